This is an optimization exercise on Yosys and OpenROAD, whose aim is small area, a short achievable clock period and few clock cycles per item, not a production implementation. Only simulation tests tie the RTL to the original design; equivalence was not proved. Runs are listed by start time; runs that overlapped did not see each other's results, and the first one shown may already differ from the original design. The series may have gaps, and a smaller design here may also do less where the tests do not look. No activity file was given, so power comes from the tool's default toggle rates.

==> design/flow/run.sh <==
#!/bin/bash
# synth_recipe.tcl (not shown) runs the flow's synth.tcl, then flattens the netlist and writes it again
# the make line also repeats each setting of config.mk as NAME=value (left out here)
make -C /OpenROAD-flow-scripts/flow DESIGN_CONFIG=/design/flow/config.mk WORK_HOME=/design/flow/orfs CLKGATE_MAP_FILE= SYNTH_SCRIPT=/design/flow/synth_recipe.tcl finish
==> design/flow/config.mk <==
export PLATFORM = sky130hd
export DESIGN_NAME = gactx_tile
export DESIGN_NICKNAME = gactx_tile
export VERILOG_FILES = /design/flow/design.v
export SDC_FILE = /design/flow/constraint.sdc
export NUM_CORES = 4
export LEC_CHECK = 0
export CAP_MARGIN = 20
export CORE_MARGIN = 2
export CORE_UTILIZATION = 40
export SLEW_MARGIN = 20
==> design/flow/constraint.sdc <==
create_clock -name core_clock -period 10.0 [get_ports {clk}]
set_input_delay 2.0000 -clock core_clock [delete_from_list [all_inputs] [get_ports {clk}]]
set_output_delay 2.0000 -clock core_clock [all_outputs]
set_load 0.01 [all_outputs]
==> design/flow/design.v <==
module Ascii2Nt (
    input [7:0] ascii,
    input complement,
    output reg [3:0] nt);
    localparam A=1, C=2, G=3, T=4, N=0;
    always @(*) begin
        case ({ascii})
            8'h61 : nt = (complement) ? T : A;  
            8'h41 : nt = (complement) ? T : A;  
            8'h63 : nt = (complement) ? G : C;  
            8'h43 : nt = (complement) ? G : C;  
            8'h67 : nt = (complement) ? C : G;  
            8'h47 : nt = (complement) ? C : G;  
            8'h74 : nt = (complement) ? A : T;  
            8'h54 : nt = (complement) ? A : T;  
            8'h6e : nt = N;
            8'h4e : nt = N;
            default : nt = N;
        endcase
    end
endmodule
module Nt2Param #(
    parameter PE_WIDTH=16
)
(
    input [3:0] nt,
    input [13*PE_WIDTH-1:0] in_param,
    output reg [4*PE_WIDTH-1:0] out_param);
    localparam A=1, C=2, G=3, T=4, N=0;
    always @(*) begin
        case ({nt})
            A : out_param = {in_param[13*PE_WIDTH-1:9*PE_WIDTH]};
            C : out_param = {in_param[12*PE_WIDTH-1:11*PE_WIDTH], in_param[9*PE_WIDTH-1:6*PE_WIDTH]};
            G : out_param = {in_param[11*PE_WIDTH-1:10*PE_WIDTH], in_param[8*PE_WIDTH-1:7*PE_WIDTH], in_param[6*PE_WIDTH-1:4*PE_WIDTH]};
            T : out_param = {in_param[10*PE_WIDTH-1:9*PE_WIDTH], in_param[7*PE_WIDTH-1:6*PE_WIDTH], in_param[5*PE_WIDTH-1:3*PE_WIDTH]};
            N : out_param = {in_param[3*PE_WIDTH-1:2*PE_WIDTH], in_param[3*PE_WIDTH-1:2*PE_WIDTH], in_param[3*PE_WIDTH-1:2*PE_WIDTH], in_param[3*PE_WIDTH-1:2*PE_WIDTH]};
            default : out_param = {{(4*PE_WIDTH){1'b0}}};
        endcase
    end
endmodule
module DP_BRAM #( 
  parameter ADDR_WIDTH = 4,
  parameter DATA_WIDTH = 8
)(
  input clk,
  input rst,
  input [ADDR_WIDTH-1:0] raddr,
  input [ADDR_WIDTH-1:0] waddr,
  input wr_en,
  input [DATA_WIDTH-1:0] data_in,
  output reg [DATA_WIDTH-1:0] data_out);
  localparam DEPTH = 2**ADDR_WIDTH;
  reg [DATA_WIDTH*DEPTH-1:0] mem;
  genvar g;
  generate
  for (g = 0; g < DEPTH; g = g + 1) begin : entry
      always @(posedge clk) begin
          if (rst)
              mem[g*DATA_WIDTH +: DATA_WIDTH] <= {DATA_WIDTH{1'b0}};
          else if (wr_en == 1 && waddr == g)
              mem[g*DATA_WIDTH +: DATA_WIDTH] <= data_in;
      end
  end
  endgenerate
  always @(posedge clk) begin
      data_out <= mem[raddr*DATA_WIDTH +: DATA_WIDTH];
  end
endmodule
module mux_1OfN #(
    parameter NUM_PORTS_WIDTH = 2,
    parameter DATA_WIDTH = 32
)(
    input clk,
    input [NUM_PORTS_WIDTH-1:0] select,
    input [(2 ** NUM_PORTS_WIDTH)*DATA_WIDTH-1:0] data_in,
    output reg [DATA_WIDTH-1:0] data_out
);
localparam NUM_PORTS = 2**NUM_PORTS_WIDTH;
always @(posedge clk) begin
    data_out <= data_in[(select+1)*DATA_WIDTH-1-:DATA_WIDTH];
end
endmodule
module GACTX_NWPE #(
    parameter WIDTH = 10,
    parameter REF_WIDTH = 10,
    parameter BT_BRAM_ADDR_WIDTH = 10,
    parameter QUERY_LEN_WIDTH = 10,
    parameter LOG_NUM_PE = 2,
    parameter PE_ID = 0
)(
    input  clk,                      
    input  rst,                      
    input [WIDTH-1:0] sub_A_in,
    input [WIDTH-1:0] sub_C_in,
    input [WIDTH-1:0] sub_G_in,
    input [WIDTH-1:0] sub_T_in,
    input [WIDTH-1:0] sub_N_in,
    input [WIDTH-1:0] gap_open_in,
    input [WIDTH-1:0] gap_extend_in,
    input [WIDTH-1:0] y_in,
    input set_param,
    input  [WIDTH-1:0] V_in,         
    input  [WIDTH-1:0] M_in,         
    input  [WIDTH-1:0] F_in,         
    input  [WIDTH-1:0] E_in,         
    input  [2:0] T_in,               
    input  init_in,                  
    input  [WIDTH-1:0] init_V,       
    input  [WIDTH-1:0] init_E,       
    input  [WIDTH-1:0] init_M,       
    input start_final,
    input [BT_BRAM_ADDR_WIDTH-1:0] max_ref_pos_in,
    input [BT_BRAM_ADDR_WIDTH-1:0] max_ref_mod_in,
    input [QUERY_LEN_WIDTH-1:0] max_query_mod_in,
    input [QUERY_LEN_WIDTH-1:0] max_stripe_num_in,
    input [LOG_NUM_PE-1:0] max_query_pos_in,
    input [1:0] max_pe_state_in,
    input last_query_sent,
    input compute_max_in,
    input compute_global_max_in,
    input last,
    input last_in,
    input [WIDTH-1:0] global_max_in,
    input [WIDTH-1:0] max_with_y,
    input [REF_WIDTH-1:0] start_pos,
    input [REF_WIDTH-1:0] stop_pos,
    input [REF_WIDTH-1:0] ref_length,
    input [QUERY_LEN_WIDTH-1:0] query_length,
    input start_increment,
    input start_transmit_in,
    input [BT_BRAM_ADDR_WIDTH-1:0] current_position,
    output wire [WIDTH-1:0] global_max_out,
    output reg [BT_BRAM_ADDR_WIDTH-1:0] max_ref_pos_out,
    output reg [BT_BRAM_ADDR_WIDTH-1:0] max_ref_mod_out,
    output reg [LOG_NUM_PE-1:0] max_query_pos_out,
    output reg [QUERY_LEN_WIDTH-1:0] max_query_mod_out,
    output reg [1:0] max_pe_state_out,
    output reg [QUERY_LEN_WIDTH-1:0] max_stripe_num_out,
    output reg start_transmit_out,
    output reg compute_max_out,
    output reg compute_global_max_out,
    output reg last_out,
    output wire [WIDTH-1:0] V_out,        
    output wire [WIDTH-1:0] E_out,        
    output wire [WIDTH-1:0] F_out,        
    output wire [WIDTH-1:0] M_out,        
    output wire [2:0] T_out,              
    output wire init_out,                 
    output reg dir_valid,
    output wire [BT_BRAM_ADDR_WIDTH-1:0] dir_addr, 
    output reg signed [3:0] dir, 
    output wire max_with_y_out,
    output reg [REF_WIDTH-1:0] curr_ref_mod
    );
    localparam ZERO=0, MATCH=3, VER=1, HOR=2;
    reg [2:0] T;
    reg signed [WIDTH-1:0] V_diag;
    reg signed [WIDTH-1:0] F_diag;
    reg signed [WIDTH-1:0] E_diag;
    reg signed [WIDTH-1:0] V;
    reg signed [WIDTH-1:0] M;
    reg signed [WIDTH-1:0] E;
    reg signed [WIDTH-1:0] F;
    reg signed [WIDTH-1:0] max_V;
    reg store_S;
    reg init;
    reg reg_last;
    reg [BT_BRAM_ADDR_WIDTH-1:0] curr_ref_pos;
    reg [QUERY_LEN_WIDTH-1:0] stripe_num;
    reg [QUERY_LEN_WIDTH-1:0] curr_query_mod;
    reg [REF_WIDTH-1:0] curr_start_pos;
    reg [REF_WIDTH-1:0] prev_start_pos;
    reg signed [WIDTH-1:0] sub_A;
    reg signed [WIDTH-1:0] sub_C;
    reg signed [WIDTH-1:0] sub_G;
    reg signed [WIDTH-1:0] sub_T;
    reg signed [WIDTH-1:0] sub_N;
    reg signed [WIDTH-1:0] gap_open;
    reg signed [WIDTH-1:0] gap_extend;
    reg signed [WIDTH-1:0] y;
    reg signed [WIDTH-1:0] V_gap_open;
    reg signed [WIDTH-1:0] E_gap_extend;
    reg signed [WIDTH-1:0] upV_gap_open;
    reg signed [WIDTH-1:0] upF_gap_extend;
    reg signed [WIDTH-1:0] match_score;
    reg signed [WIDTH-1:0] match_scoreF;
    reg signed [WIDTH-1:0] match_scoreE;
    reg signed [WIDTH-1:0] match_scoreV;
    reg signed [WIDTH-1:0] new_E;
    reg signed [WIDTH-1:0] new_M;
    reg signed [WIDTH-1:0] new_F;
    reg signed [WIDTH-1:0] new_V;
    reg [3:0] new_dir;
    reg signed [WIDTH-1:0] global_max_out_reg;
    reg signed [WIDTH-1:0] match_reward;
    reg [1:0] pe_state;
    reg [1:0] last_pe_state;
    reg compute_global_max_in_reg;
    reg stop_last_query_sent;
    assign global_max_out = global_max_out_reg;
    assign V_out = V;
    assign M_out = M;
    assign E_out = E;
    assign F_out = F;
    assign T_out = T;
    assign init_out = init;
    assign store_S_out = store_S;
    assign dir_addr = curr_ref_pos-1;
    always @(*) begin
        y <= y_in;
        case ({T_in}) 
            3'b000 : match_reward = sub_N;
            3'b001 : match_reward = sub_A;
            3'b010 : match_reward = sub_C;
            3'b011 : match_reward = sub_G;
            3'b100 : match_reward = sub_T;
            default : match_reward = 0;
        endcase
    end
    always @(*) begin
        V_gap_open = M + gap_open;
        E_gap_extend = E + gap_extend;
        upV_gap_open = M_in + gap_open;
        upF_gap_extend = F_in + gap_extend;
        match_score = V_diag + match_reward;          
        if ($signed(V_gap_open) >= $signed(E_gap_extend)) begin
            new_E = V_gap_open;
            new_dir[3] = 1;
        end
        else begin
            new_E = E_gap_extend;
            new_dir[3] = 0;
        end
        if ($signed(upV_gap_open) >= $signed(upF_gap_extend)) begin
            new_F = upV_gap_open;
            new_dir[2] = 1;
        end
        else begin
            new_F = upF_gap_extend;
            new_dir[2] = 0;
        end
        if ($signed(match_score) >= $signed(new_E) && $signed(match_score) >= $signed(new_F)) begin
            new_V = match_score;
            pe_state = MATCH;
            new_dir[1:0] = 3;
        end
        else if ($signed(new_F) >= $signed(new_E)) begin
            new_V = new_F;
            pe_state = VER;
            new_dir[1:0] = 1;
        end
        else begin
            new_V = new_E;
            pe_state = HOR;
            new_dir[1:0] = 2;
        end
    end
    always @(posedge clk) begin
        last_pe_state <= pe_state;
        if (rst) begin
            max_ref_pos_out <= 0;
            max_ref_mod_out <= 0;
            max_query_mod_out <= 0;
            max_pe_state_out <= 0;
            max_V <= 0;
            max_stripe_num_out <= 0;
        end
        else if ((init == 1'b1) && ((reg_last == 1'b1) || (stop_last_query_sent==0 &&  $signed(V) >= $signed(max_V)))) begin
            max_ref_pos_out <= curr_ref_pos - 1;
            max_ref_mod_out <= curr_ref_mod - 1;
            max_query_mod_out <= curr_query_mod - 1;
            max_pe_state_out <= last_pe_state;
            max_V <= V;
            max_stripe_num_out <= stripe_num;
        end
        else if (compute_max_in) begin
            if ((($signed(max_V) < $signed(V_in)) || (last_in == 1'b1)) && (reg_last == 1'b0)) begin
                max_ref_pos_out <= max_ref_pos_in;
                max_ref_mod_out <= max_ref_mod_in;
                max_query_mod_out <= max_query_mod_in;
                max_pe_state_out <= max_pe_state_in;
                max_stripe_num_out <= max_stripe_num_in;
            end
        end
    end
    always @(posedge clk) begin
        if (rst) begin
            T <= 0;
            V_diag <= 0;
            F_diag <= 0;
            E_diag <= 0;
            M <= 0;
            V <= 0;
            E <= (2'b11 << (WIDTH-2));
            F <= 0;
            store_S <= 0;
            init <= 0;
            dir <= 0;
            dir_valid <= 0;
            curr_ref_pos <= 0;
            curr_ref_mod <= 0;
            prev_start_pos <= 0;
            curr_start_pos <= 0;
            curr_query_mod <= 0;
            max_query_pos_out <= PE_ID;
            compute_max_out <= 0;
            compute_global_max_out <= 0;
            reg_last <= 0;
            stripe_num <= -1;
            stop_last_query_sent <= 0;
        end 
        else if (set_param) begin
            sub_A <= sub_A_in;
            sub_C <= sub_C_in;
            sub_G <= sub_G_in;
            sub_T <= sub_T_in;
            sub_N <= sub_N_in;
            gap_open <= gap_open_in;
            gap_extend <= gap_extend_in;
            reg_last <= last;
            init <= 0; 
            dir_valid <= 0;
            curr_start_pos <= start_pos;
            prev_start_pos <= curr_start_pos;
            curr_ref_pos <= current_position;
            curr_ref_mod <= start_pos;
            curr_query_mod <= curr_query_mod + 1;
            V <= init_V;
            E <= init_E;
            M <= init_M;
            stop_last_query_sent <= last_query_sent;
            stripe_num <= stripe_num +1;
            F_diag <= (2'b11) << (WIDTH-2);
            E_diag <= (2'b11) << (WIDTH-2);
            if((curr_query_mod==0 && PE_ID==0)) begin
                V_diag <= init_V - gap_open_in;
            end
            else if(start_pos == 0) begin
                V_diag <= init_V - gap_extend_in;
            end
            else begin
                V_diag <= (2'b11) << (WIDTH-2);
            end
        end 
        else begin
            init <= init_in;
            T <= T_in;
            compute_max_out <= compute_max_in;
            compute_global_max_out <= compute_global_max_in;
            last_out <= (reg_last | last_in);
            compute_global_max_in_reg <= compute_global_max_in;
            start_transmit_out <= start_transmit_in;
            if (init_in) begin
                E <= new_E;
                F <= new_F;
                M <= match_score;
                V_diag <= V_in;
                F_diag <= F_in;
                E_diag <= E_in;
                V <= new_V;
                dir <= new_dir;
                dir_valid <= 1;
                curr_ref_mod <= curr_ref_mod + 1;
                curr_ref_pos <= curr_ref_pos +1;
            end 
            else if (compute_max_in) begin
                if (((($signed(max_V) >= $signed(V_in)) || (reg_last == 1'b1))) && (last_in == 1'b0)) begin
                    V <= max_V;
                    max_query_pos_out <= PE_ID;
                end
                else begin
                    max_query_pos_out <= max_query_pos_in;
                    V <= V_in; 
                end
                dir_valid <= 0;
            end 
            else begin
                dir_valid <= 0;
            end
        end
    end
    generate
        assign max_with_y_out = ($signed(V) >= $signed(max_with_y)) ? 1 : 0;
    endgenerate
    always@(posedge clk) begin
        if(rst) begin
            global_max_out_reg <= 0;
        end
        else if (!set_param) begin
            if(compute_global_max_in ==1) begin
                if($signed(global_max_in) >= $signed(V) && $signed(global_max_in) > $signed(global_max_out)) begin
                    global_max_out_reg <= global_max_in;
                end
                else begin
                    if($signed(global_max_out) < $signed(V) && $signed(global_max_in) < $signed(V)) begin
                        global_max_out_reg <= V;
                    end
                end
            end
        end
    end
endmodule
module GACTX_BTLogic #(
  parameter ADDR_WIDTH = 20,
  parameter REF_LEN_WIDTH = 12,
  parameter LOG_NUM_PE = 6
)
(
    input clk,
    input rst,
    input start,
    input [REF_LEN_WIDTH-1:0] ref_length,
    input [ADDR_WIDTH-1:0] max_score_mod_addr,
    input [ADDR_WIDTH-1:0] max_score_addr,
    input [LOG_NUM_PE-1:0] max_score_pe,
    input [1:0] max_score_pe_state,
    input [3:0] input_dir,
    input [3:0] input_dir_diag,
    input [REF_LEN_WIDTH-1:0] start_pos,
    input [REF_LEN_WIDTH-1:0] next_stop_pos,
    input [REF_LEN_WIDTH-1:0] max_stripe_num,
    output reg [ADDR_WIDTH-1:0] next_addr,
    output reg [LOG_NUM_PE-1:0] next_pe,
    output wire [ADDR_WIDTH-1:0] next_addr_diag,
    output wire [LOG_NUM_PE-1:0] next_pe_diag,
    output wire addr_valid,
    output wire [1:0] dir,
    output wire dir_valid,
    output wire [REF_LEN_WIDTH-1:0] start_pos_addr,
    output wire [REF_LEN_WIDTH-1:0] next_stop_pos_addr,
    output reg [REF_LEN_WIDTH-1:0] H_offset,
    input [REF_LEN_WIDTH-1:0] max_H_offset,
    output reg [REF_LEN_WIDTH-1:0] V_offset,
    input [REF_LEN_WIDTH-1:0] max_V_offset,
    output reg [ADDR_WIDTH+LOG_NUM_PE-1:0] num_tb_steps,
    output done
);
  localparam MAX_PE = (2**LOG_NUM_PE) - 1;
  reg [REF_LEN_WIDTH-1:0] max_stripe;
  reg [ADDR_WIDTH-1:0] mod_count;
  reg [1:0] next_pe_state;
  reg [2:0] state;
  reg [2:0] next_state;
  reg final_H;
  reg final_V;
  reg stripe_change;
  reg stripe0;
  reg [REF_LEN_WIDTH-1:0] curr_start_pos;
  reg [REF_LEN_WIDTH-1:0] curr_stop_pos;
  reg [REF_LEN_WIDTH-1:0] position_addr;
  localparam WAIT=0, BLOCK0=1, BLOCK1=2, BLOCK2=3, CALC=4, DONE=5;
  localparam ZERO=0, M=3, V=1, H=2;
  wire [LOG_NUM_PE-1:0] next_pe_decr_mod;
  wire [ADDR_WIDTH-1:0] next_addr_mod;
  wire [REF_LEN_WIDTH-1:0] next_V_offset;
  wire [REF_LEN_WIDTH-1:0] next_H_offset;
  assign done = (state == DONE);
  assign dir_valid = (state == CALC) && (dir != 0);
  assign addr_valid = (next_state == CALC);
  assign dir = next_pe_state;
  assign start_pos_addr = position_addr;
  assign next_stop_pos_addr = position_addr;
  assign next_pe_decr_mod = (next_pe == 0) ? MAX_PE : (next_pe - 1);
  assign next_addr_mod = (next_pe == 0) ? (next_addr - next_stop_pos + start_pos -2) : (next_addr - 1);
  assign next_addr_diag = next_addr_mod;
  assign next_pe_diag = next_pe_decr_mod;
  assign next_V_offset = ((next_pe_state == M) || (next_pe_state == V)) ? (V_offset + 1) : V_offset;
  assign next_H_offset = ((next_pe_state == M) || (next_pe_state == H)) ? (H_offset + 1) : H_offset;
  always @(posedge clk) begin
      curr_start_pos <= start_pos;
      curr_stop_pos <= next_stop_pos;
  end
  always @(posedge clk) begin
      if (rst) begin
          state <= WAIT;
      end
      else begin
          state <= next_state;
          case (state)
              WAIT: begin
                  stripe0 <= 0;
                  max_stripe <= max_stripe_num;
                  mod_count <= max_score_mod_addr;
                  next_addr <= max_score_addr;
                  next_pe <= max_score_pe; 
                  next_pe_state <= max_score_pe_state;
                  H_offset <= 0;
                  V_offset <= 0;
                  num_tb_steps <= 0;
                  final_H <= 0;
                  final_V <= 0;
                  stripe_change <= 0;
                  if(max_stripe_num > 0) begin
                      position_addr <= max_stripe_num - 1;
                  end
                  else begin
                      stripe0 <= 1;
                      position_addr <= 0;
                  end
              end
              BLOCK0: begin
              end
              BLOCK1: begin
              end
              BLOCK2: begin
              end
              CALC: begin
                  H_offset <= next_H_offset;
                  V_offset <= next_V_offset;
                  num_tb_steps <= num_tb_steps + (dir != 0);
                  if (next_pe_state == M) begin
                      if (next_pe == 0 && position_addr > 0) begin
                          position_addr <= position_addr - 1;
                      end
                      else if(next_pe == 0 && position_addr == 0) begin
                          stripe0 <= 1;
                      end
                      if(next_pe==0 && next_addr ==0) begin
                          next_pe_state <= ZERO;
                      end
                      else begin
                          if(mod_count == 0 && ((stripe0 == 1 && next_pe > 0) || (stripe0 == 0))) begin
                              final_V <= 1;
                              next_pe_state <= V;
                              if (next_pe == 0 && stripe0 == 0) begin
                                  next_pe <= MAX_PE;
                                  next_addr <= next_addr - curr_stop_pos + curr_start_pos - 1;
                              end
                              else begin
                                  next_pe <= next_pe - 1;
                              end
                          end
                          else if ((next_pe==0 && mod_count > 0) && (next_addr < curr_stop_pos) && (stripe0 == 1)) begin
                              next_pe_state <= H;
                              final_H <= 1;
                              mod_count <= mod_count - 1;
                              next_addr <= next_addr - 1;
                          end
                          else begin 
                              if (next_pe == 0 && stripe0 == 0) begin
                                  next_addr <= next_addr - curr_stop_pos + curr_start_pos - 2;
                                  next_pe <= MAX_PE;
                              end
                              else begin
                                  next_addr <= next_addr - 1;
                                  next_pe <= next_pe - 1;
                              end
                              next_pe_state <= input_dir_diag[1:0];
                              mod_count <= mod_count - 1;
                          end
                      end
                  end
                  else if (next_pe_state == V) begin
                      if (next_pe == 0 && position_addr > 0) begin
                          position_addr <= position_addr - 1;
                      end
                      else if(next_pe == 0 && position_addr == 0) begin
                          stripe0 <= 1;
                      end
                      if(next_pe==0 && next_addr==0) begin
                          next_pe_state <= ZERO;
                          final_V <= 0;
                      end
                      else begin
                          if ((next_pe == 0 && mod_count > 0) && (next_addr < curr_stop_pos) && (stripe0 == 1)) begin
                              next_pe_state <= H; 
                              final_H <= 1;
                          end
                          else begin
                              if (next_pe == 0 && stripe0 == 0) begin
                                  next_pe <= MAX_PE;
                                  next_addr <= next_addr - curr_stop_pos + curr_start_pos -1;
                              end
                              else begin
                                  next_pe <= next_pe - 1;
                              end
                              if(input_dir[2] == 0 || final_V) begin
                                  next_pe_state <= V;
                              end
                              else begin
                                  next_pe_state <= M;
                              end
                          end
                      end
                  end
                  else if (next_pe_state == H) begin
                      if(next_addr == 0 && next_pe == 0) begin
                          next_pe_state <= ZERO;
                          final_H <= 0;
                      end
                      else begin
                          if(mod_count == 0 && ((stripe0 == 1 && next_pe > 0) || (stripe0 == 0))) begin
                              final_V <= 1;
                              next_pe_state <= V;
                          end
                          else begin
                              if (input_dir[3] == 0 || (final_H && next_addr > 0)) begin
                                  next_pe_state <= H;
                              end
                              else begin
                                  next_pe_state <= M;
                              end
                          end
                          mod_count <= mod_count - 1;
                          next_addr <= next_addr - 1;
                      end
                  end
              end
             DONE: begin
             end
         endcase
     end
  end
  always @(*) 
  begin
      next_state = state;
      case (state)
          WAIT:
              if (start)
                  next_state = BLOCK0;
          BLOCK0:
              next_state = BLOCK1;
          BLOCK1:
              next_state = BLOCK2;
          BLOCK2:
              next_state = CALC;
          CALC:
              if ((next_pe_state == ZERO) || (next_H_offset == max_H_offset) || (next_V_offset == max_V_offset))
                  next_state = DONE;
              else
                  next_state = BLOCK1;
          DONE:
              next_state = WAIT;
      endcase
  end
endmodule
module GACTX_ArrayTop #(
    parameter NUM_PE = 32,
    parameter LOG_NUM_PE = 5,
    parameter REF_LEN_WIDTH = 10,
    parameter QUERY_LEN_WIDTH = 10,
    parameter PE_WIDTH = 8,
    parameter PARAM_ADDR_WIDTH = 10,
    parameter BT_BRAM_ADDR_WIDTH = 22 - LOG_NUM_PE
)(
    input  clk,         
    input  rst,        
    input start,
    input [13*PE_WIDTH-1:0] in_param,
    input reverse_ref_in,
    input reverse_query_in,
    input complement_ref_in,
    input complement_query_in,
    input [REF_LEN_WIDTH-1:0] ref_length,
    input [QUERY_LEN_WIDTH-1:0] query_length,
    output reg [REF_LEN_WIDTH-1:0] ref_bram_rd_addr, 
    input [7:0] ref_bram_data_in,
    output reg [PARAM_ADDR_WIDTH-1:0] query_bram_rd_addr,
    input [7:0] query_bram_data_in,
    input [PE_WIDTH-1:0] y_in, 
    input start_last,
    output reg [PE_WIDTH-1:0] max_score,
    output reg [REF_LEN_WIDTH-1:0] H_offset,
    input [REF_LEN_WIDTH-1:0] max_H_offset,
    output reg [QUERY_LEN_WIDTH-1:0] V_offset,
    input [QUERY_LEN_WIDTH-1:0] max_V_offset,
    output reg [REF_LEN_WIDTH-1:0] ref_max_score_pos,
    output reg [QUERY_LEN_WIDTH-1:0] query_max_score_pos,
    output reg [(REF_LEN_WIDTH + (QUERY_LEN_WIDTH - LOG_NUM_PE))+LOG_NUM_PE-1:0] num_tb_steps,
    output wire [1:0] dir,
    output wire dir_valid,
    output done);
    localparam PARAM_WIDTH = 4 * PE_WIDTH;
    localparam V_FIFO_DEPTH_WIDTH = REF_LEN_WIDTH;
    localparam M_FIFO_DEPTH_WIDTH = REF_LEN_WIDTH;
    localparam F_FIFO_DEPTH_WIDTH = REF_LEN_WIDTH;
    reg first_query_block;
    reg global_max_fifo_rd_en;
    reg [NUM_PE-1:0] set_param;
    reg [NUM_PE-1:0] last;
    wire [PARAM_WIDTH-1:0] param;
    wire [PARAM_WIDTH-1:0] param_out;
    reg [REF_LEN_WIDTH-1:0] curr_ref_len;
    reg [QUERY_LEN_WIDTH-1:0] curr_query_len;
    reg reverse_query, reverse_ref;
    reg complement_query, complement_ref;
    reg rst_pe[NUM_PE-1:0];
    reg [3:0] state;
    wire [3:0] ref_nt; 
    wire [3:0] query_nt; 
    wire [4*NUM_PE-1:0] select_dir_data_in;
    wire [PE_WIDTH-1:0] sub_A_in;
    wire [PE_WIDTH-1:0] sub_C_in;
    wire [PE_WIDTH-1:0] sub_G_in;
    wire [PE_WIDTH-1:0] sub_T_in;
    reg [PE_WIDTH-1:0] sub_N_in;
    wire [PE_WIDTH-1:0] y; 
    wire [PE_WIDTH-1:0] F_in[0:NUM_PE-1];
    wire [2:0] T_in[0:NUM_PE-1];
    wire [PE_WIDTH-1:0] V_in[0:NUM_PE-1];
    wire [PE_WIDTH-1:0] M_in[0:NUM_PE-1];
    wire [PE_WIDTH-1:0] E_in[0:NUM_PE-1];
    wire [PE_WIDTH-1:0] F_out[0:NUM_PE-1];
    wire [2:0] T_out[0:NUM_PE-1];
    wire [PE_WIDTH-1:0] V_out[0:NUM_PE-1];
    wire [PE_WIDTH-1:0] M_out[0:NUM_PE-1];
    wire [PE_WIDTH-1:0] E_out[0:NUM_PE-1];
    reg [PE_WIDTH-1:0] reg_init_V;
    wire [PE_WIDTH-1:0] init_V;
    wire [PE_WIDTH-1:0] init_M;
    wire [PE_WIDTH-1:0] init_E;
    wire [3:0] pe_dir [0:NUM_PE-1];
    wire [BT_BRAM_ADDR_WIDTH-1:0] pe_dir_addr [0:NUM_PE-1];
    wire [BT_BRAM_ADDR_WIDTH-1:0] bt_current_addr [0:NUM_PE-1];
    wire pe_dir_valid [0:NUM_PE-1];
    wire pe_dir_valid_y_drop [0:NUM_PE-1];
    wire init_in [0:NUM_PE-1];
    wire init_out [0:NUM_PE-1];
    wire start_transmit_out [0:NUM_PE-1];
    wire start_transmit_in [0:NUM_PE-1];
    wire [BT_BRAM_ADDR_WIDTH-1:0] max_ref_pos_in [0:NUM_PE-1];
    wire [BT_BRAM_ADDR_WIDTH-1:0] max_ref_pos_out [0:NUM_PE-1];
    wire [BT_BRAM_ADDR_WIDTH-1:0] max_ref_mod_in [0:NUM_PE-1];
    wire [BT_BRAM_ADDR_WIDTH-1:0] max_ref_mod_out [0:NUM_PE-1];
    wire [LOG_NUM_PE-1:0] max_query_pos_in [0:NUM_PE-1];
    wire [LOG_NUM_PE-1:0] max_query_pos_out [0:NUM_PE-1];
    wire [QUERY_LEN_WIDTH-1:0] max_query_mod_in [0:NUM_PE-1];
    wire [QUERY_LEN_WIDTH-1:0] max_query_mod_out [0:NUM_PE-1];
    wire [QUERY_LEN_WIDTH-1:0] max_stripe_num_out [0:NUM_PE-1];
    wire [QUERY_LEN_WIDTH-1:0] max_stripe_num_in [0:NUM_PE-1];
    wire [1:0] max_pe_state_in [0:NUM_PE-1];
    wire [1:0] max_pe_state_out [0:NUM_PE-1];
    wire max_with_y_out [0:NUM_PE-1];
    wire [PE_WIDTH-1:0] global_max_in [0:NUM_PE-1];
    wire [PE_WIDTH-1:0] global_max_out [0:NUM_PE-1];
    wire compute_global_max_in [0:NUM_PE-1];
    wire compute_global_max_out [0:NUM_PE-1];
    wire compute_max_in [0:NUM_PE-1];
    wire compute_max_out [0:NUM_PE-1];
    wire last_in [0:NUM_PE-1];
    wire last_out [0:NUM_PE-1];
    wire stall;
    wire [BT_BRAM_ADDR_WIDTH-1:0] bt_bram_addr[0:NUM_PE-1];
    wire [3:0] bt_bram_data_out[0:NUM_PE-1];
    wire V_intern_fifo_wr_en;
    wire [PE_WIDTH-1:0] V_intern_fifo_wr_data_in;
    wire [PE_WIDTH-1:0] V_intern_fifo_rd_data_out;
    wire F_intern_fifo_wr_en;
    wire [PE_WIDTH-1:0] F_intern_fifo_wr_data_in;
    wire [PE_WIDTH-1:0] F_intern_fifo_rd_data_out;
    wire E_intern_fifo_wr_en;
    wire [PE_WIDTH-1:0] E_intern_fifo_wr_data_in;
    wire [PE_WIDTH-1:0] E_intern_fifo_rd_data_out;
    wire M_intern_fifo_wr_en;
    wire [PE_WIDTH-1:0] M_intern_fifo_wr_data_in;
    wire [PE_WIDTH-1:0] M_intern_fifo_rd_data_out;
    wire bt_logic_start;
    wire [BT_BRAM_ADDR_WIDTH-1:0] bt_logic_max_score_addr;
    wire [BT_BRAM_ADDR_WIDTH-1:0] bt_logic_max_score_mod_addr;
    wire [LOG_NUM_PE-1:0] bt_logic_max_score_pe;
    wire [1:0] bt_logic_max_score_pe_state;
    wire [3:0] bt_logic_input_dir;
    wire [3:0] bt_logic_input_dir_diag;
    wire [BT_BRAM_ADDR_WIDTH-1:0] bt_logic_next_addr;
    wire [BT_BRAM_ADDR_WIDTH-1:0] bt_logic_next_addr_diag;
    wire [LOG_NUM_PE-1:0] bt_logic_next_pe;
    wire [LOG_NUM_PE-1:0] bt_logic_next_pe_diag;
    wire bt_logic_addr_valid;
    wire [1:0] bt_logic_dir_out;
    wire [REF_LEN_WIDTH-1:0] bt_logic_H_offset;
    wire [REF_LEN_WIDTH-1:0] bt_logic_V_offset;
    wire bt_logic_dir_valid;
    wire bt_logic_done;
    reg [REF_LEN_WIDTH-1:0] bt_ref_length;
    wire[BT_BRAM_ADDR_WIDTH+LOG_NUM_PE-1:0] bt_logic_num_tb_steps;
    wire [REF_LEN_WIDTH-1:0] bt_start_pos;
    wire [REF_LEN_WIDTH-1:0] bt_next_stop_pos;
    wire [QUERY_LEN_WIDTH-1:0] bt_max_stripe_num;
    wire [REF_LEN_WIDTH-1:0] bt_start_pos_addr;
    wire [REF_LEN_WIDTH-1:0] bt_next_stop_pos_addr;
    wire start_final;
    wire stop_final;
    wire stop;
    wire [QUERY_LEN_WIDTH-1:0] rd_start_pos_counter;
    wire [QUERY_LEN_WIDTH-1:0] wr_start_pos_counter;
    wire wr_start_pos_en;
    wire [REF_LEN_WIDTH-1:0] start_pos_in;
    wire [REF_LEN_WIDTH-1:0] start_pos_out;
    reg [REF_LEN_WIDTH-1:0] start_pos_in_reg;
    reg wr_start_pos_en_reg;
    reg state_wr_en_reg;
    reg [QUERY_LEN_WIDTH-1:0] wr_start_pos_counter_reg;
    wire [QUERY_LEN_WIDTH-1:0] rd_stop_pos_counter;
    wire [QUERY_LEN_WIDTH-1:0] wr_stop_pos_counter;
    wire wr_stop_pos_en;
    wire [REF_LEN_WIDTH-1:0] stop_pos_in;
    wire [REF_LEN_WIDTH-1:0] stop_pos_out;
    reg [REF_LEN_WIDTH-1:0] stop_pos_in_reg;
    reg wr_stop_pos_en_reg;
    reg [QUERY_LEN_WIDTH-1:0] wr_stop_pos_counter_reg;
    reg max_val_for_stop[NUM_PE-1:0];
    reg [PE_WIDTH-1:0] global_max;  
    reg [PE_WIDTH-1:0] reg_y;  
    reg [PE_WIDTH-1:0] global_max_in_0;
    reg [PE_WIDTH-1:0] F_in_0;
    reg [PE_WIDTH-1:0] E_in_0;
    reg [PE_WIDTH-1:0] V_in_0;
    reg [PE_WIDTH-1:0] M_in_0;
    reg [3:0] T_in_0;
    reg last_query_sent;
    reg init_in_0;
    reg delayed_init_in_0;
    reg delayed_compute_global_max_in_0;
    reg compute_max_in_0;
    reg compute_global_max_in_0;
    reg first_start;
    reg first_element_first_query_block;
    reg [PE_WIDTH-1:0] gap_open;
    reg [PE_WIDTH-1:0] gap_extend;
    reg [1:0]first_element_start; 
    reg [REF_LEN_WIDTH-1:0] first_pe_counter;
    wire [PE_WIDTH-1:0] max_with_y;
    reg stop_prev;
    wire [REF_LEN_WIDTH-1:0] start_pos_pe [NUM_PE-1:0];
    wire [REF_LEN_WIDTH-1:0] V_dpbram_waddr;  
    wire [REF_LEN_WIDTH-1:0] F_dpbram_waddr;  
    wire [REF_LEN_WIDTH-1:0] E_dpbram_waddr;  
    wire [REF_LEN_WIDTH-1:0] M_dpbram_waddr;  
    reg [REF_LEN_WIDTH-1:0] start_pos;
    reg [REF_LEN_WIDTH-1:0] prev_start_pos;
    reg [REF_LEN_WIDTH-1:0] stop_pos;
    reg start_done;
    reg stop_done;
    reg [BT_BRAM_ADDR_WIDTH-1:0] current_position;
    Ascii2Nt ref_ascii2nt
    (
        .ascii(ref_bram_data_in),
        .complement(complement_ref),
        .nt(ref_nt)
    );
    Ascii2Nt query_ascii2nt (
        .ascii(query_bram_data_in),
        .complement(complement_query),
        .nt(query_nt)
    );
    Nt2Param #(
        .PE_WIDTH(PE_WIDTH)
    ) query_nt2param (
        .nt(query_nt),
        .in_param(in_param),
        .out_param(param_out)
    );
    genvar k;
    integer t;
    localparam WAIT=0, READ_PARAM_FIFO=1, SET_PARAM=2, STREAM_REF_START=3, STREAM_REF=4, STREAM_REF_STOP=5, STREAM_CONTINUE=6, STREAM_REF_DONE=7, COMPUTE_MAX_START=8, COMPUTE_MAX_WAIT=9, BT_START=10, BT_WAIT=11, DONE=12;
    generate
        genvar k1;
        genvar k2;
        for (k1=0;k1<LOG_NUM_PE;k1=k1+1) begin: gen_levels
            for (k2=0;k2 < 2**(LOG_NUM_PE - k1 -1); k2=k2+1) begin: gen_nodes
                wire in1;
                wire in2;
                wire out;
                if(k1 == 0) begin
                    assign in1 = max_with_y_out[k2*2];
                    assign in2 = max_with_y_out[k2*2 + 1];
                end
                else begin
                    assign in1 = gen_levels[k1-1].gen_nodes[k2*2].out;
                    assign in2 = gen_levels[k1-1].gen_nodes[k2*2+1].out;
                end
                assign out = in1 | in2;
            end
        end
        assign stop = gen_levels[LOG_NUM_PE-1].gen_nodes[0].out;
    endgenerate
    assign dir = bt_logic_dir_out; 
    assign dir_valid = bt_logic_dir_valid;
    assign param = (curr_query_len > query_length) ? 0 : param_out;
    assign done = (state == DONE);
    assign init_V = (start_pos == 0) ? reg_init_V : ((2'b11) << (PE_WIDTH-2));  
    assign init_M = ((2'b11) << (PE_WIDTH-2));
    assign y = y_in;
    assign max_with_y = global_max - reg_y;
    assign start_final = ~stop_prev & stop;
    assign stop_final = stop_prev & ~stop;
    always@(posedge clk) begin
        if(stop == 1 || stop == 0) begin
            stop_prev<=stop;
        end
        else begin  
            stop_prev <= 0;
        end
    end
    always@(posedge clk) begin 
        reg_y <= y_in;
        global_max <= global_max_out[NUM_PE-1];
        if(rst) begin
            start_pos <=0;
            start_pos_in_reg <= 0;
            stop_pos <= ref_length;
            start_done <= 0;
            stop_done <= 1;
        end
        else begin
            if(state == WAIT) begin
                start_pos <=0;
                start_pos_in_reg <= 0;
                stop_pos <= ref_length;
            end
            else if(state == STREAM_REF || state == STREAM_CONTINUE) begin
                if((first_query_block && (start_pos_pe[0]-1)==0) || (~first_query_block && ((start_final == 1 && stop_done == 1) || (init_out[0]==1 && stop ==1 && stop_done==1 && start_pos_pe[0]-1 >=start_pos && start_pos_pe[0]-1 <= stop_pos)))) begin
                    start_pos <= start_pos_pe[0]-1;
                    start_pos_in_reg <= start_pos_pe[0]-1;
                    wr_start_pos_en_reg <= 1;
                    stop_done <= 0;
                    start_done <= 1;
                end
                else begin
                    if(start_done==1) begin
                        if(stop_final==1 &&(first_query_block || start_pos_pe[0]>=stop_pos+1)) begin
                            stop_pos <= start_pos_pe[0]-1;
                            stop_pos_in_reg <= start_pos_pe[0]-1;
                            wr_stop_pos_en_reg <= 1;
                            stop_done <= 1;
                            start_done <= 0;
                        end
                        else if(stop==0 && start_pos_pe[0]-1>=stop_pos) begin
                            stop_pos <= start_pos_pe[0]-1;
                            stop_pos_in_reg <= start_pos_pe[0]-1;
                            wr_stop_pos_en_reg <= 1;
                            stop_done <= 1;
                            start_done <= 0;
                        end
                        else if(start_pos_pe[0] >= ref_length) begin
                            stop_pos <= ref_length -1;
                            stop_pos_in_reg <= ref_length-1;
                            wr_stop_pos_en_reg <= 1;
                            stop_done <= 1;
                            start_done <= 0;
                        end
                    end
                    else begin
                        wr_start_pos_en_reg <= 0;
                        wr_stop_pos_en_reg <= 0;
                    end
                end
            end
        end
    end
    always @(posedge clk) begin
      if (rst) begin
          set_param <= 0;
          last <= 0;
          first_query_block <= 1'b0;
          first_element_first_query_block <= 1'b0;
          curr_query_len <= 0;
          H_offset <= 0;
          V_offset <= 0;
          init_in_0 <= 0;
          compute_global_max_in_0 <= 0;
          wr_start_pos_counter_reg <= 0;
          wr_stop_pos_counter_reg <= 0;
          ref_max_score_pos <=0;
          query_max_score_pos <= 0;
          ref_bram_rd_addr <= 0;
          query_bram_rd_addr <= 0;
      end
      else begin
          delayed_init_in_0 <= init_in_0;
          delayed_compute_global_max_in_0 <= compute_global_max_in_0;
          case(state)
              WAIT: begin
                  bt_ref_length <= ref_length;
                  reverse_query <= reverse_query_in;
                  reverse_ref <= reverse_ref_in;
                  complement_query <= complement_query_in;
                  complement_ref <= complement_ref_in;
                  sub_N_in <= in_param[3*PE_WIDTH-1-:PE_WIDTH];
                  gap_open <= in_param[2*PE_WIDTH-1-:PE_WIDTH];
                  gap_extend <= in_param[PE_WIDTH-1:0];
                  first_query_block <= 1'b1;
                  first_start <= 1'b0;
                  last_query_sent <= 0;
                  ref_max_score_pos <=0;
                  query_max_score_pos <= 0;
              end
              READ_PARAM_FIFO: begin
                  wr_start_pos_counter_reg <= 0;
                  wr_stop_pos_counter_reg <= 0;
                  prev_start_pos <= 0;
                  if (reverse_query) begin
                      query_bram_rd_addr <= query_length - 1;
                  end
                  else begin
                      query_bram_rd_addr <= 0;
                  end
                  reg_init_V <= gap_open;
                  if(first_query_block == 1) begin
                      current_position <= 0;
                  end
              end
              SET_PARAM: begin
                  if (reverse_query) begin
                      query_bram_rd_addr <= query_bram_rd_addr - 1;
                  end
                  else begin
                      query_bram_rd_addr <= query_bram_rd_addr + 1;
                  end
                  curr_query_len <= curr_query_len + 1;
                  if (curr_query_len == query_length) begin
                      last_query_sent <= 1;
                  end
                  if (set_param == 0) begin
                      state_wr_en_reg <= 1;
                      set_param <= 1;
                      if ((start_last == 1'b1) && (curr_query_len + 1 == query_length)) begin
                          last <= 1;
                      end
                      else begin
                          last <= 0;
                      end
                  end
                  else begin
                      state_wr_en_reg <= 0;
                      prev_start_pos <= start_pos;
                      set_param <= (set_param << 1);
                      reg_init_V <= reg_init_V + gap_extend;
                      if ((start_last == 1'b1) && (curr_query_len + 1 == query_length)) begin
                          last <= (set_param << 1);
                      end
                      else begin
                          last <= 0;
                      end
                  end
              end
              STREAM_REF_START: begin
                  first_element_start <= 2'd2;
                  set_param <= 0;
                  last <= 0;
                  curr_ref_len <= start_pos +1;
                  if (reverse_ref) begin
                      ref_bram_rd_addr <= ref_length - 1 - start_pos;
                  end
                  else begin
                      ref_bram_rd_addr <= start_pos;
                  end
                  global_max_fifo_rd_en <= 1;
                  first_pe_counter <= start_pos;
              end
              STREAM_REF: begin
                  init_in_0 <= 1;
                  compute_global_max_in_0 <= 1;
                  curr_ref_len <= curr_ref_len + 1;
                  if(first_element_start == 2'd2) begin
                      first_element_start <= 2'd1;
                      first_element_first_query_block <=1;
                  end
                  else if(first_element_start== 2'd1)begin
                      first_element_start <= 0;
                      first_element_first_query_block <= 0;
                  end
                  else begin
                      first_start <= 1'b0;
                      first_element_first_query_block <= 0;
                  end
                  if (reverse_ref) begin
                      ref_bram_rd_addr <= ref_bram_rd_addr - 1;
                  end
                  else begin
                      ref_bram_rd_addr <= ref_bram_rd_addr + 1;
                  end
                  first_pe_counter <= first_pe_counter + 1;
              end
              STREAM_CONTINUE: begin
                  init_in_0 <= 0;              
                  first_query_block <= 0;
                  first_pe_counter <= first_pe_counter + 1;
              end
              STREAM_REF_STOP: begin
                  init_in_0 <= 0;              
                  compute_global_max_in_0 <= 0;
                  first_query_block <= 0;
                  current_position <= current_position + stop_pos - prev_start_pos + 1;
                  wr_start_pos_counter_reg <= wr_start_pos_counter_reg +1;
                  wr_stop_pos_counter_reg <= wr_stop_pos_counter_reg +1;
                  reg_init_V <= reg_init_V + gap_extend;
              end
              BT_WAIT: begin
                  if (bt_logic_done) begin
                      H_offset <= bt_logic_H_offset;
                      V_offset <= bt_logic_V_offset;
                      num_tb_steps <= bt_logic_num_tb_steps;
                  end
              end
              BT_START: begin
                  max_score <= V_out[NUM_PE-1];
                  ref_max_score_pos <= max_ref_mod_out[NUM_PE-1];
                  query_max_score_pos <= (max_query_mod_out[NUM_PE-1] << LOG_NUM_PE) + max_query_pos_out[NUM_PE-1];
              end
          endcase
      end
  end
  assign stall = 0;
  genvar j;
  assign {sub_A_in, sub_C_in, sub_G_in, sub_T_in} = param;
  assign init_E = ((2'b11) << (PE_WIDTH-2));  
  assign compute_max_in[0] = compute_max_in_0;
  assign last_in[0] = 0;
  assign max_ref_pos_in[0] = 0;
  assign max_ref_mod_in[0] = 0;
  assign max_query_pos_in[0] = 0;
  assign max_query_mod_in[0] = 0;
  assign max_pe_state_in[0] = 0;
  assign max_stripe_num_in[0] = 0;
  assign E_in[0] = E_in_0;
  assign F_in[0] = F_in_0;
  assign V_in[0] = V_in_0;
  assign M_in[0] = M_in_0;
  assign T_in[0] = T_in_0; 
  assign init_in[0] = delayed_init_in_0; 
  assign compute_global_max_in[0] = delayed_compute_global_max_in_0;
  assign global_max_in[0] = global_max_in_0;
  always @(posedge clk) begin
      if (rst) begin
          E_in_0 <= 0;
          F_in_0 <= 0;
          T_in_0 <= 0;
          compute_max_in_0 <= 0;
      end
      else begin          
          if(first_query_block) begin
              E_in_0 <= (2'b11) << (PE_WIDTH-2);
              F_in_0 <= (2'b11) << (PE_WIDTH-2);
              M_in_0 <= (2'b11) << (PE_WIDTH-2);
              global_max_in_0 <= 0;
              if(state == STREAM_REF_START || state == WAIT || state == READ_PARAM_FIFO || state == SET_PARAM || first_element_start==2'd2) begin
                  V_in_0 <= 0;
              end
              else begin
                  if(first_element_first_query_block == 1'b1) begin
                      V_in_0 <= V_in_0 + gap_open;
                  end
                  else begin
                      V_in_0 <= V_in_0 + gap_extend;
                  end
              end
          end
          else if(state == COMPUTE_MAX_START) begin
              E_in_0 <= E_intern_fifo_rd_data_out;
              F_in_0 <= F_intern_fifo_rd_data_out;
              V_in_0 <= 0;
              global_max_in_0 <= 0;
          end
          else begin
              if(first_pe_counter < stop_pos+2) begin
                  E_in_0 <= E_intern_fifo_rd_data_out;
                  F_in_0 <= F_intern_fifo_rd_data_out;
                  V_in_0 <= V_intern_fifo_rd_data_out;
                  M_in_0 <= M_intern_fifo_rd_data_out;
              end
              else begin
                  E_in_0 <= ((2'b11) << (PE_WIDTH-2));
                  F_in_0 <= ((2'b11) << (PE_WIDTH-2));
                  V_in_0 <= ((2'b11) << (PE_WIDTH-2));
                  M_in_0 <= ((2'b11) << (PE_WIDTH-2));
              end
          end
          T_in_0 <= ref_nt; 
          compute_max_in_0 <= (state == COMPUTE_MAX_START);
      end
  end
  generate
  for (j = 0; j < NUM_PE; j = j+1)
  begin: rst_pe_gen
      always @(posedge clk) begin
          if (rst) begin
              rst_pe[j] <= 1;
          end
          else begin
              rst_pe[j] <= 0;
          end
      end
  end
  endgenerate
  generate
  for (j = 1; j < NUM_PE; j=j+1) 
  begin:systolic_connections
      assign F_in[j] = F_out[j-1]; 
      assign E_in[j] = E_out[j-1]; 
      assign M_in[j] = M_out[j-1]; 
      assign T_in[j] = T_out[j-1]; 
      assign V_in[j] = V_out[j-1]; 
      assign compute_global_max_in[j] = compute_global_max_out[j-1];
      assign compute_max_in[j] = compute_max_out[j-1];
      assign last_in[j] = last_out[j-1];
      assign max_ref_pos_in[j] = max_ref_pos_out[j-1];
      assign max_ref_mod_in[j] = max_ref_mod_out[j-1];
      assign max_query_pos_in[j] = max_query_pos_out[j-1]; 
      assign max_query_mod_in[j] = max_query_mod_out[j-1]; 
      assign max_pe_state_in[j] = max_pe_state_out[j-1];
      assign max_stripe_num_in[j] = max_stripe_num_out[j-1];
      assign init_in[j] = init_out[j-1];
      assign global_max_in[j] = global_max_out[j-1];
  end
  endgenerate
  generate
  for (k = 0; k < NUM_PE; k = k + 1) 
  begin:pe_gen 
  GACTX_NWPE #(
          .WIDTH(PE_WIDTH),
          .REF_WIDTH(REF_LEN_WIDTH),
          .BT_BRAM_ADDR_WIDTH(BT_BRAM_ADDR_WIDTH),
          .QUERY_LEN_WIDTH(QUERY_LEN_WIDTH),
          .LOG_NUM_PE(LOG_NUM_PE),
          .PE_ID(k)
      ) inst_nwpe (
          .clk (clk),
          .rst (rst_pe[k]),
          .sub_A_in (sub_A_in),
          .sub_C_in (sub_C_in),
          .sub_G_in (sub_G_in),
          .sub_N_in (sub_N_in),
          .sub_T_in (sub_T_in),
          .gap_extend_in (gap_extend),
          .gap_open_in (gap_open),
          .y_in(reg_y),
          .set_param (set_param[k]),
          .start_increment(pe_dir_valid_y_drop[k]),
          .E_in (E_in[k]),
          .F_in (F_in[k]),
          .T_in (T_in[k]),
          .V_in (V_in[k]),
          .M_in (M_in[k]),
          .init_E (init_E),
          .init_V (init_V),
          .init_M (init_M),
          .init_in (init_in[k]),
          .start_transmit_in(start_transmit_in[k]),
          .start_transmit_out(start_transmit_out[k]),
          .start_final(start_final),
          .max_stripe_num_in(max_stripe_num_in[k]),
          .max_stripe_num_out(max_stripe_num_out[k]),
          .max_ref_pos_in (max_ref_pos_in[k]),
          .max_ref_mod_in (max_ref_mod_in[k]),
          .max_query_pos_in (max_query_pos_in[k]),
          .max_query_mod_in (max_query_mod_in[k]),
          .max_pe_state_in (max_pe_state_in[k]),
          .compute_max_in(compute_max_in[k]),
          .last (last[k]),
          .last_in (last_in[k]),
          .global_max_in (global_max_in[k]),
          .max_with_y(max_with_y),
          .compute_global_max_in (compute_global_max_in[k]),
          .start_pos(start_pos),
          .stop_pos(stop_pos),
          .ref_length(ref_length),
          .query_length(query_length),
          .current_position(current_position),
          .global_max_out (global_max_out[k]),
          .max_ref_pos_out (max_ref_pos_out[k]),
          .max_ref_mod_out (max_ref_mod_out[k]),
          .max_query_pos_out (max_query_pos_out[k]),
          .max_query_mod_out (max_query_mod_out[k]),
          .max_pe_state_out (max_pe_state_out[k]),
          .last_query_sent(last_query_sent),
          .compute_max_out(compute_max_out[k]),
          .compute_global_max_out (compute_global_max_out[k]),
          .last_out (last_out[k]),
          .E_out (E_out[k]),
          .F_out (F_out[k]),
          .T_out (T_out[k]),
          .V_out (V_out[k]),
          .M_out (M_out[k]),
          .init_out (init_out[k]),
          .dir_addr (pe_dir_addr[k]),
          .dir_valid (pe_dir_valid[k]),
          .dir (pe_dir[k]),
          .max_with_y_out(max_with_y_out[k]),
          .curr_ref_mod(start_pos_pe[k])
      );
  end
  endgenerate
  generate
  for (k = 0; k < NUM_PE; k = k + 1) 
  begin:bram_dir_gen
      assign select_dir_data_in[4*(k+1)-1:4*k] = bt_bram_data_out[k];
      assign bt_bram_addr[k] = (bt_logic_next_pe == k) ? bt_logic_next_addr : bt_logic_next_addr_diag;
      assign pe_dir_valid_y_drop[k] = pe_dir_valid[k] & ((k==0) ? start_transmit_in[1] : start_transmit_out[k]);
  end
  endgenerate
  generate
  for (j = 2; j < NUM_PE; j=j+1) 
  begin:systolic_transmit_connections
      assign start_transmit_in[j] = start_transmit_out[j-1];
  end
  endgenerate
  generate
    assign start_transmit_in[1] = ((first_query_block && (start_pos_pe[0]-1)==0) || (~first_query_block && ((start_final == 1 && stop_done == 1 && start_pos_pe[0]-1 < stop_pos+1) || (init_out[0]==1 && stop ==1 && stop_done==1 && start_pos_pe[0]-1 >=start_pos && start_pos_pe[0]-1<=stop_pos)))) | start_done;
  endgenerate
  generate
  for (k = 0; k < NUM_PE; k = k + 1) 
  begin:bram_gen
      DP_BRAM #(
          .ADDR_WIDTH(BT_BRAM_ADDR_WIDTH),
          .DATA_WIDTH(4)  
      ) bt_dp_bram (
      .clk(clk),
      .rst(rst),
      .waddr(pe_dir_addr[k]),
      .raddr(bt_bram_addr[k]),
      .wr_en(pe_dir_valid[k]),
      .data_in(pe_dir[k]),
      .data_out(bt_bram_data_out[k]));
  end
  endgenerate
  assign wr_start_pos_en = wr_start_pos_en_reg | state_wr_en_reg;
  assign start_pos_in  = start_pos_in_reg;
  assign wr_start_pos_counter = wr_start_pos_counter_reg;
  DP_BRAM #(
      .ADDR_WIDTH(REF_LEN_WIDTH),
      .DATA_WIDTH(REF_LEN_WIDTH)
  ) start_pos_dpbram
  (
      .clk(clk),
      .rst(rst),
      .raddr(bt_start_pos_addr),
      .waddr(wr_start_pos_counter),
      .wr_en(wr_start_pos_en),
      .data_in(start_pos_in),
      .data_out(bt_start_pos)
  );
  assign wr_stop_pos_en = wr_stop_pos_en_reg | state_wr_en_reg;
  assign stop_pos_in  = stop_pos_in_reg;
  assign wr_stop_pos_counter = wr_stop_pos_counter_reg;
  DP_BRAM #(
      .ADDR_WIDTH(REF_LEN_WIDTH),
      .DATA_WIDTH(REF_LEN_WIDTH)
  ) stop_pos_dpbram
  (
      .clk(clk),
      .rst(rst),
      .raddr(bt_next_stop_pos_addr),
      .waddr(wr_stop_pos_counter),
      .wr_en(wr_stop_pos_en),
      .data_in(stop_pos_in),
      .data_out(bt_next_stop_pos)
  );
  assign V_intern_fifo_wr_en = init_out[NUM_PE-1];
  assign V_intern_fifo_wr_data_in = V_out[NUM_PE-1];
  assign V_dpbram_waddr = start_pos_pe[NUM_PE-1]-1;
  DP_BRAM #(
      .ADDR_WIDTH(REF_LEN_WIDTH),
      .DATA_WIDTH(PE_WIDTH)
  ) V_dpbram
  (
      .clk(clk),
      .rst(rst),
      .raddr(first_pe_counter),
      .waddr(V_dpbram_waddr),
      .wr_en(V_intern_fifo_wr_en),
      .data_in(V_intern_fifo_wr_data_in),
      .data_out(V_intern_fifo_rd_data_out)
  );
  assign M_intern_fifo_wr_en = init_out[NUM_PE-1]; 
  assign M_intern_fifo_wr_data_in = M_out[NUM_PE-1];
  assign M_dpbram_waddr = start_pos_pe[NUM_PE-1]-1;
  DP_BRAM #(
      .ADDR_WIDTH(REF_LEN_WIDTH),
      .DATA_WIDTH(PE_WIDTH)
  ) M_dpbram
  (
      .clk(clk),
      .rst(rst),
      .raddr(first_pe_counter),
      .waddr(M_dpbram_waddr),
      .wr_en(M_intern_fifo_wr_en),
      .data_in(M_intern_fifo_wr_data_in),
      .data_out(M_intern_fifo_rd_data_out)
  );
  assign F_intern_fifo_wr_en = init_out[NUM_PE-1];
  assign F_intern_fifo_wr_data_in = F_out[NUM_PE-1];
  assign F_dpbram_waddr = start_pos_pe[NUM_PE-1]-1;
  DP_BRAM #(
      .ADDR_WIDTH(REF_LEN_WIDTH),
      .DATA_WIDTH(PE_WIDTH)
  ) F_dpbram
  (
      .clk(clk),
      .rst(rst),
      .raddr(first_pe_counter),
      .waddr(F_dpbram_waddr),
      .wr_en(F_intern_fifo_wr_en),
      .data_in(F_intern_fifo_wr_data_in),
      .data_out(F_intern_fifo_rd_data_out)
  );
  assign E_intern_fifo_wr_en = init_out[NUM_PE-1];
  assign E_intern_fifo_wr_data_in = E_out[NUM_PE-1];
  assign E_dpbram_waddr = start_pos_pe[NUM_PE-1]-1;
  DP_BRAM #(
      .ADDR_WIDTH(REF_LEN_WIDTH),
      .DATA_WIDTH(PE_WIDTH)
  ) E_dpbram
  (
      .clk(clk),
      .rst(rst),
      .raddr(first_pe_counter),
      .waddr(E_dpbram_waddr),
      .wr_en(E_intern_fifo_wr_en),
      .data_in(E_intern_fifo_wr_data_in),
      .data_out(E_intern_fifo_rd_data_out)
  );
  assign bt_logic_start = (state == BT_START);
  assign bt_logic_max_score_addr = max_ref_pos_out[NUM_PE-1];
  assign bt_logic_max_score_mod_addr = max_ref_mod_out[NUM_PE-1];
  assign bt_logic_max_score_pe = max_query_pos_out[NUM_PE-1];
  assign bt_logic_max_score_pe_state = max_pe_state_out[NUM_PE-1];  
  assign bt_max_stripe_num = max_stripe_num_out[NUM_PE-1];
  GACTX_BTLogic #(
      .ADDR_WIDTH(BT_BRAM_ADDR_WIDTH),
      .REF_LEN_WIDTH(REF_LEN_WIDTH),
      .LOG_NUM_PE(LOG_NUM_PE)
  ) inst_bt_logic (
      .clk(clk),
      .rst(rst),
      .start(bt_logic_start),
      .ref_length(bt_ref_length),
      .max_score_addr(bt_logic_max_score_addr),
      .max_score_mod_addr(bt_logic_max_score_mod_addr),
      .max_score_pe(bt_logic_max_score_pe),
      .max_score_pe_state(bt_logic_max_score_pe_state),
      .input_dir(bt_logic_input_dir),
      .input_dir_diag(bt_logic_input_dir_diag),
      .start_pos(bt_start_pos),
      .next_stop_pos(bt_next_stop_pos),
      .max_stripe_num(bt_max_stripe_num),
      .start_pos_addr(bt_start_pos_addr),
      .next_stop_pos_addr(bt_next_stop_pos_addr),
      .next_addr(bt_logic_next_addr),
      .next_pe(bt_logic_next_pe),
      .next_addr_diag(bt_logic_next_addr_diag),
      .next_pe_diag(bt_logic_next_pe_diag),
      .addr_valid(bt_logic_addr_valid),
      .dir(bt_logic_dir_out),
      .dir_valid(bt_logic_dir_valid),
      .H_offset(bt_logic_H_offset),
      .max_H_offset(max_H_offset),
      .V_offset(bt_logic_V_offset),
      .max_V_offset(max_V_offset),
      .num_tb_steps(bt_logic_num_tb_steps),
      .done(bt_logic_done)
  );
  mux_1OfN #( 
      .NUM_PORTS_WIDTH(LOG_NUM_PE),
      .DATA_WIDTH(4)
  ) dir_select (
      .clk(clk),
      .select (bt_logic_next_pe), 
      .data_in (select_dir_data_in),
      .data_out (bt_logic_input_dir)
  );
  mux_1OfN #( 
      .NUM_PORTS_WIDTH(LOG_NUM_PE),
      .DATA_WIDTH(4)
  ) dir_select_diag (
      .clk(clk),
      .select (bt_logic_next_pe_diag), 
      .data_in (select_dir_data_in),
      .data_out (bt_logic_input_dir_diag)
  );
  always @(posedge clk) begin
      if(rst) begin
          state <= WAIT;
      end
      else begin
          case (state)
              WAIT: begin
                  if (start) begin
                      state <= READ_PARAM_FIFO;
                  end
              end
              READ_PARAM_FIFO: begin
                  state <= SET_PARAM;
              end
              SET_PARAM: begin
                  if (set_param[NUM_PE-2] == 1) begin
                      state <= STREAM_REF_START;
                  end
              end
              STREAM_REF_START: begin
                  state <= STREAM_REF;
              end
              STREAM_REF: begin
                  if(start_done==1) begin
                      if(stop_final==1 &&(first_query_block || start_pos_pe[0]-1>=stop_pos)) begin
                          state <= STREAM_REF_STOP;
                      end
                      else if(stop==0 && start_pos_pe[0]-1>=stop_pos) begin
                          state <= STREAM_REF_STOP;
                      end
                      else if(start_pos_pe[0] >= ref_length) begin
                          state <= STREAM_REF_STOP;
                      end
                      else if (curr_ref_len >= ref_length) begin
                          state <= STREAM_CONTINUE;
                      end
                  end
                  else if(curr_ref_len >= ref_length && stop_done==1) begin
                      state <= STREAM_REF_STOP;
                  end
              end
              STREAM_CONTINUE: begin
                  if(start_done==1) begin
                      if(stop_final==1 &&(first_query_block || start_pos_pe[0]-1>=stop_pos)) begin
                          state <= STREAM_REF_STOP;
                      end
                      else if(stop==0 && start_pos_pe[0]-1>=stop_pos) begin
                          state <= STREAM_REF_STOP;
                      end
                      else if(start_pos_pe[0] >= ref_length) begin
                          state <= STREAM_REF_STOP;
                      end
                  end
              end
              STREAM_REF_STOP: begin
                  if (curr_query_len >= query_length) begin
                      state <= STREAM_REF_DONE;
                  end
                  else begin
                      state <= SET_PARAM;
                  end
              end
              STREAM_REF_DONE: begin
                  state <= COMPUTE_MAX_START;
              end
              COMPUTE_MAX_START: begin
                  state <= COMPUTE_MAX_WAIT;
              end
              COMPUTE_MAX_WAIT: begin
                  if (compute_max_out[NUM_PE-1] == 1'b1) begin
                      state <= BT_START;
                  end
              end
              BT_START: begin
                  state <= BT_WAIT;
              end
              BT_WAIT: begin
                  if (bt_logic_done) begin
                      state <= DONE;
                  end
              end
              DONE: begin
                  state <= WAIT;
              end
          endcase
      end
  end
endmodule
module gactx_tile (
    input         clk,
    input         rst,
    input         start,
    input  [155:0] in_param,
    input         reverse_ref_in,
    input         reverse_query_in,
    input         complement_ref_in,
    input         complement_query_in,
    input  [3:0]  ref_length,
    input  [3:0]  query_length,
    output [3:0]  ref_bram_rd_addr,
    input  [7:0]  ref_bram_data_in,
    output [3:0]  query_bram_rd_addr,
    input  [7:0]  query_bram_data_in,
    input  [11:0] y_in,
    input         start_last,
    output [11:0] max_score,
    output [3:0]  H_offset,
    input  [3:0]  max_H_offset,
    output [3:0]  V_offset,
    input  [3:0]  max_V_offset,
    output [3:0]  ref_max_score_pos,
    output [3:0]  query_max_score_pos,
    output [7:0]  num_tb_steps,
    output [1:0]  dir,
    output        dir_valid,
    output        done
);
    GACTX_ArrayTop #(
        .NUM_PE(4),
        .LOG_NUM_PE(2),
        .REF_LEN_WIDTH(4),
        .QUERY_LEN_WIDTH(4),
        .PE_WIDTH(12),
        .PARAM_ADDR_WIDTH(4),
        .BT_BRAM_ADDR_WIDTH(6)
    ) u_array (
        .clk                 (clk),
        .rst                 (rst),
        .start               (start),
        .in_param            (in_param),
        .reverse_ref_in      (reverse_ref_in),
        .reverse_query_in    (reverse_query_in),
        .complement_ref_in   (complement_ref_in),
        .complement_query_in (complement_query_in),
        .ref_length          (ref_length),
        .query_length        (query_length),
        .ref_bram_rd_addr    (ref_bram_rd_addr),
        .ref_bram_data_in    (ref_bram_data_in),
        .query_bram_rd_addr  (query_bram_rd_addr),
        .query_bram_data_in  (query_bram_data_in),
        .y_in                (y_in),
        .start_last          (start_last),
        .max_score           (max_score),
        .H_offset            (H_offset),
        .max_H_offset        (max_H_offset),
        .V_offset            (V_offset),
        .max_V_offset        (max_V_offset),
        .ref_max_score_pos   (ref_max_score_pos),
        .query_max_score_pos (query_max_score_pos),
        .num_tb_steps        (num_tb_steps),
        .dir                 (dir),
        .dir_valid           (dir_valid),
        .done                (done)
    );
endmodule
==> results of run 1 <==
-- worst paths after layout --
path              cells after the start                                       to
hold reg to reg                       0  u_array.inst_bt_logic.curr_start_pos[0]
setup / recovery                     25        u_array.pe_gen[1].inst_nwpe.V[11]
setup reg to reg                     25        u_array.pe_gen[1].inst_nwpe.V[11]
hold / removal                        0  u_array.inst_bt_logic.curr_start_pos[0]
-- layout make-up --
type | instances | area [sq um]
diodes | 21 | 52.55
clock buffers | 490 | 9762
clock inverters | 116 | 1197
fillers | 36849 | 210200
inverters | 576 | 2162
multi-input cells | 12364 | 83680
flip-flops and latches | 2946 | 64120
well taps | 5038 | 6304
repair buffers | 542 | 4840
-- layer usage --
layer	share of wire	GRT usage	vias to the layer above
li1	-	-	59594
met1	0.43	0.3535	60938
met2	0.44	0.4019	4272
met5	0.00023	0	-
met3	0.072	0.03561	889
met4	0.049	0.1138	18
-- stage by stage --
| step | worst slack [ps] | cell area [sq um] | std cells | hold WS, ps | total power [W] |
|---|---|---|---|---|---|
| 3_5_place_dp | 2120 | 161100 | 21465 | 344.9 | 0.02455 |
| 2_1_floorplan | 3428 | 153700 | 17046 | 336.8 | 0.02091 |
| 5_1_grt | 1244 | 172100 | 22085 | 362.9 | 0.03862 |
| 4_1_cts | 2038 | 172000 | 22071 | 351.8 | 0.03692 |
| 6_report | 1883 | 172100 | 22093 | 347.2 | 0.03698 |
| 3_3_place_gp | 2078 | 161100 | 21465 | 347.4 | 0.02450 |
-- critical path, stage by stage, from the launching register on --
cell and delay [ps]:
sky130_fd_sc_hd__edfxtp_1 420, sky130_fd_sc_hd__ha_1 260, sky130_fd_sc_hd__fa_1 510, sky130_fd_sc_hd__a211oi_1 340, sky130_fd_sc_hd__nor2_1 110, sky130_fd_sc_hd__o21a_1 180
sky130_fd_sc_hd__nor2_1 110, sky130_fd_sc_hd__xor2_1 450, sky130_fd_sc_hd__ha_1 340, sky130_fd_sc_hd__o21a_1 200, sky130_fd_sc_hd__o21a_1 190, sky130_fd_sc_hd__o31a_1 110
sky130_fd_sc_hd__a311o_1 340, sky130_fd_sc_hd__o32ai_1 360, sky130_fd_sc_hd__nand4_1 240, sky130_fd_sc_hd__nand2_1 420, sky130_fd_sc_hd__mux2_2 470, sky130_fd_sc_hd__ha_1 370
sky130_fd_sc_hd__nand4_1 160, sky130_fd_sc_hd__or4_1 570, sky130_fd_sc_hd__o32ai_1 340, sky130_fd_sc_hd__a311oi_1 120, sky130_fd_sc_hd__mux2i_1 190, sky130_fd_sc_hd__a211o_1 680
sky130_fd_sc_hd__mux2i_1 360, sky130_fd_sc_hd__o22ai_1 120
-- cell usage in the layout, fill, tap and decap left out, drive strengths merged, types with 89 or more instances in the layout --
cell type and count:
nand2 2512, dfxtp 2438, nor2 1809, a21oi 1650, mux2i 1279, ha 866
a211oi 647, inv 581, edfxtp 508, clkbuf 490, nand3 473, o21ai 365
mux4 314, buf 290, xnor2 257, clkdlybuf4s50 252, a21o 241, and2 232
a31oi 153, nor2b 149, xor2 144, nor3 131, a311oi 118, nand2b 115
o21a 89
-- cell families after synthesis --
logic type,count (synthesis),synth area share
DFF,2946,0.4169
xor gates and xnor gates,401,0.02285
adders and majority gates,917,0.07645
buffers and inverters,1736,0.04266
and+or+nand+nor,5699,0.1579
AOI/OAI and AO/OA,3714,0.1510
muxes,1633,0.1323
-- Yosys cell counts (16+ instances only) --
library cell / instances / area, sq um
sky130_fd_sc_hd__a22o_1: 39 / 341.6
sky130_fd_sc_hd__nor2b_1: 149 / 932.1
sky130_fd_sc_hd__a31oi_1: 151 / 944.7
sky130_fd_sc_hd__o21ai_1: 24 / 120.1
sky130_fd_sc_hd__mux4_2: 314 / 7072
sky130_fd_sc_hd__nor4_1: 23 / 143.9
sky130_fd_sc_hd__clkbuf_1: 1046 / 3926
sky130_fd_sc_hd__dfxtp_1: 2438 / 48810
sky130_fd_sc_hd__nor3b_1: 27 / 202.7
sky130_fd_sc_hd__fa_1: 40 / 800.8
sky130_fd_sc_hd__or3_1: 36 / 225.2
sky130_fd_sc_hd__o21bai_1: 58 / 435.4
sky130_fd_sc_hd__ha_1: 866 / 10840
sky130_fd_sc_hd__and2_1: 232 / 1451
sky130_fd_sc_hd__nand4_1: 76 / 475.5
sky130_fd_sc_hd__o211ai_1: 30 / 225.2
sky130_fd_sc_hd__or2_2: 16 / 100.1
sky130_fd_sc_hd__a311oi_1: 117 / 1025
sky130_fd_sc_hd__inv_1: 571 / 2143
sky130_fd_sc_hd__a21o_1: 241 / 1809
sky130_fd_sc_hd__o21ai_0: 339 / 1697
sky130_fd_sc_hd__o21a_1: 89 / 668.1
sky130_fd_sc_hd__nand3b_1: 18 / 135.1
sky130_fd_sc_hd__mux2i_1: 1279 / 12800
sky130_fd_sc_hd__nand2b_1: 115 / 719.4
sky130_fd_sc_hd__nor2_1: 1808 / 6787
sky130_fd_sc_hd__o31ai_1: 24 / 180.2
sky130_fd_sc_hd__a21boi_0: 16 / 120.1
sky130_fd_sc_hd__nor3_1: 129 / 645.6
sky130_fd_sc_hd__edfxtp_1: 508 / 15250
sky130_fd_sc_hd__o22ai_1: 64 / 400.4
sky130_fd_sc_hd__xnor2_1: 257 / 2251
sky130_fd_sc_hd__nand2_1: 2512 / 9429
sky130_fd_sc_hd__and3_1: 44 / 275.3
sky130_fd_sc_hd__mux2_2: 38 / 427.9
sky130_fd_sc_hd__buf_1: 101 / 379.1
sky130_fd_sc_hd__a211oi_1: 642 / 4820
sky130_fd_sc_hd__xor2_1: 144 / 1261
sky130_fd_sc_hd__a221oi_1: 60 / 525.5
sky130_fd_sc_hd__nand3_1: 472 / 2362
sky130_fd_sc_hd__a21oi_1: 1649 / 8253
-- power by group through the flow --
| stage | clock (W) | sequential [W] | combinational [W] |
|---|---|---|---|
| 2_1_floorplan | 0 | 0.0131 | 0.00784 |
| 3_3_place_gp | 0 | 0.0133 | 0.0112 |
| 3_5_place_dp | 0 | 0.0133 | 0.0112 |
| 4_1_cts | 0.0126 | 0.0130 | 0.0113 |
| 5_1_grt | 0.0130 | 0.0131 | 0.0125 |
| 6_report | 0.0124 | 0.0131 | 0.0115 |
==> qor.txt, run 1 <==
========================================================================================
Switching power as a share of total power                                         0.3547
Maximum net fanout on the critical path                                               19
Post-route DRC                                                                         0
Floorplan Core Area                                                         0.3823 sq mm
Max rail drop VDD                                                            0.0004263 V
Syn Nets                                                                           18160
Count of flip-flops with a built-in enable after synthesis                           508
Proportion of synthesized chip area in sequential cells                           0.4169
Crit. End Element                                                                   flop
Number of library cell types mapped by synthesis                                     109
CP required                                                                     10800 ps
I/O pins                                                                             256
Average vias per placed instance                                                   5.690
Post-detail-place hpwl                                                          356.8 mm
Element type at the critical path start                                             flop
CTS HTree Levels                                                                       5
Critical setup path kind                                                    flop to flop
Pin count of the biggest net entering global routing                                 214
Total negative slack for setup checks                                               0 ps
RePlAce Congestion                                                                0.9465
First-pass GRT wire length                                                      766.7 mm
Setup repair after global routing missed its margin                                   no
Netlist area before placement                                               0.1537 sq mm
Number of antenna violations at the first check in global routing                     31
Layout net count                                                                   17877
Worst reg2reg path startpoint                                               u_array.pe_gen[1].inst_nwpe.gap_extend[0]
Number of gates resized after cts                                                      0
Number of DRC violations after detailed-routing iteration 0                        13113
Internal power                                                                 0.02387 W
Remaining max-slew budget at the tightest pin                                     0.1682
Wire length after detailed routing                                              519.8 mm
Fmax                                                                           123.2 MHz
Post-CTS setup buffer count                                                            0
Row count                                                                            227
Starting density of the core                                                      0.4020
Share of async-settable or async-resettable flops after synthesis                      0
Min-delay worst type                                                        flop to flop
Cells after Synth                                                                  17046
Clock transition at the registers of the reported paths                            60 ps
Setup-violating endpoint count in the final report                                     0
Pleak                                                                           63.90 nW
Worst Tran Pin Value                                                             1248 ps
Post-route clock skew                                                           53.14 ps
Cts-stage hold buffer count                                                            0
Per-cell routed wire length                                                     23.53 um
Dominant register cell in the synthesized netlist                           sky130_fd_sc_hd__dfxtp_1
Hold_sp                                                                     u_array.start_pos_dpbram.data_out[0]
First-pass DRT Iterations                                                              6
Number of sinks driven by the clock tree                                            2946
Maximum clock path buffer count                                                        4
Yosys warning count                                                                   18
Die width                                                                       623.8 um
Core occupancy in the finished layout                                             0.4502
Combinational fraction of design power                                             0.312
Max Cap Viol                                                                           0
Reg2Reg Setup Slack                                                              1880 ps
Data arrival time of the critical path                                           8910 ps
Area Growth Syn to Fin                                                            12.00%
Root buffer cell                                                            sky130_fd_sc_hd__clkbuf_16
Net switching power of the design                                              0.01312 W
Clock network fraction of design power                                             0.335
Proportion of layout cells with a drive suffix above 1                           0.07837
Power Dens Cells                                                            214.9 mW/mm^2
First element of the critical path                                          u_array.pe_gen[1].inst_nwpe.gap_extend[0]
Most flop-heavy register                                                    u_array.bram_gen.bt_dp_bram.mem
Number of slew-limit violations in the final report                                    0
Result of the run                                       no timing/DRC/antenna violations
Post-synthesis sequential element count                                             2946
Total vias in the final route                                                     125711
Number of clock buffers inserted by TritonCTS                                        333
Clock tree from TritonCTS                                                            yes
Final global-route overflow total                                                      0
Number of global-route vias before repair                                         116765
Sequential group share of total power                                              0.353
Port buffer count                                                                    253
Tmin final                                                                       8117 ps
Largest register FFs                                                                1024
Die ar.                                                                     0.3892 sq mm
GRT Total Usage                                                                   0.2572
Endpoints failing hold                                                                 0
Portion of the clock cycle consumed by the worst path in the final layout         0.8117
Clock latency of the later-clocked register in the worst-skew pair                970 ps
Post-route antenna net violation count                                                 0
Vertical die dimension                                                          623.8 um
Mean area per synthesized cell                                               9.015 sq um
========================================================================================
Testbench counts, summed over its fixed seeds: cycles 18,871, tiles 192.
==> run 2, diff against run 1 <==
--- a/design/flow/design.v
+++ b/design/flow/design.v
@@ -41,5 +41,6 @@
 module DP_BRAM #( 
   parameter ADDR_WIDTH = 4,
-  parameter DATA_WIDTH = 8
+  parameter DATA_WIDTH = 8,
+  parameter ASYNC_READ = 0
 )(
   input clk,
@@ -49,5 +50,5 @@
   input wr_en,
   input [DATA_WIDTH-1:0] data_in,
-  output reg [DATA_WIDTH-1:0] data_out);
+  output [DATA_WIDTH-1:0] data_out);
   localparam DEPTH = 2**ADDR_WIDTH;
   reg [DATA_WIDTH*DEPTH-1:0] mem;
@@ -63,21 +64,41 @@
   end
   endgenerate
-  always @(posedge clk) begin
-      data_out <= mem[raddr*DATA_WIDTH +: DATA_WIDTH];
+  generate
+  if (ASYNC_READ) begin : rd_async
+      assign data_out = mem[raddr*DATA_WIDTH +: DATA_WIDTH];
+  end
+  else begin : rd_sync
+      reg [DATA_WIDTH-1:0] data_out_r;
+      always @(posedge clk) begin
+          data_out_r <= mem[raddr*DATA_WIDTH +: DATA_WIDTH];
+      end
+      assign data_out = data_out_r;
   end
+  endgenerate
 endmodule
 module mux_1OfN #(
     parameter NUM_PORTS_WIDTH = 2,
-    parameter DATA_WIDTH = 32
+    parameter DATA_WIDTH = 32,
+    parameter REG_OUT = 1
 )(
     input clk,
     input [NUM_PORTS_WIDTH-1:0] select,
     input [(2 ** NUM_PORTS_WIDTH)*DATA_WIDTH-1:0] data_in,
-    output reg [DATA_WIDTH-1:0] data_out
+    output [DATA_WIDTH-1:0] data_out
 );
 localparam NUM_PORTS = 2**NUM_PORTS_WIDTH;
-always @(posedge clk) begin
-    data_out <= data_in[(select+1)*DATA_WIDTH-1-:DATA_WIDTH];
+wire [DATA_WIDTH-1:0] sel_data = data_in[(select+1)*DATA_WIDTH-1-:DATA_WIDTH];
+generate
+if (REG_OUT) begin : out_reg
+    reg [DATA_WIDTH-1:0] data_out_r;
+    always @(posedge clk) begin
+        data_out_r <= sel_data;
+    end
+    assign data_out = data_out_r;
 end
+else begin : out_comb
+    assign data_out = sel_data;
+end
+endgenerate
 endmodule
 module GACTX_NWPE #(
@@ -467,7 +488,7 @@
   assign next_V_offset = ((next_pe_state == M) || (next_pe_state == V)) ? (V_offset + 1) : V_offset;
   assign next_H_offset = ((next_pe_state == M) || (next_pe_state == H)) ? (H_offset + 1) : H_offset;
-  always @(posedge clk) begin
-      curr_start_pos <= start_pos;
-      curr_stop_pos <= next_stop_pos;
+  always @(*) begin
+      curr_start_pos = start_pos;
+      curr_stop_pos = next_stop_pos;
   end
   always @(posedge clk) begin
@@ -618,5 +639,5 @@
           WAIT:
               if (start)
-                  next_state = BLOCK0;
+                  next_state = CALC;
           BLOCK0:
               next_state = BLOCK1;
@@ -629,5 +650,5 @@
                   next_state = DONE;
               else
-                  next_state = BLOCK1;
+                  next_state = CALC;
           DONE:
               next_state = WAIT;
@@ -1304,5 +1325,6 @@
       DP_BRAM #(
           .ADDR_WIDTH(BT_BRAM_ADDR_WIDTH),
-          .DATA_WIDTH(4)  
+          .DATA_WIDTH(4),  
+          .ASYNC_READ(1)
       ) bt_dp_bram (
       .clk(clk),
@@ -1320,5 +1342,6 @@
   DP_BRAM #(
       .ADDR_WIDTH(REF_LEN_WIDTH),
-      .DATA_WIDTH(REF_LEN_WIDTH)
+      .DATA_WIDTH(REF_LEN_WIDTH),
+      .ASYNC_READ(1)
   ) start_pos_dpbram
   (
@@ -1336,5 +1359,6 @@
   DP_BRAM #(
       .ADDR_WIDTH(REF_LEN_WIDTH),
-      .DATA_WIDTH(REF_LEN_WIDTH)
+      .DATA_WIDTH(REF_LEN_WIDTH),
+      .ASYNC_READ(1)
   ) stop_pos_dpbram
   (
@@ -1453,5 +1477,6 @@
   mux_1OfN #( 
       .NUM_PORTS_WIDTH(LOG_NUM_PE),
-      .DATA_WIDTH(4)
+      .DATA_WIDTH(4),
+      .REG_OUT(0)
   ) dir_select (
       .clk(clk),
@@ -1462,5 +1487,6 @@
   mux_1OfN #( 
       .NUM_PORTS_WIDTH(LOG_NUM_PE),
-      .DATA_WIDTH(4)
+      .DATA_WIDTH(4),
+      .REG_OUT(0)
   ) dir_select_diag (
       .clk(clk),
==> qor.txt, run 2 <==
========================================================================================
Switching power as a share of total power                                         0.3766   +0.02190
GRT Total Usage                                                                   0.2507   -0.006522
Total negative slack for setup checks                                               0 ps   unchanged
Cell taking the most area after synthesis                                   sky130_fd_sc_hd__dfxtp_1
Cells after Synth                                                                  16628   -2.5%
Max rail drop VDD                                                            0.0003210 V   -25%
Endpoints failing hold                                                                 0   unchanged
Hold path cells                                                                        0   unchanged
First-pass DRT Iterations                                                              7   +1
Largest register FFs                                                                1024   unchanged
Slowest Stage Delay on Critical Path                                              840 ps   +160 ps
Most common cell after layout, fill and taps aside                          sky130_fd_sc_hd__dfxtp_1
Setup-violating endpoint count in the final report                                     0   unchanged
Min-delay worst type                                                        flop to flop
Mean area per synthesized cell                                               9.200 sq um   +2.1%
Worst setup margin                                                               1798 ps   -84.78 ps
Cts-stage hold buffer count                                                            0   unchanged
Number of DRC violations after detailed-routing iteration 0                        12370   -5.7%
Number of library cell types mapped by synthesis                                      94   -14%
Worst reg2reg path startpoint                                               u_array.pe_gen[2].inst_nwpe.M[1]
Number of sinks driven by the clock tree                                            2910   -1.2%
Proportion of synthesized chip area in sequential cells                           0.4140   -0.002832
Data arrival time of the critical path                                           9030 ps   +120 ps
Remaining max-slew budget at the tightest pin                                     0.2088   +0.04059
Post-route antenna net violation count                                                 0   unchanged
Maximum net fanout on the critical path                                               23   +4
Most instantiated library cell after synthesis                              sky130_fd_sc_hd__dfxtp_1
Clock latency of the later-clocked register in the worst-skew pair                960 ps   about the same
Worst Tran Pin Value                                                             1181 ps   -66.40 ps
Port buffer count                                                                    253   unchanged
First-pass GRT wire length                                                      749.4 mm   -2.3%
Share of async-settable or async-resettable flops after synthesis                      0   unchanged
Power Dens Cells                                                            231.6 mW/mm^2   +7.8%
Final global-route overflow total                                                      0   unchanged
Most flop-heavy register                                                    u_array.bram_gen.bt_dp_bram.mem
Path depth of the worst reg2reg path                                                  26   +4.0%
Setup repair after global routing missed its margin                                   no
Met3 WL post-DR                                                                 38.18 mm   +1.8%
Clock transition at the registers of the reported paths                            60 ps   about the same
Row count                                                                            227   unchanged
Tmin final                                                                       8202 ps   +84.78 ps
Post-route clock skew                                                           58.87 ps   +5.726 ps
Number of slew-limit violations in the final report                                    0   unchanged
Overall power consumption                                                      0.03976 W   +7.5%
Master of the slowest instance on the critical path                         sky130_fd_sc_hd__o21ai_2
Sequential group share of total power                                              0.333   -0.020
Dominant register cell in the synthesized netlist                           sky130_fd_sc_hd__dfxtp_1
Sink of the worst hold path                                                 u_array.global_max[2]
I/O pins                                                                             256   unchanged
Proportion of layout cells with a drive suffix above 1                           0.09764   +0.01927
Per-cell routed wire length                                                     23.23 um   -1.2%
Crit. End Element                                                                   flop
CP required                                                                     10830 ps   +30 ps
Clock network fraction of design power                                             0.311   -0.024
Met1 wire length                                                                220.8 mm   -2.3%
Die width                                                                       622.4 um   -0.22%
Fmax                                                                           121.9 MHz   -1.0%
Starting density of the core                                                      0.4011   -0.0009095
Floorplan Core Area                                                         0.3814 sq mm   -0.22%
Sum of met2 wire segment lengths after detailed routing                         224.3 mm   -2.8%
Syn Nets                                                                           17725   -2.4%
CTS HTree Levels                                                                       5   unchanged
Yosys warning count                                                                   17   -1
Max Cap Viol                                                                           0   unchanged
Cell types occupying the most area after synthesis                          sky130_fd_sc_hd__dfxtp_1 (31%), sky130_fd_sc_hd__edfxtp_1 (10%), sky130_fd_sc_hd__mux4_2 (7.4%)
Average vias per placed instance                                                   5.706   +0.28%
Portion of the clock cycle consumed by the worst path in the final layout         0.8202   +0.008478
Post-CTS setup buffer count                                                            0   unchanged
Number of global-route vias before repair                                         115657   -0.95%
Post-route DRC                                                                         0   unchanged
Vertical die dimension                                                          622.4 um   -0.22%
Place WS                                                                         1789 ps   -331.1 ps
Top layer in use                                                                    met5
Number of clock buffers inserted by TritonCTS                                        325   -2.4%
Clock tree from TritonCTS                                                            yes
Area Growth Syn to Fin                                                            12.19%
Die ar.                                                                     0.3874 sq mm   -0.45%
Fraction of synthesized cell area taken by the top area cell type                 0.3143   -0.003280
Combinational fraction of design power                                             0.356   +0.044
Post-detail-place hpwl                                                          344.4 mm   -3.5%
Reg-to-reg critical path endpoint                                           u_array.pe_gen[3].inst_nwpe.V[4]
Pleak                                                                           62.04 nW   -2.9%
RePlAce Congestion                                                                0.9611   +1.5%
Most frequent cells in the layout                                           sky130_fd_sc_hd__dfxtp_1 (2374), sky130_fd_sc_hd__nand2_1 (2317), sky130_fd_sc_hd__a21oi_1 (1843), sky130_fd_sc_hd__nor2_1 (1575), sky130_fd_sc_hd__mux2i_1 (1031)
Number of antenna violations at the first check in global routing                     38   +23%
Result of the run                                       no timing/DRC/antenna violations
Critical setup path kind                                                    flop to flop
Element type at the critical path start                                             flop
Synth cell count leaders                                                    sky130_fd_sc_hd__dfxtp_1 (2402), sky130_fd_sc_hd__nand2_1 (2317), sky130_fd_sc_hd__a21oi_1 (1846)
Number of gates resized after cts                                                      0   unchanged
Total vias in the final route                                                     123802   -1.5%
Wire length after detailed routing                                              504.1 mm   -3.0%
Netlist area before placement                                               0.1530 sq mm   -0.45%
Maximum clock path buffer count                                                        4   unchanged
Pin count of the biggest net entering global routing                                 222   +3.7%
Net switching power of the design                                              0.01497 W   +14%
Fillcell total                                                                     36379   -1.3%
Layout net count                                                                   17483   -2.2%
Post-synthesis sequential element count                                             2910   -1.2%
Root buffer cell                                                            sky130_fd_sc_hd__clkbuf_16
Reg2Reg Setup Slack                                                              1800 ps   -80 ps
Count of flip-flops with a built-in enable after synthesis                           508   unchanged
Internal power                                                                 0.02479 W   +3.9%
========================================================================================
==> run 2: kinds of logic (layout without fill, tap and decap cells) <==
kind of cell    count (synthesis)  in the layout  synth area share
mux                          1622           1622            0.1482
other cells                     0              6                 0
fa+ha+maj                     905            905           0.07555
xor+xnor                      397            397           0.02309
compound gates               3471           3471            0.1383
flops                        2910           2910            0.4140
buf+inv                      1708           1733           0.04214
simple gates                 5615           5615            0.1587
==> run 2: area by class of cell <==
type,instances,area (sq um),share of cell area
Antenna cell,6,15.01,0.00008748
Clock buffer,460,9454,0.05508
Clock inverter,134,1451,0.008456
Inverter,576,2162,0.01260
Multi-Input combinational cell,12010,83870,0.4887
Sequential cell,2910,63400,0.3694
Tap cell,5038,6304,0.03673
Timing Repair Buffer,563,4975,0.02899
==> run 2: power groups by stage <==
stage                     Combinational, W  Clock, W  Sequential [W]
final                               0.0141    0.0124          0.0133
after global routing                0.0153    0.0130          0.0133
after CTS                           0.0138    0.0126          0.0132
after detailed placement            0.0138         0          0.0135
after global placement              0.0136         0          0.0135
after floorplan                    0.00959         0          0.0131
==> run 2: worst max-delay path: cells and delay by family (launching register included) <==
family / cells / cell delay, ps
flops: 1 / 630
fa+ha+maj: 3 / 1010
compound gates: 15 / 4530
xor+xnor: 1 / 230
simple gates: 6 / 1380
mux: 1 / 310
==> run 2: per-layer routing <==
layer,global-route usage,vias to the layer above
li1,-,58530
met1,0.3479,59908
met2,0.3929,4420
met3,0.03959,932
met4,0.09215,12
met5,0,-
==> run 2: how the worst max path moves through the flow <==
stage	start	endpoint	slack, ps	depth (start not counted)
final	u_array.pe_gen[2].inst_nwpe.M[1]	u_array.pe_gen[3].inst_nwpe.V[4]	1800	26
after global routing	u_array.inst_bt_logic.position_addr[0]	u_array.inst_bt_logic.next_pe_state[0]	1300	23
after CTS	u_array.inst_bt_logic.position_addr[0]	u_array.inst_bt_logic.next_pe_state[0]	1750	23
after detailed placement	u_array.inst_bt_logic.position_addr[0]	u_array.inst_bt_logic.next_pe_state[0]	1790	22
after global placement	u_array.inst_bt_logic.position_addr[0]	u_array.inst_bt_logic.next_pe_state[0]	1790	23
after floorplan	u_array.inst_bt_logic.position_addr[0]	u_array.inst_bt_logic.next_pe_state[0]	2760	22
==> run 2: metrics by stage <==
stage,instance area [sq um],hold slack (ps),cells,util
after floorplan,153000,363.6,16628,-
after global placement,160700,382.7,21096,0.4213
after detailed placement,160700,389.3,21096,0.4213
after CTS,171600,389.6,21690,0.4498
after global routing,171600,405.5,21693,0.4499
final,171600,392.9,21697,0.4500
Testbench counts for the RTL of run 2, summed over its fixed seeds: cycles 14,821, tiles 192.
==> run 3: too many edits to list; what changed since run 2 <==
design/flow/design.v: 1651 -> 1760 lines; modules unchanged: 4
  DP_BRAM: edited, 38 -> 65 lines
  DIR_MEM: new, 28 lines
  GACTX_NWPE: edited, 320 -> 350 lines
  GACTX_BTLogic: edited, 234 -> 235 lines
  GACTX_ArrayTop: edited, 927 -> 950 lines, shown in part
==> module DP_BRAM as of run 3 <==
module DP_BRAM #( 
  parameter ADDR_WIDTH = 4,
  parameter DATA_WIDTH = 8,
  parameter ASYNC_READ = 0,
  parameter USED = 2**ADDR_WIDTH,
  parameter VALID_BITS = 0
)(
  input clk,
  input rst,
  input [ADDR_WIDTH-1:0] raddr,
  input [ADDR_WIDTH-1:0] waddr,
  input wr_en,
  input [DATA_WIDTH-1:0] data_in,
  output [DATA_WIDTH-1:0] data_out,
  output [DATA_WIDTH*USED-1:0] contents);
  localparam DEPTH = USED;
  reg [DATA_WIDTH*DEPTH-1:0] mem;
  assign contents = mem;
  wire [DATA_WIDTH-1:0] rd_word = (raddr < DEPTH) ? mem[raddr*DATA_WIDTH +: DATA_WIDTH] : {DATA_WIDTH{1'b0}};
  genvar g;
  generate
  if (VALID_BITS) begin : vb
      reg [DEPTH-1:0] valid;
      for (g = 0; g < DEPTH; g = g + 1) begin : entry
          always @(posedge clk) begin
              if (rst)
                  valid[g] <= 1'b0;
              else if (wr_en == 1 && waddr == g)
                  valid[g] <= 1'b1;
          end
          always @(posedge clk) begin
              if (!rst && wr_en == 1 && waddr == g)
                  mem[g*DATA_WIDTH +: DATA_WIDTH] <= data_in;
          end
      end
      reg [DATA_WIDTH-1:0] data_out_r;
      reg valid_r;
      always @(posedge clk) begin
          data_out_r <= (raddr < DEPTH) ? mem[raddr*DATA_WIDTH +: DATA_WIDTH] : {DATA_WIDTH{1'b0}};
          valid_r <= (raddr < DEPTH) ? valid[raddr] : 1'b0;
      end
      assign data_out = valid_r ? data_out_r : {DATA_WIDTH{1'b0}};
  end
  else begin : nvb
  for (g = 0; g < DEPTH; g = g + 1) begin : entry
      always @(posedge clk) begin
          if (rst)
              mem[g*DATA_WIDTH +: DATA_WIDTH] <= {DATA_WIDTH{1'b0}};
          else if (wr_en == 1 && waddr == g)
              mem[g*DATA_WIDTH +: DATA_WIDTH] <= data_in;
      end
  end
  if (ASYNC_READ) begin : rd_async
      assign data_out = rd_word;
  end
  else begin : rd_sync
      reg [DATA_WIDTH-1:0] data_out_r;
      always @(posedge clk) begin
          data_out_r <= rd_word;
      end
      assign data_out = data_out_r;
  end
  end
  endgenerate
endmodule
==> module DIR_MEM as of run 3 <==
module DIR_MEM #(
  parameter ADDR_WIDTH = 6,
  parameter USED = 2**ADDR_WIDTH
)(
  input clk,
  input rst,
  input [ADDR_WIDTH-1:0] waddr,
  input wr_en,
  input [3:0] data_in,
  input [ADDR_WIDTH-1:0] raddr_a,
  input [ADDR_WIDTH-1:0] raddr_b,
  output [1:0] data_a,
  output [1:0] data_b);
  reg [4*USED-1:0] mem;
  genvar g;
  generate
  for (g = 0; g < USED; g = g + 1) begin : entry
      always @(posedge clk) begin
          if (rst)
              mem[g*4 +: 4] <= 4'b0;
          else if (wr_en == 1 && waddr == g)
              mem[g*4 +: 4] <= data_in;
      end
  end
  endgenerate
  assign data_a = (raddr_a < USED) ? mem[raddr_a*4+2 +: 2] : 2'b0;
  assign data_b = (raddr_b < USED) ? mem[raddr_b*4 +: 2] : 2'b0;
endmodule
==> module GACTX_NWPE as of run 3 <==
module GACTX_NWPE #(
    parameter WIDTH = 10,
    parameter REF_WIDTH = 10,
    parameter BT_BRAM_ADDR_WIDTH = 10,
    parameter QUERY_LEN_WIDTH = 10,
    parameter LOG_NUM_PE = 2,
    parameter PE_ID = 0
)(
    input  clk,                      
    input  rst,                      
    input [13*WIDTH-1:0] in_param,
    input [3:0] q_nt_in,
    input q_zero_in,
    input [WIDTH-1:0] gap_open_in,
    input [WIDTH-1:0] gap_extend_in,
    input [WIDTH-1:0] y_in,
    input set_param,
    input  [WIDTH-1:0] V_in,         
    input  [WIDTH-1:0] M_in,         
    input  [WIDTH-1:0] F_in,         
    input  [WIDTH-1:0] E_in,         
    input  [2:0] T_in,               
    input  [2:0] T_nxt,              
    input  init_in,                  
    input  [WIDTH-1:0] init_V,       
    input  [WIDTH-1:0] init_E,       
    input  [WIDTH-1:0] init_M,       
    input start_final,
    input [BT_BRAM_ADDR_WIDTH-1:0] max_ref_pos_in,
    input [BT_BRAM_ADDR_WIDTH-1:0] max_ref_mod_in,
    input [QUERY_LEN_WIDTH-1:0] max_query_mod_in,
    input [QUERY_LEN_WIDTH-1:0] max_stripe_num_in,
    input [LOG_NUM_PE-1:0] max_query_pos_in,
    input [1:0] max_pe_state_in,
    input last_query_sent,
    input compute_max_in,
    input compute_global_max_in,
    input last,
    input last_in,
    input [WIDTH-1:0] global_max_in,
    input [WIDTH-1:0] max_with_y,
    input [REF_WIDTH-1:0] start_pos,
    input [REF_WIDTH-1:0] stop_pos,
    input [REF_WIDTH-1:0] ref_length,
    input [QUERY_LEN_WIDTH-1:0] query_length,
    input start_increment,
    input start_transmit_in,
    input [BT_BRAM_ADDR_WIDTH-1:0] current_position,
    output wire [WIDTH-1:0] global_max_out,
    output reg [BT_BRAM_ADDR_WIDTH-1:0] max_ref_pos_out,
    output reg [BT_BRAM_ADDR_WIDTH-1:0] max_ref_mod_out,
    output reg [LOG_NUM_PE-1:0] max_query_pos_out,
    output reg [QUERY_LEN_WIDTH-1:0] max_query_mod_out,
    output reg [1:0] max_pe_state_out,
    output reg [QUERY_LEN_WIDTH-1:0] max_stripe_num_out,
    output [WIDTH-1:0] cm_V_next,
    output [BT_BRAM_ADDR_WIDTH-1:0] cm_ref_pos_next,
    output [BT_BRAM_ADDR_WIDTH-1:0] cm_ref_mod_next,
    output [LOG_NUM_PE-1:0] cm_query_pos_next,
    output [QUERY_LEN_WIDTH-1:0] cm_query_mod_next,
    output [1:0] cm_pe_state_next,
    output [QUERY_LEN_WIDTH-1:0] cm_stripe_num_next,
    output reg start_transmit_out,
    output reg compute_max_out,
    output reg compute_global_max_out,
    output reg last_out,
    output wire [WIDTH-1:0] V_out,        
    output wire [WIDTH-1:0] E_out,        
    output wire [WIDTH-1:0] F_out,        
    output wire [WIDTH-1:0] M_out,        
    output wire [WIDTH-1:0] Fg_out,       
    output wire [WIDTH-1:0] Mg_out,       
    output wire [2:0] T_out,              
    output wire [2:0] T_nxt_out,          
    output wire init_out,                 
    output reg dir_valid,
    output wire [BT_BRAM_ADDR_WIDTH-1:0] dir_addr, 
    output reg signed [3:0] dir, 
    output wire max_with_y_out,
    output reg [REF_WIDTH-1:0] curr_ref_mod
    );
    localparam ZERO=0, MATCH=3, VER=1, HOR=2;
    reg [2:0] T;
    reg signed [WIDTH-1:0] V_diag;
    reg signed [WIDTH-1:0] F_diag;
    reg signed [WIDTH-1:0] E_diag;
    reg signed [WIDTH-1:0] V;
    reg signed [WIDTH-1:0] M;
    reg signed [WIDTH-1:0] F;
    reg signed [WIDTH-1:0] Mg;
    reg signed [WIDTH-1:0] Eg;
    reg signed [WIDTH-1:0] Fg;
    reg signed [WIDTH-1:0] rew;
    reg signed [WIDTH-1:0] rew_nxt;
    reg signed [WIDTH-1:0] max_V;
    reg store_S;
    reg init;
    reg reg_last;
    reg [BT_BRAM_ADDR_WIDTH-1:0] curr_ref_pos;
    reg [QUERY_LEN_WIDTH-1:0] stripe_num;
    reg [QUERY_LEN_WIDTH-1:0] curr_query_mod;
    reg [REF_WIDTH-1:0] curr_start_pos;
    reg [REF_WIDTH-1:0] prev_start_pos;
    reg [3:0] q_nt;
    reg q_zero;
    wire [4*WIDTH-1:0] q_param;
    Nt2Param #(
        .PE_WIDTH(WIDTH)
    ) q_nt2param (
        .nt(q_nt),
        .in_param(in_param),
        .out_param(q_param)
    );
    wire signed [WIDTH-1:0] sub_A = q_zero ? {WIDTH{1'b0}} : q_param[4*WIDTH-1-:WIDTH];
    wire signed [WIDTH-1:0] sub_C = q_zero ? {WIDTH{1'b0}} : q_param[3*WIDTH-1-:WIDTH];
    wire signed [WIDTH-1:0] sub_G = q_zero ? {WIDTH{1'b0}} : q_param[2*WIDTH-1-:WIDTH];
    wire signed [WIDTH-1:0] sub_T = q_zero ? {WIDTH{1'b0}} : q_param[WIDTH-1:0];
    wire signed [WIDTH-1:0] sub_N = in_param[3*WIDTH-1-:WIDTH];
    wire signed [WIDTH-1:0] gap_open = gap_open_in;
    wire signed [WIDTH-1:0] gap_extend = gap_extend_in;
    reg signed [WIDTH-1:0] match_score;
    reg signed [WIDTH-1:0] match_scoreF;
    reg signed [WIDTH-1:0] match_scoreE;
    reg signed [WIDTH-1:0] match_scoreV;
    reg signed [WIDTH-1:0] new_E;
    reg signed [WIDTH-1:0] new_M;
    reg signed [WIDTH-1:0] new_F;
    reg signed [WIDTH-1:0] new_V;
    reg [3:0] new_dir;
    reg signed [WIDTH-1:0] global_max_out_reg;
    reg [1:0] pe_state;
    reg [1:0] last_pe_state;
    reg compute_global_max_in_reg;
    reg stop_last_query_sent;
    assign global_max_out = global_max_out_reg;
    assign V_out = V;
    assign M_out = M;
    assign E_out = {WIDTH{1'b0}};
    assign Mg_out = Mg;
    assign Fg_out = Fg;
    assign F_out = F;
    assign T_out = T;
    assign T_nxt_out = (rst || set_param) ? T : T_in;
    assign init_out = init;
    assign store_S_out = store_S;
    assign dir_addr = curr_ref_pos-1;
    always @(*) begin
        case (T_nxt)
            3'b000 : rew_nxt = sub_N;
            3'b001 : rew_nxt = sub_A;
            3'b010 : rew_nxt = sub_C;
            3'b011 : rew_nxt = sub_G;
            3'b100 : rew_nxt = sub_T;
            default : rew_nxt = 0;
        endcase
    end
    always @(posedge clk) begin
        rew <= rew_nxt;
    end
    reg signed [WIDTH-1:0] ga, gb, gc, gd;
    reg e_sel, f_sel;
    reg m_ge_E, m_ge_F, F_ge_E;
    reg signed [WIDTH-1:0] new_Eg, new_Fg, new_Mg;
    always @(*) begin
        ga = Mg;         
        gb = Eg;         
        gc = M_in;       
        gd = F_in;       
        match_score = V_diag + rew;
        new_Mg = V_diag + rew + gap_open;
        e_sel  = (ga >= gb);
        f_sel  = (gc >= gd);
        new_E = e_sel ? ga : gb;
        new_F = f_sel ? gc : gd;
        new_Eg = e_sel ? (ga + gap_extend) : (gb + gap_extend);
        new_Fg = f_sel ? (gc + gap_extend) : (gd + gap_extend);
        new_dir[3] = e_sel;
        new_dir[2] = f_sel;
        m_ge_E = (match_score >= new_E);
        m_ge_F = (match_score >= new_F);
        F_ge_E = (new_F >= new_E);
        if (m_ge_E && m_ge_F) begin
            new_V = match_score;
            pe_state = MATCH;
            new_dir[1:0] = 3;
        end
        else if (F_ge_E) begin
            new_V = new_F;
            pe_state = VER;
            new_dir[1:0] = 1;
        end
        else begin
            new_V = new_E;
            pe_state = HOR;
            new_dir[1:0] = 2;
        end
    end
    always @(posedge clk) begin
        if (!rst && !set_param && init_in)
            last_pe_state <= pe_state;
    end
    wire maxV_ge_Vin = ($signed(max_V) >= $signed(V_in));
    wire gin_ge_V = ($signed(global_max_in) >= $signed(V));
    wire cm_take_in = ((!maxV_ge_Vin) || (last_in == 1'b1)) && (reg_last == 1'b0);
    wire cm_keep_V = ((maxV_ge_Vin) || (reg_last == 1'b1)) && (last_in == 1'b0);
    assign cm_V_next = cm_keep_V ? max_V : V_in;
    assign cm_query_pos_next = cm_keep_V ? PE_ID : max_query_pos_in;
    assign cm_ref_pos_next = cm_take_in ? max_ref_pos_in : max_ref_pos_out;
    assign cm_ref_mod_next = cm_take_in ? max_ref_mod_in : max_ref_mod_out;
    assign cm_query_mod_next = cm_take_in ? max_query_mod_in : max_query_mod_out;
    assign cm_pe_state_next = cm_take_in ? max_pe_state_in : max_pe_state_out;
    assign cm_stripe_num_next = cm_take_in ? max_stripe_num_in : max_stripe_num_out;
    always @(posedge clk) begin
        if (rst) begin
            max_ref_pos_out <= 0;
            max_ref_mod_out <= 0;
            max_query_mod_out <= 0;
            max_pe_state_out <= 0;
            max_V <= 0;
            max_stripe_num_out <= 0;
        end
        else if ((init == 1'b1) && ((reg_last == 1'b1) || (stop_last_query_sent==0 &&  $signed(V) >= $signed(max_V)))) begin
            max_ref_pos_out <= curr_ref_pos - 1;
            max_ref_mod_out <= curr_ref_mod - 1;
            max_query_mod_out <= curr_query_mod - 1;
            max_pe_state_out <= last_pe_state;
            max_V <= V;
            max_stripe_num_out <= stripe_num;
        end
        else if (compute_max_in) begin
            if (((!maxV_ge_Vin) || (last_in == 1'b1)) && (reg_last == 1'b0)) begin
                max_ref_pos_out <= max_ref_pos_in;
                max_ref_mod_out <= max_ref_mod_in;
                max_query_mod_out <= max_query_mod_in;
                max_pe_state_out <= max_pe_state_in;
                max_stripe_num_out <= max_stripe_num_in;
            end
        end
    end
    always @(posedge clk) begin
        if (rst) begin
            T <= 0;
            V_diag <= 0;
            F_diag <= 0;
            E_diag <= 0;
            V <= 0;
            store_S <= 0;
            init <= 0;
            dir <= 0;
            dir_valid <= 0;
            curr_ref_pos <= 0;
            curr_ref_mod <= 0;
            prev_start_pos <= 0;
            curr_start_pos <= 0;
            curr_query_mod <= 0;
            max_query_pos_out <= PE_ID;
            compute_max_out <= 0;
            compute_global_max_out <= 0;
            reg_last <= 0;
            stripe_num <= -1;
            stop_last_query_sent <= 0;
        end 
        else if (set_param) begin
            q_nt <= q_nt_in;
            q_zero <= q_zero_in;
            reg_last <= last;
            init <= 0; 
            dir_valid <= 0;
            curr_start_pos <= start_pos;
            prev_start_pos <= curr_start_pos;
            curr_ref_pos <= current_position;
            curr_ref_mod <= start_pos;
            curr_query_mod <= curr_query_mod + 1;
            V <= init_V;
            Eg <= init_E + gap_extend_in;
            Mg <= init_M + gap_open_in;
            stop_last_query_sent <= last_query_sent;
            stripe_num <= stripe_num +1;
            F_diag <= (2'b11) << (WIDTH-2);
            E_diag <= (2'b11) << (WIDTH-2);
            if((curr_query_mod==0 && PE_ID==0)) begin
                V_diag <= init_V - gap_open_in;
            end
            else if(start_pos == 0) begin
                V_diag <= init_V - gap_extend_in;
            end
            else begin
                V_diag <= (2'b11) << (WIDTH-2);
            end
        end 
        else begin
            init <= init_in;
            T <= T_in;
            compute_max_out <= compute_max_in;
            compute_global_max_out <= compute_global_max_in;
            last_out <= (reg_last | last_in);
            compute_global_max_in_reg <= compute_global_max_in;
            start_transmit_out <= start_transmit_in;
            if (init_in) begin
                Eg <= new_Eg;
                Fg <= new_Fg;
                Mg <= new_Mg;
                F <= new_F;
                M <= match_score;
                V_diag <= V_in;
                F_diag <= F_in;
                E_diag <= E_in;
                V <= new_V;
                dir <= new_dir;
                dir_valid <= 1;
                curr_ref_mod <= curr_ref_mod + 1;
                curr_ref_pos <= curr_ref_pos +1;
            end 
            else if (compute_max_in) begin
                if ((((maxV_ge_Vin) || (reg_last == 1'b1))) && (last_in == 1'b0)) begin
                    V <= max_V;
                    max_query_pos_out <= PE_ID;
                end
                else begin
                    max_query_pos_out <= max_query_pos_in;
                    V <= V_in; 
                end
                dir_valid <= 0;
            end 
            else begin
                dir_valid <= 0;
            end
        end
    end
    generate
        assign max_with_y_out = ($signed(V) >= $signed(max_with_y)) ? 1 : 0;
    endgenerate
    always@(posedge clk) begin
        if(rst) begin
            global_max_out_reg <= 0;
        end
        else if (!set_param) begin
            if(compute_global_max_in ==1) begin
                if(gin_ge_V && $signed(global_max_in) > $signed(global_max_out)) begin
                    global_max_out_reg <= global_max_in;
                end
                else begin
                    if($signed(global_max_out) < $signed(V) && !gin_ge_V) begin
                        global_max_out_reg <= V;
                    end
                end
            end
        end
    end
endmodule
==> module GACTX_BTLogic, changes in run 3 <==
@@ -15,16 +15,16 @@
     input [3:0] input_dir,
     input [3:0] input_dir_diag,
-    input [REF_LEN_WIDTH-1:0] start_pos,
-    input [REF_LEN_WIDTH-1:0] next_stop_pos,
+    input [2*ADDR_WIDTH-1:0] off1_tab,
+    input [2*ADDR_WIDTH-1:0] off2_tab,
+    input [2*REF_LEN_WIDTH-1:0] stop_tab,
     input [REF_LEN_WIDTH-1:0] max_stripe_num,
     output reg [ADDR_WIDTH-1:0] next_addr,
     output reg [LOG_NUM_PE-1:0] next_pe,
     output wire [ADDR_WIDTH-1:0] next_addr_diag,
+    output wire [ADDR_WIDTH-1:0] next_addr_wrap,
     output wire [LOG_NUM_PE-1:0] next_pe_diag,
     output wire addr_valid,
     output wire [1:0] dir,
     output wire dir_valid,
-    output wire [REF_LEN_WIDTH-1:0] start_pos_addr,
-    output wire [REF_LEN_WIDTH-1:0] next_stop_pos_addr,
     output reg [REF_LEN_WIDTH-1:0] H_offset,
     input [REF_LEN_WIDTH-1:0] max_H_offset,
@@ -57,16 +57,16 @@
   assign addr_valid = (next_state == CALC);
   assign dir = next_pe_state;
-  assign start_pos_addr = position_addr;
-  assign next_stop_pos_addr = position_addr;
+  wire [ADDR_WIDTH-1:0] stripe_off1 = position_addr[0] ? off1_tab[2*ADDR_WIDTH-1-:ADDR_WIDTH] : off1_tab[ADDR_WIDTH-1:0];
+  wire [ADDR_WIDTH-1:0] stripe_off2 = position_addr[0] ? off2_tab[2*ADDR_WIDTH-1-:ADDR_WIDTH] : off2_tab[ADDR_WIDTH-1:0];
+  always @(*) begin
+      curr_stop_pos = position_addr[0] ? stop_tab[2*REF_LEN_WIDTH-1-:REF_LEN_WIDTH] : stop_tab[REF_LEN_WIDTH-1:0];
+  end
   assign next_pe_decr_mod = (next_pe == 0) ? MAX_PE : (next_pe - 1);
-  assign next_addr_mod = (next_pe == 0) ? (next_addr - next_stop_pos + start_pos -2) : (next_addr - 1);
+  assign next_addr_mod = (next_pe == 0) ? (next_addr + stripe_off2) : (next_addr - 1);
   assign next_addr_diag = next_addr_mod;
+  assign next_addr_wrap = next_addr + stripe_off2;
   assign next_pe_diag = next_pe_decr_mod;
   assign next_V_offset = ((next_pe_state == M) || (next_pe_state == V)) ? (V_offset + 1) : V_offset;
   assign next_H_offset = ((next_pe_state == M) || (next_pe_state == H)) ? (H_offset + 1) : H_offset;
-  always @(*) begin
-      curr_start_pos = start_pos;
-      curr_stop_pos = next_stop_pos;
-  end
   always @(posedge clk) begin
       if (rst) begin
@@ -123,5 +123,5 @@
                               if (next_pe == 0 && stripe0 == 0) begin
                                   next_pe <= MAX_PE;
-                                  next_addr <= next_addr - curr_stop_pos + curr_start_pos - 1;
+                                  next_addr <= next_addr + stripe_off1;
                               end
                               else begin
@@ -137,5 +137,5 @@
                           else begin 
                               if (next_pe == 0 && stripe0 == 0) begin
-                                  next_addr <= next_addr - curr_stop_pos + curr_start_pos - 2;
+                                  next_addr <= next_addr + stripe_off2;
                                   next_pe <= MAX_PE;
                               end
@@ -168,5 +168,5 @@
                               if (next_pe == 0 && stripe0 == 0) begin
                                   next_pe <= MAX_PE;
-                                  next_addr <= next_addr - curr_stop_pos + curr_start_pos -1;
+                                  next_addr <= next_addr + stripe_off1;
                               end
                               else begin
@@ -224,5 +224,6 @@
               next_state = CALC;
           CALC:
-              if ((next_pe_state == ZERO) || (next_H_offset == max_H_offset) || (next_V_offset == max_V_offset))
+              if ((next_pe_state == ZERO) || (next_H_offset == max_H_offset) || (next_V_offset == max_V_offset)
+                  || (next_pe == 0 && next_addr == 0))
                   next_state = DONE;
               else
==> module GACTX_ArrayTop, changes in run 3, first 42 of 498 lines <==
@@ -25,11 +25,11 @@
     input start_last,
     output reg [PE_WIDTH-1:0] max_score,
-    output reg [REF_LEN_WIDTH-1:0] H_offset,
+    output [REF_LEN_WIDTH-1:0] H_offset,
     input [REF_LEN_WIDTH-1:0] max_H_offset,
-    output reg [QUERY_LEN_WIDTH-1:0] V_offset,
+    output [QUERY_LEN_WIDTH-1:0] V_offset,
     input [QUERY_LEN_WIDTH-1:0] max_V_offset,
     output reg [REF_LEN_WIDTH-1:0] ref_max_score_pos,
     output reg [QUERY_LEN_WIDTH-1:0] query_max_score_pos,
-    output reg [(REF_LEN_WIDTH + (QUERY_LEN_WIDTH - LOG_NUM_PE))+LOG_NUM_PE-1:0] num_tb_steps,
+    output [(REF_LEN_WIDTH + (QUERY_LEN_WIDTH - LOG_NUM_PE))+LOG_NUM_PE-1:0] num_tb_steps,
     output wire [1:0] dir,
     output wire dir_valid,
@@ -51,4 +51,6 @@
     reg rst_pe[NUM_PE-1:0];
     reg [3:0] state;
+    reg prev_continue;
+    always @(posedge clk) prev_continue <= (state == STREAM_CONTINUE);
     wire [3:0] ref_nt; 
     wire [3:0] query_nt; 
@@ -62,4 +64,8 @@
     wire [PE_WIDTH-1:0] F_in[0:NUM_PE-1];
     wire [2:0] T_in[0:NUM_PE-1];
+    wire [2:0] T_nxt[0:NUM_PE-1];
+    wire [2:0] T_nxt_out[0:NUM_PE-1];
+    wire [PE_WIDTH-1:0] Fg_out[0:NUM_PE-1];
+    wire [PE_WIDTH-1:0] Mg_out[0:NUM_PE-1];
     wire [PE_WIDTH-1:0] V_in[0:NUM_PE-1];
     wire [PE_WIDTH-1:0] M_in[0:NUM_PE-1];
@@ -71,4 +77,14 @@
     wire [PE_WIDTH-1:0] E_out[0:NUM_PE-1];
     reg [PE_WIDTH-1:0] reg_init_V;
+    reg [PE_WIDTH-1:0] reg_init_V_m_go;
+    reg [PE_WIDTH-1:0] reg_init_V_m_ge;
+    reg [PE_WIDTH-1:0] c00_m_go, c00_p_go, c00_p_ge;
+    always @(posedge clk) begin
+        c00_m_go <= ((2'b11) << (PE_WIDTH-2)) - gap_open;
+        c00_p_go <= ((2'b11) << (PE_WIDTH-2)) + gap_open;
+        c00_p_ge <= ((2'b11) << (PE_WIDTH-2)) + gap_extend;
+    end
--- a/design/flow/config.mk
+++ b/design/flow/config.mk
@@ -6,6 +6,8 @@
 export NUM_CORES = 4
 export LEC_CHECK = 0
+export ABC_CLOCK_PERIOD_IN_PS = 4000
 export CAP_MARGIN = 20
 export CORE_MARGIN = 2
-export CORE_UTILIZATION = 40
+export CORE_UTILIZATION = 55
+export SETUP_SLACK_MARGIN = 5
 export SLEW_MARGIN = 20
==> qor.txt, run 3 <==
========================================================================================
Core occupancy in the finished layout                                             0.6208   +0.1708
Number of antenna violations at the first check in global routing                     21   -45%
Synth cell count leaders                                                    sky130_fd_sc_hd__dfxtp_1 (1381), sky130_fd_sc_hd__nand2_1 (1273), sky130_fd_sc_hd__a21oi_1 (1176)
Post-route antenna net violation count                                                 0   unchanged
Die ar.                                                                     0.2395 sq mm   -38%
Max Cap Viol                                                                           0   unchanged
Tmin final                                                                       4979 ps   -3223 ps
Die width                                                                       489.4 um   -21%
Share of async-settable or async-resettable flops after synthesis                      0   unchanged
Sink of the worst hold path                                                 u_array.bt_stop_tab[6]
Reg2Reg Setup Slack                                                              5020 ps   +3220 ps
Number of slew-limit violations in the final report                                    0   unchanged
Proportion of synthesized chip area in sequential cells                           0.4154   +0.001397
Critical setup path kind                                                    flop to flop
Vertical die dimension                                                          489.4 um   -21%
Number of library cell types mapped by synthesis                                     101   +7.4%
Fraction of synthesized cell area taken by the top area cell type                 0.2134   -0.1010
Post-detail-place hpwl                                                          316.3 mm   -8.1%
Post-synthesis sequential element count                                             2253   -23%
Series of cell instances along the critical path                            ha_1 > and3_4 > a221o_1 > a21oi_4 > buf_4 > a21o_2 > mux2_2 > inv_1 > ha_1 > nand3_1 > nor2_4 > nand3_2 > o21ai_2 > o21ai_0 > o2111ai_2 > a21oi_4 > a211oi_4 > buf_4 > buf_8 > clkinvlp_4 > o22ai_4 > a311oi_2
Pleak                                                                           55.23 nW   -11%
Pin count of the biggest net entering global routing                                 150   -32%
Crit. End Element                                                                   flop
Mean area per synthesized cell                                               9.644 sq um   +4.8%
Worst Tran Pin Value                                                             1278 ps   +97.02 ps
Worst reg2reg path startpoint                                               u_array.pe_gen[2].inst_nwpe.Mg[2]
Cts-stage hold buffer count                                                            0   unchanged
Setup-violating endpoint count in the final report                                     0   unchanged
Most common cell after layout, fill and taps aside                          sky130_fd_sc_hd__dfxtp_1
CTS HTree Levels                                                                       4   -1
Clock tree from TritonCTS                                                            yes
Port buffer count                                                                    253   unchanged
Wire length after detailed routing                                              456.9 mm   -9.4%
Maximum net fanout on the critical path                                               11   -52%
Number of clock buffers inserted by TritonCTS                                        235   -28%
Per-cell routed wire length                                                     27.24 um   +17%
Largest delay contributor family on the critical path                       compound AO/OA/AOI/OAI gates
RePlAce Congestion                                                                0.9837   +2.4%
Average vias per placed instance                                                   6.449   +13%
First-pass DRT Iterations                                                              9   +2
Hold_sp                                                                     u_array.stop_pos_dpbram.mem[6]
Cells after Synth                                                                  13436   -19%
Root buffer cell                                                            sky130_fd_sc_hd__clkbuf_16
Layout net count                                                                   14524   -17%
Yosys warning count                                                                   17   unchanged
Path depth of the worst reg2reg path                                                  22   -15%
First-pass GRT wire length                                                      663.6 mm   -11%
Cell taking the most area after synthesis                                   sky130_fd_sc_hd__dfxtp_1
Number of DRC violations after detailed-routing iteration 0                        12162   -1.7%
CP Depth                                                                              22   -15%
Endpoints failing hold                                                                 0   unchanged
Proportion of layout cells with a drive suffix above 1                            0.1171   +0.01942
Floorplan Core Area                                                         0.2347 sq mm   -38%
Number of global-route vias before repair                                         101310   -12%
Post-route DRC                                                                         0   unchanged
I/O pins                                                                             256   unchanged
Row count                                                                            178   -22%
Min-delay worst type                                                        flop to flop
Number of sinks driven by the clock tree                                            2253   -23%
Total vias in the final route                                                     108188   -13%
Buf+Inv Stages, Crit Path                                                              5   +5
Slowest Stage Delay on Critical Path                                              450 ps   -390 ps
Post-route clock skew                                                           106.2 ps   +47.35 ps
Data arrival time of the critical path                                           5690 ps   -3340 ps
Total negative slack for setup checks                                               0 ps   unchanged
Hold path cells                                                                        0   unchanged
Count of flip-flops with a built-in enable after synthesis                           872   +72%
Largest register FFs                                                                 768   -25%
Area Growth Syn to Fin                                                            12.46%
Fmax                                                                           200.8 MHz   +65%
Power Dens Cells                                                            264.3 mW/mm^2   +14%
Fillcell total                                                                     19481   -46%
Maximum clock path buffer count                                                        3   -1
Most frequent cells in the layout                                           sky130_fd_sc_hd__dfxtp_1 (1355), sky130_fd_sc_hd__nand2_1 (1267), sky130_fd_sc_hd__a21oi_1 (1134), sky130_fd_sc_hd__nor2_1 (1110), sky130_fd_sc_hd__edfxtp_1 (872)
Clock transition at the registers of the reported paths                            60 ps   about the same
Most flop-heavy register                                                    u_array.bram_gen.bt_dp_bram.mem
Netlist area before placement                                               0.1296 sq mm   -15%
Starting density of the core                                                      0.5520   +0.1509
Sequential cell area                                                        0.05390 sq mm   -15%
Syn Nets                                                                           14550   -18%
CP required                                                                     10710 ps   -120 ps
Post-Route Hold Slack                                                           392.3 ps   -0.6320 ps
GRT Total Usage                                                                   0.3690   +0.1183
Remaining max-slew budget at the tightest pin                                     0.1459   -0.06282
Clock latency of the later-clocked register in the worst-skew pair                930 ps   -30 ps
Placed cells                                                                       16194   -23%
Portion of the clock cycle consumed by the worst path in the final layout         0.4979   -0.3223
Combined area of the multi-input logic cells                                0.07104 sq mm   -15%
Max rail drop VDD                                                            0.0002391 V   -26%
Result of the run                                       no timing/DRC/antenna violations
Element type at the critical path start                                             flop
Dominant register cell in the synthesized netlist                           sky130_fd_sc_hd__dfxtp_1
Master of the slowest instance on the critical path                         sky130_fd_sc_hd__edfxtp_1
Cell types occupying the most area after synthesis                          sky130_fd_sc_hd__dfxtp_1 (21%), sky130_fd_sc_hd__edfxtp_1 (20%), sky130_fd_sc_hd__ha_1 (8.4%)
Final global-route overflow total                                                      0   unchanged
Number of cells in the finished layout apart from fillers                          16776   -23%
Top Registers                                                               u_array.bram_gen.bt_dp_bram.mem: 768 flops, u_array.VMF_dpbram.mem: 540 flops
Most instantiated library cell after synthesis                              sky130_fd_sc_hd__dfxtp_1
Reg-to-reg critical path endpoint                                           u_array.pe_gen[2].inst_nwpe.V[8]
Setup repair after global routing missed its margin                                  yes
========================================================================================
==> run 3: routing by layer <==
metal	wire [um]	track usage	vias to the layer above
met3	38240	0.05954	1130
met1	189400	0.5035	53177
li1	-	-	48714
met5	69	0	-
met4	27840	0.1902	10
met2	201400	0.5665	5157
==> run 3: cell families (layout without fill, tap and decap cells) <==
| logic type | after synthesis | in the layout | synth area share |
|---|---|---|---|
| buf+inv | 1662 | 1838 | 0.04844 |
| fa+ha+maj | 911 | 911 | 0.08990 |
| flops | 2253 | 2253 | 0.4154 |
| simple gates | 3707 | 3709 | 0.1264 |
| compound gates | 3270 | 3273 | 0.1609 |
| other cells | 0 | 9 | 0 |
| xor+xnor | 417 | 417 | 0.02840 |
| mux | 1216 | 1216 | 0.1305 |
==> run 3: report_power, final <==
group	switching, W	internal, W
registers	0.00108	0.0106
logic	0.0109	0.00681
clock network	0.00393	0.00523
total	0.0159	0.0226
==> run 3: area by class of cell <==
| cell class | instances | area share |
|---|---|---|
| Multi-Input combinational cell | 9526 | 0.4875 |
| Tap cell | 3150 | 0.02705 |
| Clock inverter | 125 | 0.01038 |
| Timing Repair Buffer | 663 | 0.04078 |
| Antenna cell | 9 | 0.0001545 |
| Sequential cell | 2253 | 0.3699 |
| Clock buffer | 319 | 0.04538 |
| Inverter | 731 | 0.01891 |
==> run 3: what timing repair did <==
action,4_1_cts,5_1_grt
resized for setup,111,153
pin swaps,17,44
cloned,2,8
buffers inserted,36,83
endpoints found under the setup margin,81,95
==> run 3: worst max path at each step <==
stage	from	endpoint	slack, ps
final	u_array.pe_gen[2].inst_nwpe.Mg[2]	u_array.pe_gen[2].inst_nwpe.V[8]	5020
after detailed placement	u_array.pe_gen[2].inst_nwpe.Mg[2]	u_array.pe_gen[2].inst_nwpe.last_pe_state[1]	3700
after floorplan	u_array.pe_gen[1].inst_nwpe.Mg[1]	u_array.pe_gen[1].inst_nwpe.V[11]	5060
after global placement	u_array.pe_gen[2].inst_nwpe.Mg[2]	u_array.pe_gen[2].inst_nwpe.last_pe_state[1]	3770
after CTS	u_array.start_pos_in_reg[2]	u_array.pe_gen[0].inst_nwpe.V_diag[10]	4950
after global routing	u_array.pe_gen[2].inst_nwpe.rew[1]	u_array.pe_gen[2].inst_nwpe.V[8]	4800
==> run 3: through the flow <==
stage | cell area (sq um) | worst slack (ps) | power (W)
final | 145700 | 5021 | 0.03851
after global routing | 145700 | 4800 | 0.04031
after CTS | 144200 | 4952 | 0.03730
after detailed placement | 135200 | 3705 | 0.02768
after global placement | 135200 | 3769 | 0.02734
after floorplan | 129600 | 5056 | 0.02232
==> run 3: worst reg2reg max path, cell delays in order (launching register included) <==
cell and delay (ps):
sky130_fd_sc_hd__edfxtp_1 450, sky130_fd_sc_hd__ha_1 330, sky130_fd_sc_hd__and3_4 210, sky130_fd_sc_hd__a221o_1 390
sky130_fd_sc_hd__a21oi_4 210, sky130_fd_sc_hd__buf_4 140, sky130_fd_sc_hd__a21o_2 190, sky130_fd_sc_hd__mux2_2 420
sky130_fd_sc_hd__inv_1 150, sky130_fd_sc_hd__ha_1 170, sky130_fd_sc_hd__nand3_1 120, sky130_fd_sc_hd__nor2_4 150
sky130_fd_sc_hd__nand3_2 100, sky130_fd_sc_hd__o21ai_2 170, sky130_fd_sc_hd__o21ai_0 130, sky130_fd_sc_hd__o2111ai_2 340
sky130_fd_sc_hd__a21oi_4 100, sky130_fd_sc_hd__a211oi_4 290, sky130_fd_sc_hd__buf_4 180, sky130_fd_sc_hd__buf_8 150
sky130_fd_sc_hd__clkinvlp_4 160, sky130_fd_sc_hd__o22ai_4 170, sky130_fd_sc_hd__a311oi_2 110
Testbench counts for the RTL of run 3, summed over its fixed seeds: cycles 13,695, tiles 192.
==> run 4, diff against run 3 <==
--- a/design/flow/design.v
+++ b/design/flow/design.v
@@ -331,6 +331,6 @@
         new_E = e_sel ? ga : gb;
         new_F = f_sel ? gc : gd;
-        new_Eg = e_sel ? (ga + gap_extend) : (gb + gap_extend);
-        new_Fg = f_sel ? (gc + gap_extend) : (gd + gap_extend);
+        new_Eg = new_E + gap_extend;
+        new_Fg = new_F + gap_extend;
         new_dir[3] = e_sel;
         new_dir[2] = f_sel;
==> design/flow/flow/run.sh (new file) <==
#!/bin/bash
set -euo pipefail
bash standard.sh SETUP_SLACK_MARGIN=5.8 finish > flow_make.log 2>&1
==> design/flow/standard.sh (new file) <==
#!/bin/bash
# synth_recipe.tcl (not shown) runs the flow's synth.tcl, then flattens the netlist and writes it again
# the make line also repeats each setting of config.mk as NAME=value (left out here)
make -C /OpenROAD-flow-scripts/flow DESIGN_CONFIG=/design/flow/config.mk WORK_HOME=/design/flow/orfs CLKGATE_MAP_FILE= SYNTH_SCRIPT=/design/flow/synth_recipe.tcl "${@:-finish}"
--- a/design/flow/config.mk
+++ b/design/flow/config.mk
@@ -9,5 +9,4 @@
 export CAP_MARGIN = 20
 export CORE_MARGIN = 2
-export CORE_UTILIZATION = 55
-export SETUP_SLACK_MARGIN = 5
+export CORE_UTILIZATION = 65
 export SLEW_MARGIN = 20
removed: design/flow/run.sh
==> qor.txt, run 4 <==
========================================================================================
Cell types occupying the most area after synthesis                          sky130_fd_sc_hd__dfxtp_1 (22%), sky130_fd_sc_hd__edfxtp_1 (21%), sky130_fd_sc_hd__ha_1 (8.4%)
Most common cell after layout, fill and taps aside                          sky130_fd_sc_hd__dfxtp_1
Max Cap Viol                                                                           0   unchanged
Most flop-heavy register                                                    u_array.bram_gen.bt_dp_bram.mem
Proportion of synthesized chip area in sequential cells                           0.4225   +0.007058
Mean area per synthesized cell                                               9.799 sq um   +1.6%
Fmax                                                                           190.5 MHz   -5.1%
Final global-route overflow total                                                      0   unchanged
Netlist area before placement                                               0.1274 sq mm   -1.7%
Element type at the critical path start                                             flop
Crit. End Element                                                                   flop
RePlAce Congestion                                                                 1.045   +6.3%
Syn Nets                                                                           14094   -3.1%
Clock tree from TritonCTS                                                            yes
Total vias in the final route                                                     111075   +2.7%
Setup-violating endpoint count in the final report                                     0   unchanged
Post-route clock skew                                                           96.44 ps   -9.776 ps
Area Growth Syn to Fin                                                            16.40%
Min-delay worst type                                                        flop to flop
Post-route antenna net violation count                                                 0   unchanged
Clock network fraction of design power                                             0.217   -0.021
Series of cell instances along the critical path                            ha_1 > nand4_1 > o21bai_2 > o31ai_4 > mux2i_4 > buf_6 > buf_12 > mux2i_4 > ha_4 > nor2b_4 > o21a_1 > o21ai_1 > nand2b_1 > maj3_2 > maj3_2 > a221oi_2 > o21ai_2 > buf_12 > mux2_2 > o211ai_1 > a211oi_1
Pleak                                                                           56.49 nW   +2.3%
Internal power                                                                 0.02494 W   +10%
Number of slew-limit violations in the final report                                    0   unchanged
Result of the run                                       no timing/DRC/antenna violations
Max rail drop VDD                                                            0.0004858 V   +100%
Net switching power of the design                                              0.01734 W   +8.9%
Most frequent cells in the layout                                           sky130_fd_sc_hd__dfxtp_1 (1346), sky130_fd_sc_hd__nand2_1 (1158), sky130_fd_sc_hd__nor2_1 (1076), sky130_fd_sc_hd__a21oi_1 (972), sky130_fd_sc_hd__edfxtp_1 (872)
Clock transition at the registers of the reported paths                            60 ps   about the same
Largest register FFs                                                                 768   unchanged
Total negative slack for setup checks                                               0 ps   unchanged
Cell taking the most area after synthesis                                   sky130_fd_sc_hd__dfxtp_1
Number of library cell types mapped by synthesis                                      98   -3.0%
Wire length after detailed routing                                              460.3 mm   +0.74%
Overall power consumption                                                      0.04228 W   +9.8%
Proportion of layout cells with a drive suffix above 1                            0.1634   +0.04630
Remaining max-slew budget at the tightest pin                                    0.04425   -0.1017
Maximum clock path buffer count                                                        3   unchanged
Core occupancy in the finished layout                                             0.7613   +0.1406
Slowest Stage Delay on Critical Path                                              490 ps   +40 ps
Portion of the clock cycle consumed by the worst path in the final layout         0.5249   +0.02697
Fillcell total                                                                     12738   -35%
Per-cell routed wire length                                                     28.48 um   +4.6%
Floorplan Core Area                                                         0.1948 sq mm   -17%
Vertical die dimension                                                          446.7 um   -8.7%
Switching power as a share of total power                                         0.4101   -0.003284
Port buffer count                                                                    253   unchanged
Tmin final                                                                       5249 ps   +269.7 ps
Average vias per placed instance                                                   6.873   +6.6%
Data arrival time of the critical path                                           5950 ps   +260 ps
Clock latency of the later-clocked register in the worst-skew pair                940 ps   about the same
Most instantiated library cell after synthesis                              sky130_fd_sc_hd__dfxtp_1
Endpoints failing hold                                                                 0   unchanged
Top Registers                                                               u_array.bram_gen.bt_dp_bram.mem: 768 flops, u_array.VMF_dpbram.mem: 540 flops
Pin count of the biggest net entering global routing                                 225   +50%
I/O pins                                                                             256   unchanged
First-pass GRT wire length                                                      657.6 mm   -0.90%
Maximum net fanout on the critical path                                                6   -5
Root buffer cell                                                            sky130_fd_sc_hd__clkbuf_16
Power Dens Cells                                                            285.1 mW/mm^2   +7.9%
Critical setup path kind                                                    flop to flop
Yosys warning count                                                                   17   unchanged
Number of global-route vias before repair                                         105669   +4.3%
Number of antenna violations at the first check in global routing                     22   +4.8%
Master of the slowest instance on the critical path                         sky130_fd_sc_hd__edfxtp_1
Combinational fraction of design power                                             0.512   +0.052
Starting density of the core                                                      0.6541   +0.1021
Synth cell count leaders                                                    sky130_fd_sc_hd__dfxtp_1 (1381), sky130_fd_sc_hd__nand2_1 (1188), sky130_fd_sc_hd__nor2_1 (1147)
Count of flip-flops with a built-in enable after synthesis                           872   unchanged
Post-synthesis sequential element count                                             2253   unchanged
Setup repair after global routing missed its margin                                  yes
Die ar.                                                                     0.1996 sq mm   -17%
Layout net count                                                                   14413   -0.76%
Dominant register cell in the synthesized netlist                           sky130_fd_sc_hd__dfxtp_1
CTS HTree Levels                                                                       4   unchanged
CP required                                                                     10700 ps   about the same
Post-route DRC                                                                         0   unchanged
Fraction of synthesized cell area taken by the top area cell type                 0.2170   +0.003625
First-pass DRT Iterations                                                              9   unchanged
Share of async-settable or async-resettable flops after synthesis                      0   unchanged
Number of DRC violations after detailed-routing iteration 0                        15908   +31%
Number of clock buffers inserted by TritonCTS                                        227   -3.4%
Worst Tran Pin Value                                                             1431 ps   +152.3 ps
Sequential group share of total power                                              0.271   -0.031
Row count                                                                            162   -9.0%
Post-detail-place hpwl                                                          296.2 mm   -6.3%
Cells after Synth                                                                  13002   -3.2%
Cts-stage hold buffer count                                                            0   unchanged
Die width                                                                       446.7 um   -8.7%
Number of sinks driven by the clock tree                                            2253   unchanged
GRT Total Usage                                                                   0.4362   +0.06724
========================================================================================
==> run 4: changes by cell type after synthesis, moves of 32 or more <==
cell | previous run | this run
sky130_fd_sc_hd__a21o_1 | 235 | 181
sky130_fd_sc_hd__a21oi_1 | 1176 | 1078
sky130_fd_sc_hd__a22oi_1 | 148 | 185
sky130_fd_sc_hd__buf_1 | 159 | 127
sky130_fd_sc_hd__clkbuf_1 | 758 | 720
sky130_fd_sc_hd__nand2_1 | 1273 | 1188
sky130_fd_sc_hd__o21ai_0 | 514 | 444
sky130_fd_sc_hd__o21bai_1 | 62 | 97
==> run 4: final timing paths <==
kind / end / slack [ps] / depth (start not counted) / startpoint
setup / recovery: u_array.pe_gen[1].inst_nwpe.V[8] / 4750 / 21 / u_array.pe_gen[1].inst_nwpe.Mg[8]
hold / removal: u_array.bt_stop_tab[6] / 380 / 0 / u_array.stop_pos_dpbram.mem[6]
setup reg to reg: u_array.pe_gen[1].inst_nwpe.V[8] / 4750 / 21 / u_array.pe_gen[1].inst_nwpe.Mg[8]
hold reg to reg: u_array.bt_stop_tab[6] / 380 / 0 / u_array.stop_pos_dpbram.mem[6]
==> run 4: area by class of cell <==
cell class,count,area (sq um),share of cell area
clock buffers,332,6787,0.04576
clock inverters,98,1314,0.008859
repair buffers,960,8853,0.05970
flip-flops and latches,2253,53890,0.3634
diodes,16,40.04,0.0002700
inverters,706,2668,0.01799
multi-input cells,9173,71460,0.4819
well taps,2624,3283,0.02214
==> run 4: power groups by stage <==
stage | Combinational [W] | Sequential (W) | Clock [W]
finish | 0.0217 | 0.0115 | 0.00916
global route | 0.0226 | 0.0115 | 0.00953
CTS | 0.0185 | 0.0114 | 0.00914
detailed placement | 0.0152 | 0.0116 | 0
global placement | 0.0147 | 0.0116 | 0
floorplan | 0.0109 | 0.0112 | 0
==> run 4: worst max-delay path: cells and delay by family (launching register included) <==
kind / cells / cell delay [ps]
AOI/OAI and AO/OA: 8 / 1520
adders and majority gates: 4 / 1260
buffers and inverters: 3 / 420
DFF: 1 / 490
muxes: 3 / 930
and+or+nand+nor: 3 / 420
==> run 4: timing repair <==
item | in CTS | in global routing
pin swaps | 181 | 196
buffers inserted | 311 | 132
setup endpoints to repair | 233 | 190
cloned | 15 | 4
gates resized for setup | 423 | 320
==> run 4: logic make-up after synthesis <==
logic type	Yosys count	share of synthesized area
mux	1248	0.1357
buf+inv	1582	0.04714
simple gates	3578	0.1242
compound gates	3025	0.1519
xor+xnor	423	0.02908
fa+ha+maj	893	0.08948
flops	2253	0.4225
==> run 4: per-layer routing <==
layer / track usage / up-vias / wire length [um]
li1: - / 47854 / -
met4: 0.2964 / 22 / 38570
met2: 0.6619 / 7620 / 201000
met3: 0.1066 / 2085 / 54500
met1: 0.5519 / 53494 / 166000
met5: 0.005128 / - / 208
==> run 4: stage by stage <==
| stage | hold WS [ps] | worst slack [ps] | cells | instance area [sq um] |
|---|---|---|---|---|
| 3_5_place_dp | 368.9 | 4020 | 15253 | 132900 |
| 5_1_grt | 378.7 | 4680 | 16151 | 148300 |
| 6_report | 377.8 | 4751 | 16162 | 148300 |
| 2_1_floorplan | 350.8 | 5480 | 13002 | 128200 |
| 4_1_cts | 375.5 | 5110 | 16009 | 145700 |
| 3_3_place_gp | 367.5 | 4053 | 15252 | 132800 |
Testbench counts for the RTL of run 4, summed over its fixed seeds: cycles 13,695, tiles 192.
==> run 5, diff against run 4 <==
--- a/design/flow/design.v
+++ b/design/flow/design.v
@@ -118,12 +118,11 @@
   output [1:0] data_b);
   reg [4*USED-1:0] mem;
+  wire [3:0] wdata = rst ? 4'b0 : data_in;
   genvar g;
   generate
   for (g = 0; g < USED; g = g + 1) begin : entry
       always @(posedge clk) begin
-          if (rst)
-              mem[g*4 +: 4] <= 4'b0;
-          else if (wr_en == 1 && waddr == g)
-              mem[g*4 +: 4] <= data_in;
+          if (rst || (wr_en == 1 && waddr == g))
+              mem[g*4 +: 4] <= wdata;
       end
   end
@@ -796,4 +795,20 @@
     reg prev_continue;
     always @(posedge clk) prev_continue <= (state == STREAM_CONTINUE);
+    reg [1:0] cont_cnt;
+    always @(posedge clk) begin
+        if (rst || state == STREAM_REF)
+            cont_cnt <= 0;
+        else if (state == STREAM_CONTINUE && cont_cnt != 2'd3)
+            cont_cnt <= cont_cnt + 1'b1;
+    end
+    wire last_stripe_end = (state == STREAM_REF_STOP) && (curr_query_len >= query_length);
+    wire cms_in_stop = last_stripe_end && (cont_cnt >= 2'd2);
+    wire sp0_in_stop = (state == STREAM_REF_STOP) && !(curr_query_len >= query_length) && (cont_cnt == 2'd3);
+    wire cont_end = (start_done == 1) &&
+                    ((stop_final == 1 && (first_query_block || start_pos_pe[0]-1 >= stop_pos)) ||
+                     (stop == 0 && start_pos_pe[0]-1 >= stop_pos) ||
+                     (start_pos_pe[0] >= ref_length));
+    wire cms_in_cont = (state == STREAM_CONTINUE) && (curr_query_len >= query_length) && (cont_cnt >= 2'd2) && cont_end;
+    wire cms_now = (state == COMPUTE_MAX_START) || cms_in_stop || cms_in_cont;
     wire [3:0] ref_nt; 
     wire [3:0] query_nt; 
@@ -1245,4 +1260,6 @@
                   first_query_block <= 0;
                   first_pe_counter <= first_pe_counter + 1;
+                  if (cms_in_cont)
+                      compute_global_max_in_0 <= 0;
               end
               STREAM_REF_STOP: begin
@@ -1256,4 +1273,24 @@
                   reg_init_V_m_go <= reg_init_V_m_go + gap_extend;
                   reg_init_V_m_ge <= reg_init_V_m_ge + gap_extend;
+                  if (sp0_in_stop) begin
+                      if (reverse_query) begin
+                          query_bram_rd_addr <= query_bram_rd_addr - 1;
+                      end
+                      else begin
+                          query_bram_rd_addr <= query_bram_rd_addr + 1;
+                      end
+                      curr_query_len <= curr_query_len + 1;
+                      if (curr_query_len == query_length) begin
+                          last_query_sent <= 1;
+                      end
+                      state_wr_en_reg <= 1;
+                      set_param <= 1;
+                      if ((start_last == 1'b1) && (curr_query_len + 1 == query_length)) begin
+                          last <= 1;
+                      end
+                      else begin
+                          last <= 0;
+                      end
+                  end
               end
               COMPUTE_MAX_WAIT: if (compute_max_out[NUM_PE-2] == 1'b1) begin
@@ -1314,5 +1351,5 @@
               end
           end
-          else if(state == COMPUTE_MAX_START) begin
+          else if(cms_now) begin
               E_in_0 <= E_intern_fifo_rd_data_out;
               F_in_0 <= F_intern_fifo_rd_data_out;
@@ -1340,5 +1377,5 @@
           end
           T_in_0 <= ref_nt; 
-          compute_max_in_0 <= (state == COMPUTE_MAX_START);
+          compute_max_in_0 <= cms_now;
       end
   end
@@ -1643,5 +1680,8 @@
               end
               STREAM_CONTINUE: begin
-                  if(start_done==1) begin
+                  if (cms_in_cont) begin
+                      state <= COMPUTE_MAX_WAIT;
+                  end
+                  else if(start_done==1) begin
                       if(stop_final==1 &&(first_query_block || start_pos_pe[0]-1>=stop_pos)) begin
                           state <= STREAM_REF_STOP;
@@ -1657,5 +1697,7 @@
               STREAM_REF_STOP: begin
                   if (curr_query_len >= query_length) begin
-                      if (prev_continue)
+                      if (cms_in_stop)
+                          state <= COMPUTE_MAX_WAIT;
+                      else if (prev_continue)
                           state <= COMPUTE_MAX_START;
                       else
--- a/design/flow/config.mk
+++ b/design/flow/config.mk
@@ -6,7 +6,6 @@
 export NUM_CORES = 4
 export LEC_CHECK = 0
-export ABC_CLOCK_PERIOD_IN_PS = 4000
 export CAP_MARGIN = 20
 export CORE_MARGIN = 2
-export CORE_UTILIZATION = 65
+export CORE_UTILIZATION = 55
 export SLEW_MARGIN = 20
==> qor.txt, run 5 <==
========================================================================================
Result of the run                                       no timing/DRC/antenna violations
Clock latency of the later-clocked register in the worst-skew pair                930 ps   about the same
Count of flip-flops with a built-in enable after synthesis                          1640   +88%
Cell taking the most area after synthesis                                   sky130_fd_sc_hd__edfxtp_1
Post-synthesis sequential element count                                             2255   +0.089%
Synth cell count leaders                                                    sky130_fd_sc_hd__edfxtp_1 (1640), sky130_fd_sc_hd__ha_1 (847), sky130_fd_sc_hd__nand2_1 (772)
Critical setup path kind                                                    flop to flop
Wire length after detailed routing                                              428.1 mm   -7.0%
Max rail drop VDD                                                            0.0005894 V   +21%
CP required                                                                     10710 ps   about the same
Post-route antenna net violation count                                                 0   unchanged
Cells after Synth                                                                  10863   -16%
Portion of the clock cycle consumed by the worst path in the final layout         0.4712   -0.05370
Pin count of the biggest net entering global routing                                  99   -56%
Share of async-settable or async-resettable flops after synthesis                      0   unchanged
Element type at the critical path start                                             flop
Die width                                                                       479.3 um   +7.3%
First-pass DRT Iterations                                                             10   +1
Proportion of synthesized chip area in sequential cells                           0.4954   +0.07289
Most common cell after layout, fill and taps aside                          sky130_fd_sc_hd__edfxtp_1
Min-delay worst type                                                        flop to flop
Floorplan Core Area                                                         0.2247 sq mm   +15%
Row count                                                                            174   +7.4%
Total negative slack for setup checks                                               0 ps   unchanged
Top Registers                                                               u_array.bram_gen.bt_dp_bram.mem: 768 flops, u_array.VMF_dpbram.mem: 540 flops
Vertical die dimension                                                          479.3 um   +7.3%
Setup repair after global routing missed its margin                                  yes
Power Dens Cells                                                            296.5 mW/mm^2   +4.0%
Maximum net fanout on the critical path                                                7   +1
Mean area per synthesized cell                                               11.44 sq um   +17%
Dominant register cell in the synthesized netlist                           sky130_fd_sc_hd__edfxtp_1
Remaining max-slew budget at the tightest pin                                     0.1380   +0.09378
Post-detail-place hpwl                                                          291.5 mm   -1.6%
Number of sinks driven by the clock tree                                            2255   +0.089%
Average vias per placed instance                                                   6.484   -5.6%
Final global-route overflow total                                                      0   unchanged
First-pass GRT wire length                                                      611.9 mm   -6.9%
Hold path cells                                                                        0   unchanged
Total vias in the final route                                                      95386   -14%
Number of DRC violations after detailed-routing iteration 0                        10863   -32%
Number of library cell types mapped by synthesis                                     101   +3.1%
Setup-violating endpoint count in the final report                                     0   unchanged
Fmax                                                                           212.2 MHz   +11%
Number of antenna violations at the first check in global routing                     33   +50%
Per-cell routed wire length                                                     29.10 um   +2.2%
Post-route clock skew                                                           94.80 ps   -1.639 ps
Maximum clock path buffer count                                                        3   unchanged
Area Growth Syn to Fin                                                            19.00%
Number of slew-limit violations in the final report                                    0   unchanged
Endpoints failing hold                                                                 0   unchanged
Largest register FFs                                                                 768   unchanged
Root buffer cell                                                            sky130_fd_sc_hd__clkbuf_16
Path depth of the worst reg2reg path                                                  25   +19%
Placed cells                                                                       13746   -9.9%
Proportion of layout cells with a drive suffix above 1                            0.2060   +0.04267
Tmin final                                                                       4712 ps   -537.0 ps
CTS HTree Levels                                                                       4   unchanged
Number of clock buffers inserted by TritonCTS                                        233   +2.6%
Port buffer count                                                                    253   unchanged
Most frequent cells in the layout                                           sky130_fd_sc_hd__edfxtp_1 (1640), sky130_fd_sc_hd__ha_1 (774), sky130_fd_sc_hd__nand2_1 (744), sky130_fd_sc_hd__inv_1 (661), sky130_fd_sc_hd__nor2_1 (642)
Most instantiated library cell after synthesis                              sky130_fd_sc_hd__edfxtp_1
Fraction of synthesized cell area taken by the top area cell type                 0.3963   +0.1793
Syn Nets                                                                           11951   -15%
Number of cells in the finished layout apart from fillers                          14710   -9.0%
Cell types occupying the most area after synthesis                          sky130_fd_sc_hd__edfxtp_1 (40%), sky130_fd_sc_hd__dfxtp_1 (9.9%), sky130_fd_sc_hd__ha_1 (8.5%)
Netlist area before placement                                               0.1243 sq mm   -2.5%
Crit. End Element                                                                   flop
I/O pins                                                                             256   unchanged
Die ar.                                                                     0.2298 sq mm   +15%
Layout net count                                                                   12580   -13%
Yosys warning count                                                                   17   unchanged
RePlAce Congestion                                                                 1.009   -3.5%
Clock tree from TritonCTS                                                            yes
Number of global-route vias before repair                                          91665   -13%
GRT Total Usage                                                                   0.3607   -0.07556
Post-route DRC                                                                         0   unchanged
Max Cap Viol                                                                           0   unchanged
Data arrival time of the critical path                                           5420 ps   -530 ps
Worst Tran Pin Value                                                             1293 ps   -137.7 ps
Clock transition at the registers of the reported paths                            60 ps   about the same
Pleak                                                                           56.84 nW   +0.63%
Most flop-heavy register                                                    u_array.bram_gen.bt_dp_bram.mem
Starting density of the core                                                      0.5531   -0.1010
========================================================================================
[run 5: metrics by stage]
step / hold slack [ps] / power [W] / area [sq um] / setup WS, ps / utilization
floorplan: 350.8 / 0.02318 / 124900 / 5422 / -
global placement: 383.4 / 0.02788 / 131000 / 3967 / 0.5831
detailed placement: 386.8 / 0.02830 / 131100 / 3830 / 0.5836
CTS: 403.1 / 0.04098 / 144500 / 5374 / 0.6433
global route: 408.8 / 0.04569 / 147800 / 5146 / 0.6580
finish: 398.8 / 0.04385 / 147900 / 5288 / 0.6582
[run 5: kinds of logic (layout without fill, tap and decap cells)]
kind of cell    Yosys count  in the layout  synth area share
flops                  2255           2255            0.4954
other cells               0             16                 0
xor+xnor                419            419           0.02953
buf+inv                1329           2160           0.04056
mux                     917            917            0.1132
compound gates         2745           2749            0.1444
simple gates           2314           2318           0.08592
fa+ha+maj               884            884           0.09093
[run 5: area by class of cell]
class / instances / area, sq um
diodes: 16 / 40.04
clock buffers: 316 / 6507
clock inverters: 129 / 1588
fillers: 16959 / 76800
inverters: 707 / 2688
multi-input cells: 7287 / 62420
flip-flops and latches: 2255 / 61620
well taps: 2992 / 3744
repair buffers: 1008 / 9259
[run 5: power by group]
part	internal, W	leakage, nW	switching, W
Clock	0.00521	3.93	0.00387
Sequential	0.0114	21.0	0.000907
Combinational	0.0100	31.9	0.0124
Total	0.0267	56.8	0.0171
[run 5: timing repair]
action / in CTS / in global routing
setup buffers: 308 / 172
setup endpoints to repair: 274 / 236
gates cloned: 16 / 5
pin swaps: 269 / 266
gates resized for setup: 549 / 380
hold buffers: 0 / 0
[run 5: worst paths after layout]
path	startpoint	endpoint	slack, ps
setup reg to reg	u_array.pe_gen[2].inst_nwpe.Mg[5]	u_array.pe_gen[2].inst_nwpe.V[1]	5290
setup / recovery	u_array.pe_gen[2].inst_nwpe.Mg[5]	u_array.pe_gen[2].inst_nwpe.V[1]	5290
hold reg to reg	u_array.stop_pos_dpbram.mem[5]	u_array.bt_stop_tab[5]	400
hold / removal	u_array.stop_pos_dpbram.mem[5]	u_array.bt_stop_tab[5]	400
[run 5: metal layers]
metal  routed length [um]  up-vias  global-route usage
met5                  153        -                   0
met4                25510       24              0.1769
met3                40450     1142             0.07142
met2               191900     4874              0.5571
met1               170100    47415              0.4882
li1                     -    41931                   -
[run 5: critical path, stage by stage, from the launching register on]
cell                       delay, ps
sky130_fd_sc_hd__edfxtp_1        450
sky130_fd_sc_hd__ha_4            290
sky130_fd_sc_hd__a21oi_2         150
sky130_fd_sc_hd__o21ai_1         100
sky130_fd_sc_hd__a221oi_2        240
sky130_fd_sc_hd__o211ai_1        140
sky130_fd_sc_hd__o22ai_2         240
sky130_fd_sc_hd__buf_6           160
sky130_fd_sc_hd__buf_16          110
sky130_fd_sc_hd__buf_4           100
sky130_fd_sc_hd__buf_6           100
sky130_fd_sc_hd__buf_6           120
sky130_fd_sc_hd__mux2i_4         240
sky130_fd_sc_hd__ha_1            250
sky130_fd_sc_hd__and3_4          170
sky130_fd_sc_hd__nand3_4          70
sky130_fd_sc_hd__nor3_2           50
sky130_fd_sc_hd__o32ai_2         360
sky130_fd_sc_hd__mux2i_1         270
sky130_fd_sc_hd__buf_4           190
sky130_fd_sc_hd__buf_6           100
sky130_fd_sc_hd__and2_4          210
sky130_fd_sc_hd__nor2_4           60
sky130_fd_sc_hd__buf_12          180
sky130_fd_sc_hd__o211ai_1        100
sky130_fd_sc_hd__a21oi_1         100
Testbench counts for the RTL of run 5, summed over its fixed seeds: cycles 13,033, tiles 192.
==> run 6, diff against run 5 <==
--- a/design/flow/design.v
+++ b/design/flow/design.v
@@ -315,4 +315,26 @@
         rew <= rew_nxt;
     end
+    function sge;
+        input [WIDTH-1:0] a;
+        input [WIDTH-1:0] b;
+        reg [WIDTH-1:0] x, y;
+        reg [WIDTH-1:0] g, e;
+        integer i, s;
+        begin
+            x = {~a[WIDTH-1], a[WIDTH-2:0]};
+            y = {~b[WIDTH-1], b[WIDTH-2:0]};
+            g = x & ~y;
+            e = ~(x ^ y);
+            for (s = 1; s < WIDTH; s = s * 2) begin
+                for (i = WIDTH-1; i >= 0; i = i - 1) begin
+                    if (i - s >= 0) begin
+                        g[i] = g[i] | (e[i] & g[i-s]);
+                        e[i] = e[i] & e[i-s];
+                    end
+                end
+            end
+            sge = g[WIDTH-1] | e[WIDTH-1];
+        end
+    endfunction
     reg signed [WIDTH-1:0] ga, gb, gc, gd;
     reg e_sel, f_sel;
@@ -326,6 +348,6 @@
         match_score = V_diag + rew;
         new_Mg = V_diag + rew + gap_open;
-        e_sel  = (ga >= gb);
-        f_sel  = (gc >= gd);
+        e_sel  = sge(ga, gb);
+        f_sel  = sge(gc, gd);
         new_E = e_sel ? ga : gb;
         new_F = f_sel ? gc : gd;
@@ -334,7 +356,7 @@
         new_dir[3] = e_sel;
         new_dir[2] = f_sel;
-        m_ge_E = (match_score >= new_E);
-        m_ge_F = (match_score >= new_F);
-        F_ge_E = (new_F >= new_E);
+        m_ge_E = sge(match_score, new_E);
+        m_ge_F = sge(match_score, new_F);
+        F_ge_E = sge(new_F, new_E);
         if (m_ge_E && m_ge_F) begin
             new_V = match_score;
==> qor.txt, run 6 <==
========================================================================================
Result of the run                                       no timing/DRC/antenna violations
Root buffer cell                                                            sky130_fd_sc_hd__clkbuf_16
Syn Nets                                                                           12082   +1.1%
Setup repair after global routing missed its margin                                  yes
First-pass GRT wire length                                                      621.4 mm   +1.5%
Largest register FFs                                                                 768   unchanged
Portion of the clock cycle consumed by the worst path in the final layout         0.4728   +0.001663
Pin count of the biggest net entering global routing                                 154   +56%
Post-Place Cell Area                                                        0.1311 sq mm   about the same
Critical setup path kind                                                    flop to flop
Top Registers                                                               u_array.bram_gen.bt_dp_bram.mem: 768 flops, u_array.VMF_dpbram.mem: 540 flops
Number of slew-limit violations in the final report                                    0   unchanged
Most frequent cells in the layout                                           sky130_fd_sc_hd__edfxtp_1 (1640), sky130_fd_sc_hd__nand2_1 (912), sky130_fd_sc_hd__ha_1 (817), sky130_fd_sc_hd__nor2_1 (674), sky130_fd_sc_hd__inv_1 (655)
Path depth of the worst reg2reg path                                                  19   -24%
Worst Tran Pin Value                                                             1283 ps   -10.24 ps
Cts-stage hold buffer count                                                            0   unchanged
Total vias in the final route                                                      96004   +0.65%
Proportion of synthesized chip area in sequential cells                           0.4938   -0.001596
Total negative slack for setup checks                                               0 ps   unchanged
Post-detail-place hpwl                                                          299.3 mm   +2.7%
Mean area per synthesized cell                                               11.37 sq um   -0.65%
Fraction of met1 tracks used by global routing                                    0.4962   +0.008049
Fraction of synthesized cell area taken by the top area cell type                 0.3950   -0.001277
Maximum net fanout on the critical path                                                7   unchanged
Netlist area before placement                                               0.1247 sq mm   +0.32%
Dominant register cell in the synthesized netlist                           sky130_fd_sc_hd__edfxtp_1
Average vias per placed instance                                                   6.493   +0.14%
Clock transition at the registers of the reported paths                            60 ps   about the same
Post-synthesis sequential element count                                             2255   unchanged
Fmax                                                                           211.5 MHz   -0.35%
Overall power consumption                                                      0.03049 W   -30%
Clock tree from TritonCTS                                                            yes
Number of antenna violations at the first check in global routing                     28   -15%
Layout net count                                                                   12680   +0.79%
Min-delay worst type                                                        flop to flop
RePlAce Congestion                                                                 1.000   -0.89%
Number of DRC violations after detailed-routing iteration 0                        10858   -0.046%
Cell types occupying the most area after synthesis                          sky130_fd_sc_hd__edfxtp_1 (40%), sky130_fd_sc_hd__dfxtp_1 (9.9%), sky130_fd_sc_hd__ha_1 (8.8%)
Area Growth Syn to Fin                                                            18.12%
Number of library cell types mapped by synthesis                                     101   unchanged
Global Route met3 Usage                                                          0.07255   +0.001132
GRT Total Usage                                                                   0.3654   +0.004782
Number of sinks driven by the clock tree                                            2255   unchanged
Crit. End Element                                                                   flop
CP required                                                                     10710 ps   about the same
Die width                                                                       480.1 um   +0.16%
Pleak                                                                           56.41 nW   -0.75%
Port buffer count                                                                    253   unchanged
Starting density of the core                                                      0.5538   +0.0007144
Synth cell count leaders                                                    sky130_fd_sc_hd__edfxtp_1 (1640), sky130_fd_sc_hd__nand2_1 (935), sky130_fd_sc_hd__ha_1 (872)
CTS HTree Levels                                                                       4   unchanged
Cell area after layout                                                      0.1473 sq mm   -0.42%
Post-route antenna net violation count                                                 0   unchanged
Floorplan Core Area                                                         0.2251 sq mm   +0.19%
Count of flip-flops with a built-in enable after synthesis                          1640   unchanged
Most instantiated library cell after synthesis                              sky130_fd_sc_hd__edfxtp_1
Place WS                                                                         3878 ps   +48.27 ps
Post-Route Hold Slack                                                           321.9 ps   -76.88 ps
Row count                                                                            174   unchanged
Setup-violating endpoint count in the final report                                     0   unchanged
Share of async-settable or async-resettable flops after synthesis                      0   unchanged
Most common cell after layout, fill and taps aside                          sky130_fd_sc_hd__edfxtp_1
Number of clock buffers inserted by TritonCTS                                        230   -1.3%
Met2 track utilization from global routing                                        0.5592   +0.002121
Worst setup margin                                                               5272 ps   -16.63 ps
Power Dens Cells                                                            207.1 mW/mm^2   -30%
Post-route clock skew                                                           123.3 ps   +28.47 ps
Wire length after detailed routing                                              433.4 mm   +1.2%
Tmin final                                                                       4728 ps   +16.63 ps
First-pass DRT Iterations                                                              6   -4
Data arrival time of the critical path                                           5440 ps   +20 ps
Most flop-heavy register                                                    u_array.bram_gen.bt_dp_bram.mem
Per-cell routed wire length                                                     29.31 um   +0.72%
Endpoints failing hold                                                                 0   unchanged
Clock latency of the later-clocked register in the worst-skew pair                950 ps   +20 ps
Element type at the critical path start                                             flop
Final global-route overflow total                                                      0   unchanged
Hold path cells                                                                        0   unchanged
Cells after Synth                                                                  10969   +0.98%
GRT busiest layer                                                                   met2
Die ar.                                                                     0.2305 sq mm   +0.32%
Max rail drop VDD                                                            0.0002015 V   -66%
Remaining max-slew budget at the tightest pin                                     0.1314   -0.006689
Proportion of layout cells with a drive suffix above 1                            0.1889   -0.01714
Yosys warning count                                                                   17   unchanged
Post-route DRC                                                                         0   unchanged
Maximum clock path buffer count                                                        3   unchanged
I/O pins                                                                             256   unchanged
Cell taking the most area after synthesis                                   sky130_fd_sc_hd__edfxtp_1
Max Cap Viol                                                                           0   unchanged
Vertical die dimension                                                          480.1 um   +0.16%
Number of global-route vias before repair                                          92310   +0.70%
========================================================================================
## run 6: cell count changes after synthesis, sizes merged, moves of 44 or more
cell   change
nand2    +165
a21o      -74
mux2i     +46
a21oi    -109
xnor2     -44
o21ai     +56
## run 6: path summary, 6_finish.rpt
path | slack [ps] | to | startpoint
hold reg to reg | 320 | u_array.bt_stop_tab[1] | u_array.stop_pos_dpbram.mem[1]
setup / recovery | 5270 | u_array.pe_gen[0].inst_nwpe.V[9] | u_array.pe_gen[0].inst_nwpe.Mg[0]
hold / removal | 320 | u_array.bt_stop_tab[1] | u_array.stop_pos_dpbram.mem[1]
setup reg to reg | 5270 | u_array.pe_gen[0].inst_nwpe.V[9] | u_array.pe_gen[0].inst_nwpe.Mg[0]
## run 6: through the flow
step | util | cells
detailed placement | 0.5825 | 13856
finish | 0.6541 | 14785
global placement | 0.5823 | 13855
floorplan | - | 10969
CTS | 0.6410 | 14603
global route | 0.6540 | 14772
## run 6: final cells by class
class	count	area, sq um
Multi-Input combinational cell	7405	62260
Sequential cell	2255	61610
Clock inverter	136	1660
Fill cell	16923	77860
Antenna cell	19	47.55
Tap cell	2992	3744
Inverter	699	2661
Clock buffer	303	6359
Timing Repair Buffer	976	8914
## run 6: worst max-delay path: stages, from the launching register on
cell                       delay, ps
sky130_fd_sc_hd__edfxtp_1        420
sky130_fd_sc_hd__ha_1            300
sky130_fd_sc_hd__o21ai_1         130
sky130_fd_sc_hd__nand2b_1         70
sky130_fd_sc_hd__a21oi_1         150
sky130_fd_sc_hd__o21ai_1         100
sky130_fd_sc_hd__a221o_1         340
sky130_fd_sc_hd__a31oi_4         190
sky130_fd_sc_hd__buf_12          150
sky130_fd_sc_hd__buf_4           160
sky130_fd_sc_hd__mux2i_2         570
sky130_fd_sc_hd__ha_1            370
sky130_fd_sc_hd__a211oi_1        240
sky130_fd_sc_hd__nand3_1         160
sky130_fd_sc_hd__a221oi_4        300
sky130_fd_sc_hd__buf_6           170
sky130_fd_sc_hd__buf_8           140
sky130_fd_sc_hd__nand2_2          80
sky130_fd_sc_hd__o211ai_1        290
sky130_fd_sc_hd__a311oi_1        160
## run 6: layer usage
metal	part of all wire	wire length, um	up-vias
met5	0.00015	64	-
met4	0.059	25710	10
met3	0.094	40850	1090
met2	0.45	193700	5003
met1	0.40	173100	47548
li1	-	-	42353
## run 6: power by group
group          internal, W  switching [W]  leakage, nW
logic              0.00441        0.00586         31.5
clock network      0.00510        0.00391         3.88
registers           0.0107       0.000502         21.0
total               0.0202         0.0103         56.4
## run 6: logic make-up after synthesis
family | after synthesis | share of synthesized area
AO/OA/AOI/OAI | 2705 | 0.1424
AND/OR/NAND/NOR | 2469 | 0.08912
flip-flops | 2255 | 0.4938
buffers and inverters | 1320 | 0.04033
multiplexers | 938 | 0.1151
adder cells (fa/ha/maj) | 906 | 0.09290
XOR/XNOR | 376 | 0.02642
## run 6: what timing repair did
action / 4_1_cts / 5_1_grt
endpoints found under the setup margin: 230 / 220
gates cloned: 14 / 2
gates resized for setup: 576 / 341
pin swaps: 200 / 251
buffers inserted: 294 / 155
Testbench counts for the RTL of run 6, summed over its fixed seeds: cycles 13,033, tiles 192.
==> run 7, diff against run 6 <==
--- a/design/flow/config.mk
+++ b/design/flow/config.mk
@@ -9,3 +9,4 @@
 export CORE_MARGIN = 2
 export CORE_UTILIZATION = 55
+export CTS_CLUSTER_SIZE = 30
 export SLEW_MARGIN = 20
==> qor.txt, run 7 <==
========================================================================================
Post-detail-place hpwl                                                          299.3 mm   unchanged
Clock tree from TritonCTS                                                            yes
Setup-violating endpoint count in the final report                                     0   unchanged
Remaining max-slew budget at the tightest pin                                     0.1314   unchanged
Vertical die dimension                                                          480.1 um   unchanged
Xor/xnor share of the synthesized area                                           0.02642   unchanged
GRT Total Usage                                                                   0.3654   unchanged
Synth cell count leaders                                                    sky130_fd_sc_hd__edfxtp_1 (1640), sky130_fd_sc_hd__nand2_1 (935), sky130_fd_sc_hd__ha_1 (872)
Average vias per placed instance                                                   6.493   unchanged
Sum of met2 wire segment lengths after detailed routing                         193.7 mm   unchanged
Combinational family with the most area after synthesis                     compound AO/OA/AOI/OAI gates
Most frequent cells in the layout                                           sky130_fd_sc_hd__edfxtp_1 (1640), sky130_fd_sc_hd__nand2_1 (912), sky130_fd_sc_hd__ha_1 (817), sky130_fd_sc_hd__nor2_1 (674), sky130_fd_sc_hd__inv_1 (655)
Net switching power of the design                                              0.01027 W   unchanged
Die ar.                                                                     0.2305 sq mm   unchanged
Synthesized-area fraction occupied by adder cells                                0.09290   unchanged
Clock network fraction of design power                                             0.295   about the same
Mux contribution to synthesized area                                              0.1151   unchanged
Total vias in the final route                                                      96004   unchanged
Pleak                                                                           56.41 nW   unchanged
Internal power                                                                 0.02022 W   unchanged
Number of antenna violations at the first check in global routing                     28   unchanged
Port buffer count                                                                    253   unchanged
Crit. End Element                                                                   flop
Mean area per synthesized cell                                               11.37 sq um   unchanged
Maximum clock path buffer count                                                        3   unchanged
Number of clock buffers inserted by TritonCTS                                        230   unchanged
Endpoints failing hold                                                                 0   unchanged
Portion of the clock cycle consumed by the worst path in the final layout         0.4728   unchanged
Number of sinks driven by the clock tree                                            2255   unchanged
Clock latency of the later-clocked register in the worst-skew pair                950 ps   about the same
Largest register FFs                                                                 768   unchanged
Combinational fraction of design power                                             0.337   about the same
Layout net count                                                                   12680   unchanged
Netlist area before placement                                               0.1247 sq mm   unchanged
Top layer in use                                                                    met5
Worst Tran Pin Value                                                             1283 ps   unchanged
First-pass GRT wire length                                                      621.4 mm   unchanged
Fmax                                                                           211.5 MHz   unchanged
Row count                                                                            174   unchanged
Most instantiated library cell after synthesis                              sky130_fd_sc_hd__edfxtp_1
Dominant register cell in the synthesized netlist                           sky130_fd_sc_hd__edfxtp_1
Post-synthesis sequential element count                                             2255   unchanged
Element type at the critical path start                                             flop
Switching power as a share of total power                                         0.3369   unchanged
Clock transition at the registers of the reported paths                            60 ps   about the same
Sequential group share of total power                                              0.368   about the same
Share of async-settable or async-resettable flops after synthesis                      0   unchanged
Cell taking the most area after synthesis                                   sky130_fd_sc_hd__edfxtp_1
Number of DRC violations after detailed-routing iteration 0                        10858   unchanged
Most common cell after layout, fill and taps aside                          sky130_fd_sc_hd__edfxtp_1
Syn Nets                                                                           12082   unchanged
Final global-route overflow total                                                      0   unchanged
Max Cap Viol                                                                           0   unchanged
Number of global-route vias before repair                                          92310   unchanged
Number of library cell types mapped by synthesis                                     101   unchanged
Synthesized-area fraction occupied by ao, oa, aoi and oai cells                   0.1424   unchanged
Max rail drop VDD                                                            0.0002015 V   unchanged
Tmin final                                                                       4728 ps   unchanged
Setup repair after global routing missed its margin                                  yes
Met3 WL post-DR                                                                 40.85 mm   unchanged
Post-synthesis simple-gate area fraction                                         0.08912   unchanged
Starting density of the core                                                      0.5538   unchanged
Maximum net fanout on the critical path                                                7   unchanged
Cell types occupying the most area after synthesis                          sky130_fd_sc_hd__edfxtp_1 (40%), sky130_fd_sc_hd__dfxtp_1 (9.9%), sky130_fd_sc_hd__ha_1 (8.8%)
Most flop-heavy register                                                    u_array.bram_gen.bt_dp_bram.mem
Wire length after detailed routing                                              433.4 mm   unchanged
Post-Route Hold Slack                                                           321.9 ps   unchanged
CTS HTree Levels                                                                       4   unchanged
Proportion of layout cells with a drive suffix above 1                            0.1889   unchanged
Min-delay worst type                                                        flop to flop
Cells after Synth                                                                  10969   unchanged
I/O pins                                                                             256   unchanged
Fraction of synthesized cell area taken by the top area cell type                 0.3950   unchanged
Result of the run                                       no timing/DRC/antenna violations
Data arrival time of the critical path                                           5440 ps   about the same
Post-route clock skew                                                           123.3 ps   unchanged
Pin count of the biggest net entering global routing                                 154   unchanged
Area Growth Syn to Fin                                                            18.12%   unchanged
Proportion of synthesized chip area in sequential cells                           0.4938   unchanged
Total negative slack for setup checks                                               0 ps   unchanged
Root buffer cell                                                            sky130_fd_sc_hd__clkbuf_16
RePlAce Congestion                                                                 1.000   unchanged
First-pass DRT Iterations                                                              6   unchanged
Cts-stage hold buffer count                                                            0   unchanged
Die width                                                                       480.1 um   unchanged
Met1 wire length                                                                173.1 mm   unchanged
Power Dens Cells                                                            207.1 mW/mm^2   unchanged
Count of flip-flops with a built-in enable after synthesis                          1640   unchanged
Top Registers                                                               u_array.bram_gen.bt_dp_bram.mem: 768 flops, u_array.VMF_dpbram.mem: 540 flops
Per-cell routed wire length                                                     29.31 um   unchanged
Post-route antenna net violation count                                                 0   unchanged
Critical setup path kind                                                    flop to flop
Post-route DRC                                                                         0   unchanged
Floorplan Core Area                                                         0.2251 sq mm   unchanged
Number of slew-limit violations in the final report                                    0   unchanged
Yosys warning count                                                                   17   unchanged
Fillcell total                                                                     16923   unchanged
CP required                                                                     10710 ps   about the same
========================================================================================
-- run 7: cell counts after synthesis --
Identical to the previous run, type by type.
-- run 7: worst max-delay path: stages (launching register included) --
cell and delay (ps):
sky130_fd_sc_hd__edfxtp_1 420, sky130_fd_sc_hd__ha_1 300, sky130_fd_sc_hd__o21ai_1 130, sky130_fd_sc_hd__nand2b_1 70
sky130_fd_sc_hd__a21oi_1 150, sky130_fd_sc_hd__o21ai_1 100, sky130_fd_sc_hd__a221o_1 340, sky130_fd_sc_hd__a31oi_4 190
sky130_fd_sc_hd__buf_12 150, sky130_fd_sc_hd__buf_4 160, sky130_fd_sc_hd__mux2i_2 570, sky130_fd_sc_hd__ha_1 370
sky130_fd_sc_hd__a211oi_1 240, sky130_fd_sc_hd__nand3_1 160, sky130_fd_sc_hd__a221oi_4 300, sky130_fd_sc_hd__buf_6 170
sky130_fd_sc_hd__buf_8 140, sky130_fd_sc_hd__nand2_2 80, sky130_fd_sc_hd__o211ai_1 290, sky130_fd_sc_hd__a311oi_1 160
-- run 7: final timing paths --
path,slack (ps),end,cells past startpoint,from
min reg2reg,320,u_array.bt_stop_tab[1],0,u_array.stop_pos_dpbram.mem[1]
max,5270,u_array.pe_gen[0].inst_nwpe.V[9],19,u_array.pe_gen[0].inst_nwpe.Mg[0]
min,320,u_array.bt_stop_tab[1],0,u_array.stop_pos_dpbram.mem[1]
max reg2reg,5270,u_array.pe_gen[0].inst_nwpe.V[9],19,u_array.pe_gen[0].inst_nwpe.Mg[0]
-- run 7: logic make-up after synthesis --
family | Yosys count
AND/OR/NAND/NOR | 2469
XOR/XNOR | 376
adder cells (fa/ha/maj) | 906
multiplexers | 938
AO/OA/AOI/OAI | 2705
buffers and inverters | 1320
flip-flops | 2255
-- run 7: layer usage --
metal | GRT usage | up-vias
met5 | 0 | -
met4 | 0.1857 | 10
met3 | 0.07255 | 1090
met2 | 0.5592 | 5003
met1 | 0.4962 | 47548
li1 | - | 42353
-- run 7: cell type report --
type / count / area, sq um / area share
antenna: 19 / 47.55 / 0.0003229
sequential: 2255 / 61610 / 0.4184
tap: 2992 / 3744 / 0.02542
clock inverter: 136 / 1660 / 0.01128
multi-input combinational: 7405 / 62260 / 0.4228
inverter: 699 / 2661 / 0.01807
timing repair buffer: 976 / 8914 / 0.06053
clock buffer: 303 / 6359 / 0.04318
-- run 7: per-stage QoR --
step                      std cells  total power (W)  utilization  setup slack (ps)  area, sq um
after floorplan               10969          0.01649            -              5477       124900
after global placement        13855          0.01906       0.5823              3922       131100
after detailed placement      13856          0.01925       0.5825              3878       131100
after CTS                     14603          0.02965       0.6410              5353       144300
after global routing          14772          0.03166       0.6540              5126       147200
final                         14785          0.03049       0.6541              5272       147300
-- run 7: power groups by stage --
| stage | clock network [W] | logic, W | registers (W) |
|---|---|---|---|
| 6_report | 0.00901 | 0.0103 | 0.0112 |
| 5_1_grt | 0.00945 | 0.0110 | 0.0113 |
| 4_1_cts | 0.00909 | 0.00936 | 0.0112 |
| 3_5_place_dp | 0 | 0.00786 | 0.0114 |
| 3_3_place_gp | 0 | 0.00769 | 0.0114 |
| 2_1_floorplan | 0 | 0.00532 | 0.0112 |
-- run 7: repair_timing --
action | CTS | global route
cloned | 14 | 2
pin swaps | 200 | 251
hold endpoints to repair | 0 | 0
setup buffers | 294 | 155
endpoints found under the setup margin | 230 | 220
resized for setup | 576 | 341
==> run 8, diff against run 7 <==
--- a/design/flow/config.mk
+++ b/design/flow/config.mk
@@ -9,4 +9,5 @@
 export CORE_MARGIN = 2
 export CORE_UTILIZATION = 55
-export CTS_CLUSTER_SIZE = 30
+export CTS_CLUSTER_DIAMETER = 110
+export CTS_CLUSTER_SIZE = 20
 export SLEW_MARGIN = 20
==> qor.txt, run 8 <==
========================================================================================
Result of the run                                       no timing/DRC/antenna violations
Count of flip-flops with a built-in enable after synthesis                          1640   unchanged
Maximum clock path buffer count                                                        3   unchanged
Remaining max-slew budget at the tightest pin                                     0.1889   +0.05757
Root buffer cell                                                            sky130_fd_sc_hd__clkbuf_16
Met3 WL post-DR                                                                 40.87 mm   about the same
Mean area per synthesized cell                                               11.37 sq um   unchanged
Total negative slack for setup checks                                               0 ps   unchanged
Most instantiated library cell after synthesis                              sky130_fd_sc_hd__edfxtp_1
Fraction of synthesized cell area taken by the top area cell type                 0.3950   unchanged
Number of antenna violations at the first check in global routing                     27   -3.6%
Fmax                                                                           212.6 MHz   +0.51%
Final global-route overflow total                                                      0   unchanged
Proportion of layout cells with a drive suffix above 1                            0.1754   -0.01354
CTS HTree Levels                                                                       4   unchanged
Share of async-settable or async-resettable flops after synthesis                      0   unchanged
Syn Nets                                                                           12082   unchanged
Cells after Synth                                                                  10969   unchanged
Area Growth Syn to Fin                                                            15.13%
Number of sinks driven by the clock tree                                            2255   unchanged
Endpoints failing hold                                                                 0   unchanged
Largest register FFs                                                                 768   unchanged
Post-route clock skew                                                           104.6 ps   -18.70 ps
Sum of met2 wire segment lengths after detailed routing                         192.8 mm   -0.49%
Combined area of the multi-input logic cells                                0.06249 sq mm   +0.37%
Clock latency of the later-clocked register in the worst-skew pair                890 ps   -60 ps
Crit. End Element                                                                   flop
Number of clock buffers inserted by TritonCTS                                        134   -42%
Buf+Inv Stages, Crit Path                                                              5   +1
Data arrival time of the critical path                                           5450 ps   about the same
GRT Total Usage                                                                   0.3621   -0.003343
Largest delay contributor family on the critical path                       compound AO/OA/AOI/OAI gates
Die width                                                                       480.1 um   unchanged
Clock transition at the registers of the reported paths                           100 ps   +40 ps
Setup-violating endpoint count in the final report                                     0   unchanged
Critical setup path kind                                                    flop to flop
Most flop-heavy register                                                    u_array.bram_gen.bt_dp_bram.mem
Slowest Stage Delay on Critical Path                                              490 ps   -80 ps
RePlAce Congestion                                                                 1.000   unchanged
Fillcell total                                                                     17350   +2.5%
Number of DRC violations after detailed-routing iteration 0                        10977   +1.1%
Most frequent cells in the layout                                           sky130_fd_sc_hd__edfxtp_1 (1640), sky130_fd_sc_hd__nand2_1 (916), sky130_fd_sc_hd__ha_1 (806), sky130_fd_sc_hd__nor2_1 (670), sky130_fd_sc_hd__inv_1 (650)
Portion of the clock cycle consumed by the worst path in the final layout         0.4704   -0.002392
Die ar.                                                                     0.2305 sq mm   unchanged
Number of cells in the finished layout apart from fillers                          14564   -1.5%
Post-detail-place hpwl                                                          299.3 mm   unchanged
Placed cells                                                                       13856   unchanged
Met1 wire length                                                                172.1 mm   -0.56%
CP required                                                                     10740 ps   +30 ps
Clock tree from TritonCTS                                                            yes
First-pass GRT wire length                                                      615.7 mm   -0.92%
Starting density of the core                                                      0.5538   unchanged
First-pass DRT Iterations                                                              8   +2
Layout net count                                                                   12578   -0.80%
I/O pins                                                                             256   unchanged
Floorplan Core Area                                                         0.2251 sq mm   unchanged
Per-cell routed wire length                                                     29.58 um   +0.89%
Master of the slowest instance on the critical path                         sky130_fd_sc_hd__mux2i_2
Number of global-route vias before repair                                          91118   -1.3%
Cell taking the most area after synthesis                                   sky130_fd_sc_hd__edfxtp_1
Maximum net fanout on the critical path                                                5   -2
Pin count of the biggest net entering global routing                                 154   unchanged
Top layer in use                                                                    met5
Synth cell count leaders                                                    sky130_fd_sc_hd__edfxtp_1 (1640), sky130_fd_sc_hd__nand2_1 (935), sky130_fd_sc_hd__ha_1 (872)
Crit-path most repeated cell                                                sky130_fd_sc_hd__buf_4
Number of slew-limit violations in the final report                                    0   unchanged
Vertical die dimension                                                          480.1 um   unchanged
Pleak                                                                           54.51 nW   -3.4%
Max rail drop VDD                                                            0.0002148 V   +6.6%
Setup repair after global routing missed its margin                                  yes
Average vias per placed instance                                                   6.546   +0.81%
Post-route DRC                                                                         0   unchanged
Most common cell after layout, fill and taps aside                          sky130_fd_sc_hd__edfxtp_1
Max Cap Viol                                                                           0   unchanged
Min-delay worst type                                                        flop to flop
Tmin final                                                                       4704 ps   -23.92 ps
Yosys warning count                                                                   17   unchanged
Row count                                                                            174   unchanged
Power Dens Cells                                                            191.8 mW/mm^2   -7.4%
Post-Route Hold Slack                                                           372.6 ps   +50.74 ps
Wire length after detailed routing                                              430.8 mm   -0.61%
Post-synthesis sequential element count                                             2255   unchanged
Sequential cell area                                                        0.06161 sq mm   about the same
Top Registers                                                               u_array.bram_gen.bt_dp_bram.mem: 768 flops, u_array.VMF_dpbram.mem: 540 flops
Dominant register cell in the synthesized netlist                           sky130_fd_sc_hd__edfxtp_1
Proportion of synthesized chip area in sequential cells                           0.4938   unchanged
Element type at the critical path start                                             flop
Cell types occupying the most area after synthesis                          sky130_fd_sc_hd__edfxtp_1 (40%), sky130_fd_sc_hd__dfxtp_1 (9.9%), sky130_fd_sc_hd__ha_1 (8.8%)
Total vias in the final route                                                      95333   -0.70%
Number of library cell types mapped by synthesis                                     101   unchanged
Series of cell instances along the critical path                            ha_1 > o21a_1 > o21a_1 > o21ai_2 > a21oi_2 > o211ai_1 > buf_4 > nand2_8 > buf_4 > mux2i_2 > inv_1 > ha_1 > a211oi_1 > nand3_1 > a221oi_4 > buf_4 > buf_6 > mux2i_4 > a221oi_2 > nor3_1
Cts-stage hold buffer count                                                            0   unchanged
Netlist area before placement                                               0.1247 sq mm   unchanged
Post-route antenna net violation count                                                 0   unchanged
Port buffer count                                                                    253   unchanged
Worst Tran Pin Value                                                             1212 ps   -70.55 ps
========================================================================================
## run 8: changes by cell type in the layout (fill, tap and decap cells not counted), sizes merged, moves of 2 or more
| cell | change |
|---|---|
| clkinv | -79 |
| clkbuf | -100 |
| bufinv | -21 |
| inv | +2 |
| clkinvlp | -14 |
| buf | -10 |
## run 8: timing repair
item,in CTS,in global routing
resized for setup,570,352
pin swaps,227,252
setup endpoints to repair,219,236
gates cloned,12,3
setup buffers,297,147
## run 8: report_power, final
group	switching (W)	internal, W	leakage [nW]	total [W]
clock	0.00331	0.00264	1.97	0.00594
combinational	0.00591	0.00447	31.5	0.0104
sequential	0.000503	0.0107	21.0	0.0112
total	0.00972	0.0178	54.5	0.0275
## run 8: cell families after synthesis
group / share of synthesized area
AO/OA/AOI/OAI: 0.1424
XOR/XNOR: 0.02642
multiplexers: 0.1151
flip-flops: 0.4938
AND/OR/NAND/NOR: 0.08912
buffers and inverters: 0.04033
adder cells (fa/ha/maj): 0.09290
## run 8: path summary, 6_finish.rpt
check,start,to,slack (ps),cells past startpoint
max,u_array.Mg_in_0[0],u_array.pe_gen[0].inst_nwpe.V[5],5300,20
min,u_array.stop_pos_dpbram.mem[1],u_array.bt_stop_tab[1],370,0
max reg2reg,u_array.Mg_in_0[0],u_array.pe_gen[0].inst_nwpe.V[5],5300,20
min reg2reg,u_array.stop_pos_dpbram.mem[1],u_array.bt_stop_tab[1],370,0
## run 8: metal layers
metal  track usage  up-vias
li1              -    42009
met5      0.003521        -
met3       0.07361     1069
met2        0.5547     4873
met4        0.1746       10
met1        0.4935    47372
## run 8: worst register-to-register path: cells and delay by family, from the launching register on
family,cells,cell delay (ps)
compound gates,8,1430
buf+inv,5,930
mux,2,810
fa+ha+maj,2,570
simple gates,3,440
flops,1,410
## run 8: area by class of cell
type	instances	share of cell area
antenna	18	0.0003138
multi-input combinational	7406	0.4354
tap	2992	0.02608
sequential	2255	0.4292
clock buffer	201	0.02526
inverter	699	0.01851
timing repair buffer	969	0.06143
clock inverter	24	0.003766
## run 8: per-stage QoR
stage          power (W)  instance area (sq um)  setup WS, ps    util
3_3_place_gp     0.01906                 131100          3922  0.5823
5_1_grt          0.02866                 143500          5106  0.6375
2_1_floorplan    0.01649                 124900          5477       -
3_5_place_dp     0.01925                 131100          3878  0.5825
4_1_cts          0.02653                 140400          5305  0.6239
6_report         0.02753                 143500          5296  0.6376
==> run 9, diff against run 8 <==
==> design/flow/flow/run.sh (replaced) <==
#!/bin/bash
set -euo pipefail
bash standard.sh SETUP_SLACK_MARGIN=5.5 finish > flow_make.log 2>&1
--- a/design/flow/config.mk
+++ b/design/flow/config.mk
@@ -6,5 +6,5 @@
 export NUM_CORES = 4
 export LEC_CHECK = 0
-export CAP_MARGIN = 20
+export CAP_MARGIN = 30
 export CORE_MARGIN = 2
 export CORE_UTILIZATION = 55
==> qor.txt, run 9 <==
========================================================================================
Area Growth Syn to Fin                                                            12.82%
Mean area per synthesized cell                                               11.37 sq um   unchanged
Slowest Stage Delay on Critical Path                                              690 ps   +200 ps
Fmax                                                                           203.4 MHz   -4.3%
Dominant register cell in the synthesized netlist                           sky130_fd_sc_hd__edfxtp_1
Worst Tran Pin Value                                                             1042 ps   -170.1 ps
Wire length after detailed routing                                              430.3 mm   -0.11%
Number of antenna violations at the first check in global routing                     27   unchanged
Number of global-route vias before repair                                          89782   -1.5%
Data arrival time of the critical path                                           5670 ps   +220 ps
Maximum clock path buffer count                                                        3   unchanged
Layout net count                                                                   12408   -1.4%
RePlAce Congestion                                                                 1.007   +0.67%
Clock tree from TritonCTS                                                            yes
Tmin final                                                                       4916 ps   +211.6 ps
Vertical die dimension                                                          480.1 um   unchanged
Cells after Synth                                                                  10969   unchanged
Number of sinks driven by the clock tree                                            2255   unchanged
Proportion of synthesized chip area in sequential cells                           0.4938   unchanged
Number of library cell types mapped by synthesis                                     101   unchanged
Die ar.                                                                     0.2305 sq mm   unchanged
I/O pins                                                                             256   unchanged
Cell area after layout                                                      0.1406 sq mm   -2.0%
Setup-violating endpoint count in the final report                                     0   unchanged
Die width                                                                       480.1 um   unchanged
Count of flip-flops with a built-in enable after synthesis                          1640   unchanged
Post-route antenna net violation count                                                 0   unchanged
Netlist area before placement                                               0.1247 sq mm   unchanged
Fraction of synthesized cell area taken by the top area cell type                 0.3950   unchanged
CTS HTree Levels                                                                       4   unchanged
Portion of the clock cycle consumed by the worst path in the final layout         0.4916   +0.02116
Syn Nets                                                                           12082   unchanged
Pleak                                                                           53.38 nW   -2.1%
Per-cell routed wire length                                                     29.89 um   +1.0%
Synth cell count leaders                                                    sky130_fd_sc_hd__edfxtp_1 (1640), sky130_fd_sc_hd__nand2_1 (935), sky130_fd_sc_hd__ha_1 (872)
Cell taking the most area after synthesis                                   sky130_fd_sc_hd__edfxtp_1
Largest register FFs                                                                 768   unchanged
Top Registers                                                               u_array.bram_gen.bt_dp_bram.mem: 768 flops, u_array.VMF_dpbram.mem: 540 flops
Most common cell after layout, fill and taps aside                          sky130_fd_sc_hd__edfxtp_1
Number of DRC violations after detailed-routing iteration 0                        10760   -2.0%
Post-route clock skew                                                           77.39 ps   -27.19 ps
Share of async-settable or async-resettable flops after synthesis                      0   unchanged
Master of the slowest instance on the critical path                         sky130_fd_sc_hd__mux2i_2
Root buffer cell                                                            sky130_fd_sc_hd__clkbuf_16
Max Cap Viol                                                                           0   unchanged
Setup repair after global routing missed its margin                                  yes
Number of clock buffers inserted by TritonCTS                                        134   unchanged
CP required                                                                     10750 ps   about the same
Yosys warning count                                                                   17   unchanged
Most flop-heavy register                                                    u_array.bram_gen.bt_dp_bram.mem
Starting density of the core                                                      0.5538   unchanged
Element type at the critical path start                                             flop
Post-detail-place hpwl                                                          301.1 mm   +0.60%
Series of cell instances along the critical path                            ha_1 > a21o_1 > a21oi_1 > o21ai_2 > a221o_1 > a31oi_4 > bufbuf_16 > mux2i_2 > ha_1 > o211ai_1 > nand3_1 > a221oi_4 > buf_6 > buf_12 > mux2i_4 > a221oi_1 > nor3_1
Buf+Inv Stages, Crit Path                                                              3   -2
Maximum net fanout on the critical path                                                6   +1
Clock transition at the registers of the reported paths                           100 ps   about the same
Remaining max-slew budget at the tightest pin                                     0.3027   +0.1138
Post-Place Cell Area                                                        0.1312 sq mm   about the same
Floorplan Core Area                                                         0.2251 sq mm   unchanged
Min-delay worst type                                                        flop to flop
Most instantiated library cell after synthesis                              sky130_fd_sc_hd__edfxtp_1
GRT Total Usage                                                                   0.3634   +0.001286
Row count                                                                            174   unchanged
Post-synthesis sequential element count                                             2255   unchanged
First-pass GRT wire length                                                      613.9 mm   -0.29%
Cell types occupying the most area after synthesis                          sky130_fd_sc_hd__edfxtp_1 (40%), sky130_fd_sc_hd__dfxtp_1 (9.9%), sky130_fd_sc_hd__ha_1 (8.8%)
Number of slew-limit violations in the final report                                    0   unchanged
Power Dens Cells                                                            191.2 mW/mm^2   -0.32%
Port buffer count                                                                    253   unchanged
Reg2Reg Setup Slack                                                              5080 ps   -210 ps
Critical setup path kind                                                    flop to flop
Crit. End Element                                                                   flop
Most frequent cells in the layout                                           sky130_fd_sc_hd__edfxtp_1 (1640), sky130_fd_sc_hd__nand2_1 (918), sky130_fd_sc_hd__ha_1 (845), sky130_fd_sc_hd__nor2_1 (681), sky130_fd_sc_hd__inv_1 (669)
Average vias per placed instance                                                   6.555   +0.15%
Crit-path most repeated cell                                                sky130_fd_sc_hd__ha_1
Post-route DRC                                                                         0   unchanged
Final global-route overflow total                                                      0   unchanged
Largest delay contributor family on the critical path                       compound AO/OA/AOI/OAI gates
Proportion of layout cells with a drive suffix above 1                            0.1474   -0.02793
First-pass DRT Iterations                                                             13   +5
Fillcell total                                                                     17773   +2.4%
Max rail drop VDD                                                            0.0001803 V   -16%
Total vias in the final route                                                      94378   -1.0%
Result of the run                                       no timing/DRC/antenna violations
Pin count of the biggest net entering global routing                                 174   +13%
Endpoints failing hold                                                                 0   unchanged
Total negative slack for setup checks                                               0 ps   unchanged
Clock latency of the later-clocked register in the worst-skew pair                890 ps   about the same
========================================================================================
[run 9: cell count changes in the layout (fill, tap and decap cells not counted), sizes merged, moves of 2 or more]
cell / before / now
buf: 713 / 543
o21ai: 643 / 641
clkdlybuf4s50: 243 / 251
diode: 18 / 16
clkinvlp: 2 / 5
dlygate4sd2: 3 / 1
bufbuf: 0 / 3
inv: 701 / 699
dlymetal6s2s: 5 / 0
[run 9: worst reg2reg max path, cell delays in order (launching register included)]
cell	delay (ps)
sky130_fd_sc_hd__edfxtp_1	510
sky130_fd_sc_hd__ha_1	240
sky130_fd_sc_hd__a21o_1	180
sky130_fd_sc_hd__a21oi_1	170
sky130_fd_sc_hd__o21ai_2	80
sky130_fd_sc_hd__a221o_1	330
sky130_fd_sc_hd__a31oi_4	270
sky130_fd_sc_hd__bufbuf_16	320
sky130_fd_sc_hd__mux2i_2	690
sky130_fd_sc_hd__ha_1	380
sky130_fd_sc_hd__o211ai_1	100
sky130_fd_sc_hd__nand3_1	160
sky130_fd_sc_hd__a221oi_4	350
sky130_fd_sc_hd__buf_6	250
sky130_fd_sc_hd__buf_12	130
sky130_fd_sc_hd__mux2i_4	280
sky130_fd_sc_hd__a221oi_1	130
sky130_fd_sc_hd__nor3_1	200
[run 9: power breakdown]
group / switching [W] / total (W) / internal [W]
Sequential: 0.000509 / 0.0112 / 0.0107
Clock: 0.00331 / 0.00593 / 0.00262
Combinational: 0.00565 / 0.00975 / 0.00409
[run 9: final timing paths]
check / to / from / cells past startpoint
setup / recovery: u_array.pe_gen[0].inst_nwpe.V[5] / u_array.pe_gen[0].inst_nwpe.Mg[3] / 17
setup reg to reg: u_array.pe_gen[0].inst_nwpe.V[5] / u_array.pe_gen[0].inst_nwpe.Mg[3] / 17
hold / removal: u_array.bt_stop_tab[2] / u_array.stop_pos_dpbram.mem[2] / 0
hold reg to reg: u_array.bt_stop_tab[2] / u_array.stop_pos_dpbram.mem[2] / 0
[run 9: what timing repair did]
action | 4_1_cts | 5_1_grt
buffers inserted | 110 | 139
endpoints found under the setup margin | 140 | 126
pin swaps | 68 | 175
resized for setup | 278 | 330
hold buffers | 0 | 0
cloned | 13 | 3
[run 9: area by class of cell]
type	count	area (sq um)	area share
clock buffer	204	3616	0.02571
clock inverter	26	546.8	0.003888
sequential	2255	61590	0.4379
antenna	16	40.04	0.0002847
timing repair buffer	800	7391	0.05255
inverter	699	2639	0.01876
tap	2992	3744	0.02662
multi-input combinational	7405	61080	0.4343
[run 9: per-stage QoR]
stage | cells | power [W] | util | setup slack [ps] | hold WS, ps
floorplan | 10969 | 0.01645 | - | 5477 | 350.8
global placement | 13847 | 0.01906 | 0.5816 | 3727 | 364.4
detailed placement | 13869 | 0.01931 | 0.5829 | 3563 | 368.6
CTS | 14222 | 0.02598 | 0.6119 | 5287 | 380.2
global route | 14389 | 0.02799 | 0.6247 | 4985 | 388.8
finish | 14397 | 0.02688 | 0.6248 | 5084 | 381.0
[run 9: routing by layer]
| layer | routed length (um) | up-vias | GRT usage |
|---|---|---|---|
| met2 | 194200 | 4628 | 0.5607 |
| li1 | - | 41690 | - |
| met3 | 40080 | 1014 | 0.07331 |
| met5 | 149 | - | 0.003314 |
| met4 | 23880 | 20 | 0.1720 |
| met1 | 171900 | 47026 | 0.4933 |
[run 9: kinds of logic (layout without fill, tap and decap cells)]
| family | after synthesis | after routing | synth area share |
|---|---|---|---|
| AOI/OAI and AO/OA | 2705 | 2711 | 0.1424 |
| DFF | 2255 | 2255 | 0.4938 |
| buffers and inverters | 1320 | 1729 | 0.04033 |
| other | 0 | 16 | 0 |
| and+or+nand+nor | 2469 | 2474 | 0.08912 |
| muxes | 938 | 938 | 0.1151 |
| xor gates and xnor gates | 376 | 376 | 0.02642 |
| adders and majority gates | 906 | 906 | 0.09290 |
==> run 10, diff against run 9 <==
==> design/flow/flow/run.sh (replaced) <==
#!/bin/bash
set -euo pipefail
bash standard.sh SETUP_SLACK_MARGIN=6.2 finish > flow_make.log 2>&1
--- a/design/flow/config.mk
+++ b/design/flow/config.mk
@@ -6,5 +6,5 @@
 export NUM_CORES = 4
 export LEC_CHECK = 0
-export CAP_MARGIN = 30
+export CAP_MARGIN = 20
 export CORE_MARGIN = 2
 export CORE_UTILIZATION = 55
@@ -12,2 +12,3 @@
 export CTS_CLUSTER_SIZE = 20
 export SLEW_MARGIN = 20
+export TNS_END_PERCENT = 5
==> qor.txt, run 10 <==
========================================================================================
Met1 wire length                                                                171.9 mm   about the same
Series of cell instances along the critical path                            ha_4 > a21o_1 > a21oi_2 > o21ai_2 > a221o_1 > a31oi_4 > buf_12 > mux2i_4 > ha_1 > o21a_1 > o21a_1 > o21ai_2 > a21oi_2 > o211ai_1 > nand3_1 > a221oi_4 > buf_6 > buf_16 > o211ai_1 > a311oi_1
Cts-stage hold buffer count                                                            0   unchanged
Post-synthesis sequential element count                                             2255   unchanged
Fraction of synthesized cell area taken by the top area cell type                 0.3950   unchanged
Clock latency of the later-clocked register in the worst-skew pair                860 ps   -30 ps
Die ar.                                                                     0.2305 sq mm   unchanged
Max Cap Viol                                                                           0   unchanged
Post-route antenna net violation count                                                 0   unchanged
Setup repair after global routing missed its margin                                  yes
Data arrival time of the critical path                                           5440 ps   -230 ps
Reg2Reg Setup Slack                                                              5280 ps   +200 ps
Largest register FFs                                                                 768   unchanged
Mean area per synthesized cell                                               11.37 sq um   unchanged
Path depth of the worst reg2reg path                                                  20   +3
Area Growth Syn to Fin                                                            12.31%
Number of clock buffers inserted by TritonCTS                                        133   -0.75%
Per-cell routed wire length                                                     29.68 um   -0.68%
Total vias in the final route                                                      94243   -0.14%
Pin count of the biggest net entering global routing                                 137   -21%
Number of global-route vias before repair                                          89200   -0.65%
Clock tree from TritonCTS                                                            yes
Number of sinks driven by the clock tree                                            2255   unchanged
Critical setup path kind                                                    flop to flop
Root buffer cell                                                            sky130_fd_sc_hd__clkbuf_16
Vertical die dimension                                                          480.1 um   unchanged
Hold path cells                                                                        0   unchanged
Fmax                                                                           211.9 MHz   +4.2%
I/O pins                                                                             256   unchanged
Endpoints failing hold                                                                 0   unchanged
Die width                                                                       480.1 um   unchanged
Clock transition at the registers of the reported paths                            90 ps   about the same
Layout net count                                                                   12374   -0.27%
Count of flip-flops with a built-in enable after synthesis                          1640   unchanged
Dominant register cell in the synthesized netlist                           sky130_fd_sc_hd__edfxtp_1
Syn Nets                                                                           12082   unchanged
Portion of the clock cycle consumed by the worst path in the final layout         0.4720   -0.01964
Worst Tran Pin Value                                                             1316 ps   +274.1 ps
Largest delay contributor family on the critical path                       compound AO/OA/AOI/OAI gates
Post-route clock skew                                                           66.44 ps   -10.94 ps
Sink of the worst hold path                                                 u_array.bt_stop_tab[1]
Yosys warning count                                                                   17   unchanged
Met3 WL post-DR                                                                 39.78 mm   -0.74%
Most flop-heavy register                                                    u_array.bram_gen.bt_dp_bram.mem
Maximum net fanout on the critical path                                                7   +1
GRT Total Usage                                                                   0.3591   -0.004255
Post-route DRC                                                                         0   unchanged
Placed cells                                                                       13853   -0.12%
Proportion of layout cells with a drive suffix above 1                            0.1439   -0.003534
Tmin final                                                                       4720 ps   -196.4 ps
Worst reg2reg path startpoint                                               u_array.pe_gen[0].inst_nwpe.Mg[4]
Total negative slack for setup checks                                               0 ps   unchanged
Final global-route overflow total                                                      0   unchanged
Cell types occupying the most area after synthesis                          sky130_fd_sc_hd__edfxtp_1 (40%), sky130_fd_sc_hd__dfxtp_1 (9.9%), sky130_fd_sc_hd__ha_1 (8.8%)
Power Dens Cells                                                            188.2 mW/mm^2   -1.6%
Starting density of the core                                                      0.5538   unchanged
Most common cell after layout, fill and taps aside                          sky130_fd_sc_hd__edfxtp_1
Netlist area before placement                                               0.1247 sq mm   unchanged
First-pass DRT Iterations                                                              9   -4
Top Registers                                                               u_array.bram_gen.bt_dp_bram.mem: 768 flops, u_array.VMF_dpbram.mem: 540 flops
Setup-violating endpoint count in the final report                                     0   unchanged
Synth cell count leaders                                                    sky130_fd_sc_hd__edfxtp_1 (1640), sky130_fd_sc_hd__nand2_1 (935), sky130_fd_sc_hd__ha_1 (872)
Most instantiated library cell after synthesis                              sky130_fd_sc_hd__edfxtp_1
First-pass GRT wire length                                                      609.2 mm   -0.77%
Average vias per placed instance                                                   6.561   about the same
Cells after Synth                                                                  10969   unchanged
Max rail drop VDD                                                            0.0001922 V   +6.6%
Floorplan Core Area                                                         0.2251 sq mm   unchanged
Top layer in use                                                                    met5
Hold_sp                                                                     u_array.stop_pos_dpbram.mem[1]
Master of the slowest instance on the critical path                         sky130_fd_sc_hd__edfxtp_1
Number of cells in the finished layout apart from fillers                          14365   -0.22%
Buf+Inv Stages, Crit Path                                                              3   unchanged
Proportion of synthesized chip area in sequential cells                           0.4938   unchanged
Number of DRC violations after detailed-routing iteration 0                        10937   +1.6%
Row count                                                                            174   unchanged
CTS HTree Levels                                                                       4   unchanged
Reg-to-reg critical path endpoint                                           u_array.pe_gen[0].inst_nwpe.V[11]
Number of antenna violations at the first check in global routing                     26   -3.7%
Element type at the critical path start                                             flop
CP required                                                                     10720 ps   -30 ps
Result of the run                                       no timing/DRC/antenna violations
Remaining max-slew budget at the tightest pin                                     0.1087   -0.1940
Slowest Stage Delay on Critical Path                                              480 ps   -210 ps
Maximum clock path buffer count                                                        3   unchanged
Min-delay worst type                                                        flop to flop
Pleak                                                                           53.10 nW   -0.52%
Post-detail-place hpwl                                                          298.7 mm   -0.81%
Number of library cell types mapped by synthesis                                     101   unchanged
Number of slew-limit violations in the final report                                    0   unchanged
Most frequent cells in the layout                                           sky130_fd_sc_hd__edfxtp_1 (1640), sky130_fd_sc_hd__nand2_1 (920), sky130_fd_sc_hd__ha_1 (836), sky130_fd_sc_hd__nor2_1 (681), sky130_fd_sc_hd__inv_1 (666)
Port buffer count                                                                    253   unchanged
Sum of met2 wire segment lengths after detailed routing                         191.2 mm   -1.6%
Crit. End Element                                                                   flop
Wire length after detailed routing                                              426.4 mm   -0.90%
Share of async-settable or async-resettable flops after synthesis                      0   unchanged
Cell taking the most area after synthesis                                   sky130_fd_sc_hd__edfxtp_1
RePlAce Congestion                                                                0.9964   -1.0%
========================================================================================
run 10: how the worst max path moves through the flow:
stage | end | from | cells after the start | slack [ps]
detailed placement | u_array.pe_gen[0].inst_nwpe.V[4] | u_array.Mg_in_0[0] | 20 | 3800
finish | u_array.pe_gen[0].inst_nwpe.V[11] | u_array.pe_gen[0].inst_nwpe.Mg[4] | 20 | 5280
global placement | u_array.pe_gen[0].inst_nwpe.V[4] | u_array.Mg_in_0[0] | 20 | 3800
CTS | u_array.pe_gen[0].inst_nwpe.V[11] | u_array.pe_gen[0].inst_nwpe.Mg[0] | 21 | 5380
floorplan | u_array.Fg_in_0[0] | query_length[1] | 12 | 5870
global route | u_array.pe_gen[0].inst_nwpe.V[5] | u_array.pe_gen[0].inst_nwpe.Mg[4] | 21 | 5100
run 10: what timing repair did:
action                                  4_1_cts  5_1_grt
endpoints found under the setup margin      409      486
resized for setup                           195      301
buffers inserted                             86      157
pin swaps                                    58      159
gates cloned                                 11        4
run 10: metrics by stage:
| stage | instance area, sq um | power, W | hold slack (ps) | util | setup slack (ps) |
|---|---|---|---|---|---|
| 2_1_floorplan | 125200 | 0.01659 | 350.8 | - | 5869 |
| 3_3_place_gp | 131300 | 0.01905 | 364.2 | 0.5832 | 3801 |
| 3_5_place_dp | 131300 | 0.01927 | 368.1 | 0.5834 | 3801 |
| 4_1_cts | 137200 | 0.02565 | 362.0 | 0.6093 | 5380 |
| 5_1_grt | 140000 | 0.02747 | 374.6 | 0.6218 | 5099 |
| 6_report | 140000 | 0.02635 | 368.6 | 0.6219 | 5280 |
run 10: layer usage:
metal	vias up	track usage
li1	41618	-
met1	46853	0.4959
met2	4771	0.5523
met3	987	0.06362
met4	14	0.1684
met5	-	0
run 10: layout make-up:
cell class / count / area [sq um]
clock buffer: 210 / 3665
clock inverter: 20 / 376.6
multi-input combinational: 7406 / 61060
timing repair buffer: 766 / 6874
tap: 2992 / 3744
fill: 17789 / 85100
antenna: 17 / 42.54
sequential: 2255 / 61590
inverter: 699 / 2651
run 10: power breakdown:
part / leakage, nW / total [W] / internal, W / switching (W)
logic: 30.2 / 0.00925 / 0.00383 / 0.00542
clock network: 1.92 / 0.00587 / 0.00260 / 0.00327
registers: 21.0 / 0.0112 / 0.0107 / 0.000527
run 10: cell families after synthesis:
logic type / count (synthesis) / share of synthesized area
mux: 938 / 0.1151
fa+ha+maj: 906 / 0.09290
simple gates: 2469 / 0.08912
compound gates: 2705 / 0.1424
xor+xnor: 376 / 0.02642
buf+inv: 1320 / 0.04033
flops: 2255 / 0.4938
==> run 11, diff against run 10 <==
==> design/flow/flow/run.sh (replaced) <==
#!/bin/bash
set -euo pipefail
bash standard.sh SETUP_SLACK_MARGIN=5.8 finish > flow_make.log 2>&1
--- a/design/flow/config.mk
+++ b/design/flow/config.mk
@@ -8,7 +8,6 @@
 export CAP_MARGIN = 20
 export CORE_MARGIN = 2
-export CORE_UTILIZATION = 55
+export CORE_UTILIZATION = 60
 export CTS_CLUSTER_DIAMETER = 110
 export CTS_CLUSTER_SIZE = 20
 export SLEW_MARGIN = 20
-export TNS_END_PERCENT = 5
==> qor.txt, run 11 <==
========================================================================================
Row count                                                                            167   -4.0%
Internal power                                                                 0.01767 W   +3.1%
Root buffer cell                                                            sky130_fd_sc_hd__clkbuf_16
Remaining max-slew budget at the tightest pin                                     0.1233   +0.01466
RePlAce Congestion                                                                 1.028   +3.2%
Cells after Synth                                                                  10969   unchanged
Post-route clock skew                                                           107.3 ps   +40.83 ps
Starting density of the core                                                      0.6027   +0.04886
Fmax                                                                           199.3 MHz   -6.0%
Data arrival time of the critical path                                           5720 ps   +280 ps
Layout net count                                                                   12574   +1.6%
Reg-to-reg critical path endpoint                                           u_array.pe_gen[2].inst_nwpe.V[3]
Worst Tran Pin Value                                                             1295 ps   -21.65 ps
Cell types occupying the most area after synthesis                          sky130_fd_sc_hd__edfxtp_1 (40%), sky130_fd_sc_hd__dfxtp_1 (9.9%), sky130_fd_sc_hd__ha_1 (8.8%)
CTS HTree Levels                                                                       4   unchanged
CP required                                                                     10700 ps   -20 ps
Combinational fraction of design power                                             0.373   +0.022
Setup-violating endpoint count in the final report                                     0   unchanged
Sequential group share of total power                                              0.413   -0.013
Final global-route overflow total                                                      0   unchanged
Post-route DRC                                                                         0   unchanged
Wire length after detailed routing                                              420.4 mm   -1.4%
Setup repair after global routing missed its margin                                  yes
Number of clock buffers inserted by TritonCTS                                        132   -0.75%
Largest register FFs                                                                 768   unchanged
Most frequent cells in the layout                                           sky130_fd_sc_hd__edfxtp_1 (1640), sky130_fd_sc_hd__nand2_1 (916), sky130_fd_sc_hd__ha_1 (809), sky130_fd_sc_hd__nor2_1 (673), sky130_fd_sc_hd__inv_1 (657)
Total vias in the final route                                                      95692   +1.5%
Element type at the critical path start                                             flop
Endpoints failing hold                                                                 0   unchanged
Port buffer count                                                                    253   unchanged
Power Dens Cells                                                            190.1 mW/mm^2   +0.99%
Clock network fraction of design power                                             0.214   -0.009
Portion of the clock cycle consumed by the worst path in the final layout         0.5018   +0.02988
Reg2Reg Setup Slack                                                              4980 ps   -300 ps
Maximum net fanout on the critical path                                                8   +1
Proportion of synthesized chip area in sequential cells                           0.4938   unchanged
Crit. End Element                                                                   flop
Net switching power of the design                                             0.009465 W   +2.7%
Die ar.                                                                     0.2114 sq mm   -8.3%
GRT Total Usage                                                                   0.3839   +0.02473
I/O pins                                                                             256   unchanged
Placed cells                                                                       13556   -2.1%
Number of sinks driven by the clock tree                                            2255   unchanged
Fraction of synthesized cell area taken by the top area cell type                 0.3950   unchanged
Floorplan Core Area                                                         0.2069 sq mm   -8.1%
Number of slew-limit violations in the final report                                    0   unchanged
Yosys warning count                                                                   17   unchanged
Switching power as a share of total power                                         0.3488   -0.0009883
Pleak                                                                           54.41 nW   +2.5%
Tmin final                                                                       5018 ps   +298.8 ps
Critical setup path kind                                                    flop to flop
Total negative slack for setup checks                                               0 ps   unchanged
Hold path cells                                                                        0   unchanged
Vertical die dimension                                                          459.8 um   -4.2%
Cell taking the most area after synthesis                                   sky130_fd_sc_hd__edfxtp_1
Per-cell routed wire length                                                     29.46 um   -0.76%
Worst reg2reg path startpoint                                               u_array.pe_gen[1].inst_nwpe.Fg[2]
Pin count of the biggest net entering global routing                                 161   +18%
Most instantiated library cell after synthesis                              sky130_fd_sc_hd__edfxtp_1
Sink of the worst hold path                                                 u_array.bt_stop_tab[2]
Post-route antenna net violation count                                                 0   unchanged
Dominant register cell in the synthesized netlist                           sky130_fd_sc_hd__edfxtp_1
Die width                                                                       459.8 um   -4.2%
Share of async-settable or async-resettable flops after synthesis                      0   unchanged
Area Growth Syn to Fin                                                            14.52%
Number of antenna violations at the first check in global routing                     25   -3.8%
Max rail drop VDD                                                            0.0002537 V   +32%
Most flop-heavy register                                                    u_array.bram_gen.bt_dp_bram.mem
Maximum clock path buffer count                                                        3   unchanged
Hold_sp                                                                     u_array.stop_pos_dpbram.mem[2]
Clock transition at the registers of the reported paths                           100 ps   about the same
First-pass DRT Iterations                                                             10   +1
Clock tree from TritonCTS                                                            yes
Mean area per synthesized cell                                               11.37 sq um   unchanged
Most common cell after layout, fill and taps aside                          sky130_fd_sc_hd__edfxtp_1
Number of cells in the finished layout apart from fillers                          14270   -0.66%
Top Registers                                                               u_array.bram_gen.bt_dp_bram.mem: 768 flops, u_array.VMF_dpbram.mem: 540 flops
Proportion of layout cells with a drive suffix above 1                            0.1726   +0.02871
Max Cap Viol                                                                           0   unchanged
Netlist area before placement                                               0.1247 sq mm   unchanged
First-pass GRT wire length                                                      598.4 mm   -1.8%
Number of DRC violations after detailed-routing iteration 0                        11601   +6.1%
Post-synthesis sequential element count                                             2255   unchanged
Fillcell total                                                                     14870   -16%
Average vias per placed instance                                                   6.706   +2.2%
Post-detail-place hpwl                                                          287.1 mm   -3.9%
Clock latency of the later-clocked register in the worst-skew pair                890 ps   +30 ps
Path depth of the worst reg2reg path                                                  20   unchanged
Result of the run                                       no timing/DRC/antenna violations
Count of flip-flops with a built-in enable after synthesis                          1640   unchanged
Synth cell count leaders                                                    sky130_fd_sc_hd__edfxtp_1 (1640), sky130_fd_sc_hd__nand2_1 (935), sky130_fd_sc_hd__ha_1 (872)
Number of library cell types mapped by synthesis                                     101   unchanged
Min-delay worst type                                                        flop to flop
Syn Nets                                                                           12082   unchanged
Number of global-route vias before repair                                          90753   +1.7%
========================================================================================
[run 11: cell counts after synthesis]
Identical to the previous run, type by type.
[run 11: area by class of cell]
| cell class | count | area [sq um] | share of cell area |
|---|---|---|---|
| diodes | 19 | 47.55 | 0.0003330 |
| clock buffers | 201 | 3593 | 0.02517 |
| clock inverters | 19 | 384.1 | 0.002690 |
| inverters | 699 | 2669 | 0.01869 |
| multi-input cells | 7409 | 62270 | 0.4361 |
| flip-flops and latches | 2255 | 61610 | 0.4316 |
| well taps | 2704 | 3383 | 0.02370 |
| repair buffers | 964 | 8811 | 0.06171 |
[run 11: cell families after synthesis]
logic type                 share of synthesized area
and+or+nand+nor                              0.08912
adders and majority gates                    0.09290
xor gates and xnor gates                     0.02642
DFF                                           0.4938
AOI/OAI and AO/OA                             0.1424
buffers and inverters                        0.04033
muxes                                         0.1151
[run 11: through the flow]
stage,total power (W),util,setup slack [ps],hold slack (ps),area [sq um]
finish,0.02713,0.6902,4982,371.1,142800
global route,0.02820,0.6900,4918,389.1,142700
CTS,0.02598,0.6748,5319,377.9,139600
detailed placement,0.01912,0.6316,3322,372.1,130700
global placement,0.01888,0.6315,3454,365.4,130600
floorplan,0.01649,-,5477,350.8,124900
[run 11: worst max-delay path by stage]
stage / start / end / slack, ps
6_report: u_array.pe_gen[1].inst_nwpe.Fg[2] / u_array.pe_gen[2].inst_nwpe.V[3] / 4980
5_1_grt: u_array.pe_gen[1].inst_nwpe.Fg[2] / u_array.pe_gen[2].inst_nwpe.V[3] / 4920
4_1_cts: u_array.pe_gen[1].inst_nwpe.Mg[6] / u_array.pe_gen[2].inst_nwpe.V[3] / 5320
3_5_place_dp: u_array.pe_gen[1].inst_nwpe.Mg[9] / u_array.pe_gen[2].inst_nwpe.V[3] / 3320
3_3_place_gp: u_array.pe_gen[1].inst_nwpe.Mg[9] / u_array.pe_gen[2].inst_nwpe.V[3] / 3450
2_1_floorplan: rst / u_array.VMF_dpbram.mem[144] / 5480
[run 11: timing repair]
item,CTS,global route
setup endpoints to repair,180,196
gates cloned,18,4
hold endpoints to repair,0,0
hold buffers,0,0
pin swaps,222,244
setup buffers,280,168
resized for setup,545,360
[run 11: per-layer routing]
layer | vias up | track usage | share of wire
met2 | 5265 | 0.5864 | 0.44
met4 | 16 | 0.2013 | 0.065
met1 | 47166 | 0.5098 | 0.39
li1 | 41984 | - | -
met3 | 1261 | 0.09168 | 0.11
met5 | - | 0.005281 | 0.00041
[run 11: power by group through the flow]
| stage | logic, W | registers [W] | clock network (W) |
|---|---|---|---|
| after floorplan | 0.00532 | 0.0112 | 0 |
| after global placement | 0.00750 | 0.0114 | 0 |
| after detailed placement | 0.00772 | 0.0114 | 0 |
| after CTS | 0.00894 | 0.0112 | 0.00586 |
| after global routing | 0.0108 | 0.0112 | 0.00618 |
| final | 0.0101 | 0.0112 | 0.00581 |
[run 11: worst max-delay path: stages (launching register included)]
cell	delay (ps)
sky130_fd_sc_hd__edfxtp_1	380
sky130_fd_sc_hd__inv_1	140
sky130_fd_sc_hd__ha_1	270
sky130_fd_sc_hd__nor3_2	330
sky130_fd_sc_hd__nor4_4	110
sky130_fd_sc_hd__a22o_2	290
sky130_fd_sc_hd__o21ai_4	250
sky130_fd_sc_hd__and2_4	210
sky130_fd_sc_hd__ha_4	200
sky130_fd_sc_hd__o211ai_1	420
sky130_fd_sc_hd__a21oi_4	120
sky130_fd_sc_hd__a211oi_4	190
sky130_fd_sc_hd__buf_6	160
sky130_fd_sc_hd__a221oi_2	60
sky130_fd_sc_hd__mux2_4	300
sky130_fd_sc_hd__o311ai_4	80
sky130_fd_sc_hd__buf_6	160
sky130_fd_sc_hd__a31o_4	230
sky130_fd_sc_hd__and2_4	260
sky130_fd_sc_hd__o211ai_1	300
sky130_fd_sc_hd__a221oi_1	340
==> run 12, diff against run 11 <==
==> design/flow/flow/run.sh (replaced) <==
#!/bin/bash
set -euo pipefail
bash standard.sh SETUP_SLACK_MARGIN=6.8 finish > flow_make.log 2>&1
--- a/design/flow/config.mk
+++ b/design/flow/config.mk
@@ -8,6 +8,7 @@
 export CAP_MARGIN = 20
 export CORE_MARGIN = 2
-export CORE_UTILIZATION = 60
+export CORE_UTILIZATION = 55
 export CTS_CLUSTER_DIAMETER = 110
 export CTS_CLUSTER_SIZE = 20
 export SLEW_MARGIN = 20
+export TNS_END_PERCENT = 3
==> qor.txt, run 12 <==
========================================================================================
Most frequent cells in the layout                                           sky130_fd_sc_hd__edfxtp_1 (1640), sky130_fd_sc_hd__nand2_1 (917), sky130_fd_sc_hd__ha_1 (812), sky130_fd_sc_hd__nor2_1 (676), sky130_fd_sc_hd__inv_1 (642)
Number of library cell types mapped by synthesis                                     101   unchanged
RePlAce Congestion                                                                0.9928   -3.4%
Tmin final                                                                       4699 ps   -319.5 ps
Clock tree from TritonCTS                                                            yes
Max Cap Viol                                                                           0   unchanged
Mean area per synthesized cell                                               11.37 sq um   unchanged
Number of slew-limit violations in the final report                                    0   unchanged
I/O pins                                                                             256   unchanged
First-pass GRT wire length                                                      609.7 mm   +1.9%
Netlist area before placement                                               0.1247 sq mm   unchanged
Fraction of synthesized cell area taken by the top area cell type                 0.3950   unchanged
Share of async-settable or async-resettable flops after synthesis                      0   unchanged
Post-route antenna net violation count                                                 0   unchanged
Worst Tran Pin Value                                                             1317 ps   +22.14 ps
Endpoints failing hold                                                                 0   unchanged
Cts-stage hold buffer count                                                            0   unchanged
GRT Total Usage                                                                   0.3598   -0.02410
Floorplan Core Area                                                         0.2251 sq mm   +8.8%
Number of antenna violations at the first check in global routing                     28   +12%
Critical setup path kind                                                    flop to flop
Number of DRC violations after detailed-routing iteration 0                        11020   -5.0%
Final global-route overflow total                                                      0   unchanged
Cell taking the most area after synthesis                                   sky130_fd_sc_hd__edfxtp_1
Per-cell routed wire length                                                     29.69 um   +0.79%
Fmax                                                                           212.8 MHz   +6.8%
Number of global-route vias before repair                                          89625   -1.2%
Post-route clock skew                                                           68.79 ps   -38.49 ps
Clock transition at the registers of the reported paths                            90 ps   about the same
Total negative slack for setup checks                                               0 ps   unchanged
Master of the slowest instance on the critical path                         sky130_fd_sc_hd__mux2i_1
Wire length after detailed routing                                              431.7 mm   +2.7%
Most flop-heavy register                                                    u_array.bram_gen.bt_dp_bram.mem
Portion of the clock cycle consumed by the worst path in the final layout         0.4699   -0.03195
Total vias in the final route                                                      95080   -0.64%
Post-detail-place hpwl                                                          297.2 mm   +3.5%
Most common cell after layout, fill and taps aside                          sky130_fd_sc_hd__edfxtp_1
Pleak                                                                           54.26 nW   -0.29%
Remaining max-slew budget at the tightest pin                                     0.1083   -0.01499
Crit-path most repeated cell                                                sky130_fd_sc_hd__buf_4
Proportion of synthesized chip area in sequential cells                           0.4938   unchanged
Element type at the critical path start                                             flop
Clock latency of the later-clocked register in the worst-skew pair                870 ps   -20 ps
Proportion of layout cells with a drive suffix above 1                            0.1690   -0.003648
Root buffer cell                                                            sky130_fd_sc_hd__clkbuf_16
Crit. End Element                                                                   flop
Setup-violating endpoint count in the final report                                     0   unchanged
Overall power consumption                                                      0.02696 W   -0.65%
Cells after Synth                                                                  10969   unchanged
Dominant register cell in the synthesized netlist                           sky130_fd_sc_hd__edfxtp_1
Vertical die dimension                                                          480.1 um   +4.4%
Most instantiated library cell after synthesis                              sky130_fd_sc_hd__edfxtp_1
Yosys warning count                                                                   17   unchanged
Fillcell total                                                                     17484   +18%
Power Dens Cells                                                            189.0 mW/mm^2   -0.53%
Number of cells in the finished layout apart from fillers                          14539   +1.9%
Layout net count                                                                   12543   -0.25%
First-pass DRT Iterations                                                              7   -3
Area Growth Syn to Fin                                                            14.39%
Placed cells                                                                       13839   +2.1%
Largest register FFs                                                                 768   unchanged
Top Registers                                                               u_array.bram_gen.bt_dp_bram.mem: 768 flops, u_array.VMF_dpbram.mem: 540 flops
Row count                                                                            174   +4.2%
Number of sinks driven by the clock tree                                            2255   unchanged
CP required                                                                     10680 ps   -20 ps
Number of clock buffers inserted by TritonCTS                                        133   +0.76%
Sequential cell area                                                        0.06164 sq mm   about the same
Post-synthesis sequential element count                                             2255   unchanged
Data arrival time of the critical path                                           5380 ps   -340 ps
Post-route DRC                                                                         0   unchanged
Die width                                                                       480.1 um   +4.4%
Result of the run                                       no timing/DRC/antenna violations
Core occupancy in the finished layout                                             0.6335   -0.05668
Maximum clock path buffer count                                                        3   unchanged
Combined area of the multi-input logic cells                                0.06184 sq mm   -0.69%
CTS HTree Levels                                                                       4   unchanged
Series of cell instances along the critical path                            ha_1 > o21a_1 > o21a_1 > o21ai_2 > a21oi_2 > o211ai_1 > buf_4 > nand2_8 > buf_4 > mux2i_1 > inv_1 > ha_1 > o211a_1 > a221oi_4 > buf_4 > buf_12 > buf_6 > nand2_2 > o211ai_1 > a311oi_1
Port buffer count                                                                    253   unchanged
Die ar.                                                                     0.2305 sq mm   +9.0%
Synth cell count leaders                                                    sky130_fd_sc_hd__edfxtp_1 (1640), sky130_fd_sc_hd__nand2_1 (935), sky130_fd_sc_hd__ha_1 (872)
Cell types occupying the most area after synthesis                          sky130_fd_sc_hd__edfxtp_1 (40%), sky130_fd_sc_hd__dfxtp_1 (9.9%), sky130_fd_sc_hd__ha_1 (8.8%)
Maximum net fanout on the critical path                                                7   -1
Max rail drop VDD                                                            0.0001886 V   -26%
Pin count of the biggest net entering global routing                                 137   -15%
Min-delay worst type                                                        flop to flop
Count of flip-flops with a built-in enable after synthesis                          1640   unchanged
Syn Nets                                                                           12082   unchanged
Slowest Stage Delay on Critical Path                                              640 ps   +220 ps
Starting density of the core                                                      0.5538   -0.04886
Setup repair after global routing missed its margin                                  yes
Average vias per placed instance                                                   6.540   -2.5%
========================================================================================
run 12: cell counts after synthesis:
Identical to the previous run, type by type.
run 12: per-stage QoR:
step / worst slack, ps / area (sq um) / hold slack [ps]
2_1_floorplan: 5869 / 125500 / 350.8
3_3_place_gp: 3920 / 131200 / 366.0
3_5_place_dp: 3906 / 131200 / 371.3
4_1_cts: 5342 / 138300 / 383.0
5_1_grt: 5134 / 142600 / 396.1
6_report: 5301 / 142600 / 378.9
run 12: per-layer routing:
layer  GRT usage  up-vias  routed length [um]
met5           0        -                 111
met4      0.1646       18               23610
met3     0.07152     1015               40740
met2      0.5531     4780              193700
met1      0.4936    47344              173500
li1            -    41923                   -
run 12: timing repair:
| item | CTS | global route |
|---|---|---|
| resized for setup | 285 | 498 |
| pin swaps | 98 | 226 |
| cloned | 8 | 11 |
| endpoints found under the setup margin | 1227 | 1608 |
| setup buffers | 185 | 238 |
run 12: logic make-up (layout without fill, tap and decap cells):
logic type	after synthesis	count (layout)	share of synthesized area
AOI/OAI and AO/OA	2705	2710	0.1424
xor gates and xnor gates	376	376	0.02642
other	0	17	0
DFF	2255	2255	0.4938
muxes	938	938	0.1151
and+or+nand+nor	2469	2474	0.08912
adders and majority gates	906	906	0.09290
buffers and inverters	1320	1871	0.04033
run 12: power by group:
group | internal, W | switching [W] | total [W]
clock | 0.00262 | 0.00333 | 0.00594
sequential | 0.0107 | 0.000517 | 0.0112
combinational | 0.00416 | 0.00564 | 0.00980
total | 0.0175 | 0.00949 | 0.0270
run 12: cell type report:
type	instances	share of cell area
multi-input combinational	7404	0.4336
sequential	2255	0.4322
timing repair buffer	937	0.05967
tap	2992	0.02625
clock buffer	213	0.02573
inverter	699	0.01885
clock inverter	22	0.003308
antenna	17	0.0002983
run 12: worst paths after layout:
kind                             startpoint                           endpoint  slack, ps  depth (start not counted)
min reg2reg  u_array.stop_pos_dpbram.mem[3]             u_array.bt_stop_tab[3]        380                          0
min          u_array.stop_pos_dpbram.mem[3]             u_array.bt_stop_tab[3]        380                          0
max reg2reg              u_array.Mg_in_0[0]  u_array.pe_gen[0].inst_nwpe.V[11]       5300                         20
max                      u_array.Mg_in_0[0]  u_array.pe_gen[0].inst_nwpe.V[11]       5300                         20
run 12: critical path: cells and delay by family (launching register included):
| kind | cells | cell delay, ps |
|---|---|---|
| flops | 1 | 420 |
| fa+ha+maj | 2 | 670 |
| simple gates | 2 | 140 |
| compound gates | 9 | 1510 |
| mux | 1 | 640 |
| buf+inv | 6 | 1150 |
==> run 13, diff against run 12 <==
==> design/flow/flow/run.sh (replaced) <==
#!/bin/bash
set -euo pipefail
bash standard.sh SETUP_SLACK_MARGIN=6.5 finish > flow_make.log 2>&1
--- a/design/flow/config.mk
+++ b/design/flow/config.mk
@@ -12,3 +12,3 @@
 export CTS_CLUSTER_SIZE = 20
 export SLEW_MARGIN = 20
-export TNS_END_PERCENT = 3
+export TNS_END_PERCENT = 5
==> qor.txt, run 13 <==
========================================================================================
Result of the run                                       no timing/DRC/antenna violations
Count of flip-flops with a built-in enable after synthesis                          1640   unchanged
Starting density of the core                                                      0.5538   unchanged
First-pass DRT Iterations                                                              8   +1
Remaining max-slew budget at the tightest pin                                     0.1206   +0.01229
Total vias in the final route                                                      94282   -0.84%
Min-delay worst type                                                        flop to flop
Cell taking the most area after synthesis                                   sky130_fd_sc_hd__edfxtp_1
Syn Nets                                                                           12082   unchanged
CTS HTree Levels                                                                       4   unchanged
RePlAce Congestion                                                                0.9815   -1.1%
Element type at the critical path start                                             flop
Endpoints failing hold                                                                 0   unchanged
Most frequent cells in the layout                                           sky130_fd_sc_hd__edfxtp_1 (1640), sky130_fd_sc_hd__nand2_1 (914), sky130_fd_sc_hd__ha_1 (818), sky130_fd_sc_hd__nor2_1 (682), sky130_fd_sc_hd__inv_1 (651)
Number of library cell types mapped by synthesis                                     101   unchanged
CP required                                                                     10700 ps   +20 ps
Worst Tran Pin Value                                                             1299 ps   -18.14 ps
Sequential cell area                                                        0.06164 sq mm   about the same
Number of global-route vias before repair                                          89149   -0.53%
Critical setup path kind                                                    flop to flop
Area Growth Syn to Fin                                                            13.70%
Maximum clock path buffer count                                                        3   unchanged
Max rail drop VDD                                                            0.0001767 V   -6.3%
Setup repair after global routing missed its margin                                  yes
Root buffer cell                                                            sky130_fd_sc_hd__clkbuf_16
GRT busiest layer                                                                   met2
Number of slew-limit violations in the final report                                    0   unchanged
Max Cap Viol                                                                           0   unchanged
Number of DRC violations after detailed-routing iteration 0                        11043   +0.21%
Per-cell routed wire length                                                     29.48 um   -0.70%
Die width                                                                       480.1 um   unchanged
Slowest Stage Delay on Critical Path                                              520 ps   -120 ps
Proportion of synthesized chip area in sequential cells                           0.4938   unchanged
Share of async-settable or async-resettable flops after synthesis                      0   unchanged
Most flop-heavy register                                                    u_array.bram_gen.bt_dp_bram.mem
Total negative slack for setup checks                                               0 ps   unchanged
Met2 track utilization from global routing                                        0.5586   +0.005480
Number of sinks driven by the clock tree                                            2255   unchanged
Clock latency of the later-clocked register in the worst-skew pair                870 ps   about the same
Fraction of synthesized cell area taken by the top area cell type                 0.3950   unchanged
Global Route met3 Usage                                                          0.07102   -0.0005023
Cell types occupying the most area after synthesis                          sky130_fd_sc_hd__edfxtp_1 (40%), sky130_fd_sc_hd__dfxtp_1 (9.9%), sky130_fd_sc_hd__ha_1 (8.8%)
Overall power consumption                                                      0.02690 W   -0.21%
Pleak                                                                           53.71 nW   -1.0%
Floorplan Core Area                                                         0.2251 sq mm   unchanged
Largest delay contributor family on the critical path                       compound AO/OA/AOI/OAI gates
Crit. End Element                                                                   flop
CP Depth                                                                              21   +5.0%
Number of antenna violations at the first check in global routing                     28   unchanged
Synth cell count leaders                                                    sky130_fd_sc_hd__edfxtp_1 (1640), sky130_fd_sc_hd__nand2_1 (935), sky130_fd_sc_hd__ha_1 (872)
Largest register FFs                                                                 768   unchanged
Series of cell instances along the critical path                            ha_2 > or4_1 > a221o_1 > a31oi_4 > buf_12 > mux2i_4 > buf_6 > ha_4 > o21a_1 > o21a_1 > o21ai_1 > a21oi_1 > o211ai_1 > nand3_1 > a221oi_4 > buf_4 > buf_12 > buf_8 > nand2_2 > o211ai_1 > a311oi_1
Reg-to-reg critical path endpoint                                           u_array.pe_gen[0].inst_nwpe.V[9]
Wire length after detailed routing                                              425.8 mm   -1.4%
Path depth of the worst reg2reg path                                                  21   +5.0%
Port buffer count                                                                    253   unchanged
Yosys warning count                                                                   17   unchanged
First-pass GRT wire length                                                      606.0 mm   -0.60%
Fillcell total                                                                     17709   +1.3%
Worst reg2reg path startpoint                                               u_array.pe_gen[0].inst_nwpe.Mg[9]
Master of the slowest instance on the critical path                         sky130_fd_sc_hd__edfxtp_1
Combined area of the multi-input logic cells                                0.06181 sq mm   about the same
Fraction of met1 tracks used by global routing                                    0.4869   -0.006664
Buf+Inv Stages, Crit Path                                                              5   -1
Final global-route overflow total                                                      0   unchanged
Mean area per synthesized cell                                               11.37 sq um   unchanged
Reg2Reg Setup Slack                                                              5170 ps   -130 ps
Vertical die dimension                                                          480.1 um   unchanged
Post-synthesis sequential element count                                             2255   unchanged
Data arrival time of the critical path                                           5530 ps   +150 ps
Fmax                                                                           206.9 MHz   -2.8%
Average vias per placed instance                                                   6.528   -0.17%
First element of the critical path                                          u_array.pe_gen[0].inst_nwpe.Mg[9]
Post-route clock skew                                                           68.53 ps   -0.2558 ps
Post-route DRC                                                                         0   unchanged
I/O pins                                                                             256   unchanged
Most common cell after layout, fill and taps aside                          sky130_fd_sc_hd__edfxtp_1
Portion of the clock cycle consumed by the worst path in the final layout         0.4832   +0.01332
Setup-violating endpoint count in the final report                                     0   unchanged
Top Registers                                                               u_array.bram_gen.bt_dp_bram.mem: 768 flops, u_array.VMF_dpbram.mem: 540 flops
Row count                                                                            174   unchanged
GRT Total Usage                                                                   0.3577   -0.002039
Pin count of the biggest net entering global routing                                 128   -6.6%
Clock transition at the registers of the reported paths                           100 ps   about the same
Endpoint of the most critical setup path                                    u_array.pe_gen[0].inst_nwpe.V[9]
Cts-stage hold buffer count                                                            0   unchanged
Post-detail-place hpwl                                                          296.9 mm   about the same
Number of clock buffers inserted by TritonCTS                                        135   +1.5%
Post-route antenna net violation count                                                 0   unchanged
Dominant register cell in the synthesized netlist                           sky130_fd_sc_hd__edfxtp_1
Tmin final                                                                       4832 ps   +133.2 ps
Cells after Synth                                                                  10969   unchanged
Power Dens Cells                                                            189.8 mW/mm^2   +0.39%
Netlist area before placement                                               0.1247 sq mm   unchanged
Proportion of layout cells with a drive suffix above 1                            0.1620   -0.006989
Most instantiated library cell after synthesis                              sky130_fd_sc_hd__edfxtp_1
Clock tree from TritonCTS                                                            yes
Die ar.                                                                     0.2305 sq mm   unchanged
Maximum net fanout on the critical path                                                6   -1
Layout net count                                                                   12452   -0.73%
========================================================================================
-- run 13: area by class of cell --
| type | count | area share |
|---|---|---|
| flip-flops and latches | 2255 | 0.4348 |
| inverters | 699 | 0.01890 |
| diodes | 9 | 0.0001589 |
| multi-input cells | 7405 | 0.4360 |
| well taps | 2992 | 0.02641 |
| clock inverters | 26 | 0.003451 |
| clock buffers | 213 | 0.02606 |
| repair buffers | 843 | 0.05416 |
-- run 13: cell families after synthesis --
logic type / after synthesis / share of synthesized area
adders and majority gates: 906 / 0.09290
AOI/OAI and AO/OA: 2705 / 0.1424
and+or+nand+nor: 2469 / 0.08912
buffers and inverters: 1320 / 0.04033
xor gates and xnor gates: 376 / 0.02642
muxes: 938 / 0.1151
DFF: 2255 / 0.4938
-- run 13: per-stage QoR --
stage	utilization	worst slack [ps]	hold slack, ps	std cells	cell area [sq um]
3_5_place_dp	0.5829	3963	366.2	13840	131200
3_3_place_gp	0.5827	3969	365.3	13839	131200
6_report	0.6297	5168	370.3	14442	141700
5_1_grt	0.6296	5102	384.3	14434	141700
2_1_floorplan	-	5869	350.8	10969	125400
4_1_cts	0.6117	5249	378.5	14204	137700
-- run 13: worst min path at each step --
stage | slack [ps] | cells after the start | end | start
6_report | 370 | 0 | u_array.bt_stop_tab[3] | u_array.stop_pos_dpbram.mem[3]
5_1_grt | 380 | 0 | u_array.bt_stop_tab[2] | u_array.stop_pos_dpbram.mem[2]
3_5_place_dp | 370 | 0 | u_array.bt_stop_tab[2] | u_array.stop_pos_dpbram.mem[2]
2_1_floorplan | 350 | 0 | u_array.bt_stop_tab[1] | u_array.stop_pos_dpbram.mem[1]
3_3_place_gp | 370 | 0 | u_array.bt_stop_tab[3] | u_array.stop_pos_dpbram.mem[3]
4_1_cts | 380 | 0 | u_array.bt_stop_tab[2] | u_array.stop_pos_dpbram.mem[2]
-- run 13: routing by layer --
layer  share of wire  routed length [um]
met1            0.40              171200
met2            0.45              191900
met3           0.093               39570
met4           0.054               22930
met5         0.00034                 144
-- run 13: where the power goes --
part           total, W  internal, W  switching (W)  leakage, nW
Combinational   0.00972      0.00410        0.00562         30.7
Sequential       0.0112       0.0107       0.000528         21.0
Clock           0.00596      0.00264        0.00332         1.98
Total            0.0269       0.0174        0.00946         53.7
-- run 13: timing repair --
| item | CTS | global route |
|---|---|---|
| resized for setup | 254 | 504 |
| cloned | 7 | 10 |
| setup buffers | 118 | 215 |
| pin swaps | 82 | 199 |
| setup endpoints to repair | 678 | 1244 |

re-timing with driven ports:
No port has a modelled driver above. Below, the same layouts with a new extraction and two added sets of constraints.
Step 1: set_driving_cell puts a clkbuf_16 on clk and a buf_2 on each other input, an assumption about the parent block.
Step 2, shift: input delay + t, output delay - t, t = (earliest + latest rising clock arrival at the registers) / 2. This alone moves slack from input paths to output paths.
Three values: ideal ports, drivers, drivers and shift; two values: the first two.
run | t, ns | setup slack, ns | worst hold slack (ns) | cell pins on the clock port's net
run 1 | 1.054 | 1.883 / 1.883 / 1.883 | 0.347 / 0.347 / 0.347 | 1
run 2 | 1.028 | 1.798 / 1.798 / 1.798 | 0.393 / 0.393 / 0.393 | 1
run 3 | 0.974 | 5.021 / 5.021 / 4.188 | 0.392 / 0.392 / 0.392 | 1
run 4 | 0.992 | 4.751 / 4.751 / 4.751 | 0.378 / 0.378 / 0.378 | 1
run 5 | 0.989 | 5.288 / 5.288 / 4.921 | 0.399 / 0.399 / 0.399 | 1
run 6 | 0.985 | 5.272 / 5.272 / 4.874 | 0.322 / 0.322 / 0.322 | 1
run 7 | 0.985 | 5.272 / 5.272 / 4.874 | 0.322 / 0.322 / 0.322 | 1
run 8 | 0.943 | 5.296 / 5.296 / 4.930 | 0.373 / 0.373 / 0.373 | 1
run 9 | 0.938 | 5.084 / 5.084 / 4.529 | 0.381 / 0.381 / 0.381 | 1
run 10 | 0.922 | 5.280 / 5.280 / 4.400 | 0.369 / 0.369 / 0.369 | 1
run 11 | 0.936 | 4.982 / 4.982 / 4.877 | 0.371 / 0.371 / 0.371 | 1
run 12 | 0.941 | 5.301 / 5.301 / 5.008 | 0.379 / 0.379 / 0.379 | 1
run 13 | 0.930 | 5.168 / 5.168 / 5.015 | 0.370 / 0.370 / 0.370 | 1
After both steps setup and hold are still met in every run listed. For run 10, which loses most, drivers alone change the setup slack by 0.000 ns; drivers and shift together by -0.880 ns.
